Source: an optimization exercise on an open RTL-to-GDS flow (aim: small area, a short achievable clock period and few clock cycles per item). Production flows keep margins and buffers that such runs may drop. RTL that was checked went through simulation tests only; none was proved equivalent to the original. Order is by start time. A run may have started before the one above it ended, and the first run may already hold edits. The series may have gaps, and a smaller design here may also do less where the tests do not look. The RTL of runs 2, 3, 9 to 15, 18 to 20, 22 to 24 and 26 was laid out without a check of its function.

**flow/config.mk**
```make
export PLATFORM = sky130hd
export DESIGN_NAME = speck64_core
export DESIGN_NICKNAME = speck64_core
export VERILOG_FILES = /design/flow/design.v
export SDC_FILE = /design/flow/constraint.sdc
export NUM_CORES = 4
export LEC_CHECK = 0
export CAP_MARGIN = 20
export CORE_MARGIN = 2
export CORE_UTILIZATION = 40
export SLEW_MARGIN = 20
```
**flow/constraint.sdc**
```tcl
create_clock -name core_clock -period 7.0 [get_ports {clk}]
set_input_delay 1.4000 -clock core_clock [delete_from_list [all_inputs] [get_ports {clk}]]
set_output_delay 1.4000 -clock core_clock [all_outputs]
set_load 0.01 [all_outputs]
```
**flow/design.v**
```verilog
module speck_round #(
    parameter W = 32
)(
    input  wire [W-1:0] x_in,    
    input  wire [W-1:0] y_in,    
    input  wire [W-1:0] k_in,    
    output wire [W-1:0] x_out,
    output wire [W-1:0] y_out
);
    function [W-1:0] rotr;
        input [W-1:0] v;
        input [5:0]   sh;
        begin
            rotr = (v >> sh) | (v << (W - sh));
        end
    endfunction
    function [W-1:0] rotl;
        input [W-1:0] v;
        input [5:0]   sh;
        begin
            rotl = (v << sh) | (v >> (W - sh));
        end
    endfunction
    wire [W-1:0] x1 = (rotr(x_in, 8) + y_in) ^ k_in;
    wire [W-1:0] y1 =  rotl(y_in, 3) ^ x1;
    assign x_out = x1;
    assign y_out = y1;
endmodule
module speck_round_inverse #(
    parameter W = 32
)(
    input  wire [W-1:0] x_in,
    input  wire [W-1:0] y_in,
    input  wire [W-1:0] k_in,
    output wire [W-1:0] x_out,
    output wire [W-1:0] y_out
);
    wire [W-1:0] y_temp;
    wire [W-1:0] diff;
    assign y_temp = ((y_in ^ x_in) >> 3) |
                    ((y_in ^ x_in) << (W - 3));
    assign diff = (x_in ^ k_in) - y_temp;
    assign x_out = (diff << 8) |
                   (diff >> (W - 8));
    assign y_out = y_temp;
endmodule
module speck64_core (
    input  wire          clk,
    input  wire          rst,           
    output wire          ready,
    input  wire          key_load,
    input  wire [127:0]  key_in,        
    input  wire          blk_start,
    input  wire          blk_dec,
    input  wire [63:0]   blk_in,        
    output reg           blk_done,
    output wire [63:0]   blk_out
);
    reg        busy;       
    reg        expand;     
    reg        dec;        
    reg        fvalid;     
    reg  [4:0] cnt;        
    reg  [31:0] x, y;
    reg  [31:0] kk, la, lb, lc;
    reg  [127:0] km;       
    reg  [127:0] kf;       
    wire [31:0] xf, yf, xi, yi;
    wire [31:0] kf_l, kf_k, ki_l, ki_k;
    wire [4:0]  cnt_m1 = cnt - 5'd1;
    speck_round         u_dat_f (.x_in(x), .y_in(y), .k_in(kk), .x_out(xf), .y_out(yf));
    speck_round_inverse u_dat_i (.x_in(x), .y_in(y), .k_in(kk), .x_out(xi), .y_out(yi));
    speck_round         u_key_f (.x_in(la), .y_in(kk), .k_in({27'd0, cnt}),
                                 .x_out(kf_l), .y_out(kf_k));
    speck_round_inverse u_key_i (.x_in(lc), .y_in(kk), .k_in({27'd0, cnt_m1}),
                                 .x_out(ki_l), .y_out(ki_k));
    assign ready   = !busy;
    assign blk_out = {x, y};
    always @(posedge clk or posedge rst) begin
        if (rst) begin
            busy     <= 1'b0;
            blk_done <= 1'b0;
            fvalid   <= 1'b0;
        end else begin
            blk_done <= 1'b0;
            if (!busy) begin
                if (key_load)
                    fvalid <= 1'b0;
                else if (blk_start)
                    busy <= 1'b1;
            end else if (!expand && (dec ? cnt == 5'd0 : cnt == 5'd26)) begin
                busy     <= 1'b0;
                blk_done <= 1'b1;
            end
            if (busy && !dec && cnt == 5'd25)
                fvalid <= 1'b1;
            if (busy && expand && cnt == 5'd25)
                fvalid <= 1'b1;
        end
    end
    always @(posedge clk) begin
        if (!busy) begin
            if (key_load)
                km <= key_in;
            if (blk_start) begin
                x      <= blk_in[63:32];
                y      <= blk_in[31:0];
                dec    <= blk_dec;
                expand <= blk_dec && !fvalid;
                if (blk_dec && fvalid) begin
                    {lc, lb, la, kk} <= kf;
                    cnt <= 5'd26;
                end else begin
                    {lc, lb, la, kk} <= km;
                    cnt <= 5'd0;
                end
            end
        end else if (expand || !dec) begin
            if (!expand) begin
                x <= xf;
                y <= yf;
            end
            {lc, lb, la, kk} <= {kf_l, lc, lb, kf_k};
            cnt <= cnt + 5'd1;
            if (cnt == 5'd25) begin
                kf <= {kf_l, lc, lb, kf_k};
                if (expand) begin
                    expand <= 1'b0;
                    cnt    <= 5'd26;
                end
            end
        end else begin
            x <= xi;
            y <= yi;
            {lc, lb, la, kk} <= {lb, la, ki_l, ki_k};
            cnt <= cnt_m1;
        end
    end
endmodule
```
**flow/run.sh**
```bash
#!/bin/bash
# synth_recipe.tcl (not shown) runs the flow's synth.tcl, then flattens the netlist and writes it again
# the make line also repeats each setting of config.mk as NAME=value (left out here)
make -C /OpenROAD-flow-scripts/flow DESIGN_CONFIG=/design/flow/config.mk WORK_HOME=/design/flow/orfs CLKGATE_MAP_FILE= SYNTH_SCRIPT=/design/flow/synth_recipe.tcl finish
```
==> results of run 1 <==
==> flip-flops by register name, summed over array words and instances, names as in the netlist <==
name      cells
fvalid        1
lc           32
busy          1
expand        1
x            32
kf          128
lb           32
y            32
la           32
blk_done      1
cnt           5
km          128
kk           32
dec           1
==> Yosys cell counts (6+ instances only) <==
library cell	n	area share [%]
o21ai_1	12	0.22
nand2_1	301	4.0
clkbuf_1	143	1.9
xor2_1	114	3.6
and3_1	75	1.7
inv_1	43	0.58
o21bai_1	17	0.46
buf_1	19	0.26
o21a_1	25	0.67
o221ai_1	9	0.28
nand3_1	59	1.1
edfxtp_1	455	49
a32oi_1	17	0.53
mux2i_1	56	2.0
o22ai_1	8	0.18
a211o_1	7	0.22
a31oi_1	65	1.5
a21oi_1	207	3.7
nand4_1	18	0.40
nor4_1	7	0.16
a221oi_1	6	0.19
xnor2_1	194	6.1
nor2b_1	10	0.22
and2_1	6	0.13
a211oi_1	85	2.3
a21o_1	71	1.9
a21boi_0	8	0.22
nor2_1	129	1.7
mux2_2	7	0.28
or3_1	15	0.34
ha_1	129	5.8
nor3_1	34	0.61
o211ai_1	34	0.91
nand2b_1	14	0.31
o21ai_0	137	2.5
==> layer usage <==
metal  global-route usage (%)  part of all wire, %  up-vias
li1                         -                    -    10250
met1                    36.74                   42    11210
met2                    43.87                   46     1163
met3                    4.050                  7.7      219
met4                    11.38                  4.5        0
met5                        0                    0        -
==> through the flow <==
stage,area (sq um),util [%],hold slack (ps)
after floorplan,27920,-,443.2
after global placement,31290,45.47,472.2
after detailed placement,31290,45.47,468.7
after CTS,33070,48.04,460.3
after global routing,33090,48.07,495.6
final,33090,48.07,481.2
==> kinds of logic (layout without fill, tap and decap cells) <==
group / Yosys count / in the layout / share of synthesized area, %
compound gates: 773 / 773 / 18.19
simple gates: 697 / 697 / 11.59
fa+ha+maj: 133 / 133 / 6.068
flops: 458 / 458 / 49.21
buf+inv: 206 / 422 / 2.774
mux: 63 / 63 / 2.290
xor+xnor: 311 / 311 / 9.882
==> critical path: stages, from the launching register on <==
cell,delay (ps)
edfxtp_1,500
inv_1,150
ha_1,370
xnor2_1,190
fa_1,450
a21o_1,190
a211oi_1,350
o31ai_1,240
o311ai_0,640
a21o_1,330
o21ai_0,190
a21oi_1,240
o21ai_0,120
o311a_1,140
==> cell type report <==
type | instances | area share (%)
clock inverter | 37 | 1.259
timing repair buffer | 281 | 8.455
clock buffer | 61 | 4.099
tap | 931 | 3.521
inverter | 43 | 0.5105
multi-input combinational | 1977 | 40.61
sequential | 458 | 41.54
==> final timing paths <==
| kind | slack, ps | to |
|---|---|---|
| worst max-delay path | 2640 | la[4]$_DFFE_PP_ |
| worst min-delay path | 480 | kf[52]$_DFFE_PP_ |
| worst max register to register | 2640 | la[4]$_DFFE_PP_ |
| worst min register to register | 480 | kf[52]$_DFFE_PP_ |
| max in group asynchronous | 5730 | fvalid$_DFFE_PP0P_ |
| min in group asynchronous | 1080 | busy$_DFF_PP0_ |
==> reports/metrics.cfg, run 1 <==
[cells_and_area]
mostFrequentLayoutCells=455 x edfxtp_1, 299 x nand2_1, 261 x clkdlybuf4s50_1, 207 x a21oi_1, 194 x xnor2_1
drive_gt1_share_pct=4.970
fill_cells=6309
layout_commonest_cell=edfxtp_1
fin_cells=3788
final_nets=3144
syn2layout_area_growth_pct=18.52
diodes=0
multiInputGateArea_sq_um=13440
final-seq-area_sq_um=13750

[floorplanning]
rows=96
io_pins=263
die_y_um=268.2
die_area_sq_um=71920
initial_utilization_pct=40.56
core_area_sq_um=68830
die_w_um=268.2

[worst_setup_path]
reg2reg_depth=13
crit_start=cnt[0]$_SDFFCE_PN0P_
crit_path_start_kind=flip-flop
reg2reg_from=cnt[0]$_SDFFCE_PN0P_
cp_max_fo=7
timing_worst_setup_path_type=flip-flop to flip-flop
crit_required_ps=7380
cp.arrival_ps=4740
end_kind=flip-flop

[timing]
hold_viol=0
slew_headroom_pct=29.23
period_minus_slack_ps=4355
final-max-slew-violation-count=0
period_share_pct=62.22
setup_violations=0
skew_ps=43.33
setup-tns-final_ps=0
timing_worst_slew_pin_value_ps=1062
fin_ws_ps=2645
rsz0062_at_grt=false
clock.fmax_mhz=229.6

[cts]
cts_made_buffers=53
clock_latency_ps=650
post_cts_buffers=0
path_clk_slew_ps=60
hold_buffers=0
cts_sinks=458
clock_path_buffers=3
cts.repair.resized=0
cts_tree=done
h-tree-depth=2
cts-root-buf=clkbuf_16

[run]
drv_cap=0

[route]
wl_per_cell_um=26.51
via_count=22850
drt-pass1-iter-count=6
drt_wl_total_um=100400
drc=0
routed_via_density=6.031
drt_iter0_drc=2567
final_antenna_net_count=0

[yosys]
synth-edff-count=455
ys_ff_latch=458
yosysSeqAreaShare_pct=49.21
syn_area_sq_um=27920
synth_cells=2641
synth_warnings=2
synth_ff_type=edfxtp_1
syn_nets=2971
yosysUniqueCellTypes=82
synth_area_per_cell_sq_um=10.57
synthArstFlopShare_pct=0.6550

[status]
run_status=no timing/DRC/antenna violations

[global_route]
grt_antenna_before_repair=0
grt_pass1_vias=21990
grt_max_degree=178
track_usage_pct=27.24
grt_remaining_overflow=0
grt_pass1_wl_um=145300

[placed_design]
dp_hpwl_um=72490
pre_cts_slack_ps=2722
placed_cells=3689
gp_congestion=0.9673
io_buffers=262

[worst_hold_path]
holdPathStages=0
min_from=lb[20]$_DFFE_PP_
min_path_type=flip-flop to flip-flop

Testbench counts, summed over its fixed seeds: cycles 22,364, blocks 784.
Power of run 1 is left out: the tool's default activity adds up to more than one toggle a clock period on the data nets, which glitch-free logic cannot reach.
==> run 2, diff against run 1 <==
==> flow/design.v (replaced) <==
module speck_round #(
    parameter W = 32
)(
    input  wire [W-1:0] x_in,    
    input  wire [W-1:0] y_in,    
    input  wire [W-1:0] k_in,    
    output wire [W-1:0] x_out,
    output wire [W-1:0] y_out
);
    wire [W-1:0] sum;
    speck_add #(.W(W)) u_add (.a({x_in[7:0], x_in[W-1:8]}), .b(y_in), .ci(1'b0), .s(sum));
    assign x_out = sum ^ k_in;
    assign y_out = {y_in[W-4:0], y_in[W-1:W-3]} ^ x_out;
endmodule
module speck_add #(
    parameter W = 32
)(
    input  wire [W-1:0] a,
    input  wire [W-1:0] b,
    input  wire         ci,
    output wire [W-1:0] s
);
    reg [W-1:0] g, p;
    integer i, l, j;
    always @* begin
        g = a & b;
        p = a ^ b;
        g[0] = g[0] | (p[0] & ci);
        for (l = 0; (1 << l) < W; l = l + 1)
            for (i = W - 1; i >= 0; i = i - 1)
                if ((i >> l) & 1) begin
                    j = ((i >> l) << l) - 1;
                    g[i] = g[i] | (p[i] & g[j]);
                    p[i] = p[i] & p[j];
                end
    end
    assign s = a ^ b ^ {g[W-2:0], ci};
endmodule
module speck_round_inverse #(
    parameter W = 32
)(
    input  wire [W-1:0] x_in,
    input  wire [W-1:0] y_in,
    input  wire [W-1:0] k_in,
    output wire [W-1:0] x_out,
    output wire [W-1:0] y_out
);
    wire [W-1:0] t = x_in ^ y_in;
    wire [W-1:0] y_temp = {t[2:0], t[W-1:3]};
    wire [W-1:0] diff;
    speck_add #(.W(W)) u_sub (.a(x_in ^ k_in), .b(~y_temp), .ci(1'b1), .s(diff));
    assign x_out = {diff[W-9:0], diff[W-1:W-8]};
    assign y_out = y_temp;
endmodule
module speck64_core (
    input  wire          clk,
    input  wire          rst,           
    output wire          ready,
    input  wire          key_load,
    input  wire [127:0]  key_in,        
    input  wire          blk_start,
    input  wire          blk_dec,
    input  wire [63:0]   blk_in,        
    output reg           blk_done,
    output wire [63:0]   blk_out
);
    reg  [4:0]   ph;        
    reg          run;       
    reg          expand;    
    reg          dec;       
    reg  [63:0]  din;       
    reg  [63:0]  dat;       
    reg  [127:0] ka, kb;
    wire last = (ph == 5'd26);
    wire [31:0] x = (ph == 5'd0) ? din[63:32] : dat[63:32];
    wire [31:0] y = (ph == 5'd0) ? din[31:0]  : dat[31:0];
    wire [31:0] xf, yf, xi, yi;
    wire [31:0] af_l, af_k, bi_l, bi_k;
    wire [4:0]  ph_b = 5'd25 - ph;
    speck_round         u_dat_f (.x_in(x), .y_in(y), .k_in(ka[31:0]), .x_out(xf), .y_out(yf));
    speck_round_inverse u_dat_i (.x_in(x), .y_in(y), .k_in(kb[31:0]), .x_out(xi), .y_out(yi));
    speck_round         u_key_f (.x_in(ka[63:32]), .y_in(ka[31:0]), .k_in({27'd0, ph}),
                                 .x_out(af_l), .y_out(af_k));
    speck_round_inverse u_key_i (.x_in(kb[127:96]), .y_in(kb[31:0]), .k_in({27'd0, ph_b}),
                                 .x_out(bi_l), .y_out(bi_k));
    assign ready   = last;
    assign blk_out = dat;
    always @(posedge clk or posedge rst) begin
        if (rst) begin
            ph       <= 5'd0;
            run      <= 1'b0;
            expand   <= 1'b0;
            blk_done <= 1'b0;
        end else begin
            blk_done <= run && last;
            if (last) begin
                ph     <= 5'd0;
                run    <= blk_start;
                expand <= key_load;
            end else begin
                ph     <= ph + 5'd1;
            end
        end
    end
    always @(posedge clk) begin
        din <= blk_in;
        if (last)
            dec <= blk_dec;
        dat <= dec ? {xi, yi} : {xf, yf};
        if (last) begin
            ka <= key_load ? key_in : kb;
            kb <= ka;
        end else begin
            ka <= {af_l, ka[127:64], af_k};
            if (!expand)
                kb <= {kb[95:32], bi_l, bi_k};
            else if (ph == 5'd0)
                kb <= ka;
        end
    end
endmodule
--- a/flow/config.mk
+++ b/flow/config.mk
@@ -5,6 +5,7 @@
 export SDC_FILE = /design/flow/constraint.sdc
 export NUM_CORES = 4
 export LEC_CHECK = 0
+export ABC_CLOCK_PERIOD_IN_PS = 2500
 export CAP_MARGIN = 20
 export CORE_MARGIN = 2
 export CORE_UTILIZATION = 40
==> reports/metrics.cfg, run 2 <==
[status]
run_status=no timing/DRC/antenna violations

[yosys]
syn_nets=2637
yosysMostFrequentCell=nand2_1
netlist.top_cell.by_area=dfxtp_1
synth_ff_type=dfxtp_1
synth-edff-count=129
syn_area_sq_um=21760
synth_top_area_share_pct=23.55
synth_warnings=2
synth_area_per_cell_sq_um=9.481
yosysSeqAreaShare_pct=42.27
synthArstFlopShare_pct=2.036
synth_cells=2295
yosys-top-cells-area=dfxtp_1 24%, edfxtp_1 18%, mux2i_1 8.9%
yosysUniqueCellTypes=74
synth_common_cells=428 x nand2_1, 256 x dfxtp_1, 224 x o21ai_0
ys_ff_latch=393

[worst_hold_path]
min_path_type=flip-flop to flip-flop
holdPathEnd=ka[73]$_DFF_P_
holdPathStages=2
min_from=ka[105]$_DFF_P_

[worst_setup_path]
crit_required_ps=7520
reg2reg_from=ph[1]$_DFF_PP0_
path_buf_inv=3
slowest_delay_ps=770
reg2reg_slack_ps=1620
cp.arrival_ps=5900
reg2reg_depth=17
cpLargestDelayFamily=simple AND/OR/NAND/NOR gates
r2r-end=dat[28]$_DFF_P_
crit_path_start_kind=flip-flop
cp_slowest_cell=mux2i_1
cp_max_fo=65
timing_worst_setup_path_type=flip-flop to flip-flop
end_kind=flip-flop
worstPathCellList=inv_1 > ha_1 > nor4b_4 > buf_12 > mux2i_1 > inv_1 > ha_1 > a21oi_1 > o22ai_1 > nor4_1 > o31ai_1 > nor3_1 > o21ai_0 > xnor2_1 > xnor2_1 > nor2_1 > a21oi_1

[timing]
final-max-slew-violation-count=0
skew_ps=18.52
period_minus_slack_ps=5383
fin_ws_ps=1617
period_share_pct=76.90
rsz0062_at_grt=false
setup_violations=0
setup-tns-final_ps=0
slew_headroom_pct=36.08
clock.fmax_mhz=185.8
timing_worst_slew_pin_value_ps=958.8
hold_viol=0

[floorplanning]
die_area_sq_um=56280
die_y_um=237.2
die_w_um=237.2
initial_utilization_pct=40.43
rows=85
io_pins=263
core_area_sq_um=53810

[cts]
cts.repair.resized=0
cts_sinks=393
post_cts_buffers=0
cts_made_buffers=45
h-tree-depth=2
cts_tree=done
hold_buffers=0
cts-root-buf=clkbuf_16
path_clk_slew_ps=60
clock_path_buffers=3
clock_latency_ps=600

[placed_design]
gp_congestion=0.9318
placed_area_sq_um=25020
io_buffers=262
dp_hpwl_um=59450
pre_cts_slack_ps=1765

[global_route]
grt_max_degree=237
grt_remaining_overflow=0
track_usage_pct=26.86
grt_pass1_wl_um=112800
grt_pass1_vias=17400
grt_antenna_before_repair=0

[route]
drt_wl_total_um=76890
drc=0
wl_per_cell_um=23.62
routed_via_density=5.319
final_antenna_net_count=0
via_count=17310
drt-pass1-iter-count=5
drt_iter0_drc=1382

[cells_and_area]
final_nets=2864
layout_commonest_cell=nand2_1
syn2layout_area_growth_pct=21.86
reg.largest.list=ka x128, kb x128
mostFrequentLayoutCells=428 x nand2_1, 261 x clkdlybuf4s50_1, 256 x dfxtp_1, 224 x o21ai_0, 212 x xnor2_1
design_area_sq_um=26520
drive_gt1_share_pct=4.418

[run]
drv_cap=0

run 2: changes by cell type after synthesis, sizes merged, moves of 77 or more:
cell | previous run | this run
nand2 | 301 | 428
o21ai | 150 | 227
dfxtp | 0 | 256
edfxtp | 455 | 129
a21oi | 207 | 104
mux2i | 56 | 195
run 2: tightest hold or removal path, cell delays in order (launching register included):
cell,delay (ps)
dfxtp_1,330
nand2_1,50
o21ai_0,50
run 2: layout make-up:
cell class	instances	area, sq um
fillers	5090	27300
multi-input cells	1712	11850
flip-flops and latches	393	9199
repair buffers	275	2746
clock buffers	65	1292
well taps	696	870.8
inverters	95	356.6
clock inverters	18	202.7
diodes	1	2.502
run 2: cell families after synthesis:
| family | share of synthesized area (%) |
|---|---|
| mux | 9.390 |
| xor+xnor | 12.01 |
| fa+ha+maj | 9.028 |
| flops | 42.27 |
| buf+inv | 3.364 |
| simple gates | 12.19 |
| compound gates | 11.74 |
run 2: how the worst max path moves through the flow:
| stage | end | cells after the start | slack [ps] | start |
|---|---|---|---|---|
| floorplan | dat[39]$_DFF_P_ | 21 | 2310 | ph[1]$_DFF_PP0_ |
| global placement | dat[39]$_DFF_P_ | 17 | 1800 | ph[1]$_DFF_PP0_ |
| detailed placement | dat[28]$_DFF_P_ | 17 | 1770 | ph[1]$_DFF_PP0_ |
| CTS | dat[28]$_DFF_P_ | 17 | 1700 | ph[1]$_DFF_PP0_ |
| global route | dat[39]$_DFF_P_ | 19 | 1330 | ph[1]$_DFF_PP0_ |
| finish | dat[28]$_DFF_P_ | 17 | 1620 | ph[1]$_DFF_PP0_ |
run 2: through the flow:
| step | hold slack (ps) | instances | util (%) |
|---|---|---|---|
| after floorplan | 424.9 | 2295 | - |
| after global placement | 433.7 | 3171 | 46.49 |
| after detailed placement | 443.4 | 3171 | 46.49 |
| after CTS | 458.2 | 3254 | 49.27 |
| after global routing | 480.7 | 3254 | 49.27 |
| final | 454.9 | 3255 | 49.27 |
run 2: layer usage:
layer / wire (um) / GRT usage (%) / part of all wire [%] / up-vias
met2: 35070 / 43.95 / 46 / 562
met5: 0 / 0 / 0 / -
li1: - / - / - / 8315
met1: 35780 / 37.98 / 47 / 8348
met4: 1375 / 5.603 / 1.8 / 0
met3: 4666 / 3.554 / 6.1 / 87
Power of run 2 is not shown: the default activity estimate is doubtful for this run.
==> run 3, diff against run 2 <==
--- a/flow/config.mk
+++ b/flow/config.mk
@@ -9,4 +9,5 @@
 export CAP_MARGIN = 20
 export CORE_MARGIN = 2
 export CORE_UTILIZATION = 40
+export SETUP_SLACK_MARGIN = 3.6
 export SLEW_MARGIN = 20
==> reports/metrics.cfg, run 3 <==
[worst_setup_path]
crit_path_start_kind=flip-flop
reg2reg_slack_ps=2550
slowest_delay_ps=410
cp_slowest_cell=dfrtp_2
reg2reg_depth=19
crit_required_ps=7440
r2r-end=dat[39]$_DFF_P_
timing_worst_setup_path_type=flip-flop to flip-flop
cp_max_fo=5
cp.arrival_ps=4890
worstPathCellList=inv_2 > ha_4 > nor4b_4 > buf_6 > buf_12 > buf_12 > mux2i_2 > xnor2_1 > ha_1 > a21oi_2 > a2bb2oi_2 > a21oi_1 > nor3_2 > o32ai_4 > a221o_1 > o41a_1 > a21oi_2 > xnor2_1 > a21oi_1
reg2reg_from=ph[0]$_DFF_PP0_
end_kind=flip-flop

[yosys]
yosys-top-cells-area=dfxtp_1 24%, edfxtp_1 18%, mux2i_1 8.9%
yosysSeqAreaShare_pct=42.27
synth_cells=2295
synthArstFlopShare_pct=2.036
synth_area_per_cell_sq_um=9.481
synth_top_area_share_pct=23.55
synth_ff_type=dfxtp_1
yosysUniqueCellTypes=74
ys_ff_latch=393
syn_area_sq_um=21760
synth_common_cells=428 x nand2_1, 256 x dfxtp_1, 224 x o21ai_0
yosysMostFrequentCell=nand2_1
synth_warnings=2
netlist.top_cell.by_area=dfxtp_1
synth-edff-count=129
syn_nets=2637

[cells_and_area]
mostFrequentLayoutCells=422 x nand2_1, 260 x clkdlybuf4s50_1, 255 x dfxtp_1, 173 x xnor2_1, 151 x o21ai_0
layout_commonest_cell=nand2_1
reg.largest.list=ka x128, kb x128
fin_cells=3413
diodes=0
final_nets=3025
drive_gt1_share_pct=18.77
syn2layout_area_growth_pct=38.61
design_area_sq_um=30160

[route]
routed_via_density=5.494
final_antenna_net_count=0
drt_iter0_drc=1822
drc=0
via_count=18750
wl_per_cell_um=25.35
drt_wl_total_um=86510
drt-pass1-iter-count=6

[floorplanning]
io_pins=263
core_area_sq_um=53810
rows=85
die_area_sq_um=56280
initial_utilization_pct=40.43
die_w_um=237.2
die_y_um=237.2

[global_route]
grt_remaining_overflow=0
grt_antenna_before_repair=0
track_usage_pct=27.83
grt_max_degree=187
grt_pass1_vias=18260
grt_pass1_wl_um=116900

[cts]
h-tree-depth=2
clock_latency_ps=600
clock_path_buffers=3
cts_sinks=393
cts_tree=done
cts-root-buf=clkbuf_16
path_clk_slew_ps=60
cts_made_buffers=46
hold_buffers=0

[worst_hold_path]
holdPathEnd=ka[62]$_DFF_P_
holdPathStages=2
min_path_type=flip-flop to flip-flop
min_from=ka[94]$_DFF_P_

[timing]
slew_headroom_pct=31.86
hold_viol=0
timing_worst_slew_pin_value_ps=1022
clock.fmax_mhz=224.9
final-max-slew-violation-count=0
setup_violations=0
period_minus_slack_ps=4446
rsz0062_at_grt=true
setup-tns-final_ps=0
period_share_pct=63.52
skew_ps=16.23
holdWs_ps=449.3

[run]
drv_cap=0

[placed_design]
placed_area_sq_um=25220
gp_congestion=0.9248
placed_cells=3170
io_buffers=262
dp_hpwl_um=57330

[status]
run_status=no timing/DRC/antenna violations

-- run 3: changes by cell type in the layout (fill, tap and decap cells not counted), moves of 16 or more --
| cell | delta |
|---|---|
| buf_4 | +104 |
| xnor2_1 | -39 |
| buf_6 | +21 |
| mux2i_4 | +44 |
| ha_1 | -17 |
| o21ai_0 | -73 |
| o21ai_1 | +58 |
| a21oi_1 | -20 |
| a21oi_2 | +16 |
| mux2i_1 | -57 |
| xnor2_2 | +36 |
-- run 3: how the worst max path moves through the flow --
stage,startpoint,end,cells after the start
floorplan,ph[0]$_DFF_PP0_,dat[39]$_DFF_P_,21
global placement,ph[0]$_DFF_PP0_,dat[39]$_DFF_P_,19
detailed placement,ph[0]$_DFF_PP0_,dat[39]$_DFF_P_,19
CTS,ph[1]$_DFF_PP0_,dat[39]$_DFF_P_,20
global route,ph[0]$_DFF_PP0_,dat[39]$_DFF_P_,19
finish,ph[0]$_DFF_PP0_,dat[39]$_DFF_P_,19
-- run 3: kinds of logic (layout without fill, tap and decap cells) --
| kind of cell | count (synthesis) | count (layout) | share of synthesized area, % |
|---|---|---|---|
| compound gates | 439 | 439 | 11.74 |
| xor+xnor | 296 | 296 | 12.01 |
| fa+ha+maj | 145 | 145 | 9.028 |
| buf+inv | 190 | 612 | 3.364 |
| flops | 393 | 393 | 42.27 |
| mux | 202 | 202 | 9.390 |
| simple gates | 630 | 630 | 12.19 |
-- run 3: layout make-up --
class	count	area, sq um
Sequential cell	393	9204
Inverter	95	359.1
Fill cell	4705	23650
Clock inverter	10	126.4
Tap cell	696	870.8
Clock buffer	72	1370
Multi-Input combinational cell	1712	13630
Timing Repair Buffer	435	4602
-- run 3: what timing repair did --
item	in CTS	in global routing
cloned	8	25
resized for setup	162	233
pin swaps	49	81
endpoints found under the setup margin	174	243
setup buffers	63	65
-- run 3: worst max-delay path, delay by kind of cell, from the launching register on --
family | cells | cell delay, ps
buf+inv | 4 | 550
compound gates | 8 | 1610
flops | 1 | 410
fa+ha+maj | 2 | 500
mux | 1 | 350
simple gates | 2 | 450
xor+xnor | 2 | 400
-- run 3: per-layer routing --
layer,global-route usage (%),up-vias,share of wire [%]
met5,0,-,0
met4,8.767,0,3.8
met1,38.30,9099,42
li1,-,8643,-
met3,3.705,172,7.3
met2,45.45,838,47
-- run 3: metrics by stage --
| step | worst slack [ps] | utilization (%) |
|---|---|---|
| floorplan | 2758 | - |
| global placement | 2028 | 46.87 |
| detailed placement | 1955 | 46.87 |
| CTS | 2404 | 52.46 |
| global route | 2431 | 56.05 |
| finish | 2554 | 56.05 |
Power of run 3 is not shown: the default activity estimate is doubtful for this run.
==> run 4, diff against run 3 <==
--- a/flow/design.v
+++ b/flow/design.v
@@ -68,12 +68,12 @@
     reg          run;       
     reg          expand;    
     reg          dec;       
-    reg  [63:0]  din;       
     reg  [63:0]  dat;       
+    reg  [63:0]  res;       
     reg  [127:0] ka, kb;
-    wire last = (ph == 5'd26);
-    wire [31:0] x = (ph == 5'd0) ? din[63:32] : dat[63:32];
-    wire [31:0] y = (ph == 5'd0) ? din[31:0]  : dat[31:0];
+    reg  last;              
+    wire [31:0] x = dat[63:32];
+    wire [31:0] y = dat[31:0];
     wire [31:0] xf, yf, xi, yi;
     wire [31:0] af_l, af_k, bi_l, bi_k;
     wire [4:0]  ph_b = 5'd25 - ph;
@@ -84,15 +84,17 @@
     speck_round_inverse u_key_i (.x_in(kb[127:96]), .y_in(kb[31:0]), .k_in({27'd0, ph_b}),
                                  .x_out(bi_l), .y_out(bi_k));
     assign ready   = last;
-    assign blk_out = dat;
+    assign blk_out = res;
     always @(posedge clk or posedge rst) begin
         if (rst) begin
             ph       <= 5'd0;
+            last     <= 1'b0;
             run      <= 1'b0;
             expand   <= 1'b0;
             blk_done <= 1'b0;
         end else begin
             blk_done <= run && last;
+            last     <= (ph == 5'd25);
             if (last) begin
                 ph     <= 5'd0;
                 run    <= blk_start;
@@ -103,10 +105,13 @@
         end
     end
     always @(posedge clk) begin
-        din <= blk_in;
-        if (last)
+        res <= dec ? {xi, yi} : {xf, yf};
+        if (last) begin
             dec <= blk_dec;
-        dat <= dec ? {xi, yi} : {xf, yf};
+            dat <= blk_in;
+        end else begin
+            dat <= dec ? {xi, yi} : {xf, yf};
+        end
         if (last) begin
             ka <= key_load ? key_in : kb;
             kb <= ka;
--- a/flow/config.mk
+++ b/flow/config.mk
@@ -5,9 +5,7 @@
 export SDC_FILE = /design/flow/constraint.sdc
 export NUM_CORES = 4
 export LEC_CHECK = 0
-export ABC_CLOCK_PERIOD_IN_PS = 2500
 export CAP_MARGIN = 20
 export CORE_MARGIN = 2
 export CORE_UTILIZATION = 40
-export SETUP_SLACK_MARGIN = 3.6
 export SLEW_MARGIN = 20
==> reports/metrics.cfg, run 4 <==
[status]
run_status=no timing/DRC/antenna violations

[floorplanning]
core_area_sq_um=53810
rows=85
die_y_um=237.3
io_pins=263
die_area_sq_um=56290
die_w_um=237.3
initial_utilization_pct=40.44

[timing]
slew_headroom_pct=28.86
period_share_pct=54.70
setup_violations=0
rsz0062_at_grt=false
timing_worst_slew_pin_value_ps=1067
skew_ps=16.10
clock.fmax_mhz=261.2
hold_viol=0
setup-tns-final_ps=0
period_minus_slack_ps=3829
final-max-slew-violation-count=0

[yosys]
synth_common_cells=334 x nand2_1, 256 x dfxtp_1, 193 x a21oi_1
syn_area_sq_um=21760
synth_warnings=2
synth_area_per_cell_sq_um=9.690
synth_top_family_by_area=XOR/XNOR gates
yosysUniqueCellTypes=70
yosys-top-cells-area=dfxtp_1 24%, edfxtp_1 18%, xnor2_1 7.5%
syn_nets=2587
yosys-mux-area-fraction_pct=10.09
synthArstFlopShare_pct=2.284
netlist.top_cell.by_area=dfxtp_1
ys_ff_latch=394
synth_cells=2246
yosys.area_share.simple_pct=11.33
synth-edff-count=129
synth_ff_type=dfxtp_1
yosysMostFrequentCell=nand2_1
synth_fa_ha_area_share_pct=8.968
synth_xor_area_share_pct=12.38
synth_compound_area_share_pct=12.07
synth_top_area_share_pct=23.55
yosysSeqAreaShare_pct=42.38

[cts]
hold_buffers=0
cts-root-buf=clkbuf_16
cts.repair.resized=0
path_clk_slew_ps=70
clock_latency_ps=600
cts_made_buffers=45
cts_tree=done
h-tree-depth=2
clock_path_buffers=3
cts_sinks=394
post_cts_buffers=0

[placed_design]
dp_hpwl_um=54640
gp_congestion=0.9465
io_buffers=262

[worst_setup_path]
crit_required_ps=7450
path_buf_inv=1
crit_path_start_kind=flip-flop
timing_worst_setup_path_type=flip-flop to flip-flop
worstPathCellList=xnor2_1 > ha_1 > inv_1 > fa_1 > a211oi_1 > o21bai_1 > o2111a_1 > a21boi_1 > o21a_1 > o31ai_1 > a2111oi_0 > o21ai_1 > a21oi_1 > o31ai_1
cpMostUsedCell=o31ai_1
cpLargestDelayFamily=compound AO/OA/AOI/OAI gates
crit_cells=14
crit_start=kb[0]$_DFFE_PP_
cp_slowest_cell=a2111oi_0
end_kind=flip-flop
reg2reg_depth=14
cp_max_fo=3
cp.arrival_ps=4280
slowest_delay_ps=500
reg2reg_from=kb[0]$_DFFE_PP_

[route]
final_antenna_net_count=0
drt-pass1-iter-count=6
drt_iter0_drc=1169
drc=0
via_count=16980
wl_per_cell_um=22.40
routed_via_density=5.303
drt_wl_total_um=71720

[worst_hold_path]
min_path_type=flip-flop to flip-flop
holdPathStages=2
min_from=ka[77]$_DFF_P_

[global_route]
grt_antenna_before_repair=0
grt_pass1_wl_um=106300
grt_remaining_overflow=0
track_usage_pct=25.19
grt_pass1_vias=16780
grt_max_degree=123

[cells_and_area]
syn2layout_area_growth_pct=22.18
final_nets=2809
reg.largest.list=ka x128, kb x128
layout_commonest_cell=nand2_1
mostFrequentLayoutCells=334 x nand2_1, 261 x clkdlybuf4s50_1, 256 x dfxtp_1, 193 x a21oi_1, 187 x xnor2_1
drive_gt1_share_pct=7.625

[run]
drv_cap=0

## run 4: cell count changes after synthesis, sizes merged, moves of 11 or more
cell    before  now
a211oi      19    7
a21oi      104  194
inv         95   64
mux2         7   91
mux2i      195  117
nand2      428  334
nor2        93  153
nor2b       21   10
o21ai      227  143
xnor2      213  187
xor2        82  105
## run 4: area by class of cell
cell class	instances	area (sq um)
Sequential cell	394	9228
Fill cell	4963	27220
Inverter	64	240.2
Multi-Input combinational cell	1691	11950
Antenna cell	1	2.502
Timing Repair Buffer	272	2724
Clock inverter	19	256.5
Clock buffer	65	1325
Tap cell	696	870.8
## run 4: logic make-up after synthesis
group | after synthesis
AO/OA/AOI/OAI | 451
adder cells (fa/ha/maj) | 144
buffers and inverters | 161
XOR/XNOR | 298
multiplexers | 208
flip-flops | 394
AND/OR/NAND/NOR | 590
## run 4: stage by stage
stage          hold slack, ps  setup slack (ps)  std cells  util, %  cell area [sq um]
5_1_grt                 494.2              2896       3201    49.41              26590
6_report                473.6              3171       3202    49.41              26590
3_5_place_dp            464.9              3220       3117    46.47              25010
4_1_cts                 469.9              3186       3201    49.41              26590
3_3_place_gp            460.9              3276       3117    46.47              25010
2_1_floorplan           450.8              1644       2246        -              21760
## run 4: worst paths after layout
check,endpoint,slack [ps]
min reg2reg,ka[45]$_DFF_P_,470
max reg2reg,dat[37]$_DFF_P_,3170
min in group asynchronous,last$_DFF_PP0_,1100
min,ka[45]$_DFF_P_,470
max,dat[37]$_DFF_P_,3170
max in group asynchronous,last$_DFF_PP0_,5560
## run 4: routing by layer
| layer | track usage [%] | routed length [um] | up-vias |
|---|---|---|---|
| met5 | 0 | 0 | - |
| met3 | 3.182 | 3515 | 104 |
| met4 | 7.452 | 2056 | 0 |
| li1 | - | - | 8215 |
| met1 | 34.61 | 32690 | 8160 |
| met2 | 41.53 | 33460 | 501 |
## run 4: worst reg2reg max path, delay by kind of cell, from the launching register on
kind / cells / cell delay (ps)
adder cells (fa/ha/maj): 2 / 590
XOR/XNOR: 1 / 200
buffers and inverters: 1 / 50
AO/OA/AOI/OAI: 10 / 2400
flip-flops: 1 / 450
Testbench counts for the RTL of run 4, summed over its fixed seeds: cycles 22,464, blocks 784.
Power of run 4 is not shown: the default activity estimate is doubtful for this run.
==> run 5, diff against run 4 <==
--- a/flow/config.mk
+++ b/flow/config.mk
@@ -5,7 +5,9 @@
 export SDC_FILE = /design/flow/constraint.sdc
 export NUM_CORES = 4
 export LEC_CHECK = 0
+export ABC_CLOCK_PERIOD_IN_PS = 2500
 export CAP_MARGIN = 20
 export CORE_MARGIN = 2
 export CORE_UTILIZATION = 40
+export SETUP_SLACK_MARGIN = 3.6
 export SLEW_MARGIN = 20
==> reports/metrics.cfg, run 5 <==
[global_route]
grt_remaining_overflow=0
grt_max_degree=112
grt_pass1_vias=17140
track_usage_pct=26.12
grt_antenna_before_repair=1
grt_pass1_wl_um=109200

[yosys]
yosysSeqAreaShare_pct=42.38
synth-edff-count=129
yosysUniqueCellTypes=70
synth_area_per_cell_sq_um=9.690
synth_fa_ha_area_share_pct=8.968
yosys-mux-area-fraction_pct=10.09
yosys-top-cells-area=dfxtp_1 24%, edfxtp_1 18%, xnor2_1 7.5%
synth_top_area_share_pct=23.55
synth_compound_area_share_pct=12.07
synth_ff_type=dfxtp_1
synth_common_cells=334 x nand2_1, 256 x dfxtp_1, 193 x a21oi_1
yosys.area_share.simple_pct=11.33
synth_top_family_by_area=XOR/XNOR gates
synth_cells=2246
syn_area_sq_um=21760
synthArstFlopShare_pct=2.284
netlist.top_cell.by_area=dfxtp_1
syn_nets=2587
synth_xor_area_share_pct=12.38
yosysMostFrequentCell=nand2_1
ys_ff_latch=394
synth_warnings=2

[timing]
setup-tns-final_ps=0
skew_ps=14.48
period_share_pct=50.10
setup_violations=0
rsz0062_at_grt=true
hold_viol=0
period_minus_slack_ps=3507
timing_worst_slew_pin_value_ps=924.5
clock.fmax_mhz=285.1
holdWs_ps=463.3
final-max-slew-violation-count=0
slew_headroom_pct=38.22

[cells_and_area]
fin_cells=3251
fill_cells=4905
multiInputGateArea_sq_um=12420
mostFrequentLayoutCells=331 x nand2_1, 261 x clkdlybuf4s50_1, 251 x dfxtp_1, 181 x xnor2_1, 176 x a21oi_1
final-seq-area_sq_um=9238
diodes=0
layout_commonest_cell=nand2_1
design_area_sq_um=27420
final_nets=2861
syn2layout_area_growth_pct=26.00
drive_gt1_share_pct=12.68
reg.largest.list=ka x128, kb x128

[worst_hold_path]
min_path_type=flip-flop to flip-flop
min_from=ka[88]$_DFF_P_
holdPathStages=2

[route]
via_count=17500
drt_iter0_drc=1197
drc=0
drt_wl_total_um=75690
wl_per_cell_um=23.28
routed_via_density=5.382
drt-pass1-iter-count=5
final_antenna_net_count=0

[placed_design]
dp_hpwl_um=55280
io_buffers=262
placed_area_sq_um=25010
placed_cells=3119
gp_congestion=0.9237

[cts]
path_clk_slew_ps=60
clock_latency_ps=590
cts_sinks=394
clock_path_buffers=3
hold_buffers=0
cts_tree=done
h-tree-depth=2
cts_made_buffers=44
cts-root-buf=clkbuf_16

[floorplanning]
initial_utilization_pct=40.44
io_pins=263
die_w_um=237.3
die_area_sq_um=56290
core_area_sq_um=53810
die_y_um=237.3
rows=85

[worst_setup_path]
crit_path_start_kind=flip-flop
cp_slowest_cell=a2111oi_1
cp.arrival_ps=3830
timing_worst_setup_path_type=flip-flop to flip-flop
slowest_delay_ps=490
cpLargestDelayFamily=compound AO/OA/AOI/OAI gates
crit_cells=12
end_kind=flip-flop
path_buf_inv=0
cpMostUsedCell=o21ai_0
crit_required_ps=7320
reg2reg_depth=12
worstPathCellList=xnor2_1 > ha_1 > a21o_1 > a2111oi_1 > o21ai_0 > o21ai_0 > a311oi_2 > o21a_1 > o21a_4 > or3_4 > nand2_2 > o21ai_1
cp_max_fo=5
crit_start=kb[23]$_DFFE_PP_
reg2reg_from=kb[23]$_DFFE_PP_

[run]
drv_cap=0

[status]
run_status=no timing/DRC/antenna violations

-- run 5: cell types whose count changed in the layout (fill, tap and decap cells not counted), sizes merged --
cell / before / now
bufbuf: 0 / 3
clkinvlp: 2 / 6
buf: 11 / 61
diode: 1 / 0
clkbuf: 65 / 60
bufinv: 5 / 2
clkinv: 11 / 12
-- run 5: kinds of logic after synthesis --
| kind of cell | count (synthesis) |
|---|---|
| AND/OR/NAND/NOR | 590 |
| buffers and inverters | 161 |
| AO/OA/AOI/OAI | 451 |
| adder cells (fa/ha/maj) | 144 |
| flip-flops | 394 |
| multiplexers | 208 |
| XOR/XNOR | 298 |
-- run 5: per-stage QoR --
step,setup slack [ps],util [%]
final,3493,50.96
after global routing,3378,50.96
after CTS,3548,49.88
after detailed placement,3167,46.48
after global placement,3287,46.48
after floorplan,1786,-
-- run 5: path summary, 6_finish.rpt --
path | to | slack, ps
max | kb[37]$_DFFE_PP_ | 3490
min | ka[56]$_DFF_P_ | 460
max reg2reg | kb[37]$_DFFE_PP_ | 3490
min reg2reg | ka[56]$_DFF_P_ | 460
max in group asynchronous | last$_DFF_PP0_ | 5530
min in group asynchronous | last$_DFF_PP0_ | 1120
-- run 5: layout make-up --
| class | count | share of cell area, % |
|---|---|---|
| multi-input cells | 1691 | 45.30 |
| flip-flops and latches | 394 | 33.68 |
| repair buffers | 325 | 11.67 |
| clock buffers | 60 | 4.645 |
| well taps | 696 | 3.175 |
| inverters | 64 | 0.8851 |
| clock inverters | 21 | 0.6433 |
-- run 5: repair_timing --
action | in CTS | in global routing
pin swaps | 17 | 43
buffers inserted | 16 | 32
endpoints found under the setup margin | 51 | 57
gates cloned | 3 | 0
resized for setup | 39 | 73
endpoints found under the hold margin | 0 | 0
-- run 5: worst register-to-register path, cell delays in order (launching register included) --
cell and delay, ps:
edfxtp_1 440, xnor2_1 260, ha_1 360, a21o_1 240
a2111oi_1 490, o21ai_0 160, o21ai_0 200, a311oi_2 180
o21a_1 220, o21a_4 230, or3_4 350, nand2_2 70
o21ai_1 60
-- run 5: routing by layer --
layer	share of wire [%]	vias to the layer above	wire (um)	global-route usage, %
met5	0	-	0	0
met4	4.4	0	3333	11.17
met3	5.8	164	4419	3.751
met2	46	655	34710	42.44
met1	44	8360	33230	34.79
li1	-	8317	-	-
Power of run 5 is not shown: the default activity estimate is doubtful for this run.
==> run 6, diff against run 5 <==
--- a/flow/config.mk
+++ b/flow/config.mk
@@ -5,9 +5,8 @@
 export SDC_FILE = /design/flow/constraint.sdc
 export NUM_CORES = 4
 export LEC_CHECK = 0
-export ABC_CLOCK_PERIOD_IN_PS = 2500
 export CAP_MARGIN = 20
 export CORE_MARGIN = 2
 export CORE_UTILIZATION = 40
-export SETUP_SLACK_MARGIN = 3.6
+export SETUP_SLACK_MARGIN = 4.5
 export SLEW_MARGIN = 20
==> reports/metrics.cfg, run 6 <==
[status]
run_status=no timing/DRC/antenna violations

[placed_design]
gp_congestion=0.9261
io_buffers=262
dp_hpwl_um=56340

[route]
drt_iter0_drc=1308
routed_via_density=5.381
drt-pass1-iter-count=8
final_antenna_net_count=0
drt_wl_total_um=79210
wl_per_cell_um=23.25
drc=0
via_count=18330

[floorplanning]
io_pins=263
initial_utilization_pct=40.44
die_w_um=237.3
rows=85
core_area_sq_um=53810
die_area_sq_um=56290
die_y_um=237.3

[run]
drv_cap=0

[yosys]
yosys-top-cells-area=dfxtp_1 24%, edfxtp_1 18%, xnor2_1 7.5%
synth_ff_type=dfxtp_1
synth_cells=2246
synth_warnings=2
synth_top_area_share_pct=23.55
synth_area_per_cell_sq_um=9.690
ys_ff_latch=394
synthArstFlopShare_pct=2.284
synth-edff-count=129
yosysSeqAreaShare_pct=42.38
yosysUniqueCellTypes=70
netlist.top_cell.by_area=dfxtp_1
synth_common_cells=334 x nand2_1, 256 x dfxtp_1, 193 x a21oi_1
syn_area_sq_um=21760
syn_nets=2587
yosysMostFrequentCell=nand2_1

[timing]
slew_headroom_pct=37.17
hold_viol=0
clock.fmax_mhz=295.6
timing_worst_slew_pin_value_ps=942.5
period_share_pct=48.33
setup_violations=0
setup-tns-final_ps=0
rsz0062_at_grt=true
final-max-slew-violation-count=0
skew_ps=18.20
period_minus_slack_ps=3383

[cts]
cts_made_buffers=44
cts-root-buf=clkbuf_16
cts_tree=done
hold_buffers=0
path_clk_slew_ps=60
cts_sinks=394
h-tree-depth=2
clock_path_buffers=3
clock_latency_ps=590

[worst_setup_path]
crit_end=dat[36]$_DFF_P_
crit_required_ps=7470
reg2reg_slack_ps=3620
reg2reg_from=kb[0]$_DFFE_PP_
crit_path_start_kind=flip-flop
end_kind=flip-flop
cp.arrival_ps=3860
reg2reg_depth=14
cp_max_fo=2
crit_start=kb[0]$_DFFE_PP_
timing_worst_setup_path_type=flip-flop to flip-flop
r2r-end=dat[36]$_DFF_P_

[worst_hold_path]
min_path_type=flip-flop to flip-flop

[cells_and_area]
final_nets=3014
layout_commonest_cell=nand2_1
syn2layout_area_growth_pct=42.23
mostFrequentLayoutCells=323 x nand2_1, 198 x dfxtp_1, 195 x clkdlybuf4s50_1, 153 x buf_4, 139 x nor2_1
reg.largest.list=ka x128, kb x128
drive_gt1_share_pct=32.08

[global_route]
grt_pass1_vias=18050
track_usage_pct=27.22
grt_max_degree=152
grt_pass1_wl_um=114600
grt_antenna_before_repair=0
grt_remaining_overflow=0

run 6: changes by cell type in the layout (fill, tap and decap cells not counted), sizes merged:
cell | before | now
clkdlybuf4s50 | 261 | 195
buf | 61 | 283
clkinvlp | 6 | 3
bufbuf | 3 | 0
bufinv | 2 | 8
inv | 65 | 68
diode | 0 | 1
clkinv | 12 | 10
clkbuf | 60 | 57
run 6: area by class of cell:
| cell class | instances | area, sq um |
|---|---|---|
| inverter | 64 | 251.5 |
| antenna | 1 | 2.502 |
| fill | 4535 | 22860 |
| clock inverter | 25 | 339.1 |
| timing repair buffer | 478 | 4245 |
| multi-input combinational | 1691 | 14670 |
| clock buffer | 57 | 1232 |
| tap | 696 | 870.8 |
| sequential | 394 | 9348 |
run 6: stage by stage:
stage	worst slack, ps	hold WS, ps	instance area, sq um	util [%]	instances
after floorplan	1786	450.8	22190	-	2246
after global routing	3522	483.9	30950	57.52	3405
after detailed placement	3340	461.5	25370	47.15	3119
after global placement	3359	461.5	25370	47.15	3119
after CTS	3635	462.7	29490	54.80	3333
final	3617	463.6	30960	57.52	3406
run 6: worst min-delay path by stage:
stage	from	endpoint	slack (ps)	cells after the start
final	ka[72]$_DFF_P_	ka[40]$_DFF_P_	460	2
after global placement	ka[120]$_DFF_P_	ka[88]$_DFF_P_	460	2
after floorplan	ka[64]$_DFF_P_	ka[32]$_DFF_P_	450	2
after global routing	ka[76]$_DFF_P_	ka[44]$_DFF_P_	480	2
after CTS	ka[72]$_DFF_P_	ka[40]$_DFF_P_	460	2
after detailed placement	ka[72]$_DFF_P_	ka[40]$_DFF_P_	460	2
run 6: cells by family (layout without fill, tap and decap cells):
logic type	after synthesis	in the layout	synth area share, %
buffers and inverters	161	624	2.782
XOR/XNOR	298	298	12.38
flip-flops	394	394	42.38
multiplexers	208	208	10.09
AO/OA/AOI/OAI	451	451	12.07
adder cells (fa/ha/maj)	144	144	8.968
other	0	1	0
AND/OR/NAND/NOR	590	590	11.33
run 6: layer usage:
metal | global-route usage, % | share of wire, % | up-vias
met3 | 3.205 | 5.1 | 124
met4 | 9.167 | 3.4 | 0
li1 | - | - | 8600
met1 | 36.86 | 44 | 8993
met2 | 45.24 | 47 | 610
met5 | 0 | 0 | -
run 6: repair_timing:
item | CTS | global route
buffers inserted | 132 | 72
pin swaps | 158 | 135
resized for setup | 667 | 203
setup endpoints to repair | 476 | 270
run 6: critical path, stage by stage, from the launching register on:
cell and delay [ps]:
edfxtp_1 440, xnor2_2 200, ha_2 190, inv_2 40, fa_2 340, a211oi_2 260, o21bai_2 100, o2111a_2 300
a21boi_4 200, o21a_1 200, or3_4 160, a21oi_4 60, or3_1 320, a31o_1 230, mux2_4 250
Power of run 6 is left out: the tool's default activity adds up to more than one toggle a clock period on the data nets, which glitch-free logic cannot reach.
==> run 7, diff against run 6 <==
--- a/flow/config.mk
+++ b/flow/config.mk
@@ -8,5 +8,5 @@
 export CAP_MARGIN = 20
 export CORE_MARGIN = 2
 export CORE_UTILIZATION = 40
-export SETUP_SLACK_MARGIN = 4.5
+export SETUP_SLACK_MARGIN = 3.6
 export SLEW_MARGIN = 20
==> reports/metrics.cfg, run 7 <==
[status]
run_status=no timing/DRC/antenna violations

[floorplanning]
core_area_sq_um=53810
rows=85
io_pins=263
die_w_um=237.3
initial_utilization_pct=40.44
die_area_sq_um=56290
die_y_um=237.3

[global_route]
track_usage_pct=26.12
grt_pass1_wl_um=109200
grt_remaining_overflow=0
grt_antenna_before_repair=1
grt_max_degree=112
grt_pass1_vias=17140

[placed_design]
gp_congestion=0.9237
io_buffers=262
dp_hpwl_um=55280
pre_cts_slack_ps=3167

[route]
via_count=17500
drt_iter0_drc=1197
drc=0
wl_per_cell_um=23.28
drt_wl_total_um=75690
routed_via_density=5.382
drt-pass1-iter-count=5
final_antenna_net_count=0

[worst_setup_path]
crit_start=kb[23]$_DFFE_PP_
r2r-end=kb[37]$_DFFE_PP_
cp.arrival_ps=3830
reg2reg_depth=12
reg2reg_slack_ps=3490
cp_max_fo=5
cp_slowest_cell=a2111oi_1
crit_end=kb[37]$_DFFE_PP_
reg2reg_from=kb[23]$_DFFE_PP_
cpLargestDelayFamily=compound AO/OA/AOI/OAI gates
worstPathCellList=xnor2_1 > ha_1 > a21o_1 > a2111oi_1 > o21ai_0 > o21ai_0 > a311oi_2 > o21a_1 > o21a_4 > or3_4 > nand2_2 > o21ai_1
crit_required_ps=7320
end_kind=flip-flop
cpMostUsedCell=o21ai_0
timing_worst_setup_path_type=flip-flop to flip-flop
slowest_delay_ps=490
path_buf_inv=0
crit_cells=12
crit_path_start_kind=flip-flop

[yosys]
synth_ff_type=dfxtp_1
syn_nets=2587
yosys-top-cells-area=dfxtp_1 24%, edfxtp_1 18%, xnor2_1 7.5%
synth-edff-count=129
synthArstFlopShare_pct=2.284
yosysMostFrequentCell=nand2_1
yosysUniqueCellTypes=70
syn_area_sq_um=21760
synth_warnings=2
synth_common_cells=334 x nand2_1, 256 x dfxtp_1, 193 x a21oi_1
synth_cells=2246
ys_ff_latch=394
yosysSeqAreaShare_pct=42.38
netlist.top_cell.by_area=dfxtp_1
synth_area_per_cell_sq_um=9.690
synth_top_area_share_pct=23.55

[timing]
period_share_pct=50.10
clock.fmax_mhz=285.1
skew_ps=14.48
hold_viol=0
rsz0062_at_grt=true
fin_ws_ps=3493
setup-tns-final_ps=0
slew_headroom_pct=38.22
final-max-slew-violation-count=0
period_minus_slack_ps=3507
timing_worst_slew_pin_value_ps=924.5
setup_violations=0

[cells_and_area]
drive_gt1_share_pct=12.68
reg.largest.list=ka x128, kb x128
diodes=0
mostFrequentLayoutCells=331 x nand2_1, 261 x clkdlybuf4s50_1, 251 x dfxtp_1, 181 x xnor2_1, 176 x a21oi_1
layout_commonest_cell=nand2_1
final_nets=2861
syn2layout_area_growth_pct=26.00

[cts]
clock_path_buffers=3
path_clk_slew_ps=60
cts-root-buf=clkbuf_16
cts_tree=done
h-tree-depth=2
cts_sinks=394
cts_made_buffers=44
clock_latency_ps=590

[worst_hold_path]
min_path_type=flip-flop to flip-flop

[run]
drv_cap=0

-- run 7: cell counts after synthesis --
Identical to the previous run, type by type.
-- run 7: worst min path at each step --
stage	from	to	depth (start not counted)
detailed placement	ka[125]$_DFF_P_	ka[93]$_DFF_P_	2
global route	ka[108]$_DFF_P_	ka[76]$_DFF_P_	2
CTS	ka[88]$_DFF_P_	ka[56]$_DFF_P_	2
global placement	run$_DFFE_PP0P_	blk_done$_DFF_PP0_	1
floorplan	ka[64]$_DFF_P_	ka[32]$_DFF_P_	2
finish	ka[88]$_DFF_P_	ka[56]$_DFF_P_	2
-- run 7: repair_timing --
| action | in CTS | in global routing |
|---|---|---|
| hold buffers | 0 | 0 |
| endpoints found under the setup margin | 51 | 57 |
| cloned | 3 | 0 |
| gates resized for setup | 39 | 73 |
| pin swaps | 17 | 43 |
| setup buffers | 16 | 32 |
-- run 7: worst min-delay path, cell delays in order, from the launching register on --
cell     delay (ps)
dfxtp_1         300
nor2_1           80
a21oi_1          40
-- run 7: through the flow --
step                cells  hold slack [ps]  util, %  cell area (sq um)
floorplan            2246            450.8        -              21790
global placement     3119            460.6    46.48              25010
detailed placement   3119            462.5    46.48              25010
CTS                  3219            471.2    49.88              26840
global route         3251            488.8    50.96              27420
finish               3251            463.3    50.96              27420
-- run 7: final cells by class --
type | count | area (sq um)
fillers | 4905 | 26390
multi-input cells | 1691 | 12420
flip-flops and latches | 394 | 9238
repair buffers | 325 | 3199
clock buffers | 60 | 1274
well taps | 696 | 870.8
inverters | 64 | 242.7
clock inverters | 21 | 176.4
-- run 7: layer usage --
layer	track usage, %	vias to the layer above	part of all wire (%)
li1	-	8317	-
met1	34.79	8360	44
met2	42.44	655	46
met3	3.751	164	5.8
met4	11.17	0	4.4
met5	0	-	0
-- run 7: kinds of logic after synthesis --
kind of cell             share of synthesized area, %
adder cells (fa/ha/maj)                         8.968
AND/OR/NAND/NOR                                 11.33
AO/OA/AOI/OAI                                   12.07
multiplexers                                    10.09
buffers and inverters                           2.782
flip-flops                                      42.38
XOR/XNOR                                        12.38
Power of run 7 is not shown: the default activity estimate is doubtful for this run.
==> run 8, diff against run 7 <==
==> flow/flow/run.sh (new file) <==
#!/bin/bash
# The standard layout, with the port buffers made from the smallest buffer
# (buf_1) instead of the one buffer_ports picks by default.
set -euo pipefail
export BUFFER_PORTS_ARGS="-buffer_cell sky130_fd_sc_hd__buf_1"
bash standard.sh > standard_flow.log 2>&1
==> flow/standard.sh (new file) <==
#!/bin/bash
# synth_recipe.tcl (not shown) runs the flow's synth.tcl, then flattens the netlist and writes it again
# the make line also repeats each setting of config.mk as NAME=value (left out here)
make -C /OpenROAD-flow-scripts/flow DESIGN_CONFIG=/design/flow/config.mk WORK_HOME=/design/flow/orfs CLKGATE_MAP_FILE= SYNTH_SCRIPT=/design/flow/synth_recipe.tcl "${@:-finish}"
removed: flow/run.sh
==> reports/metrics.cfg, run 8 <==
[status]
run_status=no timing/DRC/antenna violations

[yosys]
yosysSeqAreaShare_pct=42.38
synth_warnings=2
netlist.top_cell.by_area=dfxtp_1
yosys-top-cells-area=dfxtp_1 24%, edfxtp_1 18%, xnor2_1 7.5%
synth_cells=2246
synth_area_per_cell_sq_um=9.690
yosysMostFrequentCell=nand2_1
synth_top_area_share_pct=23.55
synth-edff-count=129
synth_ff_type=dfxtp_1
ys_ff_latch=394
syn_nets=2587
yosysUniqueCellTypes=70
synth_common_cells=334 x nand2_1, 256 x dfxtp_1, 193 x a21oi_1
synthArstFlopShare_pct=2.284
syn_area_sq_um=21760

[cts]
clock_path_buffers=3
cts_sinks=394
cts_tree=done
h-tree-depth=2
clock_latency_ps=590
path_clk_slew_ps=60
cts_made_buffers=45
hold_buffers=0
cts-root-buf=clkbuf_16

[route]
highest_layer=met4
drc=0
via_count=17400
final_antenna_net_count=0
route.met2.wl_um=33690
routed_via_density=5.370
route.met3.wl_um=4842
drt_iter0_drc=1373
m1WireLength_um=31620
drt_wl_total_um=72370
drt-pass1-iter-count=5
wl_per_cell_um=22.33

[cells_and_area]
syn2layout_area_growth_pct=17.83
drive_gt1_share_pct=12.14
diodes=0
layout_commonest_cell=nand2_1
reg.largest.list=ka x128, kb x128
final_nets=2852
mostFrequentLayoutCells=333 x nand2_1, 261 x buf_1, 248 x dfxtp_1, 181 x xnor2_1, 181 x a21oi_1
final_core_util_pct=47.66

[floorplanning]
core_area_sq_um=53810
die_area_sq_um=56290
initial_utilization_pct=40.44
io_pins=263
die_y_um=237.3
rows=85
die_w_um=237.3

[placed_design]
io_buffers=262
dp_hpwl_um=54090
gp_congestion=0.9700

[timing]
period_minus_slack_ps=3427
skew_ps=22.01
holdWs_ps=474.8
period_share_pct=48.96
setup-tns-final_ps=0
final-max-slew-violation-count=0
timing_worst_slew_pin_value_ps=1011
hold_viol=0
rsz0062_at_grt=true
slew_headroom_pct=32.58
setup_violations=0
clock.fmax_mhz=291.8

[worst_setup_path]
cp_max_fo=5
timing_worst_setup_path_type=flip-flop to flip-flop
cp.arrival_ps=3740
end_kind=flip-flop
crit_required_ps=7310
crit_path_start_kind=flip-flop

[global_route]
grt_max_degree=133
grt_pass1_wl_um=106500
track_usage_pct=25.23
grt_antenna_before_repair=1
grt_remaining_overflow=0
grt_pass1_vias=17240

[worst_hold_path]
min_path_type=flip-flop to flip-flop

[run]
drv_cap=0

[run 8: routing by layer]
layer / vias to the layer above / GRT usage, %
li1: 8283 / -
met1: 8396 / 34.33
met2: 618 / 41.42
met3: 107 / 3.077
met4: 0 / 8.881
met5: - / 0
[run 8: cell families (layout without fill, tap and decap cells)]
family,count (synthesis),count (layout),synth area share [%]
simple gates,590,590,11.33
flops,394,394,42.38
fa+ha+maj,144,144,8.968
buf+inv,161,460,2.782
compound gates,451,451,12.07
mux,208,208,10.09
xor+xnor,298,298,12.38
[run 8: worst max-delay path, stage by stage (launching register included)]
cell and delay, ps:
edfxtp_1 410, xor2_1 220, ha_2 200, inv_1 40, fa_2 350, a211oi_2 250
o21a_2 250, nor3_4 90, o31ai_4 290, a311oi_2 140, o21a_1 230, o21a_4 220
o41ai_4 220, xnor2_1 150, o21ai_1 70
[run 8: final timing paths]
| check | slack, ps | from | depth (start not counted) | to |
|---|---|---|---|---|
| max | 3570 | kb[3]$_DFFE_PP_ | 14 | kb[39]$_DFFE_PP_ |
| min | 470 | ka[78]$_DFF_P_ | 2 | ka[46]$_DFF_P_ |
| max reg2reg | 3570 | kb[3]$_DFFE_PP_ | 14 | kb[39]$_DFFE_PP_ |
| min in group asynchronous | 750 | rst | 2 | last$_DFF_PP0_ |
| max in group asynchronous | 5930 | rst | 2 | last$_DFF_PP0_ |
| min reg2reg | 470 | ka[78]$_DFF_P_ | 2 | ka[46]$_DFF_P_ |
[run 8: per-stage QoR]
step	cells	area [sq um]	worst slack [ps]
global placement	3117	23370	3232
detailed placement	3117	23370	3186
CTS	3215	25080	3588
floorplan	2246	21790	1786
finish	3241	25650	3573
global route	3241	25650	3379
[run 8: area by class of cell]
cell class                 instances  area (sq um)
clock inverter                    13         112.6
multi-input combinational       1691         12430
tap                              696         870.8
timing repair buffer             315          1429
sequential                       394          9241
fill                            5144         28170
inverter                          64         242.7
clock buffer                      68          1315
[run 8: repair_timing]
item / CTS / global route
pin swaps: 14 / 36
setup endpoints to repair: 49 / 75
gates resized for setup: 37 / 81
setup buffers: 17 / 26
Power of run 8 is not shown: the default activity estimate is doubtful for this run.
==> run 9, diff against run 8 <==
--- a/flow/design.v
+++ b/flow/design.v
@@ -20,21 +20,7 @@
     input  wire         ci,
     output wire [W-1:0] s
 );
-    reg [W-1:0] g, p;
-    integer i, l, j;
-    always @* begin
-        g = a & b;
-        p = a ^ b;
-        g[0] = g[0] | (p[0] & ci);
-        for (l = 0; (1 << l) < W; l = l + 1)
-            for (i = W - 1; i >= 0; i = i - 1)
-                if ((i >> l) & 1) begin
-                    j = ((i >> l) << l) - 1;
-                    g[i] = g[i] | (p[i] & g[j]);
-                    p[i] = p[i] & p[j];
-                end
-    end
-    assign s = a ^ b ^ {g[W-2:0], ci};
+    assign s = a + b + ci;
 endmodule
 module speck_round_inverse #(
     parameter W = 32
==> flow/run.sh (new file) <==
#!/bin/bash
# synth_recipe.tcl (not shown) runs the flow's synth.tcl, then flattens the netlist and writes it again
# the make line also repeats each setting of config.mk as NAME=value (left out here)
make -C /OpenROAD-flow-scripts/flow DESIGN_CONFIG=/design/flow/config.mk WORK_HOME=/design/flow/orfs CLKGATE_MAP_FILE= SYNTH_SCRIPT=/design/flow/synth_recipe.tcl finish
removed: flow/flow/run.sh
removed: flow/standard.sh
==> reports/metrics.cfg, run 9 <==
[timing]
hold_viol=0
setup-tns-final_ps=0
final-max-slew-violation-count=0
rsz0062_at_grt=true
period_share_pct=47.94
timing_worst_slew_pin_value_ps=1172
skew_ps=28.23
period_minus_slack_ps=3356
setup_violations=0
slew_headroom_pct=21.67
clock.fmax_mhz=298.0
holdWs_ps=472.9

[cells_and_area]
fill_cells=5387
syn2layout_area_growth_pct=25.73
layout_commonest_cell=nand2_1
diodes=0
reg.largest.list=ka x128, kb x128
drive_gt1_share_pct=12.21
mostFrequentLayoutCells=407 x nand2_1, 261 x clkdlybuf4s50_1, 248 x dfxtp_1, 201 x a21oi_1, 184 x nor2_1
final_nets=3125

[global_route]
grt_pass1_vias=19670
grt_pass1_wl_um=128900
track_usage_pct=28.80
grt_antenna_before_repair=2
grt_max_degree=198
grt_remaining_overflow=0

[floorplanning]
io_pins=263
rows=88
die_area_sq_um=60200
initial_utilization_pct=40.39
die_w_um=245.4
core_area_sq_um=57700
die_y_um=245.4

[yosys]
yosysUniqueCellTypes=78
synth-edff-count=129
ys_ff_latch=394
synthArstFlopShare_pct=2.284
synth_ff_type=dfxtp_1
synth_common_cells=407 x nand2_1, 256 x dfxtp_1, 216 x a21oi_1
syn_area_sq_um=23300
yosysMostFrequentCell=nand2_1
yosys-top-cells-area=dfxtp_1 22%, edfxtp_1 17%, xnor2_1 7.1%
synth_top_area_share_pct=21.99
yosysSeqAreaShare_pct=39.58
syn_nets=2871
netlist.top_cell.by_area=dfxtp_1
synth_warnings=1
synth_area_per_cell_sq_um=9.167
synth_cells=2542

[cts]
h-tree-depth=2
cts_made_buffers=46
cts_sinks=394
cts_tree=done
path_clk_slew_ps=60
clock_path_buffers=3
clock_latency_ps=600
cts-root-buf=clkbuf_16

[route]
via_count=20000
final_antenna_net_count=0
wl_per_cell_um=24.72
drc=0
drt_wl_total_um=88940
drt_iter0_drc=1438
routed_via_density=5.558
drt-pass1-iter-count=8

[worst_setup_path]
worstPathCellList=clkdlybuf4s50_1
path_buf_inv=1
cp_max_fo=32
cp_slowest_cell=dfrtp_4
cp.arrival_ps=1960
slowest_delay_ps=720
timing_worst_setup_path_type=flip-flop to output port
cpLargestDelayFamily=flip-flops
end_kind=output port
crit_required_ps=5600
crit_path_start_kind=flip-flop

[worst_hold_path]
min_path_type=flip-flop to flip-flop

[status]
run_status=no timing/DRC/antenna violations

[placed_design]
dp_hpwl_um=68370
io_buffers=262
gp_congestion=0.9481

[run]
drv_cap=0

## run 9: cell families (layout without fill, tap and decap cells)
group | Yosys count | count (layout) | synth area share [%]
simple gates | 748 | 749 | 13.58
compound gates | 604 | 604 | 15.79
flops | 394 | 394 | 39.58
xor+xnor | 316 | 316 | 12.31
mux | 205 | 205 | 9.209
buf+inv | 143 | 433 | 2.309
fa+ha+maj | 132 | 132 | 7.217
## run 9: routing by layer
| layer | GRT usage (%) | vias up | part of all wire [%] |
|---|---|---|---|
| li1 | - | 9478 | - |
| met2 | 48.42 | 669 | 47 |
| met3 | 3.503 | 125 | 5.4 |
| met4 | 7.647 | 2 | 2.8 |
| met1 | 39.09 | 9722 | 45 |
| met5 | 0 | - | 0.015 |
## run 9: layout make-up
cell class | count | area [sq um] | area share (%)
tap | 765 | 957.2 | 3.267
timing repair buffer | 319 | 3113 | 10.63
clock buffer | 71 | 1408 | 4.804
multi-input combinational | 2006 | 14340 | 48.93
sequential | 394 | 9243 | 31.55
clock inverter | 14 | 130.1 | 0.4441
inverter | 29 | 111.4 | 0.3801
## run 9: path summary, 6_finish.rpt
| kind | slack (ps) | start | endpoint | depth (start not counted) |
|---|---|---|---|---|
| setup / recovery | 3640 | last$_DFF_PP0_ | ready | 1 |
| hold / removal | 470 | ka[85]$_DFF_P_ | ka[53]$_DFF_P_ | 2 |
| setup reg to reg | 3650 | kb[9]$_DFFE_PP_ | kb[57]$_DFFE_PP_ | 12 |
| hold reg to reg | 470 | ka[85]$_DFF_P_ | ka[53]$_DFF_P_ | 2 |
| max in group asynchronous | 5530 | rst | ph[2]$_DFF_PP0_ | 2 |
| min in group asynchronous | 1120 | rst | ph[4]$_DFF_PP0_ | 2 |
## run 9: per-stage QoR
step | cells | area, sq um | setup WS, ps | utilization (%)
2_1_floorplan | 2542 | 23310 | 3657 | -
3_3_place_gp | 3463 | 26590 | 2703 | 46.09
3_5_place_dp | 3463 | 26590 | 2770 | 46.09
4_1_cts | 3577 | 28730 | 3586 | 49.80
5_1_grt | 3598 | 29300 | 3470 | 50.78
6_report | 3598 | 29300 | 3644 | 50.78
## run 9: timing repair
item / 4_1_cts / 5_1_grt
gates resized for setup: 85 / 90
hold buffers: 0 / 0
cloned: 0 / 1
pin swaps: 37 / 53
setup buffers: 29 / 20
setup endpoints to repair: 71 / 65
Power of run 9 is left out: the tool's default activity adds up to more than one toggle a clock period on the data nets, which glitch-free logic cannot reach.
==> run 10, diff against run 9 <==
--- a/flow/design.v
+++ b/flow/design.v
@@ -20,7 +20,21 @@
     input  wire         ci,
     output wire [W-1:0] s
 );
-    assign s = a + b + ci;
+    reg [W-1:0] g, p;
+    integer i, l, j;
+    always @* begin
+        g = a & b;
+        p = a ^ b;
+        g[0] = g[0] | (p[0] & ci);
+        for (l = 0; (1 << l) < W; l = l + 1)
+            for (i = W - 1; i >= 0; i = i - 1)
+                if ((i >> l) & 1) begin
+                    j = ((i >> l) << l) - 1;
+                    g[i] = g[i] | (p[i] & g[j]);
+                    p[i] = p[i] & p[j];
+                end
+    end
+    assign s = a ^ b ^ {g[W-2:0], ci};
 endmodule
 module speck_round_inverse #(
     parameter W = 32
@@ -51,6 +65,7 @@
     output wire [63:0]   blk_out
 );
     reg  [4:0]   ph;        
+    reg          nokey;     
     reg          run;       
     reg          expand;    
     reg          dec;       
@@ -73,20 +88,26 @@
     assign blk_out = res;
     always @(posedge clk or posedge rst) begin
         if (rst) begin
-            ph       <= 5'd0;
-            last     <= 1'b0;
+            ph       <= 5'd26;
+            last     <= 1'b1;
+            nokey    <= 1'b1;
             run      <= 1'b0;
             expand   <= 1'b0;
             blk_done <= 1'b0;
         end else begin
             blk_done <= run && last;
-            last     <= (ph == 5'd25);
-            if (last) begin
+            if (last && nokey && !key_load) begin
+                run    <= 1'b0;
+                expand <= 1'b0;
+            end else if (last) begin
                 ph     <= 5'd0;
+                last   <= 1'b0;
+                nokey  <= 1'b0;
                 run    <= blk_start;
                 expand <= key_load;
             end else begin
                 ph     <= ph + 5'd1;
+                last   <= (ph == 5'd25);
             end
         end
     end
==> flow/flow/run.sh (new file) <==
#!/bin/bash
# The standard layout, with the port buffers made from the smallest buffer
# (buf_1) instead of the one buffer_ports picks by default.
set -euo pipefail
export BUFFER_PORTS_ARGS="-buffer_cell sky130_fd_sc_hd__buf_1"
bash standard.sh > standard_flow.log 2>&1
==> flow/standard.sh (new file) <==
#!/bin/bash
# synth_recipe.tcl (not shown) runs the flow's synth.tcl, then flattens the netlist and writes it again
# the make line also repeats each setting of config.mk as NAME=value (left out here)
make -C /OpenROAD-flow-scripts/flow DESIGN_CONFIG=/design/flow/config.mk WORK_HOME=/design/flow/orfs CLKGATE_MAP_FILE= SYNTH_SCRIPT=/design/flow/synth_recipe.tcl "${@:-finish}"
removed: flow/run.sh
==> reports/metrics.cfg, run 10 <==
[cells_and_area]
final_nets=2826
drive_gt1_share_pct=13.53
reg.largest.list=ka x128, kb x128
final-seq-area_sq_um=9281
layout_commonest_cell=nand2_1
multiInputGateArea_sq_um=12470
fill_cells=5074
mostFrequentLayoutCells=323 x nand2_1, 261 x buf_1, 239 x dfxtp_1, 175 x xnor2_1, 161 x a21oi_1
syn2layout_area_growth_pct=18.90

[route]
drt-pass1-iter-count=5
via_count=17070
wl_per_cell_um=22.20
drt_iter0_drc=1120
final_antenna_net_count=0
drc=0
routed_via_density=5.306
drt_wl_total_um=71420

[global_route]
grt_remaining_overflow=0
grt_max_degree=203
grt_pass1_vias=17030
grt_pass1_wl_um=105900
track_usage_pct=25.00
grt_antenna_before_repair=1

[yosys]
synth_compound_area_share_pct=12.00
synth_top_area_share_pct=23.50
yosys.area_share.simple_pct=10.79
yosysSeqAreaShare_pct=42.44
synth_area_per_cell_sq_um=9.854
synthArstFlopShare_pct=2.532
yosysMostFrequentCell=nand2_1
yosys-top-cells-area=dfxtp_1 24%, edfxtp_1 18%, xnor2_1 7.5%
synth_fa_ha_area_share_pct=8.951
synth_ff_type=dfxtp_1
yosysUniqueCellTypes=76
netlist.top_cell.by_area=dfxtp_1
yosys-mux-area-fraction_pct=10.44
synth-edff-count=129
ys_ff_latch=395
syn_nets=2554
synth_cells=2213
syn_area_sq_um=21810
synth_top_family_by_area=XOR/XNOR gates
synth_warnings=2
synth_xor_area_share_pct=12.65
synth_common_cells=324 x nand2_1, 256 x dfxtp_1, 186 x xnor2_1

[timing]
final-max-slew-violation-count=0
period_share_pct=50.99
setup-tns-final_ps=0
hold_viol=0
setup_violations=0
rsz0062_at_grt=true
slew_headroom_pct=14.75
clock.fmax_mhz=280.2
skew_ps=15.38
period_minus_slack_ps=3569
timing_worst_slew_pin_value_ps=1279

[worst_setup_path]
cp_slowest_cell=edfxtp_1
crit_cells=14
reg2reg_from=kb[0]$_DFFE_PP_
r2r-end=dat[35]$_DFF_P_
slowest_delay_ps=430
reg2reg_depth=14
path_buf_inv=1
cpMostUsedCell=a21o_1
crit_required_ps=7460
crit_path_start_kind=flip-flop
timing_worst_setup_path_type=flip-flop to flip-flop
cp.arrival_ps=4030
reg2reg_slack_ps=3430
cp_max_fo=4
cpLargestDelayFamily=compound AO/OA/AOI/OAI gates
worstPathCellList=xnor2_2 > ha_2 > inv_2 > fa_2 > a21o_1 > a21o_1 > a211oi_4 > o211ai_1 > a41oi_4 > nor2_1 > a21oi_1 > xor2_1 > a21oi_2 > mux2_4
end_kind=flip-flop

[placed_design]
dp_hpwl_um=53970
gp_congestion=0.9601
io_buffers=262

[cts]
cts_sinks=395
clock_latency_ps=590
cts-root-buf=clkbuf_16
clock_path_buffers=3
path_clk_slew_ps=60
hold_buffers=0
cts_made_buffers=45
h-tree-depth=2
cts_tree=done

[worst_hold_path]
holdPathEnd=ka[69]$_DFF_P_
holdPathStages=2
min_path_type=flip-flop to flip-flop
min_from=ka[101]$_DFF_P_

[run]
drv_cap=0

[floorplanning]
rows=85
die_y_um=237.5
io_pins=263
die_area_sq_um=56400
core_area_sq_um=53810
initial_utilization_pct=40.52
die_w_um=237.5

[status]
run_status=no timing/DRC/antenna violations

-- run 10: changes by cell type after synthesis, moves of 17 or more --
cell,change
o21ai_0,-48
nand3_1,-17
inv_1,+36
a21o_1,-20
nor2_1,-30
nand2_1,-83
clkbuf_1,-22
a21oi_1,-42
mux2_2,+18
-- run 10: kinds of logic after synthesis --
logic type,after synthesis
AND/OR/NAND/NOR,568
XOR/XNOR,302
flip-flops,395
adder cells (fa/ha/maj),144
multiplexers,215
buffers and inverters,159
AO/OA/AOI/OAI,430
-- run 10: worst max-delay path by stage --
stage	start	endpoint	slack, ps
after floorplan	ph[1]$_DFFE_PP1N_	kb[0]$_DFFE_PP_	1820
after global placement	kb[0]$_DFFE_PP_	dat[62]$_DFF_P_	3240
after detailed placement	dat[3]$_DFF_P_	dat[62]$_DFF_P_	3170
after CTS	kb[0]$_DFFE_PP_	dat[34]$_DFF_P_	3470
after global routing	kb[0]$_DFFE_PP_	dat[34]$_DFF_P_	3310
final	kb[0]$_DFFE_PP_	dat[35]$_DFF_P_	3430
-- run 10: worst register-to-register path: stages (launching register included) --
cell,delay (ps)
edfxtp_1,430
xnor2_2,150
ha_2,180
inv_2,40
fa_2,340
a21o_1,170
a21o_1,200
a211oi_4,350
o211ai_1,230
a41oi_4,270
nor2_1,90
a21oi_1,180
xor2_1,360
a21oi_2,120
mux2_4,320
-- run 10: per-stage QoR --
| stage | util [%] | hold WS, ps | setup slack [ps] | instances | cell area (sq um) |
|---|---|---|---|---|---|
| after floorplan | - | 450.8 | 1817 | 2213 | 21860 |
| after global placement | 43.60 | 458.6 | 3237 | 3084 | 23460 |
| after detailed placement | 43.64 | 467.2 | 3169 | 3085 | 23480 |
| after CTS | 47.08 | 464.9 | 3469 | 3184 | 25340 |
| after global routing | 48.18 | 494.7 | 3312 | 3216 | 25930 |
| final | 48.18 | 469.8 | 3431 | 3217 | 25930 |
-- run 10: metal layers --
metal  wire length (um)  GRT usage [%]  up-vias
met5                  0              0        -
met3               3975          3.554      110
met4               2344          8.481        0
li1                   -              -     8194
met2              32380          40.51      515
met1              32710          34.27     8252
-- run 10: area by class of cell --
class	count	area share, %
diodes	1	0.009651
clock buffers	68	5.308
clock inverters	14	0.6611
inverters	64	0.9265
multi-input cells	1659	48.09
flip-flops and latches	395	35.80
well taps	696	3.359
repair buffers	320	5.849
-- run 10: timing repair --
action                     CTS  global route
setup buffers               17            32
setup endpoints to repair   86            90
cloned                       0             0
pin swaps                   30            53
resized for setup           35            89
Power of run 10 is not shown: the default activity estimate is doubtful for this run.
==> run 11, diff against run 10 <==
--- a/flow/config.mk
+++ b/flow/config.mk
@@ -8,5 +8,6 @@
 export CAP_MARGIN = 20
 export CORE_MARGIN = 2
 export CORE_UTILIZATION = 40
+export CTS_BUF_LIST = sky130_fd_sc_hd__clkbuf_4 sky130_fd_sc_hd__clkbuf_8
 export SETUP_SLACK_MARGIN = 3.6
 export SLEW_MARGIN = 20
==> reports/metrics.cfg, run 11 <==
[worst_setup_path]
cpLargestDelayFamily=compound AO/OA/AOI/OAI gates
end_kind=flip-flop
r2r-end=dat[34]$_DFF_P_
timing_worst_setup_path_type=flip-flop to flip-flop
reg2reg_slack_ps=3450
reg2reg_depth=12
cp_max_fo=5
path_buf_inv=0
crit_path_start_kind=flip-flop
crit_cells=12
worstPathCellList=xor2_1 > ha_2 > a21o_1 > a21o_1 > a221o_1 > a31o_1 > a41oi_4 > o21bai_1 > a21oi_1 > xor2_1 > mux2i_1 > mux2_2
reg2reg_from=kb[17]$_DFFE_PP_
crit_start=kb[17]$_DFFE_PP_
slowest_delay_ps=510
cp_slowest_cell=edfxtp_1
cp.arrival_ps=4100
crit_end=dat[34]$_DFF_P_
crit_required_ps=7550

[cts]
clock_path_buffers=3
cts_tree=done
h-tree-depth=3
path_clk_slew_ps=60
cts_made_buffers=73
hold_buffers=0
cts-root-buf=clkbuf_8
clock_latency_ps=660
cts_sinks=395

[route]
via_count=17320
wl_per_cell_um=22.13
routed_via_density=5.300
drt_iter0_drc=1246
drt-pass1-iter-count=5
drt_wl_total_um=72310
final_antenna_net_count=0
drc=0

[cells_and_area]
final_nets=2854
final_core_util_pct=48.30
layout_commonest_cell=nand2_1
mostFrequentLayoutCells=321 x nand2_1, 261 x buf_1, 239 x dfxtp_1, 174 x xnor2_1, 163 x a21oi_1
diodes=0
syn2layout_area_growth_pct=19.18
drive_gt1_share_pct=15.79
reg.largest.list=ka x128, kb x128

[floorplanning]
core_area_sq_um=53810
die_area_sq_um=56400
rows=85
initial_utilization_pct=40.52
io_pins=263
die_w_um=237.5
die_y_um=237.5

[global_route]
track_usage_pct=25.32
grt_pass1_vias=17290
grt_max_degree=203
grt_antenna_before_repair=2
grt_pass1_wl_um=106600
grt_remaining_overflow=0

[worst_hold_path]
min_from=ka[107]$_DFF_P_
min_path_type=flip-flop to flip-flop

[timing]
period_minus_slack_ps=3549
hold_viol=0
period_share_pct=50.70
setup-tns-final_ps=0
final-max-slew-violation-count=0
timing_worst_slew_pin_value_ps=1097
rsz0062_at_grt=true
clock.fmax_mhz=281.7
setup_violations=0
skew_ps=29.99
slew_headroom_pct=26.86

[placed_design]
dp_hpwl_um=53970
gp_congestion=0.9601
io_buffers=262

[run]
drv_cap=0

[yosys]
synth-edff-count=129
syn_area_sq_um=21810
yosys-top-cells-area=dfxtp_1 24%, edfxtp_1 18%, xnor2_1 7.5%
synth_top_area_share_pct=23.50
yosysSeqAreaShare_pct=42.44
ys_ff_latch=395
synth_area_per_cell_sq_um=9.854
yosysUniqueCellTypes=76
netlist.top_cell.by_area=dfxtp_1
synth_warnings=2
synth_common_cells=324 x nand2_1, 256 x dfxtp_1, 186 x xnor2_1
synth_ff_type=dfxtp_1
yosysMostFrequentCell=nand2_1
synth_cells=2213
synthArstFlopShare_pct=2.532
syn_nets=2554

[status]
run_status=no timing/DRC/antenna violations

==> run 11: cell counts after synthesis <==
No cell type changed its count.
==> run 11: final cells by class <==
| class | count | area (sq um) |
|---|---|---|
| fill | 5074 | 27820 |
| sequential | 395 | 9281 |
| clock inverter | 14 | 110.1 |
| multi-input combinational | 1659 | 12500 |
| timing repair buffer | 320 | 1508 |
| clock buffer | 120 | 1483 |
| inverter | 64 | 240.2 |
| tap | 696 | 870.8 |
==> run 11: worst min-delay path by stage <==
stage | endpoint | slack (ps) | cells after the start
after floorplan | ka[32]$_DFF_P_ | 450 | 2
after global placement | ka[67]$_DFF_P_ | 460 | 2
after detailed placement | ka[69]$_DFF_P_ | 470 | 2
after CTS | ka[75]$_DFF_P_ | 470 | 2
after global routing | ka[67]$_DFF_P_ | 490 | 2
final | ka[75]$_DFF_P_ | 470 | 2
==> run 11: kinds of logic (layout without fill, tap and decap cells) <==
family,Yosys count,count (layout),share of synthesized area [%]
AND/OR/NAND/NOR,568,568,10.79
AO/OA/AOI/OAI,430,430,12.00
flip-flops,395,395,42.44
XOR/XNOR,302,302,12.65
multiplexers,215,215,10.44
buffers and inverters,159,518,2.737
adder cells (fa/ha/maj),144,144,8.951
==> run 11: timing repair <==
action / in CTS / in global routing
endpoints found under the setup margin: 85 / 86
pin swaps: 30 / 54
gates resized for setup: 34 / 94
setup buffers: 16 / 33
==> run 11: layer usage <==
metal | share of wire [%] | wire [um] | global-route usage [%]
met5 | 0 | 0 | 0
met3 | 6.3 | 4524 | 4.703
met2 | 45 | 32680 | 40.45
met4 | 3.7 | 2709 | 9.491
met1 | 45 | 32390 | 34.13
==> run 11: through the flow <==
stage	cell area (sq um)	setup WS [ps]	std cells	hold slack (ps)
2_1_floorplan	21860	1817	2213	450.8
3_3_place_gp	23460	3237	3084	458.6
3_5_place_dp	23480	3169	3085	467.2
4_1_cts	25370	3485	3235	470.3
5_1_grt	25990	3293	3268	494.0
6_report	25990	3451	3268	466.2
==> run 11: tightest hold or removal path: stages, from the launching register on <==
cell	delay, ps
dfxtp_1	310
nor2_1	80
a21oi_1	40
Power of run 11 is not shown: the default activity estimate is doubtful for this run.
==> run 12, diff against run 11 <==
==> flow/design.v (replaced) <==
module speck_add #(
    parameter W = 32
)(
    input  wire [W-1:0] a,
    input  wire [W-1:0] b,
    input  wire         ci,
    input  wire [W-1:0] m0,
    input  wire [W-1:0] m1,
    input  wire [W-1:0] m2,
    output wire [W-1:0] s0,      
    output wire [W-1:0] s1,      
    output wire [W-1:0] s2       
);
    reg [W-1:0] g, p;
    integer i, l, j;
    always @* begin
        g = a & b;
        p = a ^ b;
        g[0] = g[0] | (p[0] & ci);
        for (l = 0; (1 << l) < W; l = l + 1)
            for (i = W - 1; i >= 0; i = i - 1)
                if ((i >> l) & 1) begin
                    j = ((i >> l) << l) - 1;
                    g[i] = g[i] | (p[i] & g[j]);
                    p[i] = p[i] & p[j];
                end
    end
    wire [W-1:0] c = {g[W-2:0], ci};
    wire [W-1:0] h = a ^ b;
    assign s0 = (h ^ m0) ^ c;
    assign s1 = (h ^ m1) ^ c;
    assign s2 = (h ^ m2) ^ c;
endmodule
module speck64_core (
    input  wire          clk,
    input  wire          rst,           
    output wire          ready,
    input  wire          key_load,
    input  wire [127:0]  key_in,        
    input  wire          blk_start,
    input  wire          blk_dec,
    input  wire [63:0]   blk_in,        
    output reg           blk_done,
    output wire [63:0]   blk_out
);
    reg  [4:0]   ph;        
    reg          last;      
    reg          nokey;     
    reg          run;       
    reg          expand;    
    reg          dec;       
    reg  [63:0]  dat;       
    reg  [63:0]  res;       
    reg  [127:0] ka;        
    reg  [127:0] kb;        
    function [31:0] rol;
        input [31:0] v;
        input integer n;
        rol = (v << n) | (v >> (32 - n));
    endfunction
    function [31:0] ror;
        input [31:0] v;
        input integer n;
        ror = (v >> n) | (v << (32 - n));
    endfunction
    wire [31:0] ex = dat[63:32];
    wire [31:0] ey = dat[31:0];
    wire [31:0] ek = ka[31:0];
    wire [31:0] xf, yf;
    speck_add u_dat_f (
        .a(ror(ex, 8)), .b(ey), .ci(1'b0),
        .m0(ek), .m1(ek ^ rol(ey, 3)), .m2(32'd0),
        .s0(xf), .s1(yf), .s2()
    );
    wire [31:0] da   = dat[63:32];
    wire [31:0] yi   = ror(dat[31:0], 3);
    wire [31:0] knx  = ror(kb[31:0], 3);           
    wire [31:0] di0, di1, di2;
    speck_add u_dat_i (
        .a(da), .b(~yi), .ci(1'b1),
        .m0(32'd0), .m1(ror(knx, 8)), .m2(ror(yi, 8)),
        .s0(di0), .s1(di1), .s2(di2)
    );
    wire [31:0] xi   = rol(di0, 8);
    wire [31:0] xi_a = rol(di1, 8);               
    wire [31:0] xi_t = rol(di2, 8);               
    wire [31:0] c_f = {27'd0, ph};
    wire [31:0] af_l, af_k;
    speck_add u_key_f (
        .a(ka[31:0]), .b(ror(ka[63:32], 8)), .ci(1'b0),
        .m0(c_f), .m1(c_f ^ rol(ka[31:0], 3)), .m2(32'd0),
        .s0(af_l), .s1(af_k), .s2()
    );
    wire [31:0] c_b = {27'd0, 5'd25 - ph};
    wire [31:0] bi_d;
    speck_add u_key_i (
        .a(kb[127:96] ^ c_b), .b(~knx), .ci(1'b1),
        .m0(32'd0), .m1(32'd0), .m2(32'd0),
        .s0(bi_d), .s1(), .s2()
    );
    wire [127:0] kb_inv = {kb[95:64], kb[63:32], rol(bi_d, 8), knx ^ kb[95:64]};
    wire [127:0] kb_plain = {kb[127:32], kb[31:0] ^ kb[127:96]};
    wire [127:0] ka_enc   = {ka[127:32], ka[31:0] ^ ka[127:96]};
    assign ready   = last;
    assign blk_out = res;
    always @(posedge clk or posedge rst) begin
        if (rst) begin
            ph       <= 5'd26;
            last     <= 1'b1;
            nokey    <= 1'b1;
            run      <= 1'b0;
            expand   <= 1'b0;
            blk_done <= 1'b0;
        end else begin
            blk_done <= run && last;
            if (last && nokey && !key_load) begin
                run    <= 1'b0;
                expand <= 1'b0;
            end else if (last) begin
                ph     <= 5'd0;
                last   <= 1'b0;
                nokey  <= 1'b0;
                run    <= blk_start;
                expand <= key_load;
            end else begin
                ph     <= ph + 5'd1;
                last   <= (ph == 5'd25);
            end
        end
    end
    always @(posedge clk) begin
        res <= dec ? {xi, yi} : {xf, yf};
        if (last) begin
            dec <= blk_dec;
            if (blk_dec)
                dat <= {blk_in[63:32] ^ ka[31:0], blk_in[63:32] ^ blk_in[31:0]};
            else
                dat <= blk_in;
        end else begin
            dat <= dec ? {xi_a, xi_t} : {xf, yf};
        end
        if (last) begin
            ka <= key_load ? key_in : kb_plain;
            kb <= ka_enc;
        end else begin
            ka <= {af_l, ka[127:64], af_k};
            if (!expand)
                kb <= kb_inv;
            else if (ph == 5'd0)
                kb <= ka_enc;
        end
    end
endmodule
--- a/flow/config.mk
+++ b/flow/config.mk
@@ -8,6 +8,5 @@
 export CAP_MARGIN = 20
 export CORE_MARGIN = 2
 export CORE_UTILIZATION = 40
-export CTS_BUF_LIST = sky130_fd_sc_hd__clkbuf_4 sky130_fd_sc_hd__clkbuf_8
 export SETUP_SLACK_MARGIN = 3.6
 export SLEW_MARGIN = 20
==> reports/metrics.cfg, run 12 <==
[status]
run_status=no timing/DRC/antenna violations

[route]
routed_via_density=5.359
wl_per_cell_um=22.40
drt_wl_total_um=83080
via_count=19870
drc=0
drt_iter0_drc=1559
drt-pass1-iter-count=5
final_antenna_net_count=0

[cells_and_area]
final-seq-area_sq_um=9283
syn2layout_area_growth_pct=16.28
multiInputGateArea_sq_um=13900
layout_commonest_cell=nand2_1
mostFrequentLayoutCells=447 x nand2_1, 310 x xnor2_1, 260 x buf_1, 239 x dfxtp_1, 198 x a21oi_1
diodes=0
drive_gt1_share_pct=8.177
fin_cells=3708
final_core_util_pct=46.90
design_area_sq_um=27630
reg.largest.list=ka x128, kb x128
fill_cells=5668
final_nets=3232

[timing]
slew_headroom_pct=17.19
clock.fmax_mhz=294.7
period_minus_slack_ps=3393
skew_ps=20.44
rsz0062_at_grt=true
hold_viol=0
timing_worst_slew_pin_value_ps=1242
setup-tns-final_ps=0
setup_violations=0
final-max-slew-violation-count=0
period_share_pct=48.47

[yosys]
yosysUniqueCellTypes=76
synth_area_per_cell_sq_um=8.895
synth-edff-count=129
synth_top_area_share_pct=21.57
ys_ff_latch=395
netlist.top_cell.by_area=dfxtp_1
yosysMostFrequentCell=nand2_1
synth_warnings=2
synth_ff_type=dfxtp_1
yosysSeqAreaShare_pct=38.95
synth_common_cells=447 x nand2_1, 317 x xnor2_1, 256 x dfxtp_1
synthArstFlopShare_pct=2.532
syn_nets=3007
synth_cells=2671
yosys-top-cells-area=dfxtp_1 22%, edfxtp_1 16%, xnor2_1 12%
syn_area_sq_um=23760

[global_route]
grt_antenna_before_repair=0
grt_remaining_overflow=0
grt_pass1_wl_um=120300
grt_pass1_vias=19070
track_usage_pct=26.55
grt_max_degree=232

[worst_setup_path]
cp.arrival_ps=3710
timing_worst_setup_path_type=flip-flop to flip-flop
crit_path_start_kind=flip-flop
crit_required_ps=7320
end_kind=flip-flop
cp_max_fo=4

[cts]
hold_buffers=0
cts_made_buffers=47
h-tree-depth=2
clock_latency_ps=600
cts-root-buf=clkbuf_16
cts_sinks=395
path_clk_slew_ps=60
clock_path_buffers=3
cts_tree=done

[placed_design]
dp_hpwl_um=63230
placed_area_sq_um=25450
io_buffers=262
gp_congestion=0.9746
placed_cells=3601

[floorplanning]
io_pins=263
die_area_sq_um=61360
die_y_um=247.7
rows=89
die_w_um=247.7
core_area_sq_um=58910
initial_utilization_pct=40.33

[run]
drv_cap=0

[worst_hold_path]
min_path_type=flip-flop to flip-flop

run 12: cell count changes in the layout (fill, tap and decap cells not counted), sizes merged, moves of 31 or more:
cell and change:
o21ai +57, a21o +41, nor2 +37, a211oi +31, nand2 +123, inv +56, mux2 -76, xnor2 +132
clkbuf -58, a21oi +39, mux2i -37
run 12: stage by stage:
step / setup WS, ps / hold WS, ps
6_report: 3607 / 472.2
5_1_grt: 3489 / 498.4
4_1_cts: 3602 / 474.4
3_5_place_dp: 3112 / 463.1
3_3_place_gp: 3165 / 464.0
2_1_floorplan: 1824 / 450.8
run 12: cells by family after synthesis:
kind of cell / count (synthesis) / share of synthesized area, %
buffers and inverters: 243 / 3.839
muxes: 102 / 4.387
AOI/OAI and AO/OA: 601 / 15.40
xor gates and xnor gates: 450 / 16.94
DFF: 395 / 38.95
adders and majority gates: 139 / 7.699
and+or+nand+nor: 741 / 12.78
run 12: worst max-delay path: stages (launching register included):
cell and delay, ps:
dfstp_2 560, inv_2 70, ha_4 220, xor2_2 180, ha_1 300, a21o_1 150, a21o_1 200, a21o_4 260
a21oi_4 140, o21ai_2 100, a41o_1 220, a21o_1 190, a21oi_2 180, buf_4 140, xor2_1 140, o21ai_1 70
run 12: final timing paths:
kind,slack [ps],end,cells past startpoint,start
setup / recovery,3610,kb[62]$_DFFE_PP_,15,ph[1]$_DFFE_PP1N_
hold / removal,470,ka[42]$_DFF_P_,2,ka[74]$_DFF_P_
setup reg to reg,3610,kb[62]$_DFFE_PP_,15,ph[1]$_DFFE_PP1N_
hold reg to reg,470,ka[42]$_DFF_P_,2,ka[74]$_DFF_P_
max in group asynchronous,5890,ph[4]$_DFFE_PP1N_,2,rst
min in group asynchronous,770,ph[2]$_DFFE_PP0N_,2,rst
run 12: final cells by class:
type | count | share of cell area, %
multi-input cells | 2033 | 50.33
flip-flops and latches | 395 | 33.60
clock buffers | 61 | 4.891
repair buffers | 302 | 4.801
well taps | 773 | 3.501
inverters | 117 | 1.590
clock inverters | 27 | 1.291
run 12: per-layer routing:
metal | wire length [um] | GRT usage [%] | part of all wire [%] | up-vias
met2 | 38020 | 43.41 | 46 | 741
met3 | 5523 | 3.147 | 6.6 | 124
li1 | - | - | - | 9518
met4 | 2946 | 9.369 | 3.5 | 0
met1 | 36580 | 36.18 | 44 | 9488
met5 | 0 | 0 | 0 | -
run 12: what timing repair did:
item	CTS	global route
setup buffers	12	7
pin swaps	12	25
gates resized for setup	31	45
setup endpoints to repair	64	51
Power of run 12 is not shown: the default activity estimate is doubtful for this run.
==> run 13, diff against run 12 <==
==> flow/design.v (replaced) <==
module speck_round #(
    parameter W = 32
)(
    input  wire [W-1:0] x_in,    
    input  wire [W-1:0] y_in,    
    input  wire [W-1:0] k_in,    
    output wire [W-1:0] x_out,
    output wire [W-1:0] y_out
);
    wire [W-1:0] sum;
    speck_add #(.W(W)) u_add (.a({x_in[7:0], x_in[W-1:8]}), .b(y_in), .ci(1'b0), .s(sum));
    assign x_out = sum ^ k_in;
    assign y_out = {y_in[W-4:0], y_in[W-1:W-3]} ^ x_out;
endmodule
module speck_add #(
    parameter W = 32
)(
    input  wire [W-1:0] a,
    input  wire [W-1:0] b,
    input  wire         ci,
    output wire [W-1:0] s
);
    reg [W-1:0] g, p;
    integer i, l, j;
    always @* begin
        g = a & b;
        p = a ^ b;
        g[0] = g[0] | (p[0] & ci);
        for (l = 0; (1 << l) < W; l = l + 1)
            for (i = W - 1; i >= 0; i = i - 1)
                if ((i >> l) & 1) begin
                    j = ((i >> l) << l) - 1;
                    g[i] = g[i] | (p[i] & g[j]);
                    p[i] = p[i] & p[j];
                end
    end
    assign s = a ^ b ^ {g[W-2:0], ci};
endmodule
module speck_round_inverse #(
    parameter W = 32
)(
    input  wire [W-1:0] x_in,
    input  wire [W-1:0] y_in,
    input  wire [W-1:0] k_in,
    output wire [W-1:0] x_out,
    output wire [W-1:0] y_out
);
    wire [W-1:0] t = x_in ^ y_in;
    wire [W-1:0] y_temp = {t[2:0], t[W-1:3]};
    wire [W-1:0] diff;
    speck_add #(.W(W)) u_sub (.a(x_in ^ k_in), .b(~y_temp), .ci(1'b1), .s(diff));
    assign x_out = {diff[W-9:0], diff[W-1:W-8]};
    assign y_out = y_temp;
endmodule
module speck64_core (
    input  wire          clk,
    input  wire          rst,           
    output wire          ready,
    input  wire          key_load,
    input  wire [127:0]  key_in,        
    input  wire          blk_start,
    input  wire          blk_dec,
    input  wire [63:0]   blk_in,        
    output reg           blk_done,
    output wire [63:0]   blk_out
);
    reg  [4:0]   ph;        
    reg  [4:0]   ph_b;      
    reg          nokey;     
    reg          run;       
    reg          expand;    
    reg          dec;       
    reg  [63:0]  dat;       
    reg  [63:0]  res;       
    reg  [127:0] ka, kb;
    reg  last;              
    wire [31:0] x = dat[63:32];
    wire [31:0] y = dat[31:0];
    wire [31:0] xf, yf, xi, yi;
    wire [31:0] af_l, af_k, bi_l, bi_k;
    speck_round         u_dat_f (.x_in(x), .y_in(y), .k_in(ka[31:0]), .x_out(xf), .y_out(yf));
    speck_round_inverse u_dat_i (.x_in(x), .y_in(y), .k_in(kb[31:0]), .x_out(xi), .y_out(yi));
    speck_round         u_key_f (.x_in(ka[63:32]), .y_in(ka[31:0]), .k_in({27'd0, ph}),
                                 .x_out(af_l), .y_out(af_k));
    speck_round_inverse u_key_i (.x_in(kb[127:96]), .y_in(kb[31:0]), .k_in({27'd0, ph_b}),
                                 .x_out(bi_l), .y_out(bi_k));
    assign ready   = last;
    assign blk_out = res;
    always @(posedge clk or posedge rst) begin
        if (rst) begin
            ph       <= 5'd26;
            ph_b     <= 5'd31;
            last     <= 1'b1;
            nokey    <= 1'b1;
            run      <= 1'b0;
            expand   <= 1'b0;
            blk_done <= 1'b0;
        end else begin
            blk_done <= run && last;
            if (last && nokey && !key_load) begin
                run    <= 1'b0;
                expand <= 1'b0;
            end else if (last) begin
                ph     <= 5'd0;
                ph_b   <= 5'd25;
                last   <= 1'b0;
                nokey  <= 1'b0;
                run    <= blk_start;
                expand <= key_load;
            end else begin
                ph     <= ph + 5'd1;
                ph_b   <= ph_b - 5'd1;
                last   <= (ph == 5'd25);
            end
        end
    end
    always @(posedge clk) begin
        res <= dec ? {xi, yi} : {xf, yf};
        if (last) begin
            dec <= blk_dec;
            dat <= blk_in;
        end else begin
            dat <= dec ? {xi, yi} : {xf, yf};
        end
        if (last) begin
            ka <= key_load ? key_in : kb;
            kb <= ka;
        end else begin
            ka <= {af_l, ka[127:64], af_k};
            if (!expand)
                kb <= {kb[95:32], bi_l, bi_k};
            else if (ph == 5'd0)
                kb <= ka;
        end
    end
endmodule
==> reports/metrics.cfg, run 13 <==
[status]
run_status=no timing/DRC/antenna violations

[run]
drv_cap=0

[yosys]
yosys-mux-area-fraction_pct=9.879
synth_area_per_cell_sq_um=9.726
syn_area_sq_um=22210
synth_ff_type=dfxtp_1
synth_common_cells=336 x nand2_1, 256 x dfxtp_1, 180 x xnor2_1
synth_fa_ha_area_share_pct=8.787
syn_nets=2625
ys_ff_latch=400
synth_cells=2284
synthArstFlopShare_pct=3.750
yosysUniqueCellTypes=75
synth_compound_area_share_pct=12.45
yosys.area_share.simple_pct=11.56
synth_xor_area_share_pct=12.37
synth_warnings=2
yosys-top-cells-area=dfxtp_1 23%, edfxtp_1 17%, xnor2_1 7.1%
yosysMostFrequentCell=nand2_1
synth-edff-count=129
synth_top_area_share_pct=23.07
yosysSeqAreaShare_pct=42.26
netlist.top_cell.by_area=dfxtp_1
synth_top_family_by_area=compound AO/OA/AOI/OAI gates

[global_route]
track_usage_pct=25.71
grt_remaining_overflow=0
grt_pass1_wl_um=109200
grt_antenna_before_repair=0
grt_max_degree=133
grt_pass1_vias=17420

[timing]
period_minus_slack_ps=3745
final-max-slew-violation-count=0
setup-tns-final_ps=0
skew_ps=17.27
hold_viol=0
slew_headroom_pct=32.34
timing_worst_slew_pin_value_ps=1015
setup_violations=0
period_share_pct=53.50
fin_ws_ps=3255
clock.fmax_mhz=267.0
rsz0062_at_grt=true

[worst_setup_path]
cpLargestDelayFamily=compound AO/OA/AOI/OAI gates
crit_start=ph_b[0]$_DFFE_PP1N_
reg2reg_depth=16
cp_slowest_cell=dfstp_2
crit_cells=16
crit_required_ps=7290
path_buf_inv=4
timing_worst_setup_path_type=flip-flop to flip-flop
reg2reg_from=ph_b[0]$_DFFE_PP1N_
end_kind=flip-flop
r2r-end=kb[35]$_DFFE_PP_
reg2reg_slack_ps=3250
slowest_delay_ps=560
worstPathCellList=xnor2_2 > ha_2 > inv_2 > fa_2 > a21o_1 > a21o_1 > a2111oi_4 > buf_4 > o21ai_4 > a2111oi_4 > nor3_2 > buf_4 > a21o_1 > buf_4 > xnor2_2 > o21ai_0
cp.arrival_ps=4040
cp_max_fo=3
crit_path_start_kind=flip-flop

[cts]
cts_tree=done
cts_sinks=400
hold_buffers=0
cts_made_buffers=47
clock_latency_ps=590
path_clk_slew_ps=60
clock_path_buffers=3
h-tree-depth=2
cts-root-buf=clkbuf_16

[cells_and_area]
drive_gt1_share_pct=12.91
layout_commonest_cell=nand2_1
reg.largest.list=ka x128, kb x128
final_nets=2899
mostFrequentLayoutCells=334 x nand2_1, 261 x buf_1, 246 x dfxtp_1, 168 x xnor2_1, 165 x a21oi_1
syn2layout_area_growth_pct=18.28
diodes=0

[floorplanning]
die_w_um=239.7
die_y_um=239.7
rows=86
die_area_sq_um=57430
core_area_sq_um=54990
io_pins=263
initial_utilization_pct=40.40

[placed_design]
pre_cts_slack_ps=3105
io_buffers=262
dp_hpwl_um=57400
gp_congestion=0.9593

[route]
drc=0
wl_per_cell_um=22.49
via_count=17590
drt_wl_total_um=75190
drt-pass1-iter-count=5
drt_iter0_drc=1234
routed_via_density=5.261
final_antenna_net_count=0

[worst_hold_path]
holdPathStages=2
holdPathEnd=ka[73]$_DFF_P_
min_path_type=flip-flop to flip-flop
min_from=ka[105]$_DFF_P_

## run 13: metrics by stage
step,hold slack [ps],cell area (sq um),utilization (%),std cells
floorplan,450.8,22260,-,2284
global placement,459.5,23930,43.52,3210
detailed placement,462.4,23930,43.52,3210
CTS,470.5,25860,47.03,3314
global route,483.3,26270,47.78,3343
finish,466.1,26270,47.78,3343
## run 13: cell families after synthesis
logic type / count (synthesis)
DFF: 400
and+or+nand+nor: 608
adders and majority gates: 144
AOI/OAI and AO/OA: 466
xor gates and xnor gates: 299
muxes: 208
buffers and inverters: 159
## run 13: tightest hold or removal path, cell delays in order (launching register included)
cell	delay, ps
dfxtp_1	300
nor2_1	80
a21oi_1	50
## run 13: layout make-up
type,count,area (sq um)
fillers,5241,28710
repair buffers,321,1463
clock buffers,72,1395
well taps,748,935.9
multi-input cells,1725,12680
flip-flops and latches,400,9403
inverters,63,236.5
clock inverters,14,156.4
## run 13: timing repair
| action | in CTS | in global routing |
|---|---|---|
| setup endpoints to repair | 74 | 62 |
| gates resized for setup | 59 | 53 |
| pin swaps | 26 | 33 |
| buffers inserted | 18 | 29 |
| cloned | 0 | 0 |
## run 13: worst max path at each step
stage                             to  slack (ps)
floorplan            kb[0]$_DFFE_PP_        1850
global placement     dat[38]$_DFF_P_        3180
detailed placement   dat[38]$_DFF_P_        3110
CTS                 kb[39]$_DFFE_PP_        3260
global route        kb[39]$_DFFE_PP_        3110
finish              kb[35]$_DFFE_PP_        3250
## run 13: metal layers
| layer | wire [um] | global-route usage (%) | up-vias |
|---|---|---|---|
| met4 | 1972 | 7.443 | 0 |
| met1 | 34070 | 35.10 | 8481 |
| li1 | - | - | 8468 |
| met2 | 35110 | 42.35 | 536 |
| met3 | 4034 | 3.561 | 103 |
| met5 | 0 | 0 | - |
Power of run 13 is not shown: the default activity estimate is doubtful for this run.
==> run 14, diff against run 13 <==
==> flow/design.v (replaced) <==
module speck_add #(
    parameter W = 32
)(
    input  wire [W-1:0] a,
    input  wire [W-1:0] b,
    input  wire         ci,
    input  wire [W-1:0] m0,
    input  wire [W-1:0] m1,
    input  wire [W-1:0] m2,
    output wire [W-1:0] s0,      
    output wire [W-1:0] s1,      
    output wire [W-1:0] s2       
);
    reg [W-1:0] g, p;
    integer i, l, j;
    always @* begin
        g = a & b;
        p = a ^ b;
        g[0] = g[0] | (p[0] & ci);
        for (l = 0; (1 << l) < W; l = l + 1)
            for (i = W - 1; i >= 0; i = i - 1)
                if ((i >> l) & 1) begin
                    j = ((i >> l) << l) - 1;
                    g[i] = g[i] | (p[i] & g[j]);
                    p[i] = p[i] & p[j];
                end
    end
    wire [W-1:0] c = {g[W-2:0], ci};
    wire [W-1:0] h = a ^ b;
    assign s0 = (h ^ m0) ^ c;
    assign s1 = (h ^ m1) ^ c;
    assign s2 = (h ^ m2) ^ c;
endmodule
module speck64_core (
    input  wire          clk,
    input  wire          rst,           
    output wire          ready,
    input  wire          key_load,
    input  wire [127:0]  key_in,        
    input  wire          blk_start,
    input  wire          blk_dec,
    input  wire [63:0]   blk_in,        
    output reg           blk_done,
    output wire [63:0]   blk_out
);
    reg  [4:0]   ph;        
    reg  [4:0]   ph_b;      
    reg          last;      
    reg          nokey;     
    reg          run;       
    reg          expand;    
    reg          dec;       
    reg  [63:0]  dat;       
    reg  [63:0]  res;       
    reg  [127:0] ka;        
    reg  [127:0] kb;        
    function [31:0] rol;
        input [31:0] v;
        input integer n;
        rol = (v << n) | (v >> (32 - n));
    endfunction
    function [31:0] ror;
        input [31:0] v;
        input integer n;
        ror = (v >> n) | (v << (32 - n));
    endfunction
    wire [31:0] ex = dat[63:32];
    wire [31:0] ey = dat[31:0];
    wire [31:0] ek = ka[31:0];
    wire [31:0] xf, yf;
    speck_add u_dat_f (
        .a(ror(ex, 8)), .b(ey), .ci(1'b0),
        .m0(ek), .m1(ek ^ rol(ey, 3)), .m2(32'd0),
        .s0(xf), .s1(yf), .s2()
    );
    wire [31:0] da   = dat[63:32];
    wire [31:0] yi   = ror(dat[31:0], 3);
    wire [31:0] knx  = ror(kb[31:0], 3);           
    wire [31:0] di0, di1, di2;
    speck_add u_dat_i (
        .a(da), .b(~yi), .ci(1'b1),
        .m0(32'd0), .m1(ror(knx, 8)), .m2(ror(yi, 8)),
        .s0(di0), .s1(di1), .s2(di2)
    );
    wire [31:0] xi   = rol(di0, 8);
    wire [31:0] xi_a = rol(di1, 8);               
    wire [31:0] xi_t = rol(di2, 8);               
    wire [31:0] c_f = {27'd0, ph};
    wire [31:0] af_l, af_k;
    speck_add u_key_f (
        .a(ka[31:0]), .b(ror(ka[63:32], 8)), .ci(1'b0),
        .m0(c_f), .m1(c_f ^ rol(ka[31:0], 3)), .m2(32'd0),
        .s0(af_l), .s1(af_k), .s2()
    );
    wire [31:0] c_b = {27'd0, ph_b};
    wire [31:0] bi_d;
    speck_add u_key_i (
        .a(kb[127:96] ^ c_b), .b(~knx), .ci(1'b1),
        .m0(32'd0), .m1(32'd0), .m2(32'd0),
        .s0(bi_d), .s1(), .s2()
    );
    wire [127:0] kb_inv = {kb[95:64], kb[63:32], rol(bi_d, 8), knx ^ kb[95:64]};
    wire [127:0] kb_plain = {kb[127:32], kb[31:0] ^ kb[127:96]};
    wire [127:0] ka_enc   = {ka[127:32], ka[31:0] ^ ka[127:96]};
    assign ready   = last;
    assign blk_out = res;
    always @(posedge clk or posedge rst) begin
        if (rst) begin
            ph       <= 5'd26;
            ph_b     <= 5'd31;
            last     <= 1'b1;
            nokey    <= 1'b1;
            run      <= 1'b0;
            expand   <= 1'b0;
            blk_done <= 1'b0;
        end else begin
            blk_done <= run && last;
            if (last && nokey && !key_load) begin
                run    <= 1'b0;
                expand <= 1'b0;
            end else if (last) begin
                ph     <= 5'd0;
                ph_b   <= 5'd25;
                last   <= 1'b0;
                nokey  <= 1'b0;
                run    <= blk_start;
                expand <= key_load;
            end else begin
                ph     <= ph + 5'd1;
                ph_b   <= ph_b - 5'd1;
                last   <= (ph == 5'd25);
            end
        end
    end
    always @(posedge clk) begin
        res <= dec ? {xi, yi} : {xf, yf};
        if (last) begin
            dec <= blk_dec;
            if (blk_dec)
                dat <= {blk_in[63:32] ^ ka[31:0], blk_in[63:32] ^ blk_in[31:0]};
            else
                dat <= blk_in;
        end else begin
            dat <= dec ? {xi_a, xi_t} : {xf, yf};
        end
        if (last) begin
            ka <= key_load ? key_in : kb_plain;
            kb <= ka_enc;
        end else begin
            ka <= {af_l, ka[127:64], af_k};
            if (!expand)
                kb <= kb_inv;
            else if (ph == 5'd0)
                kb <= ka_enc;
        end
    end
endmodule
==> reports/metrics.cfg, run 14 <==
[status]
run_status=no timing/DRC/antenna violations

[placed_design]
io_buffers=262
dp_hpwl_um=66140
gp_congestion=0.9683
placed_cells=3648
pre_cts_slack_ps=3119

[yosys]
synth_xor_area_share_pct=16.25
yosys-mux-area-fraction_pct=4.617
yosysUniqueCellTypes=91
synth_area_per_cell_sq_um=8.921
synthArstFlopShare_pct=3.750
synth-edff-count=129
syn_nets=3055
yosysSeqAreaShare_pct=38.70
synth_fa_ha_area_share_pct=7.542
synth_common_cells=463 x nand2_1, 275 x xnor2_1, 256 x dfxtp_1
ys_ff_latch=400
synth_cells=2719
synth_top_family_by_area=XOR/XNOR gates
netlist.top_cell.by_area=dfxtp_1
synth_warnings=2
yosysMostFrequentCell=nand2_1
yosys.area_share.simple_pct=13.28
syn_area_sq_um=24260
synth_top_area_share_pct=21.13
synth_compound_area_share_pct=15.84
yosys-top-cells-area=dfxtp_1 21%, edfxtp_1 16%, xnor2_1 9.9%
synth_ff_type=dfxtp_1

[timing]
period_minus_slack_ps=3437
setup-tns-final_ps=0
timing_worst_slew_pin_value_ps=1069
skew_ps=27.36
fin_ws_ps=3563
period_share_pct=49.09
clock.fmax_mhz=291.0
final-max-slew-violation-count=0
setup_violations=0
holdWs_ps=475.2
hold_viol=0
slew_headroom_pct=28.70
rsz0062_at_grt=true

[cells_and_area]
fill_cells=5880
reg.largest.list=ka x128, kb x128
final_nets=3275
layout_commonest_cell=nand2_1
syn2layout_area_growth_pct=15.52
drive_gt1_share_pct=7.488
fin_cells=3762
mostFrequentLayoutCells=462 x nand2_1, 274 x xnor2_1, 260 x buf_1, 236 x dfxtp_1, 200 x o21ai_0

[global_route]
grt_max_degree=241
track_usage_pct=27.32
grt_pass1_wl_um=128000
grt_antenna_before_repair=2
grt_pass1_vias=19800
grt_remaining_overflow=0

[floorplanning]
die_y_um=250.3
die_area_sq_um=62630
io_pins=263
initial_utilization_pct=40.34
core_area_sq_um=60130
die_w_um=250.3
rows=90

[route]
drt-pass1-iter-count=5
drt_wl_total_um=89080
wl_per_cell_um=23.68
drt_iter0_drc=1963
routed_via_density=5.553
final_antenna_net_count=0
via_count=20890
drc=0

[cts]
cts_made_buffers=47
cts_tree=done
clock_latency_ps=610
cts-root-buf=clkbuf_16
clock_path_buffers=3
hold_buffers=0
path_clk_slew_ps=60
h-tree-depth=2
cts_sinks=400

[worst_setup_path]
cp.arrival_ps=3800
cp_max_fo=4
worstPathCellList=xnor2_1 > ha_1 > inv_1 > fa_2 > a211oi_4 > nor4b_4 > o211ai_1 > nand2_2 > a221oi_4 > o211ai_1 > a21oi_1 > xnor2_1 > mux2_2
timing_worst_setup_path_type=flip-flop to flip-flop
crit_path_start_kind=flip-flop
crit_required_ps=7360
end_kind=flip-flop
cp_slowest_cell=dfstp_2
slowest_delay_ps=560
cpLargestDelayFamily=compound AO/OA/AOI/OAI gates
path_buf_inv=1

[run]
drv_cap=0

[worst_hold_path]
min_path_type=flip-flop to flip-flop

run 14: per-layer routing:
metal / up-vias / global-route usage (%) / wire [um]
li1: 9760 / - / -
met1: 10090 / 36.91 / 37810
met2: 893 / 45.29 / 41600
met3: 149 / 3.221 / 6482
met4: 0 / 9.376 / 3193
met5: - / 0 / 0
run 14: repair_timing:
action / in CTS / in global routing
gates cloned: 0 / 1
buffers inserted: 7 / 15
endpoints found under the setup margin: 133 / 138
gates resized for setup: 43 / 34
pin swaps: 6 / 14
run 14: cells by family (layout without fill, tap and decap cells):
group                      Yosys count  after routing
DFF                                400            400
other                                0              2
buffers and inverters              238            497
and+or+nand+nor                    779            779
xor gates and xnor gates           434            434
muxes                              110            110
adders and majority gates          139            139
AOI/OAI and AO/OA                  619            619
run 14: through the flow:
step                util (%)  instance area (sq um)
finish                 46.60                  28020
global route           46.59                  28020
CTS                    46.08                  27710
detailed placement     43.03                  25870
global placement       43.03                  25870
floorplan                  -                  24270
run 14: cell type report:
| class | instances | area [sq um] | share of cell area (%) |
|---|---|---|---|
| inverter | 109 | 414.1 | 1.478 |
| antenna | 2 | 5.005 | 0.01786 |
| tap | 782 | 978.4 | 3.492 |
| sequential | 400 | 9423 | 33.63 |
| multi-input combinational | 2081 | 14250 | 50.84 |
| clock buffer | 66 | 1340 | 4.782 |
| timing repair buffer | 300 | 1360 | 4.854 |
| clock inverter | 22 | 254.0 | 0.9065 |
run 14: final timing paths:
check                      cells after the start  slack (ps)                 from                 end
max                                           13        3560  ph_b[0]$_DFFE_PP1N_    kb[37]$_DFFE_PP_
min                                            2         480       ka[75]$_DFF_P_      ka[43]$_DFF_P_
max reg2reg                                   13        3560  ph_b[0]$_DFFE_PP1N_    kb[37]$_DFFE_PP_
min reg2reg                                    2         480       ka[75]$_DFF_P_      ka[43]$_DFF_P_
max in group asynchronous                      2        5760                  rst   ph[2]$_DFFE_PP0N_
min in group asynchronous                      2         840                  rst  expand$_DFFE_PP0P_
run 14: worst register-to-register path: cells and delay by family, from the launching register on:
family | cells | cell delay, ps
simple gates | 2 | 230
xor+xnor | 2 | 210
flops | 1 | 560
compound gates | 5 | 1310
buf+inv | 1 | 60
fa+ha+maj | 2 | 570
mux | 1 | 270
Power of run 14 is not shown: the default activity estimate is doubtful for this run.
==> run 15, diff against run 14 <==
==> flow/design.v: back to that of run 13 <==
==> flow/flow/run.sh (replaced) <==
#!/bin/bash
# The standard layout, with the port buffers made from the smallest buffer
# (buf_1) instead of the one buffer_ports picks by default, and the clock
# tree built from smaller clock buffers.
set -euo pipefail
export BUFFER_PORTS_ARGS="-buffer_cell sky130_fd_sc_hd__buf_1"
export CTS_ARGS="-sink_clustering_enable -repair_clock_nets -buf_list {sky130_fd_sc_hd__clkbuf_4 sky130_fd_sc_hd__clkbuf_8}"
bash standard.sh > standard_flow.log 2>&1
==> reports/metrics.cfg, run 15 <==
[status]
run_status=no timing/DRC/antenna violations

[timing]
rsz0062_at_grt=true
final-max-slew-violation-count=0
slew_headroom_pct=30.30
period_minus_slack_ps=3684
period_share_pct=52.63
skew_ps=32.05
hold_viol=0
setup_violations=0
clock.fmax_mhz=271.4
timing_worst_slew_pin_value_ps=1045
setup-tns-final_ps=0

[cts]
h-tree-depth=3
clock_latency_ps=680
cts_sinks=400
clock_path_buffers=3
cts_made_buffers=75
cts-root-buf=clkbuf_8
cts_tree=done
path_clk_slew_ps=60
hold_buffers=0

[yosys]
synth_warnings=2
yosys-top-cells-area=dfxtp_1 23%, edfxtp_1 17%, xnor2_1 7.1%
syn_nets=2625
netlist.top_cell.by_area=dfxtp_1
synth_cells=2284
synth_area_per_cell_sq_um=9.726
synth_common_cells=336 x nand2_1, 256 x dfxtp_1, 180 x xnor2_1
yosysMostFrequentCell=nand2_1
syn_area_sq_um=22210
synthArstFlopShare_pct=3.750
synth-edff-count=129
synth_top_area_share_pct=23.07
ys_ff_latch=400
yosysUniqueCellTypes=75
synth_ff_type=dfxtp_1
yosysSeqAreaShare_pct=42.26

[global_route]
grt_pass1_wl_um=110500
grt_max_degree=133
grt_remaining_overflow=0
grt_antenna_before_repair=1
grt_pass1_vias=17640
track_usage_pct=25.99

[cells_and_area]
layout_commonest_cell=nand2_1
drive_gt1_share_pct=14.82
syn2layout_area_growth_pct=18.46
fill_cells=5263
mostFrequentLayoutCells=335 x nand2_1, 261 x buf_1, 246 x dfxtp_1, 168 x xnor2_1, 164 x a21oi_1
reg.largest.list=ka x128, kb x128
final_nets=2923
design_area_sq_um=26310

[worst_setup_path]
end_kind=flip-flop
timing_worst_setup_path_type=flip-flop to flip-flop
crit_path_start_kind=flip-flop
cp_max_fo=3
cp.arrival_ps=4080
crit_required_ps=7390

[route]
drt-pass1-iter-count=5
wl_per_cell_um=22.38
drt_iter0_drc=1353
drc=0
routed_via_density=5.247
via_count=17780
final_antenna_net_count=0
drt_wl_total_um=75810

[placed_design]
placed_area_sq_um=23930
io_buffers=262
gp_congestion=0.9593
dp_hpwl_um=57400

[floorplanning]
die_w_um=239.7
die_area_sq_um=57430
rows=86
core_area_sq_um=54990
io_pins=263
die_y_um=239.7
initial_utilization_pct=40.40

[worst_hold_path]
min_path_type=flip-flop to flip-flop

[run]
drv_cap=0

==> run 15: changes by cell type after synthesis, moves of 10 or more <==
| cell | delta |
|---|---|
| o21ai_0 | -64 |
| xnor2_1 | -95 |
| xor2_1 | -39 |
| clkbuf_1 | -31 |
| nand2_1 | -127 |
| nand3_1 | -18 |
| mux2i_1 | +23 |
| inv_1 | -45 |
| a21o_1 | -14 |
| o211ai_1 | -10 |
| nor2_1 | -35 |
| a211oi_1 | -10 |
| mux2_2 | +76 |
==> run 15: final timing paths <==
check	startpoint	endpoint	slack, ps	cells past startpoint
hold / removal	ka[106]$_DFF_P_	ka[74]$_DFF_P_	460	2
hold reg to reg	ka[106]$_DFF_P_	ka[74]$_DFF_P_	460	2
setup / recovery	ph_b[0]$_DFFE_PP1N_	kb[39]$_DFFE_PP_	3320	15
max in group asynchronous	rst	ph[2]$_DFFE_PP0N_	5830	2
min in group asynchronous	rst	expand$_DFFE_PP0P_	780	2
setup reg to reg	ph_b[0]$_DFFE_PP1N_	kb[39]$_DFFE_PP_	3320	15
==> run 15: cell families after synthesis <==
logic type	after synthesis	share of synthesized area, %
AO/OA/AOI/OAI	466	12.45
XOR/XNOR	299	12.37
adder cells (fa/ha/maj)	144	8.787
buffers and inverters	159	2.692
flip-flops	400	42.26
multiplexers	208	9.879
AND/OR/NAND/NOR	608	11.56
==> run 15: what timing repair did <==
item | in CTS | in global routing
endpoints found under the setup margin | 68 | 72
pin swaps | 25 | 35
gates cloned | 0 | 0
gates resized for setup | 56 | 49
buffers inserted | 19 | 24
==> run 15: through the flow <==
step	utilization, %	worst slack [ps]	hold slack (ps)	cells
5_1_grt	47.85	3188	480.8	3387
3_5_place_dp	43.52	3105	462.4	3210
6_report	47.86	3316	462.7	3388
3_3_place_gp	43.52	3180	459.5	3210
4_1_cts	47.20	3278	464.4	3363
2_1_floorplan	-	1851	450.8	2284
==> run 15: routing by layer <==
| layer | routed length (um) | vias up | GRT usage (%) |
|---|---|---|---|
| met5 | 0 | - | 0 |
| met4 | 1809 | 0 | 7.576 |
| met3 | 4315 | 98 | 3.411 |
| met2 | 35440 | 574 | 42.71 |
| met1 | 34240 | 8563 | 35.67 |
| li1 | - | 8543 | - |
==> run 15: cell type report <==
type / instances / area, sq um / share of cell area, %
inverters: 63 / 236.5 / 0.8987
multi-input cells: 1725 / 12650 / 48.09
clock inverters: 15 / 158.9 / 0.6039
flip-flops and latches: 400 / 9403 / 35.73
diodes: 1 / 2.502 / 0.009510
well taps: 748 / 935.9 / 3.557
clock buffers: 119 / 1481 / 5.630
repair buffers: 317 / 1441 / 5.478
==> run 15: critical path, cell delays in order, from the launching register on <==
cell and delay, ps:
dfstp_2 560, xnor2_2 130, ha_2 200, inv_2 40
fa_2 330, a21o_1 170, a21o_1 190, a2111oi_4 290
buf_4 190, o21ai_4 90, a2111oi_4 390, nor3_2 100
a211o_1 320, o31ai_2 220, xnor2_1 140, o21ai_1 80
Power of run 15 is not shown: the default activity estimate is doubtful for this run.
==> run 16, diff against run 15 <==
--- a/flow/design.v
+++ b/flow/design.v
@@ -88,8 +88,6 @@
     assign blk_out = res;
     always @(posedge clk or posedge rst) begin
         if (rst) begin
-            ph       <= 5'd26;
-            ph_b     <= 5'd31;
             last     <= 1'b1;
             nokey    <= 1'b1;
             run      <= 1'b0;
@@ -101,17 +99,22 @@
                 run    <= 1'b0;
                 expand <= 1'b0;
             end else if (last) begin
-                ph     <= 5'd0;
-                ph_b   <= 5'd25;
                 last   <= 1'b0;
                 nokey  <= 1'b0;
                 run    <= blk_start;
                 expand <= key_load;
             end else begin
-                ph     <= ph + 5'd1;
-                ph_b   <= ph_b - 5'd1;
                 last   <= (ph == 5'd25);
             end
+        end
+    end
+    always @(posedge clk) begin
+        if (last) begin
+            ph   <= 5'd0;
+            ph_b <= 5'd25;
+        end else begin
+            ph   <= ph + 5'd1;
+            ph_b <= ph_b - 5'd1;
         end
     end
     always @(posedge clk) begin
==> flow/flow/run.sh (replaced) <==
#!/bin/bash
# The standard layout, with the port buffers made from the smallest buffer
# (buf_1) instead of the one buffer_ports picks by default.
set -euo pipefail
export BUFFER_PORTS_ARGS="-buffer_cell sky130_fd_sc_hd__buf_1"
bash standard.sh > standard_flow.log 2>&1
==> reports/metrics.cfg, run 16 <==
[status]
run_status=no timing/DRC/antenna violations

[yosys]
syn_nets=2599
synth_common_cells=329 x nand2_1, 266 x dfxtp_1, 189 x xnor2_1
synth_ff_type=dfxtp_1
yosys-top-cells-area=dfxtp_1 24%, edfxtp_1 17%, xnor2_1 7.5%
synth-edff-count=129
synth_top_area_share_pct=24.05
synth_warnings=2
netlist.top_cell.by_area=dfxtp_1
ys_ff_latch=400
yosysMostFrequentCell=nand2_1
synth_area_per_cell_sq_um=9.807
synthArstFlopShare_pct=1.250
synth_cells=2258
yosysUniqueCellTypes=74
syn_area_sq_um=22140
yosysSeqAreaShare_pct=42.12

[cts]
clock_latency_ps=590
path_clk_slew_ps=60
hold_buffers=0
cts-root-buf=clkbuf_16
cts_made_buffers=45
cts_tree=done
clock_path_buffers=3
h-tree-depth=2
cts_sinks=400

[worst_setup_path]
slowest_delay_ps=430
worstPathCellList=xnor2_1 > ha_1 > inv_1 > fa_2 > a211oi_4 > o211ai_1 > a221oi_2 > buf_4 > buf_4 > inv_1 > fa_1 > mux2_2 > mux2_2
end_kind=flip-flop
cp_max_fo=3
cp_slowest_cell=fa_1
timing_worst_setup_path_type=flip-flop to flip-flop
crit_path_start_kind=flip-flop
crit_required_ps=7470
cp.arrival_ps=3870

[timing]
hold_viol=0
slew_headroom_pct=27.37
rsz0062_at_grt=true
timing_worst_slew_pin_value_ps=1089
setup_violations=0
setup-tns-final_ps=0
period_minus_slack_ps=3397
final-max-slew-violation-count=0
period_share_pct=48.52
skew_ps=20.66
clock.fmax_mhz=294.4

[cells_and_area]
fill_cells=5256
final_nets=2858
final-seq-area_sq_um=9368
layout_commonest_cell=nand2_1
diodes=0
reg.largest.list=ka x128, kb x128
multiInputGateArea_sq_um=12800
drive_gt1_share_pct=12.73
mostFrequentLayoutCells=328 x nand2_1, 261 x buf_1, 246 x dfxtp_1, 181 x xnor2_1, 159 x a21oi_1
syn2layout_area_growth_pct=18.26

[global_route]
track_usage_pct=25.27
grt_max_degree=129
grt_remaining_overflow=0
grt_antenna_before_repair=0
grt_pass1_wl_um=107200
grt_pass1_vias=17130

[floorplanning]
die_area_sq_um=57260
core_area_sq_um=54880
die_w_um=239.3
initial_utilization_pct=40.35
io_pins=263
die_y_um=239.3
rows=86

[route]
final_antenna_net_count=0
routed_via_density=5.340
via_count=17400
wl_per_cell_um=22.62
drc=0
drt_wl_total_um=73680
drt-pass1-iter-count=7
drt_iter0_drc=1307

[worst_hold_path]
min_path_type=flip-flop to flip-flop

[placed_design]
io_buffers=262
gp_congestion=0.9230
dp_hpwl_um=56420

[run]
drv_cap=0

[run 16: changes by cell type in the layout (fill, tap and decap cells not counted), sizes merged, moves of 8 or more]
cell | previous run | this run
a21o | 48 | 32
and2 | 3 | 11
buf | 316 | 304
clkbuf | 120 | 67
dfstp | 10 | 2
dfxtp | 256 | 266
mux2i | 118 | 133
nand3 | 19 | 11
o21ai | 145 | 135
xnor2 | 180 | 189
[run 16: critical path, delay by kind of cell, from the launching register on]
kind,cells,cell delay (ps)
fa+ha+maj,3,960
buf+inv,4,390
xor+xnor,1,170
mux,2,550
compound gates,3,800
flops,1,420
[run 16: logic make-up (layout without fill, tap and decap cells)]
group                    count (synthesis)  count (layout)  share of synthesized area [%]
XOR/XNOR                               308             308                          12.93
AO/OA/AOI/OAI                          442             442                          11.89
adder cells (fa/ha/maj)                144             144                          8.814
buffers and inverters                  151             447                          2.571
AND/OR/NAND/NOR                        593             593                          11.24
flip-flops                             400             400                          42.12
multiplexers                           220             220                          10.44
[run 16: final timing paths]
path                                    start            endpoint  slack, ps  depth (start not counted)
min                        ph_b[0]$_SDFF_PP1_  ph_b[0]$_SDFF_PP1_        460                          1
max                           kb[0]$_DFFE_PP_     dat[56]$_DFF_P_       3600                         13
min reg2reg                ph_b[0]$_SDFF_PP1_  ph_b[0]$_SDFF_PP1_        460                          1
max in group asynchronous                 rst    last$_DFFE_PP1N_       6080                          2
max reg2reg                   kb[0]$_DFFE_PP_     dat[56]$_DFF_P_       3600                         13
min in group asynchronous                 rst  blk_done$_DFF_PP0_        680                          2
[run 16: metrics by stage]
step	setup slack [ps]	utilization, %	instances	hold slack [ps]	area, sq um
2_1_floorplan	1828	-	2258	408.0	22210
3_3_place_gp	3003	43.39	3143	437.0	23810
6_report	3603	47.72	3258	463.0	26190
5_1_grt	3447	47.72	3258	490.9	26190
3_5_place_dp	2947	43.39	3143	443.3	23810
4_1_cts	3589	46.99	3250	464.6	25790
[run 16: what timing repair did]
item	in CTS	in global routing
pin swaps	24	35
cloned	0	0
setup buffers	23	8
setup endpoints to repair	116	81
gates resized for setup	59	78
[run 16: layout make-up]
type                            instances  share of cell area (%)
Clock inverter                         18                  0.7979
Sequential cell                       400                   35.77
Timing Repair Buffer                  305                   5.098
Inverter                               58                  0.8313
Tap cell                              704                   3.364
Clock buffer                           66                   5.260
Multi-Input combinational cell       1707                   48.88
[run 16: per-layer routing]
layer	wire length, um	vias to the layer above	global-route usage (%)
li1	-	8358	-
met1	32570	8390	34.45
met2	34740	545	42.17
met3	4365	105	2.858
met4	2015	0	7.462
met5	0	-	0
Testbench counts for the RTL of run 16, summed over its fixed seeds: cycles 22,264, blocks 784.
Power of run 16 is not shown: default switching activity piles up to over one toggle a cycle in this logic, so the estimate is an artifact.
==> run 17, diff against run 16 <==
--- a/flow/config.mk
+++ b/flow/config.mk
@@ -8,5 +8,5 @@
 export CAP_MARGIN = 20
 export CORE_MARGIN = 2
 export CORE_UTILIZATION = 40
-export SETUP_SLACK_MARGIN = 3.6
+export SETUP_SLACK_MARGIN = 4.2
 export SLEW_MARGIN = 20
==> reports/metrics.cfg, run 17 <==
[yosys]
synthArstFlopShare_pct=1.250
syn_area_sq_um=22140
synth_top_area_share_pct=24.05
yosys-top-cells-area=dfxtp_1 24%, edfxtp_1 17%, xnor2_1 7.5%
ys_ff_latch=400
synth_area_per_cell_sq_um=9.807
synth-edff-count=129
netlist.top_cell.by_area=dfxtp_1
syn_nets=2599
yosysSeqAreaShare_pct=42.12
synth_cells=2258
yosysUniqueCellTypes=74
yosysMostFrequentCell=nand2_1
synth_warnings=2
synth_common_cells=329 x nand2_1, 266 x dfxtp_1, 189 x xnor2_1
synth_ff_type=dfxtp_1

[worst_setup_path]
crit_cells=13
worstPathCellList=xnor2_2 > ha_2 > inv_2 > fa_2 > a211oi_2 > o211ai_1 > a211oi_2 > nor2_1 > or4_4 > a31oi_4 > xnor2_2 > mux2_4 > mux2_2
timing_worst_setup_path_type=flip-flop to flip-flop
crit_required_ps=7480
r2r-end=dat[55]$_DFF_P_
end_kind=flip-flop
cp.arrival_ps=4030
crit_start=kb[0]$_DFFE_PP_
crit_end=dat[55]$_DFF_P_
reg2reg_depth=13
reg2reg_slack_ps=3450
reg2reg_from=kb[0]$_DFFE_PP_
path_buf_inv=1
slowest_delay_ps=510
cp_max_fo=3
cpLargestDelayFamily=compound AO/OA/AOI/OAI gates
cp_slowest_cell=edfxtp_1
crit_path_start_kind=flip-flop

[timing]
final-max-slew-violation-count=0
period_share_pct=50.66
hold_viol=0
setup-tns-final_ps=0
timing_worst_slew_pin_value_ps=1019
period_minus_slack_ps=3546
skew_ps=14.99
rsz0062_at_grt=true
slew_headroom_pct=32.10
clock.fmax_mhz=282.0
setup_violations=0
fin_ws_ps=3454

[placed_design]
placed_area_sq_um=23960
io_buffers=262
placed_cells=3140
gp_congestion=0.9370
dp_hpwl_um=56160
pre_cts_slack_ps=3300

[cells_and_area]
fin_cells=3349
design_area_sq_um=28280
final_nets=2947
diodes=0
drive_gt1_share_pct=21.63
mostFrequentLayoutCells=323 x nand2_1, 260 x buf_1, 230 x dfxtp_1, 148 x nor2_1, 145 x xnor2_1
reg.largest.list=ka x128, kb x128
layout_commonest_cell=nand2_1
syn2layout_area_growth_pct=27.71

[run]
drv_cap=0

[cts]
clock_path_buffers=3
cts_made_buffers=47
cts_sinks=400
clock_latency_ps=600
path_clk_slew_ps=60
h-tree-depth=2
cts_tree=done
cts-root-buf=clkbuf_16
hold_buffers=0

[floorplanning]
die_w_um=239.3
die_area_sq_um=57260
io_pins=263
core_area_sq_um=54880
initial_utilization_pct=40.35
die_y_um=239.3
rows=86

[route]
drt_wl_total_um=77170
final_antenna_net_count=0
drc=0
route.met2.wl_um=36040
route.met3.wl_um=4536
m1WireLength_um=33930
routed_via_density=5.431
via_count=18190
drt_iter0_drc=1404
wl_per_cell_um=23.04
highest_layer=met4
drt-pass1-iter-count=5

[global_route]
grt_remaining_overflow=0
grt_antenna_before_repair=2
grt_max_degree=133
grt_pass1_wl_um=111000
grt_pass1_vias=17630
track_usage_pct=26.06

[worst_hold_path]
min_path_type=flip-flop to flip-flop

[status]
run_status=no timing/DRC/antenna violations

==> run 17: what timing repair did <==
item	CTS	global route
resized for setup	195	198
pin swaps	67	106
endpoints found under the setup margin	456	250
buffers inserted	60	60
==> run 17: worst reg2reg max path, cell delays in order (launching register included) <==
cell	delay [ps]
edfxtp_1	510
xnor2_2	180
ha_2	200
inv_2	40
fa_2	350
a211oi_2	230
o211ai_1	250
a211oi_2	300
nor2_1	90
or4_4	460
a31oi_4	200
xnor2_2	100
mux2_4	270
mux2_2	260
==> run 17: layout make-up <==
class	count	area, sq um
clock buffer	72	1456
clock inverter	16	142.6
fill	5030	26600
inverter	58	217.7
multi-input combinational	1707	14010
sequential	400	9410
tap	704	880.8
timing repair buffer	392	2165
==> run 17: worst min path at each step <==
| stage | endpoint | slack (ps) | from | depth (start not counted) |
|---|---|---|---|---|
| final | ph_b[0]$_SDFF_PP1_ | 450 | ph_b[0]$_SDFF_PP1_ | 1 |
| after global placement | ph_b[0]$_SDFF_PP1_ | 430 | ph_b[0]$_SDFF_PP1_ | 1 |
| after global routing | ph_b[0]$_SDFF_PP1_ | 490 | ph_b[0]$_SDFF_PP1_ | 1 |
| after detailed placement | ph_b[0]$_SDFF_PP1_ | 440 | ph_b[0]$_SDFF_PP1_ | 1 |
| after CTS | ph_b[0]$_SDFF_PP1_ | 450 | ph_b[0]$_SDFF_PP1_ | 1 |
| after floorplan | ph_b[0]$_SDFF_PP1_ | 410 | ph_b[0]$_SDFF_PP1_ | 1 |
==> run 17: routing by layer <==
metal  vias up  track usage, %
met4         0           9.242
met5         -               0
met1      8917           35.57
met2       608           42.50
met3       131           3.273
li1       8533               -
==> run 17: kinds of logic (layout without fill, tap and decap cells) <==
family / after synthesis / after routing / synth area share (%)
xor gates and xnor gates: 308 / 308 / 12.93
buffers and inverters: 151 / 538 / 2.571
and+or+nand+nor: 593 / 593 / 11.24
DFF: 400 / 400 / 42.12
adders and majority gates: 144 / 144 / 8.814
muxes: 220 / 220 / 10.44
AOI/OAI and AO/OA: 442 / 442 / 11.89
==> run 17: metrics by stage <==
stage / hold WS, ps / utilization (%)
2_1_floorplan: 408.0 / -
3_3_place_gp: 429.9 / 43.66
3_5_place_dp: 438.1 / 43.66
4_1_cts: 451.5 / 48.98
5_1_grt: 485.6 / 51.54
6_report: 451.1 / 51.54
Power of run 17 is left out for the same reason.
==> run 18, diff against run 17 <==
==> flow/design.v (replaced) <==
module speck_add #(
    parameter W = 32
)(
    input  wire [W-1:0] a,
    input  wire [W-1:0] b,
    input  wire         ci,
    output wire [W-1:0] s
);
    reg [W-1:0] g, p;
    integer i, l, j;
    always @* begin
        g = a & b;
        p = a ^ b;
        g[0] = g[0] | (p[0] & ci);
        for (l = 0; (1 << l) < W; l = l + 1)
            for (i = W - 1; i >= 0; i = i - 1)
                if ((i >> l) & 1) begin
                    j = ((i >> l) << l) - 1;
                    g[i] = g[i] | (p[i] & g[j]);
                    p[i] = p[i] & p[j];
                end
    end
    assign s = a ^ b ^ {g[W-2:0], ci};
endmodule
module speck64_core (
    input  wire          clk,
    input  wire          rst,           
    output wire          ready,
    input  wire          key_load,
    input  wire [127:0]  key_in,        
    input  wire          blk_start,
    input  wire          blk_dec,
    input  wire [63:0]   blk_in,        
    output reg           blk_done,
    output wire [63:0]   blk_out
);
    reg  [4:0]   ph;        
    reg  [4:0]   ph_b;      
    reg          last;      
    reg          nokey;     
    reg          run;       
    reg          expand;    
    reg          dec;       
    reg  [63:0]  dat;       
    reg  [63:0]  res;       
    reg  [127:0] ka;        
    reg  [127:0] kb;        
    function [31:0] rol;
        input [31:0] v;
        input integer n;
        rol = (v << n) | (v >> (32 - n));
    endfunction
    function [31:0] ror;
        input [31:0] v;
        input integer n;
        ror = (v >> n) | (v << (32 - n));
    endfunction
    wire [31:0] ex = dat[63:32];
    wire [31:0] ey = dat[31:0];
    wire [31:0] ek = ka[31:0];
    wire [31:0] es;
    speck_add u_dat_f (.a(ror(ex, 8)), .b(ey), .ci(1'b0), .s(es));
    wire [31:0] xf = es ^ ek;
    wire [31:0] yf = es ^ (ek ^ rol(ey, 3));
    wire [31:0] yi  = ror(dat[31:0], 3);
    wire [31:0] knx = ror(kb[31:0], 3);            
    wire [31:0] ds;
    speck_add u_dat_i (.a(dat[63:32]), .b(~yi), .ci(1'b1), .s(ds));
    wire [31:0] xi = rol(ds, 8);
    wire [31:0] c_f = {27'd0, ph};
    wire [31:0] as;
    speck_add u_key_f (.a(ka[31:0]), .b(ror(ka[63:32], 8)), .ci(1'b0), .s(as));
    wire [31:0] af_l = as ^ c_f;
    wire [31:0] af_k = as ^ (c_f ^ rol(ka[31:0], 3));
    wire [31:0] bs;
    speck_add u_key_i (.a(kb[127:96] ^ {27'd0, ph_b}), .b(~knx), .ci(1'b1), .s(bs));
    wire [127:0] kb_inv = {kb[95:64], kb[63:32], rol(bs, 8), knx ^ kb[95:64]};
    wire [127:0] kb_plain = {kb[127:32], kb[31:0] ^ kb[127:96]};
    wire [127:0] ka_enc   = {ka[127:32], ka[31:0] ^ ka[127:96]};
    assign ready   = last;
    assign blk_out = res;
    always @(posedge clk or posedge rst) begin
        if (rst) begin
            last     <= 1'b1;
            nokey    <= 1'b1;
            run      <= 1'b0;
            expand   <= 1'b0;
            blk_done <= 1'b0;
        end else begin
            blk_done <= run && last;
            if (last && nokey && !key_load) begin
                run    <= 1'b0;
                expand <= 1'b0;
            end else if (last) begin
                last   <= 1'b0;
                nokey  <= 1'b0;
                run    <= blk_start;
                expand <= key_load;
            end else begin
                last   <= (ph == 5'd25);
            end
        end
    end
    always @(posedge clk) begin
        if (last) begin
            ph   <= 5'd0;
            ph_b <= 5'd25;
        end else begin
            ph   <= ph + 5'd1;
            ph_b <= ph_b - 5'd1;
        end
    end
    always @(posedge clk) begin
        res <= dec ? {xi, yi} : {xf, yf};
        if (last) begin
            dec <= blk_dec;
            if (blk_dec)
                dat <= {blk_in[63:32] ^ ka[31:0], blk_in[63:32] ^ blk_in[31:0]};
            else
                dat <= blk_in;
        end else begin
            dat <= dec ? {xi ^ knx, xi ^ yi} : {xf, yf};
        end
        if (last) begin
            ka <= key_load ? key_in : kb_plain;
            kb <= ka_enc;
        end else begin
            ka <= {af_l, ka[127:64], af_k};
            if (!expand)
                kb <= kb_inv;
            else if (ph == 5'd0)
                kb <= ka_enc;
        end
    end
endmodule
--- a/flow/config.mk
+++ b/flow/config.mk
@@ -8,5 +8,5 @@
 export CAP_MARGIN = 20
 export CORE_MARGIN = 2
 export CORE_UTILIZATION = 40
-export SETUP_SLACK_MARGIN = 4.2
+export SETUP_SLACK_MARGIN = 3.6
 export SLEW_MARGIN = 20
==> reports/metrics.cfg, run 18 <==
[yosys]
synth_common_cells=496 x nand2_1, 266 x dfxtp_1, 258 x xnor2_1
synth_fa_ha_area_share_pct=8.082
synth_cells=2729
synth_xor_area_share_pct=15.17
synth-edff-count=129
synth_top_area_share_pct=22.05
yosys-top-cells-area=dfxtp_1 22%, edfxtp_1 16%, xnor2_1 9.4%
synth_ff_type=dfxtp_1
yosysSeqAreaShare_pct=38.62
syn_nets=3070
ys_ff_latch=400
synthArstFlopShare_pct=1.250
yosysUniqueCellTypes=83
yosys.area_share.simple_pct=14.28
yosys-mux-area-fraction_pct=4.880
synth_warnings=2
synth_area_per_cell_sq_um=8.850
netlist.top_cell.by_area=dfxtp_1
synth_compound_area_share_pct=15.14
synth_top_family_by_area=XOR/XNOR gates
yosysMostFrequentCell=nand2_1
syn_area_sq_um=24150

[timing]
clock.fmax_mhz=299.9
period_minus_slack_ps=3334
timing_worst_slew_pin_value_ps=1172
skew_ps=26.04
setup_violations=0
final-max-slew-violation-count=0
setup-tns-final_ps=0
slew_headroom_pct=21.56
period_share_pct=47.63
rsz0062_at_grt=true
hold_viol=0

[worst_setup_path]
reg2reg_from=dat[0]$_DFF_P_
cp.arrival_ps=3890
end_kind=flip-flop
reg2reg_slack_ps=3670
crit_required_ps=7550
crit_path_start_kind=flip-flop
timing_worst_setup_path_type=flip-flop to flip-flop
r2r-end=dat[16]$_DFF_P_
reg2reg_depth=14
cp_max_fo=5

[cells_and_area]
reg.largest.list=ka x128, kb x128
mostFrequentLayoutCells=496 x nand2_1, 260 x buf_1, 247 x xnor2_1, 244 x dfxtp_1, 189 x o21ai_0
layout_commonest_cell=nand2_1
drive_gt1_share_pct=8.548
fill_cells=5793
final-seq-area_sq_um=9375
final_nets=3296
multiInputGateArea_sq_um=14340
diodes=0
syn2layout_area_growth_pct=16.39

[floorplanning]
die_y_um=249.7
io_pins=263
rows=90
die_area_sq_um=62360
core_area_sq_um=60020
die_w_um=249.7
initial_utilization_pct=40.24

[global_route]
grt_max_degree=195
track_usage_pct=26.88
grt_pass1_vias=19840
grt_pass1_wl_um=126000
grt_remaining_overflow=0
grt_antenna_before_repair=1

[placed_design]
dp_hpwl_um=64530
io_buffers=262
gp_congestion=0.9540

[run]
drv_cap=0

[cts]
clock_path_buffers=3
clock_latency_ps=620
h-tree-depth=2
cts_made_buffers=48
cts-root-buf=clkbuf_16
cts_tree=done
cts_sinks=400
path_clk_slew_ps=70

[route]
wl_per_cell_um=22.76
drt_iter0_drc=1648
via_count=20550
routed_via_density=5.441
drc=0
final_antenna_net_count=0
drt_wl_total_um=85970
drt-pass1-iter-count=6

[worst_hold_path]
holdPathStages=1
min_path_type=flip-flop to flip-flop
holdPathEnd=ph_b[0]$_SDFF_PP1_
min_from=ph_b[0]$_SDFF_PP1_

[status]
run_status=no timing/DRC/antenna violations

==> run 18: through the flow <==
| stage | hold WS [ps] | area (sq um) | util (%) | instances | worst slack, ps |
|---|---|---|---|---|---|
| global placement | 423.0 | 25800 | 42.99 | 3662 | 3164 |
| global route | 481.5 | 28110 | 46.83 | 3777 | 3477 |
| CTS | 446.6 | 27710 | 46.17 | 3763 | 3544 |
| finish | 448.2 | 28110 | 46.83 | 3777 | 3666 |
| detailed placement | 432.2 | 25800 | 42.99 | 3662 | 3137 |
| floorplan | 408.0 | 24180 | - | 2729 | 1843 |
==> run 18: kinds of logic (layout without fill, tap and decap cells) <==
logic type / after synthesis / in the layout
xor gates and xnor gates: 401 / 401
and+or+nand+nor: 826 / 826
muxes: 115 / 115
DFF: 400 / 400
AOI/OAI and AO/OA: 597 / 597
adders and majority gates: 144 / 144
buffers and inverters: 246 / 512
==> run 18: how the worst max path moves through the flow <==
stage                          start         endpoint  slack [ps]  cells past startpoint
floorplan           last$_DFFE_PP1N_  kb[0]$_DFFE_PP_        1840                      4
detailed placement    dat[0]$_DFF_P_  dat[30]$_DFF_P_        3140                     13
global route          dat[0]$_DFF_P_   dat[9]$_DFF_P_        3480                     16
global placement      dat[0]$_DFF_P_   dat[8]$_DFF_P_        3160                     14
finish                dat[0]$_DFF_P_  dat[16]$_DFF_P_        3670                     14
CTS                  dat[32]$_DFF_P_  dat[30]$_DFF_P_        3540                     14
==> run 18: final cells by class <==
cell class / count / area share (%)
Multi-Input combinational cell: 2083 / 51.00
Sequential cell: 400 / 33.35
Clock buffer: 64 / 4.923
Timing Repair Buffer: 300 / 4.665
Tap cell: 782 / 3.481
Inverter: 122 / 1.642
Clock inverter: 26 / 0.9392
==> run 18: layer usage <==
metal	vias to the layer above	share of wire, %	global-route usage, %
met4	0	3.2	8.072
met5	-	0	0
met2	756	47	45.17
met1	9891	43	35.82
li1	9764	-	-
met3	141	6.0	3.807
==> run 18: repair_timing <==
action	CTS	global route
setup endpoints to repair	73	58
buffers inserted	11	14
resized for setup	43	67
pin swaps	8	24
hold buffers	0	0
==> run 18: worst max-delay path: stages (launching register included) <==
cell      delay, ps
dfxtp_4         410
ha_1            160
inv_1            50
fa_1            400
nand2b_4        180
a21oi_4         200
o211ai_1        220
nand2_1         160
fa_1            440
xor2_1          180
xnor2_1         160
o21ai_0         220
a21oi_1          80
a311oi_2        300
a21o_1          120
Power of run 18 is not shown: the default activity estimate is doubtful for this run.
==> run 19, diff against run 18 <==
==> flow/design.v (replaced) <==
module speck_round #(
    parameter W = 32
)(
    input  wire [W-1:0] x_in,    
    input  wire [W-1:0] y_in,    
    input  wire [W-1:0] k_in,    
    output wire [W-1:0] x_out,
    output wire [W-1:0] y_out
);
    wire [W-1:0] sum;
    speck_add #(.W(W)) u_add (.a({x_in[7:0], x_in[W-1:8]}), .b(y_in), .ci(1'b0), .s(sum));
    assign x_out = sum ^ k_in;
    assign y_out = {y_in[W-4:0], y_in[W-1:W-3]} ^ x_out;
endmodule
module speck_add #(
    parameter W = 32
)(
    input  wire [W-1:0] a,
    input  wire [W-1:0] b,
    input  wire         ci,
    output wire [W-1:0] s
);
    reg [W-1:0] g, p;
    integer i, l, j;
    always @* begin
        g = a & b;
        p = a ^ b;
        g[0] = g[0] | (p[0] & ci);
        for (l = 0; (1 << l) < W; l = l + 1)
            for (i = W - 1; i >= 0; i = i - 1)
                if ((i >> l) & 1) begin
                    j = ((i >> l) << l) - 1;
                    g[i] = g[i] | (p[i] & g[j]);
                    p[i] = p[i] & p[j];
                end
    end
    assign s = a ^ b ^ {g[W-2:0], ci};
endmodule
module speck_round_inverse #(
    parameter W = 32
)(
    input  wire [W-1:0] x_in,
    input  wire [W-1:0] y_in,
    input  wire [W-1:0] k_in,
    output wire [W-1:0] x_out,
    output wire [W-1:0] y_out
);
    wire [W-1:0] t = x_in ^ y_in;
    wire [W-1:0] y_temp = {t[2:0], t[W-1:3]};
    wire [W-1:0] diff;
    speck_add #(.W(W)) u_sub (.a(x_in ^ k_in), .b(~y_temp), .ci(1'b1), .s(diff));
    assign x_out = {diff[W-9:0], diff[W-1:W-8]};
    assign y_out = y_temp;
endmodule
module speck64_core (
    input  wire          clk,
    input  wire          rst,           
    output wire          ready,
    input  wire          key_load,
    input  wire [127:0]  key_in,        
    input  wire          blk_start,
    input  wire          blk_dec,
    input  wire [63:0]   blk_in,        
    output reg           blk_done,
    output wire [63:0]   blk_out
);
    reg  [4:0]   ph;        
    reg  [4:0]   ph_b;      
    reg          last;      
    reg          first;     
    reg          nokey;     
    reg          run0;      
    reg          run1;      
    reg          dec0, dec1;
    reg          expand;    
    reg          parked;    
    reg          park_a;    
    reg          show1;     
    reg  [63:0]  dat0, dat1;    
    reg  [63:0]  res0, res1;    
    reg  [127:0] ka, kb;
    reg  [31:0]  kd_f, kd_i;    
    wire [31:0] xf0, yf0, xi0, yi0, xf1, yf1, xi1, yi1;
    wire [31:0] af_l, af_k, bi_l, bi_k;
    speck_round         u_e0_f (.x_in(dat0[63:32]), .y_in(dat0[31:0]), .k_in(ka[31:0]),
                                .x_out(xf0), .y_out(yf0));
    speck_round_inverse u_e0_i (.x_in(dat0[63:32]), .y_in(dat0[31:0]), .k_in(kb[31:0]),
                                .x_out(xi0), .y_out(yi0));
    speck_round         u_e1_f (.x_in(dat1[63:32]), .y_in(dat1[31:0]), .k_in(kd_f),
                                .x_out(xf1), .y_out(yf1));
    speck_round_inverse u_e1_i (.x_in(dat1[63:32]), .y_in(dat1[31:0]), .k_in(kd_i),
                                .x_out(xi1), .y_out(yi1));
    speck_round         u_key_f (.x_in(ka[63:32]), .y_in(ka[31:0]), .k_in({27'd0, ph}),
                                 .x_out(af_l), .y_out(af_k));
    speck_round_inverse u_key_i (.x_in(kb[127:96]), .y_in(kb[31:0]), .k_in({27'd0, ph_b}),
                                 .x_out(bi_l), .y_out(bi_k));
    wire [127:0] ka_fwd = {af_l, ka[127:64], af_k};
    wire [127:0] kb_inv = {kb[95:32], bi_l, bi_k};
    wire take0 = last && !parked;      
    wire take1 = first && run0;        
    assign ready   = take0 || take1;
    assign blk_out = show1 ? res1 : res0;
    always @(posedge clk or posedge rst) begin
        if (rst) begin
            last     <= 1'b1;
            first    <= 1'b0;
            nokey    <= 1'b1;
            run0     <= 1'b0;
            run1     <= 1'b0;
            expand   <= 1'b0;
            parked   <= 1'b0;
            park_a   <= 1'b0;
            show1    <= 1'b0;
            blk_done <= 1'b0;
        end else begin
            blk_done <= (run0 && last) || (run1 && first);
            show1    <= first;
            if (last && nokey && !key_load) begin
                run0   <= 1'b0;
                expand <= 1'b0;
            end else if (last) begin
                last   <= 1'b0;
                first  <= 1'b1;
                nokey  <= 1'b0;
                parked <= 1'b0;
                run0   <= take0 && blk_start;
                expand <= parked || key_load;
            end else begin
                first  <= 1'b0;
                last   <= (ph == 5'd25);
            end
            if (first) begin
                run1 <= take1 && blk_start;
                if (take1 && key_load) begin
                    parked <= 1'b1;
                    park_a <= dec0;
                end
            end
        end
    end
    always @(posedge clk) begin
        if (last) begin
            ph   <= 5'd0;
            ph_b <= 5'd25;
        end else begin
            ph   <= ph + 5'd1;
            ph_b <= ph_b - 5'd1;
        end
    end
    always @(posedge clk) begin
        res0 <= dec0 ? {xi0, yi0} : {xf0, yf0};
        res1 <= dec1 ? {xi1, yi1} : {xf1, yf1};
        if (last) begin
            dec0 <= blk_dec;
            dat0 <= blk_in;
        end else begin
            dat0 <= dec0 ? {xi0, yi0} : {xf0, yf0};
        end
        if (first) begin
            dec1 <= blk_dec;
            dat1 <= blk_in;
        end else begin
            dat1 <= dec1 ? {xi1, yi1} : {xf1, yf1};
        end
        kd_f <= ka[31:0];
        kd_i <= kb[31:0];
        if (last) begin
            if (parked && park_a)
                ka <= ka;
            else if (take0 && key_load)
                ka <= key_in;
            else
                ka <= kb;
            kb <= ka;
        end else if (take1 && key_load) begin
            if (dec0) begin
                ka <= key_in;
                kb <= kb_inv;
            end else begin
                ka <= ka_fwd;
                kb <= key_in;
            end
        end else begin
            if (!(parked && park_a))
                ka <= ka_fwd;
            if (expand) begin
                if (first)
                    kb <= ka;
            end else if (!(parked && !park_a)) begin
                kb <= kb_inv;
            end
        end
    end
endmodule
==> reports/metrics.cfg, run 19 <==
[cells_and_area]
syn2layout_area_growth_pct=20.35
mostFrequentLayoutCells=540 x nand2_1, 287 x dfxtp_1, 262 x buf_1, 258 x edfxtp_1, 232 x xnor2_1
fill_cells=8081
reg.largest.list=ka x128, kb x128
layout_commonest_cell=nand2_1
final_nets=4365
drive_gt1_share_pct=18.71

[placed_design]
dp_hpwl_um=99580
io_buffers=262
gp_congestion=1.019

[cts]
path_clk_slew_ps=60
cts_sinks=598
clock_latency_ps=640
cts_tree=done
hold_buffers=0
clock_path_buffers=3
h-tree-depth=3
cts_made_buffers=69
cts-root-buf=clkbuf_16

[global_route]
grt_remaining_overflow=0
grt_antenna_before_repair=15
grt_pass1_vias=28870
track_usage_pct=29.66
grt_max_degree=139
grt_pass1_wl_um=197300

[yosys]
synth_warnings=2
synthArstFlopShare_pct=1.672
synth-edff-count=258
synth_cells=3638
synth_top_area_share_pct=22.00
synth_area_per_cell_sq_um=9.679
syn_area_sq_um=35210
yosys-top-cells-area=edfxtp_1 22%, dfxtp_1 19%, xnor2_1 6.5%
synth_common_cells=547 x nand2_1, 330 x dfxtp_1, 263 x xnor2_1
yosysUniqueCellTypes=92
ys_ff_latch=598
synth_ff_type=dfxtp_1
netlist.top_cell.by_area=edfxtp_1
yosysSeqAreaShare_pct=41.48
yosysMostFrequentCell=nand2_1
syn_nets=4048

[worst_setup_path]
reg2reg_slack_ps=3210
reg2reg_depth=15
cp_max_fo=4
crit_path_start_kind=flip-flop
crit_start=kb[96]$_DFFE_PP_
end_kind=flip-flop
cp.arrival_ps=4140
crit_end=kb[35]$_DFFE_PP_
reg2reg_from=kb[96]$_DFFE_PP_
crit_required_ps=7350
timing_worst_setup_path_type=flip-flop to flip-flop
r2r-end=kb[35]$_DFFE_PP_

[timing]
setup-tns-final_ps=0
hold_viol=0
timing_worst_slew_pin_value_ps=1103
rsz0062_at_grt=true
slew_headroom_pct=26.48
final-max-slew-violation-count=0
period_share_pct=54.08
period_minus_slack_ps=3786
clock.fmax_mhz=264.1
skew_ps=29.68
setup_violations=0

[floorplanning]
rows=108
die_y_um=300.7
io_pins=263
initial_utilization_pct=40.46
die_area_sq_um=90420
core_area_sq_um=87020
die_w_um=300.7

[route]
drc=0
via_count=30420
wl_per_cell_um=26.81
routed_via_density=5.878
drt_iter0_drc=3200
drt-pass1-iter-count=5
m1WireLength_um=55320
final_antenna_net_count=0
route.met2.wl_um=64450
drt_wl_total_um=138700
route.met3.wl_um=12750
highest_layer=met5

[run]
drv_cap=0

[worst_hold_path]
min_path_type=flip-flop to flip-flop

[status]
run_status=no timing/DRC/antenna violations

run 19: cell types whose count changed after synthesis, moves of 31 or more:
cell	delta
a22oi_1	+99
a31oi_1	+83
and3_1	+64
clkbuf_1	+64
dfxtp_1	+64
edfxtp_1	+129
ha_1	+59
inv_1	-42
mux2_2	+164
mux2i_1	-35
nand2_1	+51
o21ai_0	+31
xor2_1	+64
run 19: what timing repair did:
| item | CTS | global route |
|---|---|---|
| setup endpoints to repair | 332 | 151 |
| pin swaps | 69 | 95 |
| setup buffers | 79 | 42 |
| resized for setup | 192 | 176 |
| hold endpoints to repair | 0 | 0 |
run 19: worst min path at each step:
stage,startpoint,endpoint,depth (start not counted)
detailed placement,ph_b[0]$_SDFF_PP1_,ph_b[0]$_SDFF_PP1_,1
floorplan,ph_b[0]$_SDFF_PP1_,ph_b[0]$_SDFF_PP1_,1
finish,ph_b[0]$_SDFF_PP1_,ph_b[0]$_SDFF_PP1_,1
global route,ph_b[0]$_SDFF_PP1_,ph_b[0]$_SDFF_PP1_,1
CTS,ph_b[0]$_SDFF_PP1_,ph_b[0]$_SDFF_PP1_,1
global placement,ph_b[0]$_SDFF_PP1_,ph_b[0]$_SDFF_PP1_,1
run 19: cell type report:
class | count | area [sq um] | area share, %
repair buffers | 429 | 2419 | 5.707
inverters | 82 | 320.3 | 0.7559
clock inverters | 27 | 285.3 | 0.6732
multi-input cells | 2775 | 21210 | 50.04
clock buffers | 97 | 1976 | 4.662
diodes | 12 | 30.03 | 0.07086
well taps | 1155 | 1445 | 3.410
flip-flops and latches | 598 | 14690 | 34.68
run 19: layer usage:
metal	vias up	global-route usage, %
li1	13660	-
met1	14830	39.08
met2	1627	47.78
met3	293	5.101
met4	6	13.12
met5	-	0
run 19: logic make-up after synthesis:
logic type      share of synthesized area, %
compound gates                         15.66
buf+inv                                2.825
flops                                  41.48
mux                                    7.640
xor+xnor                               11.94
simple gates                           12.25
fa+ha+maj                              8.208
run 19: worst max-delay path, cell delays in order, from the launching register on:
cell	delay, ps
edfxtp_1	520
xnor2_1	220
ha_2	200
inv_2	40
fa_2	340
a21o_1	190
a41o_1	220
o41a_1	380
a211oi_4	330
o21ai_4	130
a31oi_4	330
buf_6	150
nor2_1	30
a31oi_1	200
xor2_1	170
o21ai_1	70
run 19: through the flow:
stage | utilization (%) | hold WS, ps | worst slack [ps] | std cells | instance area, sq um
2_1_floorplan | - | 404.4 | -1218 | 3638 | 35280
6_report | 48.69 | 455.1 | 3214 | 5175 | 42380
4_1_cts | 47.37 | 449.5 | 3210 | 5121 | 41220
5_1_grt | 48.69 | 492.2 | 3098 | 5173 | 42370
3_3_place_gp | 43.07 | 437.9 | 2922 | 4918 | 37480
3_5_place_dp | 43.08 | 437.5 | 2911 | 4918 | 37490
Power of run 19 is not shown: default switching activity piles up to over one toggle a cycle in this logic, so the estimate is an artifact.
==> run 20, diff against run 19 <==
==> flow/design.v (replaced) <==
module speck_round #(
    parameter W = 32
)(
    input  wire [W-1:0] x_in,    
    input  wire [W-1:0] y_in,    
    input  wire [W-1:0] k_in,    
    output wire [W-1:0] x_out,
    output wire [W-1:0] y_out
);
    wire [W-1:0] sum;
    speck_add #(.W(W)) u_add (.a({x_in[7:0], x_in[W-1:8]}), .b(y_in), .ci(1'b0), .s(sum));
    assign x_out = sum ^ k_in;
    assign y_out = {y_in[W-4:0], y_in[W-1:W-3]} ^ x_out;
endmodule
module speck_add #(
    parameter W = 32
)(
    input  wire [W-1:0] a,
    input  wire [W-1:0] b,
    input  wire         ci,
    output wire [W-1:0] s
);
    reg [W-1:0] g, p;
    integer i, l, j;
    always @* begin
        g = a & b;
        p = a ^ b;
        g[0] = g[0] | (p[0] & ci);
        for (l = 0; (1 << l) < W; l = l + 1)
            for (i = W - 1; i >= 0; i = i - 1)
                if ((i >> l) & 1) begin
                    j = ((i >> l) << l) - 1;
                    g[i] = g[i] | (p[i] & g[j]);
                    p[i] = p[i] & p[j];
                end
    end
    assign s = a ^ b ^ {g[W-2:0], ci};
endmodule
module speck_round_inverse #(
    parameter W = 32
)(
    input  wire [W-1:0] x_in,
    input  wire [W-1:0] y_in,
    input  wire [W-1:0] k_in,
    output wire [W-1:0] x_out,
    output wire [W-1:0] y_out
);
    wire [W-1:0] t = x_in ^ y_in;
    wire [W-1:0] y_temp = {t[2:0], t[W-1:3]};
    wire [W-1:0] diff;
    speck_add #(.W(W)) u_sub (.a(x_in ^ k_in), .b(~y_temp), .ci(1'b1), .s(diff));
    assign x_out = {diff[W-9:0], diff[W-1:W-8]};
    assign y_out = y_temp;
endmodule
module speck64_core #(
    parameter NE = 3
)(
    input  wire          clk,
    input  wire          rst,           
    output wire          ready,
    input  wire          key_load,
    input  wire [127:0]  key_in,        
    input  wire          blk_start,
    input  wire          blk_dec,
    input  wire [63:0]   blk_in,        
    output reg           blk_done,
    output wire [63:0]   blk_out
);
    reg  [4:0]    ph;        
    reg  [4:0]    ph_b;      
    reg  [NE-1:0] sl;        
    reg           nokey;     
    reg  [NE-1:0] run;       
    reg  [NE-1:0] dec;       
    reg  [NE-1:0] show;      
    reg           expand;    
    reg           pend;      
    reg  [127:0]  ka, kb, kbuf;
    wire last = sl[0];
    wire [NE-1:0] take;
    assign take[0] = last && !pend;
    genvar j;
    generate
        for (j = 1; j < NE; j = j + 1) begin : g_take
            assign take[j] = sl[j] && run[j-1];
        end
    endgenerate
    wire [NE-1:0] sl_next = {sl[NE-1:1], last};    
    wire late_key = key_load && |take[NE-1:1];
    wire stay     = last && nokey && !key_load;     
    assign ready = |take;
    wire [31:0] af_l, af_k, bi_l, bi_k;
    speck_round         u_key_f (.x_in(ka[63:32]), .y_in(ka[31:0]), .k_in({27'd0, ph}),
                                 .x_out(af_l), .y_out(af_k));
    speck_round_inverse u_key_i (.x_in(kb[127:96]), .y_in(kb[31:0]), .k_in({27'd0, ph_b}),
                                 .x_out(bi_l), .y_out(bi_k));
    wire [32*NE-1:0] kdf, kdi;
    assign kdf[31:0] = ka[31:0];
    assign kdi[31:0] = kb[31:0];
    wire [63:0] res_sel [0:NE];
    assign res_sel[0] = 64'd0;
    generate
        for (j = 0; j < NE; j = j + 1) begin : g_eng
            reg  [63:0] dat;     
            reg  [63:0] res;     
            wire [31:0] xf, yf, xi, yi;
            if (j > 0) begin : g_kd
                reg [31:0] kf, ki;
                always @(posedge clk) begin
                    kf <= kdf[32*(j-1) +: 32];
                    ki <= kdi[32*(j-1) +: 32];
                end
                assign kdf[32*j +: 32] = kf;
                assign kdi[32*j +: 32] = ki;
            end
            speck_round         u_f (.x_in(dat[63:32]), .y_in(dat[31:0]), .k_in(kdf[32*j +: 32]),
                                     .x_out(xf), .y_out(yf));
            speck_round_inverse u_i (.x_in(dat[63:32]), .y_in(dat[31:0]), .k_in(kdi[32*j +: 32]),
                                     .x_out(xi), .y_out(yi));
            always @(posedge clk) begin
                res <= dec[j] ? {xi, yi} : {xf, yf};
                if (sl[j])
                    dat <= blk_in;
                else
                    dat <= dec[j] ? {xi, yi} : {xf, yf};
            end
            assign res_sel[j+1] = res_sel[j] | (show[j] ? res : 64'd0);
        end
    endgenerate
    assign blk_out = res_sel[NE];
    always @(posedge clk or posedge rst) begin
        if (rst) begin
            sl       <= {{(NE-1){1'b0}}, 1'b1};
            nokey    <= 1'b1;
            run      <= {NE{1'b0}};
            dec      <= {NE{1'b0}};
            show     <= {NE{1'b0}};
            expand   <= 1'b0;
            pend     <= 1'b0;
            blk_done <= 1'b0;
        end else begin
            blk_done <= |(run & sl);
            show     <= sl;
            if (stay) begin
                run[0] <= 1'b0;
            end else begin
                sl[0] <= (ph == 5'd25);
                sl[NE-1:1] <= sl_next[NE-2:0];
                run <= (run & ~sl) | (take & sl & {NE{blk_start}});
                dec <= (dec & ~sl) | (sl & {NE{blk_dec}});
                if (last) begin
                    nokey  <= 1'b0;
                    expand <= pend || key_load;
                    pend   <= 1'b0;
                end
                if (late_key)
                    pend <= 1'b1;
            end
        end
    end
    always @(posedge clk) begin
        if (last) begin
            ph   <= 5'd0;
            ph_b <= 5'd25;
        end else begin
            ph   <= ph + 5'd1;
            ph_b <= ph_b - 5'd1;
        end
    end
    always @(posedge clk) begin
        if (late_key)
            kbuf <= key_in;
        if (last) begin
            if (pend)
                ka <= kbuf;
            else if (key_load)
                ka <= key_in;
            else
                ka <= kb;
            kb <= ka;
        end else begin
            ka <= {af_l, ka[127:64], af_k};
            if (!expand)
                kb <= {kb[95:32], bi_l, bi_k};
            else if (sl[1])
                kb <= ka;
        end
    end
endmodule
==> reports/metrics.cfg, run 20 <==
[status]
run_status=no timing/DRC/antenna violations

[cells_and_area]
reg.largest.list=g_eng.dat x192, g_eng.res x192
drive_gt1_share_pct=16.58
layout_commonest_cell=dfxtp_1
final_nets=5190
syn2layout_area_growth_pct=17.97
fin_cells=6317
mostFrequentLayoutCells=613 x dfxtp_1, 534 x nand2_1, 353 x xnor2_1, 303 x o21ai_0, 256 x edfxtp_1

[worst_setup_path]
cp.arrival_ps=2520
crit_required_ps=5600
cp_max_fo=5
worstPathCellList=buf_12 > a222oi_1 > inv_1 > buf_1
cp_slowest_cell=a222oi_1
r2r-end=g_eng[0].dat[39]$_DFF_P_
crit_path_start_kind=flip-flop
slowest_delay_ps=790
timing_worst_setup_path_type=flip-flop to output port
end_kind=output port
reg2reg_slack_ps=3590
reg2reg_from=kb[0]$_DFFE_PP_
reg2reg_depth=14

[run]
drv_cap=0

[route]
drt-pass1-iter-count=9
final_antenna_net_count=0
via_count=35730
routed_via_density=5.656
drt_wl_total_um=180100
drc=0
wl_per_cell_um=28.52
drt_iter0_drc=3765

[yosys]
yosys-mux-area-fraction_pct=10.50
ys_ff_latch=922
synth_compound_area_share_pct=11.45
synth_xor_area_share_pct=12.99
synth_common_cells=650 x dfxtp_1, 537 x nand2_1, 383 x xnor2_1
yosysMostFrequentCell=dfxtp_1
yosysUniqueCellTypes=79
netlist.top_cell.by_area=dfxtp_1
synth_top_family_by_area=XOR/XNOR gates
synth_ff_type=dfxtp_1
synth_warnings=2
syn_nets=4885
yosys-top-cells-area=dfxtp_1 28%, edfxtp_1 17%, xnor2_1 7.3%
synth_area_per_cell_sq_um=10.47
syn_area_sq_um=46120
synth_top_area_share_pct=28.22
yosysSeqAreaShare_pct=45.76
synth_fa_ha_area_share_pct=8.329
synthArstFlopShare_pct=1.735
yosys.area_share.simple_pct=8.101
synth-edff-count=256
synth_cells=4405

[floorplanning]
core_area_sq_um=114300
rows=124
die_w_um=343.6
initial_utilization_pct=40.33
die_area_sq_um=118000
io_pins=263
die_y_um=343.6

[cts]
path_clk_slew_ps=60
clock_latency_ps=720
clock_path_buffers=3
cts_sinks=922
cts_made_buffers=100
h-tree-depth=3
cts_tree=done
cts-root-buf=clkbuf_16

[global_route]
track_usage_pct=29.85
grt_max_degree=118
grt_pass1_vias=34300
grt_antenna_before_repair=18
grt_pass1_wl_um=251500
grt_remaining_overflow=0

[placed_design]
gp_congestion=1.013
placed_cells=6022
io_buffers=262
dp_hpwl_um=133400

[timing]
period_minus_slack_ps=3923
holdWs_ps=373.6
rsz0062_at_grt=true
hold_viol=0
final-max-slew-violation-count=0
period_share_pct=56.04
setup_violations=0
setup-tns-final_ps=0
timing_worst_slew_pin_value_ps=1098
skew_ps=36.83
clock.fmax_mhz=254.9
slew_headroom_pct=26.64

[worst_hold_path]
min_path_type=flip-flop to flip-flop
holdPathStages=0
min_from=g_eng[1].g_kd.ki[31]$_DFF_P_
holdPathEnd=g_eng[2].g_kd.ki[31]$_DFF_P_

==> run 20: changes by cell type after synthesis, sizes merged, moves of 78 or more <==
cell	previous run	this run
a31oi	94	16
o21ai	231	335
mux2i	58	187
dfxtp	330	650
a22oi	106	3
xnor2	263	383
inv	80	176
==> run 20: worst max path at each step <==
stage | depth (start not counted) | end | startpoint | slack (ps)
6_report | 4 | blk_out[37] | show[1]$_DFF_PP0_ | 3080
4_1_cts | 4 | blk_out[0] | show[0]$_DFF_PP0_ | 3130
3_3_place_gp | 14 | g_eng[2].dat[62]$_DFF_P_ | g_eng[2].dat[35]$_DFF_P_ | 2940
3_5_place_dp | 13 | g_eng[2].dat[28]$_DFF_P_ | g_eng[2].dat[0]$_DFF_P_ | 2930
2_1_floorplan | 4 | kbuf[0]$_DFFE_PP_ | key_load | 2810
5_1_grt | 4 | blk_out[0] | show[0]$_DFF_PP0_ | 3070
==> run 20: layout make-up <==
cell class | instances | area, sq um
Fill cell | 10680 | 59940
Multi-Input combinational cell | 3131 | 24860
Sequential cell | 922 | 21210
Clock buffer | 123 | 2681
Timing Repair Buffer | 379 | 2201
Tap cell | 1512 | 1892
Clock inverter | 64 | 864.6
Inverter | 176 | 664.4
Antenna cell | 10 | 25.02
==> run 20: cell families after synthesis <==
group,Yosys count
flip-flops,922
AND/OR/NAND/NOR,885
AO/OA/AOI/OAI,849
XOR/XNOR,663
multiplexers,451
buffers and inverters,352
adder cells (fa/ha/maj),283
==> run 20: timing repair <==
item                       CTS  global route
gates cloned                 2             0
gates resized for setup    128           171
hold buffers                 0             0
pin swaps                   49            91
buffers inserted            53            43
setup endpoints to repair  329           191
==> run 20: routing by layer <==
| metal | track usage, % | wire length, um |
|---|---|---|
| met1 | 40.05 | 73870 |
| met2 | 48.36 | 83210 |
| met3 | 4.078 | 14560 |
| met4 | 12.40 | 8449 |
| met5 | 0 | 57 |
==> run 20: worst max-delay path, delay by kind of cell (launching register included) <==
kind                   cells  cell delay (ps)
flip-flops                 1              550
buffers and inverters      3              470
AO/OA/AOI/OAI              1              790
==> run 20: stage by stage <==
stage	cell area [sq um]	utilization [%]	setup WS [ps]
floorplan	46170	-	2807
global placement	48580	42.49	2935
detailed placement	48580	42.49	2933
CTS	53330	46.64	3129
global route	54390	47.56	3072
finish	54400	47.58	3077
Power of run 20 is left out for the same reason.
==> run 21, diff against run 20 <==
--- a/flow/design.v
+++ b/flow/design.v
@@ -53,7 +53,7 @@
     assign y_out = y_temp;
 endmodule
 module speck64_core #(
-    parameter NE = 3
+    parameter NE = 4
 )(
     input  wire          clk,
     input  wire          rst,           
==> reports/metrics.cfg, run 21 <==
[status]
run_status=no timing/DRC/antenna violations

[cells_and_area]
syn2layout_area_growth_pct=21.48
final-seq-area_sq_um=25260
drive_gt1_share_pct=23.10
reg.largest.list=g_eng.dat x256, g_eng.res x256
multiInputGateArea_sq_um=32830
mostFrequentLayoutCells=751 x dfxtp_1, 621 x nand2_1, 392 x xnor2_1, 316 x o21ai_0, 305 x xor2_1
layout_commonest_cell=dfxtp_1
fill_cells=13000
final_nets=6345

[run]
drv_cap=0

[worst_setup_path]
path_buf_inv=3
cp.arrival_ps=2230
reg2reg_from=g_eng[1].dat[35]$_DFF_P_
timing_worst_setup_path_type=flip-flop to output port
cp_slowest_cell=dfrtp_4
crit_start=show[2]$_DFF_PP0_
end_kind=output port
reg2reg_slack_ps=3430
worstPathCellList=buf_12 > clkbuf_16 > a22oi_2 > nand2_2 > clkbuf_2
slowest_delay_ps=600
cpLargestDelayFamily=flip-flops
crit_end=blk_out[63]
crit_required_ps=5600
r2r-end=g_eng[1].dat[36]$_DFF_P_
cp_max_fo=7
reg2reg_depth=14
crit_path_start_kind=flip-flop
crit_cells=5

[placed_design]
gp_congestion=1.017
io_buffers=262
dp_hpwl_um=169900

[timing]
period_minus_slack_ps=3633
skew_ps=25.78
clock.fmax_mhz=275.3
timing_worst_slew_pin_value_ps=1084
slew_headroom_pct=27.75
period_share_pct=51.89
setup-tns-final_ps=0
holdWs_ps=360.3
hold_viol=0
final-max-slew-violation-count=0
rsz0062_at_grt=true
setup_violations=0

[worst_hold_path]
min_path_type=flip-flop to flip-flop

[floorplanning]
core_area_sq_um=141100
die_w_um=380.2
die_y_um=380.2
die_area_sq_um=144600
io_pins=263
rows=138
initial_utilization_pct=40.13

[global_route]
gr-usage-met3_pct=4.725
grtUsageMet2_pct=48.73
met1_usage_pct=39.32
grt_antenna_before_repair=27
grt.busiest_layer=met2
grt_remaining_overflow=0
grt_pass1_vias=41880
track_usage_pct=30.01
grt_max_degree=111
grt_pass1_wl_um=311000

[yosys]
syn_nets=5942
synthArstFlopShare_pct=1.789
synth_ff_type=dfxtp_1
yosysSeqAreaShare_pct=44.24
yosysUniqueCellTypes=111
yosysMostFrequentCell=dfxtp_1
yosys-top-cells-area=dfxtp_1 30%, edfxtp_1 14%, xnor2_1 6.7%
syn_area_sq_um=56620
ys_ff_latch=1118
synth_area_per_cell_sq_um=10.50
netlist.top_cell.by_area=dfxtp_1
synth_warnings=2
synth_top_area_share_pct=29.77
synth_common_cells=842 x dfxtp_1, 658 x nand2_1, 434 x xnor2_1
synth-edff-count=256
synth_cells=5392

[cts]
clock_path_buffers=3
h-tree-depth=3
path_clk_slew_ps=60
hold_buffers=0
cts_made_buffers=117
cts_tree=done
cts_sinks=1118
clock_latency_ps=750
cts-root-buf=clkbuf_16

[route]
drc=0
routed_via_density=5.610
drt_iter0_drc=4450
wl_per_cell_um=29.21
final_antenna_net_count=0
drt-pass1-iter-count=6
via_count=43730
drt_wl_total_um=227800

[run 21: changes by cell type in the layout (fill, tap and decap cells not counted), moves of 38 or more]
cell	delta
a21o_1	+38
a222oi_1	-63
a22oi_2	+103
buf_4	+76
dfxtp_1	+138
dfxtp_2	+44
ha_1	+54
inv_1	-44
nand2_1	+87
xnor2_1	+39
xor2_1	+51
[run 21: through the flow]
| step | setup WS, ps | utilization (%) | instances | area [sq um] |
|---|---|---|---|---|
| 6_report | 3367 | 48.76 | 7796 | 68780 |
| 5_1_grt | 3337 | 48.75 | 7791 | 68770 |
| 4_1_cts | 3404 | 46.94 | 7671 | 66220 |
| 3_5_place_dp | 2952 | 42.17 | 7364 | 59480 |
| 3_3_place_gp | 3013 | 42.16 | 7363 | 59480 |
| 2_1_floorplan | 2807 | - | 5392 | 56670 |
[run 21: area by class of cell]
class / count / area share [%]
Antenna cell: 9 / 0.03275
Clock buffer: 162 / 4.950
Clock inverter: 59 / 1.213
Inverter: 143 / 0.7913
Multi-Input combinational cell: 3922 / 47.74
Sequential cell: 1118 / 36.72
Tap cell: 1890 / 3.438
Timing Repair Buffer: 493 / 5.119
[run 21: cells by family (layout without fill, tap and decap cells)]
family	count (synthesis)	count (layout)	share of synthesized area (%)
mux	541	541	10.29
buf+inv	352	857	2.338
other cells	0	9	0
simple gates	1126	1126	8.597
fa+ha+maj	353	353	8.464
compound gates	1090	1090	12.44
xor+xnor	812	812	13.64
flops	1118	1118	44.24
[run 21: timing repair]
action	CTS	global route
cloned	9	10
pin swaps	107	182
setup buffers	77	105
endpoints found under the setup margin	437	247
resized for setup	394	367
[run 21: per-layer routing]
metal	up-vias	part of all wire, %
li1	19810	-
met4	12	5.9
met1	21430	41
met3	499	7.3
met5	-	0.040
met2	1986	46
[run 21: how the worst min path moves through the flow]
stage | slack, ps | from | cells past startpoint | to
2_1_floorplan | 350 | g_eng[1].g_kd.kf[12]$_DFF_P_ | 0 | g_eng[2].g_kd.kf[12]$_DFF_P_
3_3_place_gp | 350 | g_eng[1].g_kd.ki[1]$_DFF_P_ | 0 | g_eng[2].g_kd.ki[1]$_DFF_P_
3_5_place_dp | 360 | g_eng[1].g_kd.ki[0]$_DFF_P_ | 0 | g_eng[2].g_kd.ki[0]$_DFF_P_
4_1_cts | 360 | g_eng[1].g_kd.ki[0]$_DFF_P_ | 0 | g_eng[2].g_kd.ki[0]$_DFF_P_
5_1_grt | 370 | g_eng[1].g_kd.ki[0]$_DFF_P_ | 0 | g_eng[2].g_kd.ki[0]$_DFF_P_
6_report | 360 | g_eng[1].g_kd.ki[0]$_DFF_P_ | 0 | g_eng[2].g_kd.ki[0]$_DFF_P_
Testbench counts for the RTL of run 21, summed over its fixed seeds: cycles 6,520, blocks 784.
Power of run 21 is left out for the same reason.
==> run 22, diff against run 21 <==
--- a/flow/design.v
+++ b/flow/design.v
@@ -89,11 +89,16 @@
     wire late_key = key_load && |take[NE-1:1];
     wire stay     = last && nokey && !key_load;     
     assign ready = |take;
-    wire [31:0] af_l, af_k, bi_l, bi_k;
+    reg  [31:0]   kn;        
+    wire [31:0] af_l, af_k;
     speck_round         u_key_f (.x_in(ka[63:32]), .y_in(ka[31:0]), .k_in({27'd0, ph}),
                                  .x_out(af_l), .y_out(af_k));
-    speck_round_inverse u_key_i (.x_in(kb[127:96]), .y_in(kb[31:0]), .k_in({27'd0, ph_b}),
-                                 .x_out(bi_l), .y_out(bi_k));
+    wire [31:0] bd;
+    speck_add u_key_i (.a(kb[127:96] ^ {27'd0, ph_b}), .b(~kn), .ci(1'b1), .s(bd));
+    wire [127:0] kb_inv = {kb[95:64], kb[63:32], bd[23:0], bd[31:24], kn};
+    wire [31:0]  kn_inv = {kn[2:0] ^ kb[66:64], kn[31:3] ^ kb[95:67]};     
+    wire [31:0]  ka_kn  = ka[31:0] ^ ka[127:96];
+    wire [31:0]  kn_ka  = {ka_kn[2:0], ka_kn[31:3]};                      
     wire [32*NE-1:0] kdf, kdi;
     assign kdf[31:0] = ka[31:0];
     assign kdi[31:0] = kb[31:0];
@@ -178,12 +183,16 @@
             else
                 ka <= kb;
             kb <= ka;
+            kn <= kn_ka;
         end else begin
             ka <= {af_l, ka[127:64], af_k};
-            if (!expand)
-                kb <= {kb[95:32], bi_l, bi_k};
-            else if (sl[1])
+            if (!expand) begin
+                kb <= kb_inv;
+                kn <= kn_inv;
+            end else if (sl[1]) begin
                 kb <= ka;
+                kn <= kn_ka;
+            end
         end
     end
 endmodule
==> reports/metrics.cfg, run 22 <==
[global_route]
grt_max_degree=179
grt_pass1_wl_um=314000
grtUsageMet2_pct=49.77
met1_usage_pct=38.70
gr-usage-met3_pct=4.336
grt_pass1_vias=42750
grt_antenna_before_repair=14
grt.busiest_layer=met2
grt_remaining_overflow=0
track_usage_pct=30.27

[worst_setup_path]
worstPathCellList=buf_12 > buf_12 > buf_6 > a22oi_2 > nand2_2 > buf_6
cpLargestDelayFamily=buffers and inverters
slowest_delay_ps=520
r2r-end=g_eng[1].dat[56]$_DFF_P_
timing_worst_setup_path_type=flip-flop to output port
crit_cells=6
crit_end=blk_out[48]
crit_start=show[0]$_DFF_PP0_
crit_required_ps=5600
reg2reg_slack_ps=3300
path_buf_inv=4
crit_path_start_kind=flip-flop
reg2reg_depth=13
cp_slowest_cell=dfrtp_4
cp_max_fo=6
reg2reg_from=g_eng[1].dat[32]$_DFF_P_
cp.arrival_ps=2350
end_kind=output port

[cts]
clock_path_buffers=3
hold_buffers=0
cts_sinks=1150
path_clk_slew_ps=60
h-tree-depth=4
cts_made_buffers=130
clock_latency_ps=780
cts-root-buf=clkbuf_16
cts_tree=done

[yosys]
synthArstFlopShare_pct=1.739
yosysMostFrequentCell=dfxtp_1
synth_cells=5472
synth_warnings=3
ys_ff_latch=1150
synth_top_area_share_pct=29.57
synth_ff_type=dfxtp_1
yosys-top-cells-area=dfxtp_1 30%, edfxtp_1 15%, xnor2_1 7.2%
yosysSeqAreaShare_pct=45.63
synth_area_per_cell_sq_um=10.42
synth_common_cells=842 x dfxtp_1, 665 x nand2_1, 471 x xnor2_1
synth-edff-count=288
syn_nets=6022
yosysUniqueCellTypes=92
netlist.top_cell.by_area=dfxtp_1
syn_area_sq_um=57000

[cells_and_area]
final_nets=6444
reg.largest.list=g_eng.dat x256, g_eng.res x256
syn2layout_area_growth_pct=22.25
drive_gt1_share_pct=23.78
design_area_sq_um=69680
mostFrequentLayoutCells=747 x dfxtp_1, 632 x nand2_1, 401 x xnor2_1, 349 x xor2_1, 332 x o21ai_0
fill_cells=12940
final_core_util_pct=49.28
layout_commonest_cell=dfxtp_1

[timing]
setup-tns-final_ps=0
timing_worst_slew_pin_value_ps=1086
slew_headroom_pct=27.60
clock.fmax_mhz=266.9
period_minus_slack_ps=3747
setup_violations=0
final-max-slew-violation-count=0
hold_viol=0
skew_ps=19.85
rsz0062_at_grt=true
period_share_pct=53.52

[route]
via_count=43680
routed_via_density=5.535
drc=0
drt_iter0_drc=3995
drt_wl_total_um=228200
wl_per_cell_um=28.91
final_antenna_net_count=0
drt-pass1-iter-count=5

[floorplanning]
core_area_sq_um=141400
rows=138
initial_utilization_pct=40.31
die_area_sq_um=145500
io_pins=263
die_w_um=381.5
die_y_um=381.5

[run]
drv_cap=0

[placed_design]
placed_area_sq_um=59900
dp_hpwl_um=170700
io_buffers=262
gp_congestion=1.006

[status]
run_status=no timing/DRC/antenna violations

[worst_hold_path]
min_path_type=flip-flop to flip-flop

## run 22: logic make-up after synthesis
group           after synthesis  share of synthesized area, %
compound gates             1096                         11.78
flops                      1150                         45.63
buf+inv                     372                         2.450
simple gates               1118                         8.322
fa+ha+maj                   353                         8.407
mux                         519                         9.845
xor+xnor                    864                         13.57
## run 22: worst min path at each step
stage | start | endpoint | slack [ps] | cells after the start
after global routing | g_eng[2].g_kd.kf[1]$_DFF_P_ | g_eng[3].g_kd.kf[1]$_DFF_P_ | 370 | 0
after global placement | g_eng[2].g_kd.kf[1]$_DFF_P_ | g_eng[3].g_kd.kf[1]$_DFF_P_ | 360 | 0
after CTS | g_eng[2].g_kd.kf[1]$_DFF_P_ | g_eng[3].g_kd.kf[1]$_DFF_P_ | 370 | 0
after floorplan | ka[31]$_DFF_P_ | g_eng[1].g_kd.kf[31]$_DFF_P_ | 330 | 0
final | g_eng[2].g_kd.kf[1]$_DFF_P_ | g_eng[3].g_kd.kf[1]$_DFF_P_ | 370 | 0
after detailed placement | g_eng[2].g_kd.kf[1]$_DFF_P_ | g_eng[3].g_kd.kf[1]$_DFF_P_ | 360 | 0
## run 22: what timing repair did
item / in CTS / in global routing
resized for setup: 442 / 381
cloned: 3 / 7
pin swaps: 163 / 195
endpoints found under the setup margin: 451 / 268
endpoints found under the hold margin: 0 / 0
buffers inserted: 120 / 81
## run 22: through the flow
stage               setup slack [ps]  hold WS (ps)  cells
detailed placement              2653         357.5   7441
global route                    3196         374.6   7887
floorplan                       2815         329.0   5472
finish                          3253         365.1   7891
CTS                             3304         365.2   7798
global placement                2617         355.2   7441
## run 22: area by class of cell
class                   instances  area, sq um  area share, %
multi-input cells            3950        32600          46.78
flip-flops and latches       1150        26230          37.64
well taps                    1890         2365          3.394
clock buffers                 171         3682          5.284
inverters                     160        603.1         0.8655
diodes                          5        12.51        0.01796
repair buffers                502         3551          5.096
clock inverters                63        643.1         0.9229
## run 22: per-layer routing
| layer | share of wire [%] | vias to the layer above |
|---|---|---|
| met4 | 6.1 | 10 |
| met2 | 47 | 1787 |
| met1 | 41 | 21500 |
| met5 | 0.026 | - |
| met3 | 6.4 | 474 |
| li1 | - | 19910 |
Power of run 22 is left out for the same reason.
==> run 23, diff against run 22 <==
--- a/flow/design.v
+++ b/flow/design.v
@@ -72,7 +72,6 @@
     reg           nokey;     
     reg  [NE-1:0] run;       
     reg  [NE-1:0] dec;       
-    reg  [NE-1:0] show;      
     reg           expand;    
     reg           pend;      
     reg  [127:0]  ka, kb, kbuf;
@@ -104,10 +103,10 @@
     assign kdi[31:0] = kb[31:0];
     wire [63:0] res_sel [0:NE];
     assign res_sel[0] = 64'd0;
+    reg  [63:0] res;         
     generate
         for (j = 0; j < NE; j = j + 1) begin : g_eng
             reg  [63:0] dat;     
-            reg  [63:0] res;     
             wire [31:0] xf, yf, xi, yi;
             if (j > 0) begin : g_kd
                 reg [31:0] kf, ki;
@@ -123,29 +122,28 @@
             speck_round_inverse u_i (.x_in(dat[63:32]), .y_in(dat[31:0]), .k_in(kdi[32*j +: 32]),
                                      .x_out(xi), .y_out(yi));
             always @(posedge clk) begin
-                res <= dec[j] ? {xi, yi} : {xf, yf};
                 if (sl[j])
                     dat <= blk_in;
                 else
                     dat <= dec[j] ? {xi, yi} : {xf, yf};
             end
-            assign res_sel[j+1] = res_sel[j] | (show[j] ? res : 64'd0);
+            assign res_sel[j+1] = res_sel[j] | (sl[j] ? (dec[j] ? {xi, yi} : {xf, yf}) : 64'd0);
         end
     endgenerate
-    assign blk_out = res_sel[NE];
+    always @(posedge clk)
+        res <= res_sel[NE];
+    assign blk_out = res;
     always @(posedge clk or posedge rst) begin
         if (rst) begin
             sl       <= {{(NE-1){1'b0}}, 1'b1};
             nokey    <= 1'b1;
             run      <= {NE{1'b0}};
             dec      <= {NE{1'b0}};
-            show     <= {NE{1'b0}};
             expand   <= 1'b0;
             pend     <= 1'b0;
             blk_done <= 1'b0;
         end else begin
             blk_done <= |(run & sl);
-            show     <= sl;
             if (stay) begin
                 run[0] <= 1'b0;
             end else begin
==> reports/metrics.cfg, run 23 <==
[cells_and_area]
drive_gt1_share_pct=20.15
largest_reg_flops=256
final-seq-area_sq_um=22300
final_nets=6428
mostFrequentLayoutCells=758 x nand2_1, 541 x dfxtp_1, 434 x o21ai_0, 385 x xnor2_1, 345 x xor2_1
fill_cells=12400
regMostFlops=g_eng.dat
layout_commonest_cell=nand2_1
syn2layout_area_growth_pct=21.44
multiInputGateArea_sq_um=33050

[worst_hold_path]
holdPathEnd=g_eng[2].g_kd.ki[0]$_DFF_P_
holdPathStages=0
min_path_type=flip-flop to flip-flop
min_from=g_eng[1].g_kd.ki[0]$_DFF_P_

[yosys]
ys_ff_latch=954
synth_area_per_cell_sq_um=9.658
yosys-top-cells-area=dfxtp_1 24%, edfxtp_1 16%, xnor2_1 7.4%
synth-edff-count=288
synth_ff_type=dfxtp_1
yosysSeqAreaShare_pct=41.29
yosysUniqueCellTypes=100
synthArstFlopShare_pct=1.677
synth_cells=5533
synth_warnings=3
netlist.top_cell.by_area=dfxtp_1
synth_common_cells=766 x nand2_1, 650 x dfxtp_1, 510 x o21ai_0
yosysMostFrequentCell=nand2_1
synth_top_area_share_pct=24.35
syn_nets=6083
syn_area_sq_um=53440

[route]
drc=0
via_count=44190
wl_per_cell_um=30.32
routed_via_density=5.706
drt-pass1-iter-count=6
drt_iter0_drc=5160
drt_wl_total_um=234800
final_antenna_net_count=0

[floorplanning]
core_area_sq_um=133000
io_pins=263
die_area_sq_um=136500
die_y_um=369.5
initial_utilization_pct=40.19
rows=134
die_w_um=369.5

[placed_design]
dp_hpwl_um=181100
gp_congestion=1.031
io_buffers=262

[run]
drv_cap=0

[timing]
final-max-slew-violation-count=0
setup_violations=0
setup-tns-final_ps=0
clock.fmax_mhz=248.1
period_minus_slack_ps=4031
skew_ps=34.03
slew_headroom_pct=21.57
rsz0062_at_grt=true
timing_worst_slew_pin_value_ps=1173
hold_viol=0
period_share_pct=57.58

[worst_setup_path]
cp_max_fo=3
reg2reg_depth=13
end_kind=flip-flop
crit_required_ps=7580
reg2reg_from=kb[0]$_DFFE_PP_
timing_worst_setup_path_type=flip-flop to flip-flop
cp.arrival_ps=4610
crit_path_start_kind=flip-flop
reg2reg_slack_ps=2970
r2r-end=res[60]$_DFF_P_

[cts]
h-tree-depth=3
cts_sinks=954
cts-root-buf=clkbuf_16
clock_path_buffers=3
hold_buffers=0
cts_made_buffers=110
cts_tree=done
clock_latency_ps=760
path_clk_slew_ps=60

[global_route]
grt_pass1_vias=42450
grt_antenna_before_repair=24
grt_pass1_wl_um=322800
grt_max_degree=185
grt_remaining_overflow=0
track_usage_pct=33.49

[status]
run_status=no timing/DRC/antenna violations

run 23: what timing repair did:
action | 4_1_cts | 5_1_grt
resized for setup | 500 | 308
endpoints found under the setup margin | 262 | 158
pin swaps | 153 | 190
setup buffers | 85 | 63
run 23: worst max-delay path by stage:
stage	from	end	slack [ps]	depth (start not counted)
floorplan	key_load	kbuf[0]$_DFFE_PP_	2810	4
global placement	g_eng[3].dat[35]$_DFF_P_	res[37]$_DFF_P_	2410	14
detailed placement	g_eng[3].dat[35]$_DFF_P_	res[37]$_DFF_P_	2350	14
CTS	kb[0]$_DFFE_PP_	res[60]$_DFF_P_	3160	13
global route	kb[0]$_DFFE_PP_	res[60]$_DFF_P_	2990	13
finish	kb[0]$_DFFE_PP_	res[60]$_DFF_P_	2970	13
run 23: cell type report:
class / instances / share of cell area [%]
multi-input combinational: 4172 / 50.93
inverter: 182 / 1.053
antenna: 5 / 0.01928
clock buffer: 142 / 4.693
clock inverter: 63 / 1.307
sequential: 954 / 34.36
timing repair buffer: 458 / 4.228
tap: 1768 / 3.409
run 23: cell families (layout without fill, tap and decap cells):
logic type      after synthesis  count (layout)  share of synthesized area [%]
buf+inv                     407             845                          2.913
simple gates               1312            1312                          10.43
compound gates             1264            1264                          14.48
fa+ha+maj                   353             353                          8.967
mux                         388             388                          7.752
flops                       954             954                          41.29
other cells                   0               5                              0
xor+xnor                    855             855                          14.17
run 23: per-stage QoR:
stage / hold WS, ps / setup slack [ps] / instances / cell area, sq um / util [%]
after floorplan: 329.1 / 2807 / 5533 / 53500 / -
after global placement: 352.7 / 2414 / 7386 / 56250 / 42.31
after detailed placement: 354.3 / 2349 / 7386 / 56260 / 42.31
after CTS: 365.2 / 3165 / 7676 / 63010 / 47.39
after global routing: 370.7 / 2988 / 7740 / 64890 / 48.80
final: 364.6 / 2969 / 7744 / 64900 / 48.81
run 23: worst max-delay path, stage by stage (launching register included):
cell and delay, ps:
edfxtp_1 420, xnor2_1 150, ha_2 190, fa_2 360, nor2b_4 130, o211a_1 200
o31ai_4 90, a211oi_2 290, o211ai_2 200, o211ai_1 300, xnor2_1 140, mux2_4 330
a222oi_1 850, o21ai_1 170
run 23: per-layer routing:
metal	GRT usage [%]	part of all wire [%]
met5	0	0.055
met2	51.60	44
met4	19.07	6.9
met3	6.042	7.8
met1	44.09	41
Power of run 23 is left out for the same reason.
==> run 24, diff against run 23 <==
--- a/flow/design.v
+++ b/flow/design.v
@@ -53,7 +53,7 @@
     assign y_out = y_temp;
 endmodule
 module speck64_core #(
-    parameter NE = 4
+    parameter NE = 6
 )(
     input  wire          clk,
     input  wire          rst,           
==> reports/metrics.cfg, run 24 <==
[timing]
slew_headroom_pct=10.29
period_minus_slack_ps=4356
skew_ps=27.83
period_share_pct=62.23
setup-tns-final_ps=0
hold_viol=0
clock.fmax_mhz=229.6
final-max-slew-violation-count=0
setup_violations=0
timing_worst_slew_pin_value_ps=1346
rsz0062_at_grt=true

[cts]
cts-root-buf=clkbuf_16
path_clk_slew_ps=60
cts_made_buffers=148
clock_latency_ps=840
h-tree-depth=4
cts_tree=done
cts_sinks=1216
clock_path_buffers=3

[cells_and_area]
regMostFlops=g_eng.dat
drive_gt1_share_pct=28.08
largest_reg_flops=384
final_nets=8578
syn2layout_area_growth_pct=29.77
reg.largest.list=g_eng.dat x384, g_eng.g_kd.kf x160, g_eng.g_kd.ki x160
design_area_sq_um=90390
layout_commonest_cell=nand2_1
mostFrequentLayoutCells=883 x nand2_1, 697 x dfxtp_1, 507 x o21ai_0, 453 x xnor2_1, 410 x xor2_1

[route]
routed_via_density=5.976
drt-pass1-iter-count=8
via_count=61930
drc=0
final_antenna_net_count=0
drt_wl_total_um=384800
wl_per_cell_um=37.13
drt_iter0_drc=7362

[global_route]
grt_pass1_wl_um=508000
grt_max_degree=194
grt_antenna_before_repair=46
track_usage_pct=41.86
grt_pass1_vias=59420
grt_remaining_overflow=0

[yosys]
synth_top_area_share_pct=26.04
yosys-top-cells-area=dfxtp_1 26%, edfxtp_1 12%, xnor2_1 8.6%
synth_ff_type=dfxtp_1
yosysUniqueCellTypes=93
syn_nets=7981
syn_area_sq_um=69650
synth_warnings=3
netlist.top_cell.by_area=dfxtp_1
yosysSeqAreaShare_pct=39.25
synth_cells=7291
synth-edff-count=288
yosysMostFrequentCell=dfxtp_1
synth_common_cells=906 x dfxtp_1, 902 x nand2_1, 680 x xnor2_1
synth_area_per_cell_sq_um=9.553
synthArstFlopShare_pct=1.809
ys_ff_latch=1216

[floorplanning]
die_y_um=421.3
die_area_sq_um=177500
die_w_um=421.3
io_pins=263
initial_utilization_pct=40.16
core_area_sq_um=173400
rows=153

[status]
run_status=no timing/DRC/antenna violations

[worst_setup_path]
end_kind=flip-flop
timing_worst_setup_path_type=flip-flop to flip-flop
cp_max_fo=3
crit_path_start_kind=flip-flop
cp.arrival_ps=5000
crit_required_ps=7640
reg2reg_depth=14

[placed_design]
io_buffers=262
gp_congestion=1.092
dp_hpwl_um=304900
placed_area_sq_um=73500

[worst_hold_path]
min_path_type=flip-flop to flip-flop
holdPathStages=0

[run]
drv_cap=0

run 24: cell count changes after synthesis, moves of 112 or more:
cell | previous run | this run
nand2_1 | 766 | 902
xnor2_1 | 453 | 680
o21ai_0 | 510 | 659
xor2_1 | 395 | 509
dfxtp_1 | 650 | 906
a21oi_1 | 304 | 416
ha_1 | 303 | 423
run 24: per-stage QoR:
step	worst slack (ps)	hold slack [ps]	instances	utilization, %
2_1_floorplan	2581	329.1	7291	-
6_report	2644	359.1	10360	52.11
4_1_cts	2887	360.9	10210	49.60
3_3_place_gp	1715	351.7	9695	42.37
3_5_place_dp	1670	353.3	9695	42.38
5_1_grt	2740	365.9	10340	52.08
run 24: final cells by class:
cell class | instances | area, sq um
Clock buffer | 212 | 4372
Clock inverter | 62 | 870.8
Multi-Input combinational cell | 5556 | 48190
Inverter | 226 | 848.3
Antenna cell | 26 | 65.06
Timing Repair Buffer | 740 | 5303
Sequential cell | 1216 | 27830
Fill cell | 15890 | 83050
Tap cell | 2325 | 2909
run 24: timing repair:
| item | 4_1_cts | 5_1_grt |
|---|---|---|
| hold buffers | 0 | 0 |
| pin swaps | 317 | 390 |
| setup endpoints to repair | 397 | 287 |
| setup buffers | 239 | 129 |
| gates resized for setup | 1174 | 647 |
run 24: worst paths after layout:
path | from | to | slack [ps]
min in group asynchronous | rst | sl[3]$_DFFE_PP0N_ | 670
worst min register to register | g_eng[2].g_kd.kf[20]$_DFF_P_ | g_eng[3].g_kd.kf[20]$_DFF_P_ | 360
worst max-delay path | g_eng[1].dat[36]$_DFF_P_ | res[63]$_DFF_P_ | 2640
max in group asynchronous | rst | asynchronous set/reset pin | 5960
worst max register to register | g_eng[1].dat[36]$_DFF_P_ | res[63]$_DFF_P_ | 2640
worst min-delay path | g_eng[2].g_kd.kf[20]$_DFF_P_ | g_eng[3].g_kd.kf[20]$_DFF_P_ | 360
run 24: critical path, cell delays in order, from the launching register on:
cell and delay (ps):
dfxtp_4 490, xnor2_2 160, inv_1 90, fa_2 380
nor2b_2 140, o2111a_2 230, nor3_4 90, or4_4 620
a21boi_4 180, a31oi_2 130, xnor2_2 160, nand2_2 100
o21ai_2 90, a222oi_1 1060, o2111ai_1 230
run 24: logic make-up (layout without fill, tap and decap cells):
family	after synthesis	in the layout	synth area share, %
buffers and inverters	519	1240	2.797
adder cells (fa/ha/maj)	493	493	9.611
other	0	26	0
multiplexers	481	481	7.390
XOR/XNOR	1202	1202	15.38
flip-flops	1216	1216	39.25
AO/OA/AOI/OAI	1732	1732	15.40
AND/OR/NAND/NOR	1648	1648	10.17
run 24: routing by layer:
metal / routed length (um) / vias up / global-route usage [%]
met5: 124 / - / 0
met4: 38420 / 18 / 33.60
met3: 29650 / 984 / 7.367
met2: 169900 / 3536 / 65.38
met1: 146800 / 30630 / 50.82
li1: - / 26760 / -
Power of run 24 is left out for the same reason.
==> run 25, diff against run 24 <==
--- a/flow/design.v
+++ b/flow/design.v
@@ -53,7 +53,7 @@
     assign y_out = y_temp;
 endmodule
 module speck64_core #(
-    parameter NE = 6
+    parameter NE = 4
 )(
     input  wire          clk,
     input  wire          rst,           
@@ -63,11 +63,12 @@
     input  wire          blk_start,
     input  wire          blk_dec,
     input  wire [63:0]   blk_in,        
-    output reg           blk_done,
+    output wire          blk_done,
     output wire [63:0]   blk_out
 );
     reg  [4:0]    ph;        
     reg  [4:0]    ph_b;      
+    reg           hold;      
     reg  [NE-1:0] sl;        
     reg           nokey;     
     reg  [NE-1:0] run;       
@@ -87,23 +88,18 @@
     wire [NE-1:0] sl_next = {sl[NE-1:1], last};    
     wire late_key = key_load && |take[NE-1:1];
     wire stay     = last && nokey && !key_load;     
-    assign ready = |take;
-    reg  [31:0]   kn;        
-    wire [31:0] af_l, af_k;
+    assign ready    = |take;
+    assign blk_done = |(run & sl);                  
+    wire [31:0] af_l, af_k, bi_l, bi_k;
     speck_round         u_key_f (.x_in(ka[63:32]), .y_in(ka[31:0]), .k_in({27'd0, ph}),
                                  .x_out(af_l), .y_out(af_k));
-    wire [31:0] bd;
-    speck_add u_key_i (.a(kb[127:96] ^ {27'd0, ph_b}), .b(~kn), .ci(1'b1), .s(bd));
-    wire [127:0] kb_inv = {kb[95:64], kb[63:32], bd[23:0], bd[31:24], kn};
-    wire [31:0]  kn_inv = {kn[2:0] ^ kb[66:64], kn[31:3] ^ kb[95:67]};     
-    wire [31:0]  ka_kn  = ka[31:0] ^ ka[127:96];
-    wire [31:0]  kn_ka  = {ka_kn[2:0], ka_kn[31:3]};                      
+    speck_round_inverse u_key_i (.x_in(kb[127:96]), .y_in(kb[31:0]), .k_in({27'd0, ph_b}),
+                                 .x_out(bi_l), .y_out(bi_k));
     wire [32*NE-1:0] kdf, kdi;
     assign kdf[31:0] = ka[31:0];
     assign kdi[31:0] = kb[31:0];
-    wire [63:0] res_sel [0:NE];
-    assign res_sel[0] = 64'd0;
-    reg  [63:0] res;         
+    wire [63:0] out_sel [0:NE];
+    assign out_sel[0] = 64'd0;
     generate
         for (j = 0; j < NE; j = j + 1) begin : g_eng
             reg  [63:0] dat;     
@@ -127,38 +123,32 @@
                 else
                     dat <= dec[j] ? {xi, yi} : {xf, yf};
             end
-            assign res_sel[j+1] = res_sel[j] | (sl[j] ? (dec[j] ? {xi, yi} : {xf, yf}) : 64'd0);
+            assign out_sel[j+1] = out_sel[j] | (sl[j] ? dat : 64'd0);
         end
     endgenerate
-    always @(posedge clk)
-        res <= res_sel[NE];
-    assign blk_out = res;
+    assign blk_out = out_sel[NE];
     always @(posedge clk or posedge rst) begin
         if (rst) begin
             sl       <= {{(NE-1){1'b0}}, 1'b1};
+            hold     <= 1'b0;
             nokey    <= 1'b1;
             run      <= {NE{1'b0}};
             dec      <= {NE{1'b0}};
             expand   <= 1'b0;
             pend     <= 1'b0;
-            blk_done <= 1'b0;
-        end else begin
-            blk_done <= |(run & sl);
-            if (stay) begin
-                run[0] <= 1'b0;
-            end else begin
-                sl[0] <= (ph == 5'd25);
-                sl[NE-1:1] <= sl_next[NE-2:0];
-                run <= (run & ~sl) | (take & sl & {NE{blk_start}});
-                dec <= (dec & ~sl) | (sl & {NE{blk_dec}});
-                if (last) begin
-                    nokey  <= 1'b0;
-                    expand <= pend || key_load;
-                    pend   <= 1'b0;
-                end
-                if (late_key)
-                    pend <= 1'b1;
+        end else if (!stay) begin
+            sl[0]      <= (ph == 5'd26);
+            sl[NE-1:1] <= sl_next[NE-2:0];
+            hold       <= (ph == 5'd25);
+            run <= (run & ~sl) | (take & sl & {NE{blk_start}});
+            dec <= (dec & ~sl) | (sl & {NE{blk_dec}});
+            if (last) begin
+                nokey  <= 1'b0;
+                expand <= pend || key_load;
+                pend   <= 1'b0;
             end
+            if (late_key)
+                pend <= 1'b1;
         end
     end
     always @(posedge clk) begin
@@ -181,16 +171,12 @@
             else
                 ka <= kb;
             kb <= ka;
-            kn <= kn_ka;
-        end else begin
+        end else if (!hold) begin
             ka <= {af_l, ka[127:64], af_k};
-            if (!expand) begin
-                kb <= kb_inv;
-                kn <= kn_inv;
-            end else if (sl[1]) begin
+            if (!expand)
+                kb <= {kb[95:32], bi_l, bi_k};
+            else if (sl[1])
                 kb <= ka;
-                kn <= kn_ka;
-            end
         end
     end
 endmodule
==> reports/metrics.cfg, run 25 <==
[floorplanning]
rows=130
die_y_um=358.9
die_w_um=358.9
core_area_sq_um=125200
io_pins=263
die_area_sq_um=128800
initial_utilization_pct=40.22

[timing]
clock.fmax_mhz=260.5
setup-tns-final_ps=0
final-max-slew-violation-count=0
skew_ps=27.28
period_minus_slack_ps=3838
period_share_pct=54.84
hold_viol=0
setup_violations=0
rsz0062_at_grt=true
slew_headroom_pct=26.08
timing_worst_slew_pin_value_ps=1109

[worst_hold_path]
min_path_type=flip-flop to flip-flop
min_from=g_eng[2].g_kd.ki[7]$_DFF_P_
holdPathStages=0
holdPathEnd=g_eng[3].g_kd.ki[7]$_DFF_P_

[route]
wl_per_cell_um=31.30
route.met2.wl_um=104700
drc=0
via_count=43460
drt_iter0_drc=4637
final_antenna_net_count=0
route.met3.wl_um=18540
drt_wl_total_um=228900
highest_layer=met5
routed_via_density=5.941
drt-pass1-iter-count=5
m1WireLength_um=87900

[yosys]
synth_cells=5180
synth_xor_area_share_pct=14.44
syn_area_sq_um=50380
synth_fa_ha_area_share_pct=9.537
yosysUniqueCellTypes=83
yosys-top-cells-area=edfxtp_1 23%, dfxtp_1 18%, xnor2_1 8.7%
yosysSeqAreaShare_pct=41.89
synth_area_per_cell_sq_um=9.726
synth-edff-count=384
synth_compound_area_share_pct=15.92
ys_ff_latch=858
syn_nets=5731
yosys.area_share.simple_pct=10.01
netlist.top_cell.by_area=edfxtp_1
synthArstFlopShare_pct=1.865
yosys-mux-area-fraction_pct=5.355
synth_top_area_share_pct=22.89
synth_top_family_by_area=compound AO/OA/AOI/OAI gates
synth_ff_type=dfxtp_1
synth_common_cells=723 x nand2_1, 498 x xnor2_1, 458 x dfxtp_1
synth_warnings=2
yosysMostFrequentCell=nand2_1

[worst_setup_path]
end_kind=output port
reg2reg_from=kb[99]$_DFFE_PP_
reg2reg_depth=15
cp_max_fo=15
worstPathCellList=clkbuf_16 > buf_12 > buf_16 > a22oi_2 > nand2_2 > clkbuf_2
r2r-end=kb[38]$_DFFE_PP_
crit_path_start_kind=flip-flop
crit_required_ps=5600
slowest_delay_ps=520
timing_worst_setup_path_type=flip-flop to output port
reg2reg_slack_ps=3260
cp.arrival_ps=2440
cp_slowest_cell=dfstp_4

[cts]
clock_latency_ps=750
cts_sinks=858
cts_made_buffers=100
path_clk_slew_ps=60
hold_buffers=0
clock_path_buffers=3
cts-root-buf=clkbuf_16
h-tree-depth=3
cts_tree=done

[global_route]
grt_remaining_overflow=0
grt_pass1_vias=41680
grt_max_degree=129
track_usage_pct=34.04
grt_antenna_before_repair=19
grt_pass1_wl_um=313000

[cells_and_area]
fill_cells=11680
final_nets=6130
syn2layout_area_growth_pct=22.94
largest_reg_flops=256
regMostFlops=g_eng.dat
layout_commonest_cell=nand2_1
mostFrequentLayoutCells=696 x nand2_1, 455 x xnor2_1, 394 x o21ai_0, 384 x edfxtp_1, 356 x dfxtp_1
drive_gt1_share_pct=18.52
design_area_sq_um=61940

[run]
drv_cap=0

[status]
run_status=no timing/DRC/antenna violations

[placed_design]
placed_area_sq_um=53070
io_buffers=262
dp_hpwl_um=165500
gp_congestion=1.031

==> run 25: changes by cell type after synthesis, sizes merged, moves of 171 or more <==
cell,previous run,this run
dfxtp,906,458
o21ai,669,445
xor2,509,322
xnor2,680,498
nand2,902,723
mux2,263,92
==> run 25: logic make-up after synthesis <==
group | after synthesis
flops | 858
simple gates | 1208
fa+ha+maj | 354
mux | 258
buf+inv | 384
compound gates | 1294
xor+xnor | 824
==> run 25: layout make-up <==
class	count	area, sq um	area share, %
tap	1650	2064	3.333
timing repair buffer	519	4457	7.196
sequential	858	21320	34.43
multi-input combinational	3938	30080	48.56
antenna	2	5.005	0.008080
inverter	162	618.1	0.9979
clock buffer	138	2833	4.573
clock inverter	48	561.8	0.9070
==> run 25: routing by layer <==
metal  track usage, %  up-vias
met5                0        -
met4            20.77       18
li1                 -    19120
met3            6.477      749
met2            55.13     2347
met1            42.02    21220
==> run 25: how the worst max path moves through the flow <==
stage / startpoint / to / slack, ps / cells after the start
finish: sl[0]$_DFFE_PP1N_ / blk_out[32] / 3160 / 6
detailed placement: sl[0]$_DFFE_PP1N_ / blk_out[35] / 2850 / 4
CTS: kb[99]$_DFFE_PP_ / kb[38]$_DFFE_PP_ / 3230 / 15
floorplan: key_load / kbuf[0]$_DFFE_PP_ / 3140 / 3
global route: kb[99]$_DFFE_PP_ / kb[38]$_DFFE_PP_ / 3130 / 15
global placement: sl[0]$_DFFE_PP1N_ / blk_out[35] / 2820 / 4
==> run 25: through the flow <==
step	worst slack [ps]	instances	util (%)	hold WS, ps
after global routing	3129	7314	49.45	373.6
after detailed placement	2853	6913	42.37	355.7
final	3162	7315	49.45	369.3
after global placement	2823	6913	42.37	354.2
after CTS	3233	7232	47.82	367.4
after floorplan	3143	5180	-	348.7
==> run 25: critical path: cells and delay by family (launching register included) <==
family / cells / cell delay (ps)
simple gates: 1 / 160
compound gates: 1 / 340
flops: 1 / 520
buf+inv: 4 / 640
==> run 25: repair_timing <==
action                                  in CTS  in global routing
endpoints found under the setup margin     315                229
gates cloned                                28                  7
buffers inserted                           105                 74
gates resized for setup                    435                311
pin swaps                                  135                175
Testbench counts for the RTL of run 25, summed over its fixed seeds: cycles 6,752, blocks 784.
Power of run 25 is left out for the same reason.
==> run 26, diff against run 25 <==
--- a/flow/design.v
+++ b/flow/design.v
@@ -70,12 +70,14 @@
     reg  [4:0]    ph_b;      
     reg           hold;      
     reg  [NE-1:0] sl;        
+    reg  [NE-1:0] show;      
     reg           nokey;     
     reg  [NE-1:0] run;       
     reg  [NE-1:0] dec;       
     reg           expand;    
     reg           pend;      
     reg  [127:0]  ka, kb, kbuf;
+    reg  [31:0]   kn;        
     wire last = sl[0];
     wire [NE-1:0] take;
     assign take[0] = last && !pend;
@@ -88,13 +90,15 @@
     wire [NE-1:0] sl_next = {sl[NE-1:1], last};    
     wire late_key = key_load && |take[NE-1:1];
     wire stay     = last && nokey && !key_load;     
-    assign ready    = |take;
-    assign blk_done = |(run & sl);                  
-    wire [31:0] af_l, af_k, bi_l, bi_k;
+    wire [31:0] af_l, af_k;
     speck_round         u_key_f (.x_in(ka[63:32]), .y_in(ka[31:0]), .k_in({27'd0, ph}),
                                  .x_out(af_l), .y_out(af_k));
-    speck_round_inverse u_key_i (.x_in(kb[127:96]), .y_in(kb[31:0]), .k_in({27'd0, ph_b}),
-                                 .x_out(bi_l), .y_out(bi_k));
+    wire [31:0] bd;
+    speck_add u_key_i (.a(kb[127:96] ^ {27'd0, ph_b}), .b(~kn), .ci(1'b1), .s(bd));
+    wire [127:0] kb_inv = {kb[95:64], kb[63:32], bd[23:0], bd[31:24], kn};
+    wire [31:0]  kn_inv = {kn[2:0] ^ kb[66:64], kn[31:3] ^ kb[95:67]};     
+    wire [31:0]  ka_kn  = ka[31:0] ^ ka[127:96];
+    wire [31:0]  kn_ka  = {ka_kn[2:0], ka_kn[31:3]};                      
     wire [32*NE-1:0] kdf, kdi;
     assign kdf[31:0] = ka[31:0];
     assign kdi[31:0] = kb[31:0];
@@ -123,10 +127,27 @@
                 else
                     dat <= dec[j] ? {xi, yi} : {xf, yf};
             end
-            assign out_sel[j+1] = out_sel[j] | (sl[j] ? dat : 64'd0);
+            assign out_sel[j+1] = out_sel[j] | (show[j] ? dat : 64'd0);
         end
     endgenerate
-    assign blk_out = out_sel[NE];
+    reg [63:0] outr;
+    always @(posedge clk)
+        outr <= out_sel[NE];
+    assign blk_out = outr;
+    wire [NE-1:0] sl_d, run_d, dec_d, take_d;
+    wire          pend_d = (pend && !last) || late_key;
+    assign sl_d  = stay ? sl : {sl_next[NE-2:0], ph == 5'd26};
+    assign run_d = stay ? (run & ~sl) : (run & ~sl) | (take & sl & {NE{blk_start}});
+    assign dec_d = (dec & ~sl) | (sl & {NE{blk_dec}});
+    assign take_d[0] = sl_d[0] && !pend_d;
+    generate
+        for (j = 1; j < NE; j = j + 1) begin : g_take_d
+            assign take_d[j] = sl_d[j] && run_d[j-1];
+        end
+    endgenerate
+    reg          ready_r, done_r, done_o;
+    assign ready    = ready_r;
+    assign blk_done = done_o;
     always @(posedge clk or posedge rst) begin
         if (rst) begin
             sl       <= {{(NE-1){1'b0}}, 1'b1};
@@ -136,21 +157,28 @@
             dec      <= {NE{1'b0}};
             expand   <= 1'b0;
             pend     <= 1'b0;
-        end else if (!stay) begin
-            sl[0]      <= (ph == 5'd26);
-            sl[NE-1:1] <= sl_next[NE-2:0];
-            hold       <= (ph == 5'd25);
-            run <= (run & ~sl) | (take & sl & {NE{blk_start}});
-            dec <= (dec & ~sl) | (sl & {NE{blk_dec}});
-            if (last) begin
-                nokey  <= 1'b0;
-                expand <= pend || key_load;
-                pend   <= 1'b0;
-            end
-            if (late_key)
-                pend <= 1'b1;
-        end
-    end
+            ready_r  <= 1'b1;
+            done_r   <= 1'b0;
+            done_o   <= 1'b0;
+        end else begin
+            done_o  <= done_r;
+            sl      <= sl_d;
+            run     <= run_d;
+            ready_r <= |take_d;
+            done_r  <= |(run_d & sl_d);
+            if (!stay) begin
+                hold <= (ph == 5'd25);
+                dec  <= dec_d;
+                pend <= pend_d;
+                if (last) begin
+                    nokey  <= 1'b0;
+                    expand <= pend || key_load;
+                end
+            end
+        end
+    end
+    always @(posedge clk)
+        show <= sl_d;
     always @(posedge clk) begin
         if (last) begin
             ph   <= 5'd0;
@@ -171,12 +199,16 @@
             else
                 ka <= kb;
             kb <= ka;
+            kn <= kn_ka;
         end else if (!hold) begin
             ka <= {af_l, ka[127:64], af_k};
-            if (!expand)
-                kb <= {kb[95:32], bi_l, bi_k};
-            else if (sl[1])
+            if (!expand) begin
+                kb <= kb_inv;
+                kn <= kn_inv;
+            end else if (sl[1]) begin
                 kb <= ka;
-        end
-    end
-endmodule
+                kn <= kn_ka;
+            end
+        end
+    end
+endmodule
==> reports/metrics.cfg, run 26 <==
[worst_setup_path]
cpLargestDelayFamily=compound AO/OA/AOI/OAI gates
cp_slowest_cell=fa_2
crit_start=g_eng[1].dat[35]$_DFF_P_
reg2reg_slack_ps=3280
cp_max_fo=4
crit_required_ps=7640
timing_worst_setup_path_type=flip-flop to flip-flop
reg2reg_from=g_eng[1].dat[35]$_DFF_P_
slowest_delay_ps=390
cpMostUsedCell=o211ai_1
cp.arrival_ps=4350
crit_path_start_kind=flip-flop
path_buf_inv=2
worstPathCellList=xor2_2 > ha_2 > inv_2 > fa_2 > a211o_1 > a2111oi_4 > o211ai_1 > a31oi_4 > buf_12 > o21ai_4 > a21o_4 > a41o_1 > xor2_1 > nand2_1 > o211ai_1 > a21boi_2
end_kind=flip-flop

[cts]
clock_path_buffers=3
clock_latency_ps=780
hold_buffers=0
cts-root-buf=clkbuf_16
cts_sinks=961
cts_tree=done
path_clk_slew_ps=70
h-tree-depth=3
cts_made_buffers=110

[timing]
holdWs_ps=358.0
timing_worst_slew_pin_value_ps=1141
final-max-slew-violation-count=0
setup-tns-final_ps=0
skew_ps=73.25
setup_violations=0
clock.fmax_mhz=269.0
hold_viol=0
period_minus_slack_ps=3717
period_share_pct=53.10
slew_headroom_pct=23.96
rsz0062_at_grt=true

[placed_design]
gp_congestion=1.044
dp_hpwl_um=171900
io_buffers=262

[global_route]
track_usage_pct=32.07
grt_pass1_vias=41970
gr-usage-met3_pct=4.760
grt_pass1_wl_um=312100
met1_usage_pct=41.65
grt_max_degree=176
grt.busiest_layer=met2
grt_remaining_overflow=0
grt_antenna_before_repair=16
grtUsageMet2_pct=52.14

[floorplanning]
core_area_sq_um=133100
die_area_sq_um=136900
rows=134
io_pins=263
initial_utilization_pct=40.25
die_y_um=370.0
die_w_um=370.0

[yosys]
ys_ff_latch=961
synth_compound_area_share_pct=15.24
synthArstFlopShare_pct=1.977
yosysSeqAreaShare_pct=43.87
yosys-top-cells-area=edfxtp_1 23%, dfxtp_1 20%, xnor2_1 7.8%
netlist.top_cell.by_area=edfxtp_1
synth_common_cells=806 x nand2_1, 526 x dfxtp_1, 511 x o21ai_0
synth_cells=5421
synth_warnings=3
synth_ff_type=dfxtp_1
syn_area_sq_um=53580
yosys.area_share.simple_pct=9.860
synth_xor_area_share_pct=14.03
synth_area_per_cell_sq_um=9.883
synth-edff-count=416
yosysMostFrequentCell=nand2_1
yosysUniqueCellTypes=83
syn_nets=5972
synth_fa_ha_area_share_pct=8.968
synth_top_area_share_pct=23.32
synth_top_family_by_area=compound AO/OA/AOI/OAI gates
yosys-mux-area-fraction_pct=5.154

[worst_hold_path]
min_from=done_r$_DFF_PP0_
min_path_type=flip-flop to flip-flop

[route]
final_antenna_net_count=0
routed_via_density=5.778
drt_wl_total_um=226200
via_count=43940
drt-pass1-iter-count=5
drt_iter0_drc=4629
drc=0
wl_per_cell_um=29.75

[cells_and_area]
drive_gt1_share_pct=14.12
final_nets=6283
layout_commonest_cell=nand2_1
mostFrequentLayoutCells=801 x nand2_1, 468 x o21ai_0, 438 x dfxtp_1, 437 x xnor2_1, 416 x edfxtp_1
syn2layout_area_growth_pct=17.57
largest_reg_flops=256
regMostFlops=g_eng.dat

[status]
run_status=no timing/DRC/antenna violations

[run]
drv_cap=0

## run 26: cell count changes after synthesis, moves of 32 or more
| cell | previous run | this run |
|---|---|---|
| nand2_1 | 723 | 806 |
| o21ai_0 | 428 | 511 |
| dfxtp_1 | 458 | 526 |
| a21oi_1 | 313 | 256 |
| xor2_1 | 322 | 371 |
| nor2_1 | 266 | 226 |
| edfxtp_1 | 384 | 416 |
## run 26: per-layer routing
layer  share of wire [%]  vias to the layer above
li1                    -                    19690
met1                  40                    21610
met2                  46                     2127
met3                 7.7                      502
met4                 5.7                       16
met5               0.046                        -
## run 26: cells by family after synthesis
logic type	count (synthesis)
AOI/OAI and AO/OA	1317
xor gates and xnor gates	851
adders and majority gates	354
buffers and inverters	411
DFF	961
muxes	264
and+or+nand+nor	1263
## run 26: stage by stage
step / setup WS [ps] / util [%] / instances / area [sq um]
after floorplan: 2776 / - / 5421 / 53620
after global placement: 2767 / 42.32 / 7260 / 56340
after detailed placement: 2774 / 42.32 / 7260 / 56340
after CTS: 3284 / 46.48 / 7557 / 61870
after global routing: 3173 / 47.31 / 7598 / 62980
final: 3283 / 47.32 / 7604 / 62990
## run 26: cell type report
class	count	area, sq um
clock inverter	79	815.8
multi-input combinational	4049	30270
clock buffer	131	2914
antenna	6	15.01
sequential	961	23700
fill	12620	70130
timing repair buffer	430	2392
inverter	180	678.2
tap	1768	2212
## run 26: repair_timing
item | 4_1_cts | 5_1_grt
endpoints found under the setup margin | 300 | 179
gates resized for setup | 279 | 202
pin swaps | 103 | 141
setup buffers | 87 | 41
## run 26: final timing paths
path	to	cells after the start
worst max-delay path	g_eng[1].dat[61]$_DFF_P_	16
worst min-delay path	done_o$_DFF_PP0_	0
worst max register to register	g_eng[1].dat[61]$_DFF_P_	16
worst min register to register	done_o$_DFF_PP0_	0
max in group asynchronous	pend$_DFFE_PP0N_	2
min in group asynchronous	expand$_DFFE_PP0P_	2
Power of run 26 is left out for the same reason.
==> run 27, diff against run 26 <==
--- a/flow/design.v
+++ b/flow/design.v
@@ -77,7 +77,6 @@
     reg           expand;    
     reg           pend;      
     reg  [127:0]  ka, kb, kbuf;
-    reg  [31:0]   kn;        
     wire last = sl[0];
     wire [NE-1:0] take;
     assign take[0] = last && !pend;
@@ -90,15 +89,11 @@
     wire [NE-1:0] sl_next = {sl[NE-1:1], last};    
     wire late_key = key_load && |take[NE-1:1];
     wire stay     = last && nokey && !key_load;     
-    wire [31:0] af_l, af_k;
+    wire [31:0] af_l, af_k, bi_l, bi_k;
     speck_round         u_key_f (.x_in(ka[63:32]), .y_in(ka[31:0]), .k_in({27'd0, ph}),
                                  .x_out(af_l), .y_out(af_k));
-    wire [31:0] bd;
-    speck_add u_key_i (.a(kb[127:96] ^ {27'd0, ph_b}), .b(~kn), .ci(1'b1), .s(bd));
-    wire [127:0] kb_inv = {kb[95:64], kb[63:32], bd[23:0], bd[31:24], kn};
-    wire [31:0]  kn_inv = {kn[2:0] ^ kb[66:64], kn[31:3] ^ kb[95:67]};     
-    wire [31:0]  ka_kn  = ka[31:0] ^ ka[127:96];
-    wire [31:0]  kn_ka  = {ka_kn[2:0], ka_kn[31:3]};                      
+    speck_round_inverse u_key_i (.x_in(kb[127:96]), .y_in(kb[31:0]), .k_in({27'd0, ph_b}),
+                                 .x_out(bi_l), .y_out(bi_k));
     wire [32*NE-1:0] kdf, kdi;
     assign kdf[31:0] = ka[31:0];
     assign kdi[31:0] = kb[31:0];
@@ -130,10 +125,7 @@
             assign out_sel[j+1] = out_sel[j] | (show[j] ? dat : 64'd0);
         end
     endgenerate
-    reg [63:0] outr;
-    always @(posedge clk)
-        outr <= out_sel[NE];
-    assign blk_out = outr;
+    assign blk_out = out_sel[NE];
     wire [NE-1:0] sl_d, run_d, dec_d, take_d;
     wire          pend_d = (pend && !last) || late_key;
     assign sl_d  = stay ? sl : {sl_next[NE-2:0], ph == 5'd26};
@@ -145,9 +137,9 @@
             assign take_d[j] = sl_d[j] && run_d[j-1];
         end
     endgenerate
-    reg          ready_r, done_r, done_o;
+    reg          ready_r, done_r;
     assign ready    = ready_r;
-    assign blk_done = done_o;
+    assign blk_done = done_r;
     always @(posedge clk or posedge rst) begin
         if (rst) begin
             sl       <= {{(NE-1){1'b0}}, 1'b1};
@@ -159,9 +151,7 @@
             pend     <= 1'b0;
             ready_r  <= 1'b1;
             done_r   <= 1'b0;
-            done_o   <= 1'b0;
         end else begin
-            done_o  <= done_r;
             sl      <= sl_d;
             run     <= run_d;
             ready_r <= |take_d;
@@ -199,16 +189,12 @@
             else
                 ka <= kb;
             kb <= ka;
-            kn <= kn_ka;
         end else if (!hold) begin
             ka <= {af_l, ka[127:64], af_k};
-            if (!expand) begin
-                kb <= kb_inv;
-                kn <= kn_inv;
-            end else if (sl[1]) begin
+            if (!expand)
+                kb <= {kb[95:32], bi_l, bi_k};
+            else if (sl[1])
                 kb <= ka;
-                kn <= kn_ka;
-            end
-        end
-    end
-endmodule
+        end
+    end
+endmodule
==> reports/metrics.cfg, run 27 <==
[status]
run_status=no timing/DRC/antenna violations

[worst_setup_path]
crit_path_start_kind=flip-flop
reg2reg_from=kb[96]$_DFFE_PP_
reg2reg_depth=17
crit_end=kb[63]$_DFFE_PP_
r2r-end=kb[63]$_DFFE_PP_
crit_required_ps=7460
cp_max_fo=2
end_kind=flip-flop
crit_start=kb[96]$_DFFE_PP_
reg2reg_slack_ps=3290
timing_worst_setup_path_type=flip-flop to flip-flop
cp.arrival_ps=4170

[cells_and_area]
layout_commonest_cell=nand2_1
largest_reg_flops=256
final-seq-area_sq_um=21440
design_area_sq_um=61140
final_nets=6113
fill_cells=11750
final_core_util_pct=48.63
mostFrequentLayoutCells=711 x nand2_1, 430 x xnor2_1, 426 x o21ai_0, 384 x edfxtp_1, 362 x dfxtp_1
syn2layout_area_growth_pct=20.43
multiInputGateArea_sq_um=30450
regMostFlops=g_eng.dat
drive_gt1_share_pct=18.30

[placed_design]
gp_congestion=1.006
placed_area_sq_um=53420
dp_hpwl_um=164700
io_buffers=262

[yosys]
synth-edff-count=384
syn_area_sq_um=50770
synth_top_area_share_pct=22.71
yosys-top-cells-area=edfxtp_1 23%, dfxtp_1 18%, xnor2_1 8.0%
synth_warnings=2
ys_ff_latch=864
yosysUniqueCellTypes=90
synthArstFlopShare_pct=2.083
synth_cells=5220
synth_area_per_cell_sq_um=9.726
synth_common_cells=767 x nand2_1, 469 x o21ai_0, 466 x xnor2_1
yosysMostFrequentCell=nand2_1
netlist.top_cell.by_area=edfxtp_1
syn_nets=5771
yosysSeqAreaShare_pct=41.82
synth_ff_type=dfxtp_1

[route]
final_antenna_net_count=0
drt_iter0_drc=4570
drt-pass1-iter-count=6
drt_wl_total_um=220900
routed_via_density=5.875
via_count=42870
drc=0
wl_per_cell_um=30.27

[cts]
h-tree-depth=3
cts_made_buffers=101
cts_sinks=864
clock_path_buffers=3
hold_buffers=0
path_clk_slew_ps=60
clock_latency_ps=750
cts_tree=done
cts-root-buf=clkbuf_16

[timing]
period_minus_slack_ps=3712
skew_ps=41.18
rsz0062_at_grt=true
final-max-slew-violation-count=0
slew_headroom_pct=23.96
hold_viol=0
timing_worst_slew_pin_value_ps=1141
clock.fmax_mhz=269.4
setup-tns-final_ps=0
setup_violations=0
period_share_pct=53.03

[global_route]
gr-usage-met3_pct=5.388
grtUsageMet2_pct=52.46
grt.busiest_layer=met2
grt_antenna_before_repair=8
met1_usage_pct=42.04
grt_max_degree=168
track_usage_pct=33.02
grt_remaining_overflow=0
grt_pass1_vias=41540
grt_pass1_wl_um=307000

[floorplanning]
rows=130
initial_utilization_pct=40.38
die_y_um=360.3
die_area_sq_um=129800
io_pins=263
die_w_um=360.3
core_area_sq_um=125700

[worst_hold_path]
min_path_type=flip-flop to flip-flop

[run]
drv_cap=0

run 27: changes by cell type in the layout (fill, tap and decap cells not counted), moves of 14 or more:
cell and delta:
nand2_2 +52, a22oi_1 -98, o21ai_0 -42, buf_6 +18, dfxtp_1 -76, buf_1 -43, dfxtp_2 +14, inv_1 -20
edfxtp_1 -32, xor2_1 -33, a22oi_2 +97, a21o_1 +15, clkbuf_2 +24, nand2_1 -90
run 27: cell type report:
cell class | count | share of cell area (%)
multi-input cells | 3979 | 49.80
flip-flops and latches | 864 | 35.07
repair buffers | 459 | 5.245
clock buffers | 145 | 4.811
well taps | 1650 | 3.376
inverters | 157 | 0.9679
clock inverters | 40 | 0.7244
diodes | 3 | 0.01228
run 27: cell families (layout without fill, tap and decap cells):
kind of cell / count (synthesis) / after routing / synth area share, %
compound gates: 1280 / 1280 / 15.69
simple gates: 1261 / 1261 / 10.45
flops: 864 / 864 / 41.82
xor+xnor: 809 / 809 / 14.12
buf+inv: 377 / 801 / 2.790
fa+ha+maj: 354 / 354 / 9.463
mux: 275 / 275 / 5.668
other cells: 0 / 3 / 0
run 27: worst min-delay path by stage:
| stage | from | to | slack [ps] | cells past startpoint |
|---|---|---|---|---|
| after floorplan | g_eng[1].g_kd.kf[11]$_DFF_P_ | g_eng[2].g_kd.kf[11]$_DFF_P_ | 350 | 0 |
| after CTS | g_eng[2].g_kd.ki[30]$_DFF_P_ | g_eng[3].g_kd.ki[30]$_DFF_P_ | 360 | 0 |
| final | g_eng[2].g_kd.ki[30]$_DFF_P_ | g_eng[3].g_kd.ki[30]$_DFF_P_ | 360 | 0 |
| after global placement | g_eng[1].g_kd.kf[16]$_DFF_P_ | g_eng[2].g_kd.kf[16]$_DFF_P_ | 350 | 0 |
| after detailed placement | g_eng[2].g_kd.ki[3]$_DFF_P_ | g_eng[3].g_kd.ki[3]$_DFF_P_ | 350 | 0 |
| after global routing | g_eng[2].g_kd.ki[30]$_DFF_P_ | g_eng[3].g_kd.ki[30]$_DFF_P_ | 370 | 0 |
run 27: what timing repair did:
item	in CTS	in global routing
pin swaps	163	194
setup buffers	94	58
cloned	10	2
gates resized for setup	397	308
endpoints found under the setup margin	302	243
run 27: layer usage:
metal,part of all wire [%],routed length (um)
met1,39,86990
met2,45,99840
met3,7.8,17130
met4,7.6,16890
met5,0.010,23
run 27: worst max-delay path, stage by stage (launching register included):
cell and delay [ps]:
edfxtp_1 460, xnor2_2 190, ha_2 200, inv_2 40
fa_2 380, a21o_1 170, a21o_4 220, a2111oi_4 270
buf_4 180, o21ba_4 190, o21ai_4 80, buf_4 150
or2_4 260, a21oi_4 170, nor2b_1 60, nor2_1 110
xor2_1 190, o21ai_1 80
run 27: per-stage QoR:
step	hold slack [ps]	worst slack (ps)	cells
final	355.0	3288	7297
after global routing	365.7	3135	7295
after CTS	355.3	3235	7234
after detailed placement	354.9	2685	6945
after global placement	353.1	2735	6945
after floorplan	348.7	2776	5220
Testbench counts for the RTL of run 27, summed over its fixed seeds: cycles 6,752, blocks 784.
Power of run 27 is left out for the same reason.
==> run 28, diff against run 27 <==
--- a/flow/config.mk
+++ b/flow/config.mk
@@ -7,6 +7,6 @@
 export LEC_CHECK = 0
 export CAP_MARGIN = 20
 export CORE_MARGIN = 2
-export CORE_UTILIZATION = 40
+export CORE_UTILIZATION = 50
 export SETUP_SLACK_MARGIN = 3.6
 export SLEW_MARGIN = 20
==> reports/metrics.cfg, run 28 <==
[floorplanning]
die_w_um=322.7
die_area_sq_um=104100
die_y_um=322.7
io_pins=263
core_area_sq_um=100400
initial_utilization_pct=50.55
rows=116

[run]
drv_cap=0

[route]
wl_per_cell_um=31.12
drt_wl_total_um=216500
drc=0
via_count=42800
drt_iter0_drc=4649
final_antenna_net_count=0
drt-pass1-iter-count=6
routed_via_density=6.151

[yosys]
synth-edff-count=384
synth_common_cells=767 x nand2_1, 469 x o21ai_0, 466 x xnor2_1
synth_area_per_cell_sq_um=9.726
netlist.top_cell.by_area=edfxtp_1
synth_cells=5220
syn_nets=5771
synth_ff_type=dfxtp_1
yosys-top-cells-area=edfxtp_1 23%, dfxtp_1 18%, xnor2_1 8.0%
ys_ff_latch=864
yosysUniqueCellTypes=90
yosysSeqAreaShare_pct=41.82
syn_area_sq_um=50770
synth_top_area_share_pct=22.71
yosysMostFrequentCell=nand2_1
synthArstFlopShare_pct=2.083
synth_warnings=2

[timing]
slew_headroom_pct=16.41
final-max-slew-violation-count=0
period_minus_slack_ps=3625
clock.fmax_mhz=275.8
hold_viol=0
period_share_pct=51.79
setup-tns-final_ps=0
rsz0062_at_grt=true
timing_worst_slew_pin_value_ps=1254
setup_violations=0
skew_ps=32.84

[worst_setup_path]
crit_path_start_kind=flip-flop
end_kind=flip-flop
slowest_delay_ps=450
timing_worst_setup_path_type=flip-flop to flip-flop
cp_slowest_cell=edfxtp_1
crit_start=kb[96]$_DFFE_PP_
crit_end=kb[38]$_DFFE_PP_
reg2reg_slack_ps=3370
cpMostUsedCell=a21o_1
reg2reg_depth=15
reg2reg_from=kb[96]$_DFFE_PP_
cp_max_fo=3
cp.arrival_ps=4080
crit_required_ps=7450
worstPathCellList=xnor2_1 > ha_2 > inv_2 > fa_2 > a21o_1 > a21o_1 > a2111oi_4 > o21ba_4 > o21ai_4 > a221oi_4 > o21ai_2 > a21o_1 > a21oi_2 > xor2_1 > o21ai_1
r2r-end=kb[38]$_DFFE_PP_

[cts]
cts-root-buf=clkbuf_16
cts_tree=done
clock_path_buffers=3
hold_buffers=0
path_clk_slew_ps=60
clock_latency_ps=720
cts_sinks=864
cts_made_buffers=99
h-tree-depth=3

[placed_design]
dp_hpwl_um=162400
gp_congestion=1.054
io_buffers=262

[cells_and_area]
final-seq-area_sq_um=21440
fill_cells=8820
regMostFlops=g_eng.dat
final_nets=6067
layout_commonest_cell=nand2_1
drive_gt1_share_pct=14.84
largest_reg_flops=256
syn2layout_area_growth_pct=16.87
mostFrequentLayoutCells=759 x nand2_1, 437 x o21ai_0, 431 x xnor2_1, 384 x edfxtp_1, 360 x dfxtp_1
multiInputGateArea_sq_um=29880

[global_route]
grt_pass1_vias=41830
track_usage_pct=40.83
grt_antenna_before_repair=3
grt_pass1_wl_um=302200
grt_max_degree=143
grt_remaining_overflow=0

[status]
run_status=no timing/DRC/antenna violations

[worst_hold_path]
min_path_type=flip-flop to flip-flop

run 28: cell counts after synthesis:
No cell type changed its count.
run 28: kinds of logic after synthesis:
group           after synthesis  synth area share, %
flops                       864                41.82
xor+xnor                    809                14.12
simple gates               1261                10.45
fa+ha+maj                   354                9.463
mux                         275                5.668
compound gates             1280                15.69
buf+inv                     377                2.790
run 28: layer usage:
layer	GRT usage, %	up-vias	routed length, um
met5	0	-	0
met4	30.46	0	19630
met3	7.340	707	16460
met2	65.13	2299	98380
met1	49.43	20770	82050
li1	-	19020	-
run 28: critical path, delay by kind of cell (launching register included):
| family | cells | cell delay [ps] |
|---|---|---|
| XOR/XNOR | 2 | 370 |
| flip-flops | 1 | 450 |
| AO/OA/AOI/OAI | 10 | 1970 |
| buffers and inverters | 1 | 30 |
| adder cells (fa/ha/maj) | 2 | 540 |
run 28: stage by stage:
step / cells / hold slack, ps / worst slack [ps] / util [%] / cell area (sq um)
2_1_floorplan: 5220 / 348.7 / 2776 / - / 50840
3_3_place_gp: 6649 / 352.5 / 2884 / 52.80 / 53030
3_5_place_dp: 6649 / 353.1 / 2888 / 52.80 / 53030
4_1_cts: 6895 / 359.6 / 3230 / 57.64 / 57890
5_1_grt: 6956 / 365.2 / 3179 / 59.07 / 59330
6_report: 6958 / 355.8 / 3375 / 59.08 / 59340
run 28: how the worst min path moves through the flow:
stage,cells past startpoint,slack (ps),endpoint,startpoint
after floorplan,0,350,g_eng[2].g_kd.kf[11]$_DFF_P_,g_eng[1].g_kd.kf[11]$_DFF_P_
after global placement,0,350,g_eng[3].g_kd.kf[31]$_DFF_P_,g_eng[2].g_kd.kf[31]$_DFF_P_
after CTS,0,360,g_eng[3].g_kd.ki[26]$_DFF_P_,g_eng[2].g_kd.ki[26]$_DFF_P_
final,0,360,g_eng[3].g_kd.kf[1]$_DFF_P_,g_eng[2].g_kd.kf[1]$_DFF_P_
after global routing,0,370,g_eng[3].g_kd.kf[1]$_DFF_P_,g_eng[2].g_kd.kf[1]$_DFF_P_
after detailed placement,0,350,g_eng[3].g_kd.kf[1]$_DFF_P_,g_eng[2].g_kd.kf[1]$_DFF_P_
run 28: repair_timing:
action / CTS / global route
gates cloned: 0 / 4
setup endpoints to repair: 296 / 189
pin swaps: 81 / 115
setup buffers: 63 / 56
resized for setup: 255 / 227
run 28: final cells by class:
class                           count  share of cell area [%]
Clock buffer                      145                   4.837
Multi-Input combinational cell   3979                   50.35
Antenna cell                        3                 0.01265
Timing Repair Buffer              415                   4.129
Clock inverter                     38                  0.6748
Inverter                          157                  0.9974
Tap cell                         1357                   2.861
Sequential cell                   864                   36.13
Power of run 28 is left out for the same reason.
==> run 29, diff against run 28 <==
--- a/flow/design.v
+++ b/flow/design.v
@@ -68,7 +68,6 @@
 );
     reg  [4:0]    ph;        
     reg  [4:0]    ph_b;      
-    reg           hold;      
     reg  [NE-1:0] sl;        
     reg  [NE-1:0] show;      
     reg           nokey;     
@@ -77,6 +76,7 @@
     reg           expand;    
     reg           pend;      
     reg  [127:0]  ka, kb, kbuf;
+    reg  [31:0]   kn;        
     wire last = sl[0];
     wire [NE-1:0] take;
     assign take[0] = last && !pend;
@@ -89,14 +89,18 @@
     wire [NE-1:0] sl_next = {sl[NE-1:1], last};    
     wire late_key = key_load && |take[NE-1:1];
     wire stay     = last && nokey && !key_load;     
-    wire [31:0] af_l, af_k, bi_l, bi_k;
+    wire [31:0] af_l, af_k;
     speck_round         u_key_f (.x_in(ka[63:32]), .y_in(ka[31:0]), .k_in({27'd0, ph}),
                                  .x_out(af_l), .y_out(af_k));
-    speck_round_inverse u_key_i (.x_in(kb[127:96]), .y_in(kb[31:0]), .k_in({27'd0, ph_b}),
-                                 .x_out(bi_l), .y_out(bi_k));
+    wire [31:0] bd;
+    speck_add u_key_i (.a(kb[127:96] ^ {27'd0, ph_b}), .b(~kn), .ci(1'b1), .s(bd));
+    wire [127:0] kb_inv = {kb[95:64], kb[63:32], bd[23:0], bd[31:24], kn};
+    wire [31:0]  kn_inv = {kn[2:0] ^ kb[66:64], kn[31:3] ^ kb[95:67]};     
+    wire [31:0]  ka_kn  = ka[31:0] ^ ka[127:96];
+    wire [31:0]  kn_ka  = {ka_kn[2:0], ka_kn[31:3]};                      
     wire [32*NE-1:0] kdf, kdi;
     assign kdf[31:0] = ka[31:0];
-    assign kdi[31:0] = kb[31:0];
+    assign kdi[31:0] = kn;
     wire [63:0] out_sel [0:NE];
     assign out_sel[0] = 64'd0;
     generate
@@ -143,7 +147,6 @@
     always @(posedge clk or posedge rst) begin
         if (rst) begin
             sl       <= {{(NE-1){1'b0}}, 1'b1};
-            hold     <= 1'b0;
             nokey    <= 1'b1;
             run      <= {NE{1'b0}};
             dec      <= {NE{1'b0}};
@@ -157,7 +160,6 @@
             ready_r <= |take_d;
             done_r  <= |(run_d & sl_d);
             if (!stay) begin
-                hold <= (ph == 5'd25);
                 dec  <= dec_d;
                 pend <= pend_d;
                 if (last) begin
@@ -172,7 +174,7 @@
     always @(posedge clk) begin
         if (last) begin
             ph   <= 5'd0;
-            ph_b <= 5'd25;
+            ph_b <= 5'd26;
         end else begin
             ph   <= ph + 5'd1;
             ph_b <= ph_b - 5'd1;
@@ -189,10 +191,12 @@
             else
                 ka <= kb;
             kb <= ka;
-        end else if (!hold) begin
+            kn <= kn_ka;
+        end else begin
             ka <= {af_l, ka[127:64], af_k};
+            kn <= kn_inv;        
             if (!expand)
-                kb <= {kb[95:32], bi_l, bi_k};
+                kb <= kb_inv;
             else if (sl[1])
                 kb <= ka;
         end
==> reports/metrics.cfg, run 29 <==
[status]
run_status=no timing/DRC/antenna violations

[yosys]
synth_cells=5298
synthArstFlopShare_pct=1.899
ys_ff_latch=895
syn_area_sq_um=50750
syn_nets=5848
netlist.top_cell.by_area=dfxtp_1
synth_top_area_share_pct=24.54
yosysMostFrequentCell=nand2_1
synth_area_per_cell_sq_um=9.579
synth_ff_type=dfxtp_1
yosys-top-cells-area=dfxtp_1 25%, edfxtp_1 15%, xnor2_1 8.4%
synth_warnings=3
synth-edff-count=256
yosysUniqueCellTypes=95
yosysSeqAreaShare_pct=40.53
synth_common_cells=713 x nand2_1, 622 x dfxtp_1, 487 x xnor2_1

[placed_design]
gp_congestion=1.092
placed_cells=6730
dp_hpwl_um=166800
io_buffers=262

[cells_and_area]
layout_commonest_cell=nand2_1
final_core_util_pct=59.41
final_nets=6129
drive_gt1_share_pct=14.88
fill_cells=8831
mostFrequentLayoutCells=704 x nand2_1, 489 x dfxtp_1, 458 x xnor2_1, 395 x o21ai_0, 335 x xor2_1
final-seq-area_sq_um=20850
regMostFlops=g_eng.dat
syn2layout_area_growth_pct=17.42
fin_cells=7030
largest_reg_flops=256
multiInputGateArea_sq_um=30380

[global_route]
grt_antenna_before_repair=13
grt_pass1_wl_um=304900
track_usage_pct=41.38
grt_max_degree=177
grt_remaining_overflow=0
grt_pass1_vias=41560

[cts]
cts_sinks=895
cts-root-buf=clkbuf_16
cts_made_buffers=101
h-tree-depth=3
hold_buffers=0
clock_path_buffers=3
path_clk_slew_ps=60
clock_latency_ps=730
cts_tree=done

[worst_setup_path]
end_kind=flip-flop
timing_worst_setup_path_type=flip-flop to flip-flop
cp_max_fo=3
reg2reg_from=kb[96]$_DFFE_PP_
crit_required_ps=7420
reg2reg_depth=16
cp.arrival_ps=3940
r2r-end=kb[60]$_DFFE_PP_
reg2reg_slack_ps=3480
crit_path_start_kind=flip-flop

[floorplanning]
rows=116
initial_utilization_pct=50.60
core_area_sq_um=100300
io_pins=263
die_y_um=322.6
die_area_sq_um=104100
die_w_um=322.6

[timing]
setup-tns-final_ps=0
timing_worst_slew_pin_value_ps=1185
slew_headroom_pct=20.97
setup_violations=0
final-max-slew-violation-count=0
rsz0062_at_grt=true
skew_ps=40.86
period_minus_slack_ps=3519
clock.fmax_mhz=284.2
hold_viol=0
period_share_pct=50.27

[route]
drc=0
wl_per_cell_um=31.31
drt_iter0_drc=4922
via_count=43080
final_antenna_net_count=0
drt_wl_total_um=220100
routed_via_density=6.128
drt-pass1-iter-count=5

[worst_hold_path]
holdPathEnd=g_eng[3].g_kd.kf[26]$_DFF_P_
min_path_type=flip-flop to flip-flop
min_from=g_eng[2].g_kd.kf[26]$_DFF_P_
holdPathStages=0

[run]
drv_cap=0

[run 29: final cells by class]
class                           instances  share of cell area (%)
Multi-Input combinational cell       3987                   50.98
Tap cell                             1357                   2.849
Antenna cell                            6                 0.02520
Inverter                              190                   1.203
Timing Repair Buffer                  404                   4.080
Clock buffer                          153                   5.081
Sequential cell                       895                   34.98
Clock inverter                         38                  0.8000
[run 29: worst max-delay path, cell delays in order, from the launching register on]
cell and delay [ps]:
edfxtp_1 440, xnor2_1 170, ha_2 180, inv_1 50
fa_2 340, a211oi_2 220, o21a_1 190, nor3_2 80
or3b_4 390, a21oi_4 240, buf_4 160, buf_6 90
nand2b_1 140, o21bai_2 110, a21oi_2 150, xor2_1 160
o21ai_0 110
[run 29: worst max-delay path by stage]
stage | startpoint | to | slack (ps) | cells after the start
2_1_floorplan | key_load | ready_r$_DFF_PP1_ | 2580 | 7
3_3_place_gp | g_eng[2].dat[32]$_DFF_P_ | g_eng[2].dat[61]$_DFF_P_ | 2790 | 14
3_5_place_dp | g_eng[2].dat[32]$_DFF_P_ | g_eng[2].dat[61]$_DFF_P_ | 2730 | 14
4_1_cts | kb[96]$_DFFE_PP_ | kb[39]$_DFFE_PP_ | 3470 | 14
5_1_grt | kb[96]$_DFFE_PP_ | kb[63]$_DFFE_PP_ | 3340 | 15
6_report | kb[96]$_DFFE_PP_ | kb[60]$_DFFE_PP_ | 3480 | 16
[run 29: metrics by stage]
step           worst slack (ps)  instance area, sq um  hold WS [ps]
4_1_cts                    3465                 58120         365.6
5_1_grt                    3339                 59580         370.5
3_5_place_dp               2726                 53000         357.7
3_3_place_gp               2786                 53000         354.8
6_report                   3481                 59590         366.0
2_1_floorplan              2582                 50790         329.0
[run 29: logic make-up after synthesis]
kind of cell | after synthesis | synth area share [%]
AO/OA/AOI/OAI | 1336 | 16.80
XOR/XNOR | 849 | 14.90
adder cells (fa/ha/maj) | 353 | 9.443
buffers and inverters | 416 | 3.077
flip-flops | 895 | 40.53
multiplexers | 261 | 5.382
AND/OR/NAND/NOR | 1188 | 9.867
[run 29: routing by layer]
layer	up-vias	GRT usage, %	wire (um)
met5	-	0	69
met4	10	30.01	18590
met3	665	7.183	17480
met2	2255	65.67	99910
met1	20910	50.78	84090
li1	19240	-	-
[run 29: timing repair]
item	in CTS	in global routing
pin swaps	59	87
setup endpoints to repair	252	224
gates resized for setup	273	246
buffers inserted	45	52
gates cloned	2	4
Testbench counts for the RTL of run 29, summed over its fixed seeds: cycles 6,752, blocks 784.
Power of run 29 is left out for the same reason.
==> run 30, diff against run 29 <==
--- a/flow/config.mk
+++ b/flow/config.mk
@@ -7,6 +7,6 @@
 export LEC_CHECK = 0
 export CAP_MARGIN = 20
 export CORE_MARGIN = 2
-export CORE_UTILIZATION = 50
+export CORE_UTILIZATION = 40
 export SETUP_SLACK_MARGIN = 3.6
 export SLEW_MARGIN = 20
==> reports/metrics.cfg, run 30 <==
[yosys]
syn_area_sq_um=50750
synth_warnings=3
yosysMostFrequentCell=nand2_1
synth_top_area_share_pct=24.54
yosysSeqAreaShare_pct=40.53
synth_ff_type=dfxtp_1
yosys-top-cells-area=dfxtp_1 25%, edfxtp_1 15%, xnor2_1 8.4%
yosysUniqueCellTypes=95
synth-edff-count=256
synth_xor_area_share_pct=14.90
syn_nets=5848
ys_ff_latch=895
netlist.top_cell.by_area=dfxtp_1
synth_compound_area_share_pct=16.80
synthArstFlopShare_pct=1.899
synth_cells=5298
synth_common_cells=713 x nand2_1, 622 x dfxtp_1, 487 x xnor2_1
synth_area_per_cell_sq_um=9.579
synth_fa_ha_area_share_pct=9.443
yosys.area_share.simple_pct=9.867
yosys-mux-area-fraction_pct=5.382
synth_top_family_by_area=compound AO/OA/AOI/OAI gates

[cells_and_area]
final_nets=6124
drive_gt1_share_pct=15.14
largest_reg_flops=256
syn2layout_area_growth_pct=18.17
layout_commonest_cell=nand2_1
regMostFlops=g_eng.dat
mostFrequentLayoutCells=675 x nand2_1, 509 x dfxtp_1, 469 x xnor2_1, 398 x o21ai_0, 339 x xor2_1
final_core_util_pct=47.70

[worst_setup_path]
cp_max_fo=4
cp_slowest_cell=a22oi_2
slowest_delay_ps=410
timing_worst_setup_path_type=flip-flop to output port
cp.arrival_ps=2200
crit_required_ps=5600
end_kind=output port
crit_path_start_kind=flip-flop
worstPathCellList=buf_12 > buf_16 > a22oi_2 > nand2_2 > buf_6

[timing]
fin_ws_ps=3399
clock.fmax_mhz=277.7
timing_worst_slew_pin_value_ps=1138
period_minus_slack_ps=3601
setup_violations=0
period_share_pct=51.44
hold_viol=0
rsz0062_at_grt=true
setup-tns-final_ps=0
slew_headroom_pct=24.14
skew_ps=53.30
final-max-slew-violation-count=0

[route]
routed_via_density=5.940
via_count=43450
drt-pass1-iter-count=7
drt_iter0_drc=5508
wl_per_cell_um=30.49
final_antenna_net_count=0
drt_wl_total_um=223000
drc=0

[floorplanning]
rows=130
die_w_um=360.2
io_pins=263
core_area_sq_um=125700
initial_utilization_pct=40.36
die_y_um=360.2
die_area_sq_um=129700

[cts]
cts-root-buf=clkbuf_16
hold_buffers=0
cts_tree=done
h-tree-depth=3
cts_made_buffers=100
cts_sinks=895
clock_path_buffers=3
path_clk_slew_ps=60
clock_latency_ps=760

[placed_design]
pre_cts_slack_ps=2835
gp_congestion=1.081
io_buffers=262
dp_hpwl_um=167900

[status]
run_status=no timing/DRC/antenna violations

[worst_hold_path]
min_path_type=flip-flop to flip-flop

[global_route]
grt_pass1_vias=41430
grt_pass1_wl_um=304500
grt_max_degree=194
track_usage_pct=32.74
grt_remaining_overflow=0
grt_antenna_before_repair=10

[run]
drv_cap=0

-- run 30: cell counts after synthesis --
Identical to the previous run, type by type.
-- run 30: what timing repair did --
| item | 4_1_cts | 5_1_grt |
|---|---|---|
| pin swaps | 73 | 142 |
| buffers inserted | 30 | 49 |
| resized for setup | 278 | 263 |
| endpoints found under the setup margin | 253 | 199 |
| gates cloned | 5 | 12 |
-- run 30: cell families after synthesis --
kind of cell / after synthesis
fa+ha+maj: 353
xor+xnor: 849
flops: 895
compound gates: 1336
buf+inv: 416
mux: 261
simple gates: 1188
-- run 30: worst paths after layout --
check | startpoint | to | slack [ps] | cells after the start
setup / recovery | show[2]$_DFF_P_ | blk_out[21] | 3400 | 5
hold / removal | g_eng[2].g_kd.kf[0]$_DFF_P_ | g_eng[3].g_kd.kf[0]$_DFF_P_ | 370 | 0
setup reg to reg | g_eng[2].g_kd.ki[0]$_DFF_P_ | g_eng[2].dat[61]$_DFF_P_ | 3510 | 14
hold reg to reg | g_eng[2].g_kd.kf[0]$_DFF_P_ | g_eng[3].g_kd.kf[0]$_DFF_P_ | 370 | 0
max in group asynchronous | rst | pend$_DFFE_PP0N_ | 5450 | 2
min in group asynchronous | rst | run[0]$_DFF_PP0_ | 890 | 2
-- run 30: layout make-up --
class                      instances  area [sq um]
tap                             1650          2064
antenna                            3         7.507
fill                           11860         65760
clock inverter                    31         437.9
timing repair buffer             400          2590
multi-input combinational       3987         30310
sequential                       895         20800
clock buffer                     158          3038
inverter                         190         718.2
-- run 30: through the flow --
stage / std cells / area [sq um] / hold WS [ps]
3_5_place_dp: 7024 / 53340 / 354.9
5_1_grt: 7311 / 59960 / 370.4
3_3_place_gp: 7024 / 53340 / 351.1
2_1_floorplan: 5298 / 50790 / 329.0
6_report: 7314 / 59970 / 365.3
4_1_cts: 7248 / 58310 / 363.3
-- run 30: per-layer routing --
metal	GRT usage, %	wire [um]	part of all wire [%]
met5	0	0	0
met4	17.27	15040	6.7
met3	6.613	21050	9.4
met2	52.13	99400	45
met1	41.82	87520	39
-- run 30: worst max-delay path, delay by kind of cell (launching register included) --
| kind | cells | cell delay (ps) |
|---|---|---|
| buffers and inverters | 3 | 440 |
| and+or+nand+nor | 1 | 240 |
| AOI/OAI and AO/OA | 1 | 410 |
| DFF | 1 | 370 |
Power of run 30 is left out for the same reason.

separate check: timing with driven ports:
In the flow no input, the clock included, has a driving cell. The finished layouts below were timed again as built, in two steps.
Step 1 (the two cells are an assumption about what drives the block):
set clk [get_ports {clk}]
set_driving_cell -lib_cell sky130_fd_sc_hd__clkbuf_16 $clk
set_driving_cell -lib_cell sky130_fd_sc_hd__buf_2 [delete_from_list [all_inputs] $clk]
Step 2 also shifts input and output timing later by t, the mid clock arrival at the registers, as if the neighbouring blocks saw the same clock.
Three values: ideal, step 1, step 2; two values: the first two.
run	shift t [ns]	slack for setup (ns)	pins driven straight from the clock port
run 1	0.696	2.645 / 2.645 / 2.645	1
run 2	0.647	1.617 / 1.617 / 1.617	1
run 3	0.653	2.554 / 2.554 / 2.554	1
run 4	0.648	3.171 / 3.171 / 3.171	1
run 5	0.645	3.493 / 3.493 / 3.467	1
run 6	0.641	3.617 / 3.617 / 3.617	1
run 7	0.645	3.493 / 3.493 / 3.467	1
run 8	0.645	3.573 / 3.573 / 3.573	1
run 9	0.648	3.644 / 3.584 / 3.648	1
run 10	0.641	3.431 / 3.431 / 3.431	1
run 11	0.704	3.451 / 3.451 / 3.451	1
run 12	0.653	3.607 / 3.607 / 3.535	1
run 13	0.641	3.255 / 3.255 / 3.255	1
run 14	0.659	3.563 / 3.563 / 3.563	1
run 15	0.723	3.316 / 3.316 / 3.316	1
run 16	0.641	3.603 / 3.603 / 3.599	1
run 17	0.654	3.454 / 3.454 / 3.454	1
run 18	0.664	3.666 / 3.666 / 3.666	1
run 19	0.693	3.214 / 3.214 / 2.888	1
run 20	0.772	3.077 / 3.007 / 3.410	1
run 21	0.822	3.367 / 3.289 / 3.295	1
run 22	0.851	3.253 / 3.176 / 3.300	1
run 23	0.824	2.969 / 2.969 / 2.969	1
run 24	0.923	2.644 / 2.644 / 2.644	1
run 25	0.810	3.162 / 3.087 / 3.181	1
run 26	0.826	3.283 / 3.283 / 3.278	1
run 27	0.806	3.288 / 3.288 / 3.288	1
run 28	0.776	3.375 / 3.375 / 3.194	1
run 29	0.787	3.481 / 3.412 / 3.246	1
run 30	0.814	3.399 / 3.320 / 2.963	1
After both steps every run listed still meets setup and hold. The setup slack of run 30, which loses most, moves by -0.079 ns with the drivers and by -0.436 ns with both steps.
